Source: an optimization exercise on an open RTL-to-GDS flow (aim: small area). Production flows keep margins and buffers that such runs may drop.
RTL that was checked went through simulation tests only; none was proved equivalent to the original.
Runs are listed by start time; runs that overlapped did not see each other's results, and the first one shown may already differ from the original design.
Some runs may be left out. An edit can pass the tests and still lose a function that they never use.
Function not checked in run 1: the RTL went through the layout flow alone.
Power is estimated from default activity; no workload was simulated.

--- flow/lut_q31_origin.mem ---
0000
0c8c
18f9
2528
30fb
3c56
471c
5133
5a82
62f1
6a6d
70e2
7641
7a7c
7d89
7f61
7fff
7f61
7d89
7a7c
7641
70e2
6a6d
62f1
5a82
5133
471c
3c56
30fb
2528
18f9
0c8c
0000
f374
e707
dad8
cf05
c3aa
b8e4
aecd
a57e
9d0f
9593
8f1e
89bf
8584
8277
809f
8001
809f
8277
8584
89bf
8f1e
9593
9d0f
a57e
aecd
b8e4
c3aa
cf05
dad8
e707
f374
--- flow/phase_incr_origin.mem ---
0000
03b7
076f
0b26
0edd
1295
164c
1a03
1dbb
2172
2529
28e1
2c98
304f
3407
37be
3b75
3f2d
42e4
469b
4a53
4e0a
51c1
5579
5930
5ce7
609f
6456
680d
6bc5
6f7c
7333
--- flow/run.sh ---
#!/bin/bash
# synth_recipe.tcl (not shown) runs the flow's synth.tcl, then flattens the netlist and writes it again
# the make line also repeats each setting of config.mk as NAME=value (left out here)
make -C /OpenROAD-flow-scripts/flow DESIGN_CONFIG=/design/flow/config.mk WORK_HOME=/design/flow/orfs CLKGATE_MAP_FILE= SYNTH_SCRIPT=/design/flow/synth_recipe.tcl finish
--- flow/config.mk ---
export PLATFORM = sky130hd
export DESIGN_NAME = waveform_generator_v5
export DESIGN_NICKNAME = waveform_generator_v5
export VERILOG_FILES = /design/flow/design.v
export SDC_FILE = /design/flow/constraint.sdc
export NUM_CORES = 4
export LEC_CHECK = 0
export CAP_MARGIN = 20
export CORE_MARGIN = 2
export CORE_UTILIZATION = 35
export SLEW_MARGIN = 20
--- flow/constraint.sdc ---
create_clock -name core_clock -period 11.0 [get_ports {clk}]
set_input_delay 2.2000 -clock core_clock [delete_from_list [all_inputs] [get_ports {clk}]]
set_output_delay 2.2000 -clock core_clock [all_outputs]
set_load 0.01 [all_outputs]
--- flow/design.v ---
`timescale 1ns/1ps
module rom2r_sync #(
    parameter integer DATA_WIDTH = 32,
    parameter integer ADDR_WIDTH = 10,    
    parameter integer ROM_DEPTH  = 1024,
    parameter        INIT_FILE   = "lut_q31_origin.mem"
)(
    input  wire                     clk,
    input  wire [ADDR_WIDTH-1:0]    addr_a,
    output reg  [DATA_WIDTH-1:0]    dout_a,
    input  wire [ADDR_WIDTH-1:0]    addr_b,
    output reg  [DATA_WIDTH-1:0]    dout_b
);
    reg [DATA_WIDTH-1:0] rom [0:ROM_DEPTH-1];
    initial begin
        if (INIT_FILE != "") begin
            $readmemh("lut_q31_origin.mem", rom);
        end
    end
    always @(posedge clk) begin
        dout_a <= rom[addr_a];
        dout_b <= rom[addr_b];
    end
endmodule
`timescale 1ns/1ps
module lut_rom2r #(
    parameter integer LUT_DEPTH  = 4096,
    parameter        INIT_FILE   = "lut_q31_origin.mem",
    parameter integer DATA_WIDTH = 32
)(
    input  wire                          clk,
    input  wire [ADDR_W-1:0]             addr_a,
    output wire [DATA_WIDTH-1:0]         dout_a,
    input  wire [ADDR_W-1:0]             addr_b,
    output wire [DATA_WIDTH-1:0]         dout_b
);
    function integer CLOG2;
        input integer value;
        integer v, i;
    begin
        v = (value > 0) ? value - 1 : 0;
        i = 0;
        while (v > 0) begin
            v = v >> 1;
            i = i + 1;
        end
        CLOG2 = i;
    end
    endfunction
    localparam integer ADDR_W = CLOG2(LUT_DEPTH);
    rom2r_sync #(
        .DATA_WIDTH (DATA_WIDTH),
        .ADDR_WIDTH (ADDR_W),
        .ROM_DEPTH  (LUT_DEPTH),
        .INIT_FILE  (INIT_FILE)
    ) u_rom (
        .clk    (clk),
        .addr_a (addr_a),
        .dout_a (dout_a),
        .addr_b (addr_b),
        .dout_b (dout_b)
    );
endmodule
`timescale 1ns / 1ps
module q_mul_param_hold #(
    parameter integer DATA_WIDTH = 32,                 
    parameter integer GAIN_WIDTH = 18,                 
    parameter integer FRAC_BITS  = 17,                 
    parameter integer PROD_WIDTH = DATA_WIDTH + GAIN_WIDTH
)(
    input  wire                         clk,
    input  wire                         rst_n,
    input  wire                         s_axis_tvalid,
    output wire                         s_axis_tready,
    input  wire signed [DATA_WIDTH-1:0] x_in,        
    input  wire signed [GAIN_WIDTH-1:0] gain_in,     
    output reg                          m_axis_tvalid,
    input  wire                         m_axis_tready,
    output reg  signed [DATA_WIDTH-1:0] y_out        
);
    wire can_load      = (~m_axis_tvalid) || (m_axis_tvalid && m_axis_tready);
    assign s_axis_tready = can_load;
    localparam integer PWIDTH = 2*PROD_WIDTH;
    wire signed [PROD_WIDTH-1:0] x_ext =
        {{(PROD_WIDTH-DATA_WIDTH){x_in[DATA_WIDTH-1]}}, x_in};
    wire signed [PROD_WIDTH-1:0] g_ext =
        {{(PROD_WIDTH-GAIN_WIDTH){gain_in[GAIN_WIDTH-1]}}, gain_in};
    (* use_dsp = "yes" *)
    wire signed [PWIDTH-1:0] prod_full = x_ext * g_ext;
    wire signed [PWIDTH-1:0] one      = {{(PWIDTH-1){1'b0}}, 1'b1};
    wire signed [PWIDTH-1:0] POS_BIAS = one <<< (FRAC_BITS-1);
    wire signed [PWIDTH-1:0] NEG_BIAS = POS_BIAS - one;
    wire signed [PWIDTH-1:0] biased   = prod_full + (prod_full[PWIDTH-1] ? NEG_BIAS : POS_BIAS);
    wire signed [PWIDTH-1:0] shifted  = biased >>> FRAC_BITS;
    wire need_sat =
        (shifted[PWIDTH-1:DATA_WIDTH] != { (PWIDTH-DATA_WIDTH){ shifted[DATA_WIDTH-1] } });
    wire signed [DATA_WIDTH-1:0] sat_val =
        shifted[PWIDTH-1] ? {1'b1, {(DATA_WIDTH-1){1'b0}}}    
                          : {1'b0, {(DATA_WIDTH-1){1'b1}}};   
    wire signed [DATA_WIDTH-1:0] y_next = need_sat ? sat_val : shifted[DATA_WIDTH-1:0];
    always @(posedge clk or negedge rst_n) begin
        if (!rst_n) begin
            m_axis_tvalid <= 1'b0;
            y_out         <= {DATA_WIDTH{1'b0}};
        end else begin
            if (m_axis_tvalid && m_axis_tready) begin
                m_axis_tvalid <= 1'b0;
            end
            if (s_axis_tvalid && s_axis_tready) begin
                y_out         <= y_next;
                m_axis_tvalid <= 1'b1;
            end
        end
    end
    initial begin
        if (FRAC_BITS < 1)
            $display("WARNING(q_mul_param_hold): FRAC_BITS < 1 may disable rounding.");
    end
endmodule
`timescale 1ns / 1ps
module adder_tree8_axis #(
    parameter integer DATA_WIDTH = 32,             
    parameter integer ACC_WIDTH  = DATA_WIDTH + 3  
)(
    input  wire                         clk,
    input  wire                         rst_n,
    input  wire                         s_axis_tvalid,
    output wire                         s_axis_tready,
    input  wire [8*DATA_WIDTH-1:0]      s_axis_tdata,
    output reg                          m_axis_tvalid,
    input  wire                         m_axis_tready,
    output reg  signed [DATA_WIDTH-1:0] m_axis_tdata
);
    wire can_load = (~m_axis_tvalid) || (m_axis_tvalid && m_axis_tready);
    assign s_axis_tready = can_load;
    wire signed [DATA_WIDTH-1:0] x [0:7];
    genvar ui;
    generate
        for (ui=0; ui<8; ui=ui+1) begin : UNPACK
            assign x[ui] = s_axis_tdata[(ui+1)*DATA_WIDTH-1 -: DATA_WIDTH];
        end
    endgenerate
    function signed [DATA_WIDTH-1:0] sat_to_nbits;
        input signed [ACC_WIDTH-1:0] a;
    begin
        if (a[ACC_WIDTH-1:DATA_WIDTH] == { (ACC_WIDTH-DATA_WIDTH){a[DATA_WIDTH-1]} })
            sat_to_nbits = a[DATA_WIDTH-1:0];
        else
            sat_to_nbits = a[ACC_WIDTH-1] ? {1'b1, {(DATA_WIDTH-1){1'b0}}}
                                          : {1'b0, {(DATA_WIDTH-1){1'b1}}};
    end
    endfunction
    reg signed [ACC_WIDTH-1:0] s1 [0:3];   
    reg signed [ACC_WIDTH-1:0] s2 [0:1];   
    reg                        v1, v2;     
    integer i1;
    always @(posedge clk or negedge rst_n) begin
        if (!rst_n) begin
            v1 <= 1'b0;
            for (i1=0; i1<4; i1=i1+1)
                s1[i1] <= {ACC_WIDTH{1'b0}};
        end else if (can_load && s_axis_tvalid) begin
            v1    <= 1'b1;
            s1[0] <= {{(ACC_WIDTH-DATA_WIDTH){x[0][DATA_WIDTH-1]}}, x[0]} +
                     {{(ACC_WIDTH-DATA_WIDTH){x[1][DATA_WIDTH-1]}}, x[1]};
            s1[1] <= {{(ACC_WIDTH-DATA_WIDTH){x[2][DATA_WIDTH-1]}}, x[2]} +
                     {{(ACC_WIDTH-DATA_WIDTH){x[3][DATA_WIDTH-1]}}, x[3]};
            s1[2] <= {{(ACC_WIDTH-DATA_WIDTH){x[4][DATA_WIDTH-1]}}, x[4]} +
                     {{(ACC_WIDTH-DATA_WIDTH){x[5][DATA_WIDTH-1]}}, x[5]};
            s1[3] <= {{(ACC_WIDTH-DATA_WIDTH){x[6][DATA_WIDTH-1]}}, x[6]} +
                     {{(ACC_WIDTH-DATA_WIDTH){x[7][DATA_WIDTH-1]}}, x[7]};
        end else if (can_load && !s_axis_tvalid) begin
            v1 <= 1'b0;  
        end
    end
    always @(posedge clk or negedge rst_n) begin
        if (!rst_n) begin
            v2   <= 1'b0;
            s2[0] <= {ACC_WIDTH{1'b0}};
            s2[1] <= {ACC_WIDTH{1'b0}};
        end else if (can_load) begin
            v2   <= v1;
            s2[0] <= s1[0] + s1[1];
            s2[1] <= s1[2] + s1[3];
        end
    end
    wire signed [DATA_WIDTH-1:0] sum_now = sat_to_nbits(s2[0] + s2[1]);
    always @(posedge clk or negedge rst_n) begin
        if (!rst_n) begin
            m_axis_tvalid <= 1'b0;
            m_axis_tdata  <= {DATA_WIDTH{1'b0}};
        end else begin
            if (m_axis_tvalid && m_axis_tready)
                m_axis_tvalid <= 1'b0;
            if (can_load && v2) begin
                m_axis_tdata  <= sum_now;
                m_axis_tvalid <= 1'b1;
            end
        end
    end
endmodule
`timescale 1ns/1ps
module compute_core_child #(
    parameter integer DATA_WIDTH   = 32,    
    parameter integer IDX_W        = 10,    
    parameter integer GAIN_W       = 18,    
    parameter integer PHASE_W      = 32,    
    parameter integer LUT_ADDR_W   = 12,    
    parameter integer LUT_DEPTH    = (1<<LUT_ADDR_W),
    parameter integer FRAC_BITS    = 17,    
    parameter         PHASE_INCR_INIT = "phase_incr_origin.mem",  
    parameter         SINE_LUT_INIT   = "lut_q31_origin.mem"      
)(
    input  wire                        clk,
    input  wire                        rst_n,
    input  wire [8*IDX_W -1:0]         index_a_bus,
    input  wire [8*GAIN_W-1:0]         gain_a_bus,
    output wire [DATA_WIDTH-1:0]       m_axis_tdata,
    output wire                        m_axis_tvalid,
    input  wire                        m_axis_tready
);
    wire [IDX_W -1:0] idx_a_now  [0:7];
    wire [GAIN_W-1:0] gain_a_now [0:7];
    genvar u;
    generate
        for (u=0; u<8; u=u+1) begin : UNPACK_A
            assign idx_a_now [u] = index_a_bus[(u+1)*IDX_W -1 -: IDX_W];
            assign gain_a_now[u] = gain_a_bus [(u+1)*GAIN_W-1 -: GAIN_W];
        end
    endgenerate
    localparam integer PHASE_TBL_DEPTH = (1<<IDX_W);
    reg [PHASE_W-1:0] phase_incr_tbl [0:PHASE_TBL_DEPTH-1];
    integer ii;
    initial begin
        if (PHASE_INCR_INIT != "") begin
            $readmemh("phase_incr_origin.mem", phase_incr_tbl);
        end else begin
            for (ii=0; ii<PHASE_TBL_DEPTH; ii=ii+1) phase_incr_tbl[ii] = {PHASE_W{1'b0}};
        end
    end
    reg [IDX_W-1:0]   last_idx_a [0:7];
    reg [PHASE_W-1:0] dphi_a_reg [0:7];
    integer ca;
    always @(posedge clk or negedge rst_n) begin
        if (!rst_n) begin
            for (ca=0; ca<8; ca=ca+1) begin
                last_idx_a[ca] <= {IDX_W{1'b0}};
                dphi_a_reg[ca] <= {PHASE_W{1'b0}};
            end
        end else begin
            for (ca=0; ca<8; ca=ca+1) begin
                if (idx_a_now[ca] != last_idx_a[ca]) begin
                    dphi_a_reg[ca] <= phase_incr_tbl[idx_a_now[ca]];  
                    last_idx_a[ca] <= idx_a_now[ca];
                end
            end
        end
    end
    reg [GAIN_W-1:0] gain_a_reg [0:7];
    integer cg;
    always @(posedge clk or negedge rst_n) begin
        if (!rst_n) begin
            for (cg=0; cg<8; cg=cg+1) gain_a_reg[cg] <= {GAIN_W{1'b0}};
        end else begin
            for (cg=0; cg<8; cg=cg+1)
                if (gain_a_now[cg] != gain_a_reg[cg]) gain_a_reg[cg] <= gain_a_now[cg];
        end
    end
    reg                    out_valid_r;
    reg  [DATA_WIDTH-1:0]  out_data_r;
    assign m_axis_tdata  = out_data_r;
    assign m_axis_tvalid = out_valid_r;
    wire can_load = (~out_valid_r) || (out_valid_r && m_axis_tready);
    wire advance  = can_load;
    reg [PHASE_W-1:0] pha_a [0:7];
    integer k;
    always @(posedge clk or negedge rst_n) begin
        if (!rst_n) begin
            for (k=0; k<8; k=k+1) pha_a[k] <= {PHASE_W{1'b0}};
        end else if (advance) begin
            for (k=0; k<8; k=k+1) pha_a[k] <= pha_a[k] + dphi_a_reg[k];
        end
    end
    wire [LUT_ADDR_W-1:0] lut_addr_a [0:7];
    wire signed [DATA_WIDTH-1:0] wav_a      [0:7];
    generate
        for (u=0; u<8; u=u+1) begin : ADDR_A
            assign lut_addr_a[u] = pha_a[u][PHASE_W-1 -: LUT_ADDR_W];
        end
    endgenerate
    genvar l;
    generate
        for (l=0; l<4; l=l+1) begin : G_LUT_A
            lut_rom2r #(
                .LUT_DEPTH (LUT_DEPTH),
                .INIT_FILE (SINE_LUT_INIT),
                .DATA_WIDTH(DATA_WIDTH)
            ) u_lut_a (
                .clk   (clk),
                .addr_a(lut_addr_a[2*l]),
                .dout_a(wav_a     [2*l]),
                .addr_b(lut_addr_a[2*l+1]),
                .dout_b(wav_a     [2*l+1])
            );
        end
    endgenerate
    wire                  mul_v [0:7];
    wire signed [DATA_WIDTH-1:0] mul_y [0:7];
    generate
        for (u=0; u<8; u=u+1) begin : MULS_A
            q_mul_param_hold #(
                .DATA_WIDTH (DATA_WIDTH),
                .GAIN_WIDTH (GAIN_W),
                .FRAC_BITS  (FRAC_BITS)
            ) u_mul (
                .clk           (clk),
                .rst_n         (rst_n),
                .s_axis_tvalid (advance),
                .s_axis_tready ( ),
                .x_in          (wav_a[u]),
                .gain_in       (gain_a_reg[u]),
                .m_axis_tvalid (mul_v[u]),
                .m_axis_tready (can_load),
                .y_out         (mul_y[u])
            );
        end
    endgenerate
    wire mul_all_valid = &{mul_v[0],mul_v[1],mul_v[2],mul_v[3],mul_v[4],mul_v[5],mul_v[6],mul_v[7]};
    wire [8*DATA_WIDTH-1:0] adder_in_bus =
        { mul_y[7], mul_y[6], mul_y[5], mul_y[4],
          mul_y[3], mul_y[2], mul_y[1], mul_y[0] };
    wire                    sumA_valid;
    wire signed [DATA_WIDTH-1:0] sumA_q31;
    adder_tree8_axis #(
        .DATA_WIDTH (DATA_WIDTH),
        .ACC_WIDTH  (DATA_WIDTH+3)
    ) u_adder_chA (
        .clk           (clk),
        .rst_n         (rst_n),
        .s_axis_tvalid (mul_all_valid && can_load),
        .s_axis_tready ( ),
        .s_axis_tdata  (adder_in_bus),
        .m_axis_tvalid (sumA_valid),
        .m_axis_tready (can_load),
        .m_axis_tdata  (sumA_q31)
    );
    always @(posedge clk or negedge rst_n) begin
        if (!rst_n) begin
            out_valid_r <= 1'b0;
            out_data_r  <= {DATA_WIDTH{1'b0}};
        end else begin
            if (out_valid_r && m_axis_tready)
                out_valid_r <= 1'b0;
            if (sumA_valid && can_load) begin
                out_data_r  <= sumA_q31;  
                out_valid_r <= 1'b1;
            end
        end
    end
endmodule
`timescale 1ns/1ps
module gpio_cfg_decoder_axis32 #(
    parameter integer IDX_W  = 10,
    parameter integer GAIN_W = 18
)(
    input  wire         clk,
    input  wire         rst_n,
    input  wire [31:0]  s_axis_tdata,
    input  wire         s_axis_tvalid,
    output wire         s_axis_tready,
    output reg          idx_we,
    output reg          gain_we,
    output reg          wr_ch,
    output reg  [2:0]   wr_tone,
    output reg  [IDX_W-1:0]  wr_index,
    output reg  [GAIN_W-1:0] wr_gain,
    output reg          commit_req,
    output reg          safe_we,
    output reg          safe_val
);
    wire [3:0]  cmd   = s_axis_tdata[31:28];
    wire        ch    = s_axis_tdata[27];
    wire [2:0]  tone  = s_axis_tdata[26:24];
    wire [19:0] data  = s_axis_tdata[19:0];
    localparam [3:0] CMD_IDX            = 4'h1;
    localparam [3:0] CMD_GAIN           = 4'h2;
    localparam [3:0] CMD_SAFE           = 4'hC;
    localparam [3:0] CMD_COMMIT         = 4'hF;
    assign s_axis_tready = 1;
    wire accept = s_axis_tvalid & s_axis_tready;
    always @(posedge clk or negedge rst_n) begin
        if (!rst_n) begin
            wr_ch           <= 1'b0;
            wr_tone         <= 3'd0;
            idx_we          <= 1'b0;
            gain_we         <= 1'b0;
            wr_index        <= {IDX_W{1'b0}};
            wr_gain         <= {GAIN_W{1'b0}};
            commit_req      <= 1'b0;
            safe_we         <= 1'b0;
            safe_val        <= 1'b0;
        end else begin
            commit_req      <= 1'b0;
            safe_we         <= 1'b0;
            idx_we          <= 1'b0;
            gain_we         <= 1'b0;
            if (accept) begin
                case (cmd)
                    CMD_IDX: begin
                        idx_we    <= 1'b1;
                        wr_ch    <= ch;
                        wr_tone  <= tone;
                        wr_index <= data[IDX_W-1:0];
                    end
                    CMD_GAIN: begin
                        gain_we     <= 1'b1;
                        wr_ch       <= ch;
                        wr_tone     <= tone;
                        wr_gain     <= data[GAIN_W-1:0];  
                    end
                    CMD_COMMIT: begin
                        commit_req <= 1'b1;
                    end
                    CMD_SAFE: begin
                        safe_we  <= 1'b1;
                        safe_val <= data[0];  
                    end
                    default: ;  
                endcase
            end
        end
    end
endmodule
`timescale 1ns/1ps
module cfg_pingpong_idx_gain_2x8 #(
    parameter integer IDX_W  = 10,
    parameter integer GAIN_W = 18
)(
    input  wire                clk,
    input  wire                rst_n,
    input  wire                idx_we,        
    input  wire                gain_we,       
    input  wire                wr_ch,         
    input  wire [2:0]          wr_tone,       
    input  wire [IDX_W-1:0]    wr_index,
    input  wire [GAIN_W-1:0]   wr_gain,
    input  wire                commit_req,
    input  wire                commit_safe,
    output reg                 active_bank,
    output wire [8*IDX_W -1:0] index_a_bus,
    output wire [8*GAIN_W-1:0] gain_a_bus,
    output wire [8*IDX_W -1:0] index_b_bus,
    output wire [8*GAIN_W-1:0] gain_b_bus
);
    reg [IDX_W -1:0] idx_a_0 [0:7], idx_a_1 [0:7];
    reg [GAIN_W-1:0] gn_a_0  [0:7], gn_a_1  [0:7];
    reg [IDX_W -1:0] idx_b_0 [0:7], idx_b_1 [0:7];
    reg [GAIN_W-1:0] gn_b_0  [0:7], gn_b_1  [0:7];
    wire shadow_bank = ~active_bank;
    localparam [GAIN_W-1:0] GAIN_ONE = (GAIN_W >= 18) ? 18'h1_0000
                                : {{(GAIN_W-1){1'b0}},1'b1};
    integer i;
    always @(posedge clk or negedge rst_n) begin
        if (!rst_n) begin
            active_bank <= 1'b0;
            for (i=0; i<8; i=i+1) begin
                idx_a_0[i] <= {IDX_W{1'b0}}; gn_a_0[i] <= {GAIN_W{1'b0}};
                idx_b_0[i] <= {IDX_W{1'b0}}; gn_b_0[i] <= {GAIN_W{1'b0}};
                idx_a_1[i] <= {IDX_W{1'b0}}; gn_a_1[i] <= {GAIN_W{1'b0}};
                idx_b_1[i] <= {IDX_W{1'b0}}; gn_b_1[i] <= {GAIN_W{1'b0}};
            end
        end else begin
            if (idx_we && wr_ch == 1'b0) begin
                if (shadow_bank == 1'b0) begin
                    idx_a_0[wr_tone] <= wr_index;
                end else begin
                    idx_a_1[wr_tone] <= wr_index;
                end
            end
            if (idx_we && wr_ch == 1'b1) begin
                if (shadow_bank == 1'b0) begin
                    idx_b_0[wr_tone] <= wr_index;
                end else begin
                    idx_b_1[wr_tone] <= wr_index;
                end
            end
            if (gain_we && wr_ch == 1'b0) begin
                if (shadow_bank == 1'b0) begin
                    gn_a_0[wr_tone] <= wr_gain;
                end else begin
                    gn_a_1[wr_tone] <= wr_gain;
                end
            end
            if (gain_we && wr_ch == 1'b1) begin
                if (shadow_bank == 1'b0) begin
                    gn_b_0[wr_tone] <= wr_gain;
                end else begin
                    gn_b_1[wr_tone] <= wr_gain;
                end
            end
            if (commit_req && commit_safe) begin
                active_bank <= ~active_bank;
            end
        end
    end
    genvar t;
    generate
        for (t=0; t<8; t=t+1) begin : PACK
            assign index_a_bus[(t+1)*IDX_W -1 -: IDX_W] = (active_bank==1'b0) ? idx_a_0[t] : idx_a_1[t];
            assign gain_a_bus [(t+1)*GAIN_W-1 -: GAIN_W]= (active_bank==1'b0) ? gn_a_0 [t] : gn_a_1 [t];
            assign index_b_bus[(t+1)*IDX_W -1 -: IDX_W] = (active_bank==1'b0) ? idx_b_0[t] : idx_b_1[t];
            assign gain_b_bus [(t+1)*GAIN_W-1 -: GAIN_W]= (active_bank==1'b0) ? gn_b_0 [t] : gn_b_1 [t];
        end
    endgenerate
endmodule
`timescale 1ns/1ps
module stream_register_slice #(
    parameter integer DATA_WIDTH    = 32,
    parameter integer STARTUP_DELAY = 0
)(
    input  wire                   clk,
    input  wire                   rst_n,
    input  wire [DATA_WIDTH-1:0]  s_axis_tdata,
    input  wire                   s_axis_tvalid,
    output wire                   s_axis_tready,
    output reg  [DATA_WIDTH-1:0]  m_axis_tdata,
    output reg                    m_axis_tvalid,
    input  wire                   m_axis_tready
);
    localparam integer SCNT_W = (STARTUP_DELAY <= 1) ? 1 :
                                (STARTUP_DELAY <= 2) ? 2 :
                                (STARTUP_DELAY <= 4) ? 3 :
                                (STARTUP_DELAY <= 8) ? 4 : 8;
    reg [SCNT_W-1:0] start_cnt;
    wire startup_done = (STARTUP_DELAY == 0) ? 1'b1
                        : (start_cnt == STARTUP_DELAY[SCNT_W-1:0]);
    always @(posedge clk or negedge rst_n) begin
        if (!rst_n) start_cnt <= {SCNT_W{1'b0}};
        else if (!startup_done) start_cnt <= start_cnt + {{(SCNT_W-1){1'b0}},1'b1};
    end
    reg                  vld0, vld1;
    reg [DATA_WIDTH-1:0] dat0, dat1;
    assign s_axis_tready = !vld1;
    wire   push = s_axis_tvalid && s_axis_tready;
    wire   pop  = m_axis_tvalid && m_axis_tready;
    always @(posedge clk or negedge rst_n) begin
        if (!rst_n) begin
            vld0 <= 1'b0; vld1 <= 1'b0;
            dat0 <= {DATA_WIDTH{1'b0}};
            dat1 <= {DATA_WIDTH{1'b0}};
        end else begin
            if (pop) begin
                if (vld1) begin
                    dat0 <= dat1; vld0 <= 1'b1; vld1 <= 1'b0;
                end else begin
                    vld0 <= 1'b0;
                end
            end
            if (push) begin
                if (!vld0 || (pop && !vld1)) begin
                    dat0 <= s_axis_tdata; vld0 <= 1'b1;
                end else begin
                    dat1 <= s_axis_tdata; vld1 <= 1'b1;
                end
            end
        end
    end
    always @(*) begin
        m_axis_tdata  = dat0;
        m_axis_tvalid = vld0 && startup_done;
    end
endmodule
`timescale 1ns/1ps
module waveform_generator_v5 #(
    parameter integer DATA_WIDTH    = 16,   
    parameter integer IDX_W         = 5,    
    parameter integer GAIN_W        = 8,    
    parameter integer LUT_ADDR_W    = 6,    
    parameter integer PHASE_W       = 16,   
    parameter integer STARTUP_DELAY = 0
)(
    input  wire                   clk,
    input  wire                   rst_n,
    input  wire [31:0]            s_axis_tdata,
    input  wire                   s_axis_tvalid,
    output wire                   s_axis_tready,
    output wire                   active_bank_o,
    output wire [31:0]            m_axis_tdata,
    output wire                   m_axis_tvalid,
    input  wire                   m_axis_tready
);
    wire               idx_we;
    wire               gain_we;
    wire               wr_ch;
    wire [2:0]         wr_tone;
    wire [IDX_W-1:0]   wr_index;
    wire [GAIN_W-1:0]  wr_gain;
    wire               commit_req;
    wire               safe_we;
    wire               safe_val;
    gpio_cfg_decoder_axis32 #(
        .IDX_W (IDX_W),
        .GAIN_W(GAIN_W)
    ) u_dec (
        .clk          (clk),
        .rst_n        (rst_n),
        .s_axis_tdata (s_axis_tdata),
        .s_axis_tvalid(s_axis_tvalid),
        .s_axis_tready(s_axis_tready),    
        .idx_we       (idx_we),
        .gain_we      (gain_we),
        .wr_ch        (wr_ch),
        .wr_tone      (wr_tone),
        .wr_index     (wr_index),
        .wr_gain      (wr_gain),
        .commit_req   (commit_req),
        .safe_we      (safe_we),
        .safe_val     (safe_val)
    );
    reg commit_safe_reg;
    always @(posedge clk or negedge rst_n) begin
        if (!rst_n)
            commit_safe_reg <= 1'b1;    
        else if (safe_we)
            commit_safe_reg <= safe_val;
    end
    wire [8*IDX_W -1:0] index_a_bus_int;
    wire [8*GAIN_W-1:0] gain_a_bus_int;
    wire [8*IDX_W -1:0] index_b_bus_int;
    wire [8*GAIN_W-1:0] gain_b_bus_int;
    wire                 active_bank_int;
    cfg_pingpong_idx_gain_2x8 #(
        .IDX_W (IDX_W),
        .GAIN_W(GAIN_W)
    ) u_cfg (
        .clk         (clk),
        .rst_n       (rst_n),
        .idx_we      (idx_we),
        .gain_we     (gain_we),
        .wr_ch       (wr_ch),
        .wr_tone     (wr_tone),
        .wr_index    (wr_index),
        .wr_gain     (wr_gain),
        .commit_req  (commit_req),
        .commit_safe (commit_safe_reg),
        .active_bank (active_bank_int),
        .index_a_bus (index_a_bus_int),
        .gain_a_bus  (gain_a_bus_int),
        .index_b_bus (index_b_bus_int),
        .gain_b_bus  (gain_b_bus_int)
    );
    assign active_bank_o = active_bank_int;
    wire [DATA_WIDTH-1:0] coreA_tdata;
    wire                  coreA_tvalid;
    wire                  coreA_tready;
    compute_core_child #(
        .DATA_WIDTH(DATA_WIDTH),
        .IDX_W     (IDX_W),
        .GAIN_W    (GAIN_W),
        .LUT_ADDR_W(LUT_ADDR_W),
        .FRAC_BITS (GAIN_W-1),
        .PHASE_W   (PHASE_W)
    ) u_core_A (
        .clk          (clk),
        .rst_n        (rst_n),
        .index_a_bus  (index_a_bus_int),
        .gain_a_bus   (gain_a_bus_int),
        .m_axis_tdata (coreA_tdata),
        .m_axis_tvalid(coreA_tvalid),
        .m_axis_tready(coreA_tready)
    );
    wire [DATA_WIDTH-1:0] coreB_tdata;
    wire                  coreB_tvalid;
    wire                  coreB_tready;
    compute_core_child #(
        .DATA_WIDTH(DATA_WIDTH),
        .IDX_W     (IDX_W),
        .GAIN_W    (GAIN_W),
        .LUT_ADDR_W(LUT_ADDR_W),
        .FRAC_BITS (GAIN_W-1),
        .PHASE_W   (PHASE_W)
    ) u_core_B (
        .clk          (clk),
        .rst_n        (rst_n),
        .index_a_bus  (index_b_bus_int),    
        .gain_a_bus   (gain_b_bus_int),
        .m_axis_tdata (coreB_tdata),
        .m_axis_tvalid(coreB_tvalid),
        .m_axis_tready(coreB_tready)
    );
    wire                 join_s_tready;
    wire                 join_s_tvalid = coreA_tvalid & coreB_tvalid;
    assign coreA_tready = join_s_tready & coreB_tvalid;
    assign coreB_tready = join_s_tready & coreA_tvalid;
    wire [31:0] join_s_tdata = { coreA_tdata[DATA_WIDTH-1 -: 16], coreB_tdata[DATA_WIDTH-1 -: 16] };
    stream_register_slice #(
        .DATA_WIDTH   (32),
        .STARTUP_DELAY(STARTUP_DELAY)
    ) u_slice (
        .clk          (clk),
        .rst_n        (rst_n),
        .s_axis_tdata (join_s_tdata),
        .s_axis_tvalid(join_s_tvalid),
        .s_axis_tready(join_s_tready),
        .m_axis_tdata (m_axis_tdata),
        .m_axis_tvalid(m_axis_tvalid),
        .m_axis_tready(m_axis_tready)
    );
endmodule
==> reports/results.txt, run 1 <==
Status: no timing/DRC/antenna violations
Hold-fix buffers at CTS: 0
CP required: 11.82 ns
Post-layout util: 37.9%
Number of global-route vias before repair: 160985
Core area: 586000 µm²
Final worst path period share: 78.2%
EDFF count, synth: 0
Cell Pwr Density: 192 nW/µm²
Detail-routed via count per cell: 5.30
Mapped Cells: 23836
Die height: 771 µm
DRT antenna net count: 0
Initial antenna violation count: 31
Worst-Skew Late Latency: 0.98 ns
Worst slack at placement: 2.46 ns
DP HPWL: 401000 µm
Ys Warns: 26
#FFs+latches synth: 2022
Reg-to-reg slack, setup: 2.40 ns
Max Slew Vio Count: 0
Initial core utilization: 35.1%
Post-CTS setup buffers: 0
Crit. Startpoint: u_core_B.gain_a_reg[1][2]
Reg2reg end: u_core_B.MULS_A[1].u_mul.y_out[7]
Hold Path Stages: 1
DRC viols: 0
Clock Sinks: 2022
Placed Area: 214000 µm²
Syn Area/Cell: 8.64 µm²
CP endpoint: u_core_B.MULS_A[1].u_mul.y_out[7]
Syn nets: 27070
Mapped Area: 206000 µm²
Worst Setup End Kind: flop
Unrepaired setup endpoints after global routing: false
Vias: 165055
Port buffer count: 53
H-tree levels: 4
Die width: 771 µm
Synth async-reset ratio: 87.3%
Clk buf depth: 4
Tmin final: 8.60 ns
CP max stage cell: dfrtp_1
Area contributors post-synth: dfrtp_1 21%, fa_1 16%, ha_1 9.2%, inv_1 5.1%, and2_1 4.5%
Delay-heaviest family, CP: adder cells
R2R Path Start: u_core_B.gain_a_reg[1][2]
Most used DFF post-synth: dfrtp_1
First-pass GRT wire length: 881000 µm
GRT Total Usage: 17.9%
Area leader, netlist: dfrtp_1
P_leak: 104 nW
Stages on worst setup path: 29
Clock transition at path regs: 0.06 ns
Post-layout net count: 26401
Routed len/inst: 17.4 µm
Fin worst setup slack: 2.40 ns
Worst-case reg-to-reg path depth: 29
Congestion Overflow GR: 0
Row count: 281
Post-synth top area share: 21.5%
Critical Path AT: 9.43 ns
Worst-margin pin slew: 1.23 ns
Max-cap violations: 0
CP Class: flop to flop
Hold Vio Cnt, Final: 0
Routability Congestion: 0.884
P&R area growth vs syn: 7.86%
Design Area, Final: 222000 µm²
Max IR drop VDD: 0.206 mV
CTS tree: yes
FILL cells: 59231
Setup TNS: 0 ns
Fmax: 116 MHz
Max-slew headroom: 17.8%
Final wirelength: 542000 µm
Hold Crit Class: flop to flop
Critical Path Start Type: flop
Crit path buf inv count: 4
Max stage delay on crit path: 0.71 ns
Die ar.: 594000 µm²
Post_cts resized: 0
CTS Buf Count: 241
Initial DRC Count: 13788
Final setup vio count: 0
Sequential-to-total area share from yosys stat: 24.0%
IO Count: 71
Layout cells sized above 1: 7.19%
Largest net degree at the start of global routing: 161
Crit path max fanout: 16
Initial DRT Pass Iterations: 8
Netlist cell types: 130
Skew final: 0.0667 ns
Clock Root Buffer: clkbuf_16
[routing by layer]
metal | up-vias | global-route usage [%] | share of wire, % | wire (µm)
li1 | 79144 | - | - | -
met1 | 80981 | 25.7 | 47 | 255000
met2 | 4257 | 28.7 | 45 | 244000
met3 | 655 | 2.14 | 5.6 | 30500
met4 | 18 | 3.96 | 2.2 | 11700
met5 | - | 0 | 0.021 | 113
[how the worst min path moves through the flow]
stage,startpoint,endpoint,slack (ns)
2_1_floorplan,u_core_A.MULS_A[6].u_mul.m_axis_tvalid,u_core_A.MULS_A[6].u_mul.m_axis_tvalid,0.43
4_1_cts,u_core_B.MULS_A[0].u_mul.m_axis_tvalid,u_core_B.MULS_A[0].u_mul.m_axis_tvalid,0.47
3_3_place_gp,u_core_A.MULS_A[3].u_mul.m_axis_tvalid,u_core_A.MULS_A[3].u_mul.m_axis_tvalid,0.45
6_report,u_core_A.MULS_A[6].u_mul.m_axis_tvalid,u_core_A.MULS_A[6].u_mul.m_axis_tvalid,0.46
5_1_grt,u_core_A.MULS_A[0].u_mul.m_axis_tvalid,u_core_A.MULS_A[0].u_mul.m_axis_tvalid,0.49
3_5_place_dp,u_core_A.MULS_A[6].u_mul.m_axis_tvalid,u_core_A.MULS_A[6].u_mul.m_axis_tvalid,0.45
[synthesized netlist by cell type, types with 51 or more instances]
cell / instances
a31oi_1: 201
dfxtp_1: 256
o21ai_1: 51
xor2_1: 313
nor3_1: 329
clkbuf_1: 995
dfrtp_1: 1765
o211ai_1: 298
inv_1: 2770
a221o_1: 58
and3_1: 82
a21oi_1: 1564
a311oi_1: 91
maj3_1: 57
o31ai_1: 156
a221oi_1: 74
a211oi_1: 234
o21a_1: 145
o22ai_1: 118
nand3_1: 351
mux2_2: 767
mux2i_1: 168
nand4_1: 52
nand2_1: 2130
a21o_1: 217
xnor2_1: 620
nor2_1: 1915
o21ai_0: 1574
nor2b_1: 124
o21bai_1: 74
or3_1: 82
buf_1: 121
a31o_2: 53
fa_1: 1678
a21boi_0: 157
and2_1: 1497
o31a_1: 51
nand2b_1: 196
ha_1: 1520
[power breakdown]
| group | internal, mW | switching, mW | total (mW) |
|---|---|---|---|
| Sequential | 9.72 | 2.95 | 12.7 |
| Combinational | 8.00 | 13.3 | 21.3 |
| Clock | 5.09 | 3.52 | 8.61 |
[kinds of logic (layout without fill, tap and decap cells)]
logic type | count (synthesis) | in the layout | share of synthesized area [%]
other | 1 | 10 | 0.00182
xor gates and xnor gates | 934 | 934 | 3.98
buffers and inverters | 3958 | 3494 | 7.25
DFF | 2022 | 2022 | 24.0
muxes | 976 | 976 | 5.46
adders and majority gates | 3261 | 3261 | 25.9
AOI/OAI and AO/OA | 5665 | 5665 | 17.3
and+or+nand+nor | 7019 | 7019 | 16.2
[layout by cell type (no fill, tap or decap), drive strengths merged, types with 118 or more instances in the layout]
| master | synthesis | layout |
|---|---|---|
| o31ai | 158 | 158 |
| clkbuf | 995 | 325 |
| nand2b | 196 | 196 |
| inv | 2780 | 2807 |
| dfxtp | 256 | 256 |
| nor2b | 124 | 124 |
| a211oi | 240 | 240 |
| nor3 | 334 | 334 |
| mux2i | 168 | 168 |
| xor2 | 313 | 313 |
| fa | 1678 | 1678 |
| a31oi | 201 | 201 |
| o21a | 145 | 145 |
| o21ai | 1627 | 1627 |
| ha | 1520 | 1520 |
| nand3 | 352 | 352 |
| a21o | 218 | 218 |
| buf | 145 | 176 |
| o22ai | 118 | 118 |
| dfrtp | 1765 | 1765 |
| mux2 | 767 | 767 |
| o211ai | 299 | 299 |
| nand2 | 2132 | 2132 |
| a21boi | 162 | 162 |
| xnor2 | 621 | 621 |
| nor2 | 1921 | 1921 |
| a21oi | 1569 | 1569 |
| and2 | 1499 | 1499 |
[through the flow]
step | power (mW) | std cells | hold slack [ns]
2_1_floorplan | 27.4 | 23836 | 0.434
3_3_place_gp | 33.5 | 30705 | 0.448
3_5_place_dp | 33.8 | 30706 | 0.452
4_1_cts | 42.7 | 31154 | 0.469
5_1_grt | 46.0 | 31156 | 0.488
6_report | 42.6 | 31163 | 0.461
[cell type report]
cell class | count | area, µm² | share of cell area, %
antenna | 9 | 22.5 | 0.0101
clock buffer | 325 | 6920 | 3.12
clock inverter | 123 | 1580 | 0.711
inverter | 2818 | 10600 | 4.76
multi-input combinational | 17856 | 142000 | 63.9
sequential | 2022 | 49400 | 22.2
tap | 7782 | 9740 | 4.38
timing repair buffer | 228 | 1990 | 0.896
==> run 2: changes to the inputs <==
==> flow/design.v (replaced) <==
`timescale 1ns/1ps
module waveform_generator_v5 #(
    parameter integer DATA_WIDTH    = 16,
    parameter integer IDX_W         = 5,
    parameter integer GAIN_W        = 8,
    parameter integer LUT_ADDR_W    = 6,
    parameter integer PHASE_W       = 16,
    parameter integer STARTUP_DELAY = 0
)(
    input  wire                   clk,
    input  wire                   rst_n,
    input  wire [31:0]            s_axis_tdata,
    input  wire                   s_axis_tvalid,
    output wire                   s_axis_tready,
    output wire                   active_bank_o,
    output wire [31:0]            m_axis_tdata,
    output wire                   m_axis_tvalid,
    input  wire                   m_axis_tready
);
    function [15:0] sine;
        input [5:0] a;
        reg [15:0] r;
    begin
        case (a)
            6'd0: r = 16'h0000;
            6'd1: r = 16'h0c8c;
            6'd2: r = 16'h18f9;
            6'd3: r = 16'h2528;
            6'd4: r = 16'h30fb;
            6'd5: r = 16'h3c56;
            6'd6: r = 16'h471c;
            6'd7: r = 16'h5133;
            6'd8: r = 16'h5a82;
            6'd9: r = 16'h62f1;
            6'd10: r = 16'h6a6d;
            6'd11: r = 16'h70e2;
            6'd12: r = 16'h7641;
            6'd13: r = 16'h7a7c;
            6'd14: r = 16'h7d89;
            6'd15: r = 16'h7f61;
            6'd16: r = 16'h7fff;
            6'd17: r = 16'h7f61;
            6'd18: r = 16'h7d89;
            6'd19: r = 16'h7a7c;
            6'd20: r = 16'h7641;
            6'd21: r = 16'h70e2;
            6'd22: r = 16'h6a6d;
            6'd23: r = 16'h62f1;
            6'd24: r = 16'h5a82;
            6'd25: r = 16'h5133;
            6'd26: r = 16'h471c;
            6'd27: r = 16'h3c56;
            6'd28: r = 16'h30fb;
            6'd29: r = 16'h2528;
            6'd30: r = 16'h18f9;
            6'd31: r = 16'h0c8c;
            6'd32: r = 16'h0000;
            6'd33: r = 16'hf374;
            6'd34: r = 16'he707;
            6'd35: r = 16'hdad8;
            6'd36: r = 16'hcf05;
            6'd37: r = 16'hc3aa;
            6'd38: r = 16'hb8e4;
            6'd39: r = 16'haecd;
            6'd40: r = 16'ha57e;
            6'd41: r = 16'h9d0f;
            6'd42: r = 16'h9593;
            6'd43: r = 16'h8f1e;
            6'd44: r = 16'h89bf;
            6'd45: r = 16'h8584;
            6'd46: r = 16'h8277;
            6'd47: r = 16'h809f;
            6'd48: r = 16'h8001;
            6'd49: r = 16'h809f;
            6'd50: r = 16'h8277;
            6'd51: r = 16'h8584;
            6'd52: r = 16'h89bf;
            6'd53: r = 16'h8f1e;
            6'd54: r = 16'h9593;
            6'd55: r = 16'h9d0f;
            6'd56: r = 16'ha57e;
            6'd57: r = 16'haecd;
            6'd58: r = 16'hb8e4;
            6'd59: r = 16'hc3aa;
            6'd60: r = 16'hcf05;
            6'd61: r = 16'hdad8;
            6'd62: r = 16'he707;
            6'd63: r = 16'hf374;
        endcase
        sine = r;
    end
    endfunction
    function [15:0] pinc;
        input [4:0] a;
        reg [15:0] r;
    begin
        case (a)
            5'd0: r = 16'h0000;
            5'd1: r = 16'h03b7;
            5'd2: r = 16'h076f;
            5'd3: r = 16'h0b26;
            5'd4: r = 16'h0edd;
            5'd5: r = 16'h1295;
            5'd6: r = 16'h164c;
            5'd7: r = 16'h1a03;
            5'd8: r = 16'h1dbb;
            5'd9: r = 16'h2172;
            5'd10: r = 16'h2529;
            5'd11: r = 16'h28e1;
            5'd12: r = 16'h2c98;
            5'd13: r = 16'h304f;
            5'd14: r = 16'h3407;
            5'd15: r = 16'h37be;
            5'd16: r = 16'h3b75;
            5'd17: r = 16'h3f2d;
            5'd18: r = 16'h42e4;
            5'd19: r = 16'h469b;
            5'd20: r = 16'h4a53;
            5'd21: r = 16'h4e0a;
            5'd22: r = 16'h51c1;
            5'd23: r = 16'h5579;
            5'd24: r = 16'h5930;
            5'd25: r = 16'h5ce7;
            5'd26: r = 16'h609f;
            5'd27: r = 16'h6456;
            5'd28: r = 16'h680d;
            5'd29: r = 16'h6bc5;
            5'd30: r = 16'h6f7c;
            5'd31: r = 16'h7333;
        endcase
        pinc = r;
    end
    endfunction
    assign s_axis_tready = 1'b1;
    wire [3:0] cmd = s_axis_tdata[31:28];
    reg we_idx, we_gain, cpend, safe;
    reg        wch;
    reg [2:0]  wtone;
    reg [7:0]  wdata;
    always @(posedge clk or negedge rst_n) begin
        if (!rst_n) begin
            we_idx <= 1'b0; we_gain <= 1'b0; cpend <= 1'b0; safe <= 1'b1;
        end else begin
            we_idx  <= s_axis_tvalid && (cmd == 4'h1);
            we_gain <= s_axis_tvalid && (cmd == 4'h2);
            cpend   <= s_axis_tvalid && (cmd == 4'hF) && safe;
            if (s_axis_tvalid && (cmd == 4'hC)) safe <= s_axis_tdata[0];
        end
    end
    always @(posedge clk) begin
        wch   <= s_axis_tdata[27];
        wtone <= s_axis_tdata[26:24];
        wdata <= s_axis_tdata[7:0];
    end
    reg act, pa;
    always @(posedge clk or negedge rst_n) begin
        if (!rst_n) begin act <= 1'b0; pa <= 1'b0; end
        else begin act <= act ^ cpend; pa <= act; end
    end
    assign active_bank_o = act;
    reg  [2:0] wcnt;
    wire ov = (wcnt == 3'd5);
    reg  vld0, vld1;
    wire cl = ~ov | ~vld1;
    always @(posedge clk or negedge rst_n) begin
        if (!rst_n) wcnt <= 3'd0;
        else if (!ov) wcnt <= wcnt + 3'd1;
    end
    wire [15:0] chsum [0:1];
    genvar c, t;
    generate
        for (c = 0; c < 2; c = c + 1) begin : CH
            wire signed [18:0] y [0:7];
            for (t = 0; t < 8; t = t + 1) begin : TN
                reg [4:0] ix0, ix1;
                reg [7:0] g0, g1;
                wire wsel = (wch == c) && (wtone == t);
                always @(posedge clk or negedge rst_n) begin
                    if (!rst_n) begin
                        ix0 <= 5'd0; ix1 <= 5'd0; g0 <= 8'd0; g1 <= 8'd0;
                    end else begin
                        if (we_idx  && wsel &&  act) ix0 <= wdata[4:0];
                        if (we_idx  && wsel && !act) ix1 <= wdata[4:0];
                        if (we_gain && wsel &&  act) g0  <= wdata;
                        if (we_gain && wsel && !act) g1  <= wdata;
                    end
                end
                wire [4:0] ix = pa ? ix1 : ix0;
                wire signed [7:0] g = pa ? g1 : g0;
                reg [15:0] ph;
                always @(posedge clk or negedge rst_n) begin
                    if (!rst_n) ph <= 16'd0;
                    else if (cl) ph <= ph + pinc(ix);
                end
                reg [5:0] a;
                always @(posedge clk) a <= ph[15:10];
                wire signed [15:0] s = sine(a);
                wire signed [23:0] p = s * g;
                wire signed [23:0] b = p + (p[23] ? 24'sd63 : 24'sd64);
                assign y[t] = {{2{b[23]}}, b[23:7]};
            end
            wire signed [18:0] sum = ((y[0] + y[1]) + (y[2] + y[3])) + ((y[4] + y[5]) + (y[6] + y[7]));
            assign chsum[c] = (sum[18:15] == {4{sum[15]}}) ? sum[15:0] :
                              (sum[18] ? 16'h8000 : 16'h7fff);
        end
    endgenerate
    reg [31:0] d1, d2, d3, d4, d5;
    always @(posedge clk) begin
        if (cl) begin
            d1 <= {chsum[0], chsum[1]};
            d2 <= d1; d3 <= d2; d4 <= d3; d5 <= d4;
        end
    end
    reg [31:0] dat0, dat1;
    wire push = ov & ~vld1;
    wire pop  = vld0 & m_axis_tready;
    always @(posedge clk or negedge rst_n) begin
        if (!rst_n) begin
            vld0 <= 1'b0; vld1 <= 1'b0;
        end else begin
            if (pop) begin
                if (vld1) begin vld0 <= 1'b1; vld1 <= 1'b0; end
                else vld0 <= 1'b0;
            end
            if (push) begin
                if (!vld0 || pop) vld0 <= 1'b1;
                else vld1 <= 1'b1;
            end
        end
    end
    always @(posedge clk) begin
        if (pop && vld1) dat0 <= dat1;
        if (push && (!vld0 || pop)) dat0 <= d5;
        if (push && vld0 && !pop) dat1 <= d5;
    end
    assign m_axis_tdata  = dat0;
    assign m_axis_tvalid = vld0;
endmodule
removed: flow/lut_q31_origin.mem
removed: flow/phase_incr_origin.mem
==> reports/results.txt, run 2 <==
DRT antenna net count: 0 (unchanged)
Die ar.: 502000 µm² (was 594000 µm²)
CTS tree: yes (unchanged)
Top sig layer: met5 (unchanged)
Clock transition at path regs: 0.06 ns (about the same)
Worst Setup End Kind: flop (unchanged)
Final worst path period share: 113% (was 78.2%)
Fmax: 80.4 MHz (was 116 MHz)
Max-slew headroom: 21.0% (was 17.8%)
Routability Congestion: 0.893 (was 0.884)
WL met3: 26300 µm (was 30500 µm)
H-tree levels: 4 (unchanged)
P&R area growth vs syn: 17.2% (was 7.86%)
Clock Root Buffer: clkbuf_16 (unchanged)
Initial antenna violation count: 16 (was 31)
EDFF count, synth: 224 (was 0)
Count leader, synth: inv_1 (unchanged)
Congestion Overflow GR: 0 (unchanged)
Most used DFF post-synth: dfrtp_1 (unchanged)
Clk buf depth: 4 (unchanged)
Hold Crit Endpoint: d5[1] (was u_core_A.MULS_A[6].u_mul.m_axis_tvalid)
First-pass GRT wire length: 779000 µm (was 881000 µm)
Worst slack at placement: -1.62 ns (was 2.46 ns)
DP HPWL: 367000 µm (was 401000 µm)
Met2 wire length: 221000 µm (was 244000 µm)
M1 WL: 218000 µm (was 255000 µm)
P_leak: 94.6 nW (was 104 nW)
Hold-fix buffers at CTS: 0 (unchanged)
Syn Area/Cell: 8.47 µm² (was 8.64 µm²)
Fin worst setup slack: -1.44 ns (was 2.40 ns)
Netlist cell types: 130 (unchanged)
Hold Path Stages: 0 (was 1)
Commonest non-fill, non-tap cells in the layout: 2773 x inv_1, 2179 x buf_4, 1858 x fa_1 (was 2770 x inv_1, 2128 x nand2_1, 1912 x nor2_1)
Max-cap violations: 0 (unchanged)
Die width: 709 µm (was 771 µm)
Hold Crit Class: flop to flop (unchanged)
Ys Warns: 1 (was 26)
Design Area, Final: 204000 µm² (was 222000 µm²)
CP max stage cell: fa_1 (was dfrtp_1)
Hold Vio Cnt, Final: 0 (unchanged)
Failing Checks: negative setup slack
DRC viols: 0 (unchanged)
Vias: 148238 (was 165055)
Most common cell after layout, fill and taps aside: inv_1 (unchanged)
CTS Buf Count: 158 (was 241)
Port buffer count: 53 (unchanged)
Routed len/inst: 16.6 µm (was 17.4 µm)
Tmin final: 12.44 ns (was 8.60 ns)
Largest net degree at the start of global routing: 124 (was 161)
Initial DRT Pass Iterations: 8 (unchanged)
Unrepaired setup endpoints after global routing: true (was false)
GRT Total Usage: 18.7% (was 17.9%)
Crit path max fanout: 8 (was 16)
Core area: 494000 µm² (was 586000 µm²)
Skew final: 0.0602 ns (was 0.0667 ns)
Syn nets: 23793 (was 27070)
Critical Path AT: 13.08 ns (was 9.43 ns)
Worst-case reg-to-reg path depth: 54 (was 29)
Row count: 258 (was 281)
Post-layout net count: 25297 (was 26401)
Reg-to-reg slack, setup: -1.44 ns (was 2.40 ns)
Reg2reg end: d1[20] (was u_core_B.MULS_A[1].u_mul.y_out[7])
Synth cell count leaders: 2789 x inv_1, 1870 x fa_1, 1825 x nand2_1 (was 2770 x inv_1, 2130 x nand2_1, 1915 x nor2_1)
Layout cells sized above 1: 16.7% (was 7.19%)
Mapped Area: 174000 µm² (was 206000 µm²)
Status: finished with violations (was no timing/DRC/antenna violations)
Area leader, netlist: fa_1 (was dfrtp_1)
Max Slew Vio Count: 0 (unchanged)
Final wirelength: 477000 µm (was 542000 µm)
Clock Sinks: 1175 (was 2022)
Placed Area: 196000 µm² (was 214000 µm²)
R2R Path Start: pa (was u_core_B.gain_a_reg[1][2])
Synth async-reset ratio: 58.1% (was 87.3%)
Number of global-route vias before repair: 146681 (was 160985)
Detail-routed via count per cell: 5.15 (was 5.30)
IO Count: 71 (unchanged)
Max stage delay on crit path: 0.62 ns (was 0.71 ns)
Mapped Cells: 20507 (was 23836)
Sequential-to-total area share from yosys stat: 16.8% (was 24.0%)
Worst-margin pin slew: 1.18 ns (was 1.23 ns)
CP Class: flop to flop (unchanged)
Initial core utilization: 35.2% (was 35.1%)
Tot Pwr: 42.9 mW (was 42.6 mW)
Max IR drop VDD: 0.917 mV (was 0.206 mV)
Critical Path Start Type: flop (unchanged)
Worst-Skew Late Latency: 0.91 ns (was 0.98 ns)
Cell Pwr Density: 211 nW/µm² (was 192 nW/µm²)
Die height: 709 µm (was 771 µm)
Area contributors post-synth: fa_1 22%, ha_1 9.9%, dfrtp_1 9.8%, inv_1 6.0%, nand2_1 3.9% (was dfrtp_1 21%, fa_1 16%, ha_1 9.2%, inv_1 5.1%, and2_1 4.5%)
Hold Path Origin: d4[1] (was u_core_A.MULS_A[6].u_mul.m_axis_tvalid)
Final setup vio count: 32 (was 0)
Most frequent CP cell: buf_4
CP required: 11.64 ns (was 11.82 ns)
#FFs+latches synth: 1175 (was 2022)
Initial DRC Count: 12005 (was 13788)
Post-synth top area share: 21.5% (about the same)
## run 2: cell count changes after synthesis, moves of 309 or more
cell     previous run  this run
a21oi_1          1564      1255
nor2_1           1915      1420
and2_1           1497       489
dfrtp_1          1765       682
o21ai_0          1574      1165
nor2b_1           124       965
## run 2: worst max path at each step
| stage | from | end | slack, ns | cells past startpoint |
|---|---|---|---|---|
| 2_1_floorplan | pa | d1[21] | -0.99 | 54 |
| 3_3_place_gp | pa | d1[10] | -1.50 | 46 |
| 3_5_place_dp | pa | d1[8] | -1.62 | 46 |
| 4_1_cts | pa | d1[17] | -1.20 | 54 |
| 5_1_grt | pa | d1[20] | -1.82 | 53 |
| 6_report | pa | d1[20] | -1.44 | 54 |
## run 2: power breakdown
part / internal [mW] / switching [mW]
combinational: 13.0 / 16.4
clock: 3.27 / 2.27
sequential: 6.31 / 1.60
## run 2: repair_timing
item	CTS	global route
pin swaps	38	63
gates cloned	3	3
buffers inserted	74	38
resized for setup	108	136
setup endpoints to repair	32	32
## run 2: cells by family (layout without fill, tap and decap cells)
family / Yosys count / after routing / synth area share, %
buffers and inverters: 3764 / 5396 / 8.17
AO/OA/AOI/OAI: 4350 / 4351 / 15.9
AND/OR/NAND/NOR: 6275 / 6275 / 17.8
XOR/XNOR: 857 / 857 / 4.33
flip-flops: 1175 / 1175 / 16.8
multiplexers: 833 / 833 / 5.58
other: 1 / 9 / 0.00216
adder cells (fa/ha/maj): 3252 / 3252 / 31.5
## run 2: critical path, delay by kind of cell (launching register included)
family | cells | cell delay [ns]
fa+ha+maj | 10 | 4.65
buf+inv | 28 | 3.28
simple gates | 9 | 2.40
compound gates | 4 | 0.80
flops | 1 | 0.51
xor+xnor | 2 | 0.35
mux | 1 | 0.18
## run 2: routing by layer
layer  global-route usage (%)  vias up
li1                         -    71673
met1                     26.0    72309
met2                     30.7     3638
met3                     2.25      610
met4                     4.71        8
met5                        0        -
## run 2: layout make-up
cell class              count  area [µm²]
inverters                2806       10500
diodes                      8        20.0
fillers                 49065      291000
clock buffers             211        4510
clock inverters            78         988
flip-flops and latches   1175       29300
multi-input cells       15569      132000
repair buffers           2301       18100
well taps                6630        8300
## run 2: per-stage QoR
| stage | util (%) | TNS (ns) | cells | hold WS (ns) |
|---|---|---|---|---|
| 6_report | 41.2 | -41.91 | 28778 | 0.392 |
| 5_1_grt | 41.2 | -55.49 | 28771 | 0.400 |
| 4_1_cts | 41.0 | -35.44 | 28729 | 0.377 |
| 3_5_place_dp | 39.7 | -48.95 | 28365 | 0.405 |
| 3_3_place_gp | 39.7 | -46.81 | 28365 | 0.402 |
| 2_1_floorplan | - | -30.00 | 20507 | 0.400 |
==> run 3: too many edits to list; what changed since run 2 <==
flow/design.v: 238 -> 2231 lines; modules unchanged: 0
  waveform_generator_v5: edited, 237 -> 122 lines
  awg_chsum: new, 1975 lines, shown in part
  awg_phase: new, 129 lines
  awg_fa: new, 4 lines
==> module waveform_generator_v5 as of run 3 <==
module waveform_generator_v5 #(
    parameter integer DATA_WIDTH    = 16,
    parameter integer IDX_W         = 5,
    parameter integer GAIN_W        = 8,
    parameter integer LUT_ADDR_W    = 6,
    parameter integer PHASE_W       = 16,
    parameter integer STARTUP_DELAY = 0
)(
    input  wire                   clk,
    input  wire                   rst_n,
    input  wire [31:0]            s_axis_tdata,
    input  wire                   s_axis_tvalid,
    output wire                   s_axis_tready,
    output wire                   active_bank_o,
    output wire [31:0]            m_axis_tdata,
    output wire                   m_axis_tvalid,
    input  wire                   m_axis_tready
);
    assign s_axis_tready = 1'b1;
    wire [3:0] cmd = s_axis_tdata[31:28];
    reg we_idx, we_gain, cpend, safe;
    reg        wch;
    reg [2:0]  wtone;
    reg [7:0]  wdata;
    always @(posedge clk or negedge rst_n) begin
        if (!rst_n) begin
            we_idx <= 1'b0; we_gain <= 1'b0; cpend <= 1'b0; safe <= 1'b1;
        end else begin
            we_idx  <= s_axis_tvalid && (cmd == 4'h1);
            we_gain <= s_axis_tvalid && (cmd == 4'h2);
            cpend   <= s_axis_tvalid && (cmd == 4'hF) && safe;
            if (s_axis_tvalid && (cmd == 4'hC)) safe <= s_axis_tdata[0];
        end
    end
    always @(posedge clk) begin
        wch   <= s_axis_tdata[27];
        wtone <= s_axis_tdata[26:24];
        wdata <= s_axis_tdata[7:0];
    end
    reg act, pa;
    always @(posedge clk or negedge rst_n) begin
        if (!rst_n) begin act <= 1'b0; pa <= 1'b0; end
        else begin act <= act ^ cpend; pa <= act; end
    end
    assign active_bank_o = act;
    wire swap = act ^ pa;
    reg  [2:0] wcnt;
    wire ov = (wcnt == 3'd5);
    reg  vld0, vld1;
    wire cl = ~ov | ~vld1;
    always @(posedge clk or negedge rst_n) begin
        if (!rst_n) wcnt <= 3'd0;
        else if (!ov) wcnt <= wcnt + 3'd1;
    end
    wire [15:0] chsum [0:1];
    genvar c, t;
    generate
        for (c = 0; c < 2; c = c + 1) begin : CH
            wire [47:0] av;
            wire [63:0] gv;
            for (t = 0; t < 8; t = t + 1) begin : TN
                reg [4:0] ci, oi;
                reg [7:0] cg, og;
                wire wsel = (wch == c) && (wtone == t);
                always @(posedge clk or negedge rst_n) begin
                    if (!rst_n) begin
                        ci <= 5'd0; oi <= 5'd0; cg <= 8'd0; og <= 8'd0;
                    end else begin
                        ci <= swap ? oi : ci;
                        cg <= swap ? og : cg;
                        oi <= (we_idx  && wsel) ? wdata[4:0] : (swap ? ci : oi);
                        og <= (we_gain && wsel) ? wdata      : (swap ? cg : og);
                    end
                end
                reg  [15:0] ph;
                wire [15:0] phn;
                awg_phase u_ph (.ph(ph), .ix(ci & {5{cl}}), .phn(phn));
                always @(posedge clk or negedge rst_n) begin
                    if (!rst_n) ph <= 16'd0;
                    else ph <= phn;
                end
                wire [4:0] x = ph[14:10];
                reg  [5:0] a;
                always @(posedge clk) a <= {ph[15], x[4] ? (5'd16 - {1'b0, x[3:0]}) : x};
                assign av[6*t +: 6] = a;
                assign gv[8*t +: 8] = cg;
            end
            awg_chsum u_sum (.a(av), .g(gv), .y(chsum[c]));
        end
    endgenerate
    reg [31:0] d1, d2, d3, d4, d5;
    always @(posedge clk) begin
        if (cl) begin
            d1 <= {chsum[0], chsum[1]};
            d2 <= d1; d3 <= d2; d4 <= d3; d5 <= d4;
        end
    end
    reg [31:0] dat0, dat1;
    wire push = ov & ~vld1;
    wire pop  = vld0 & m_axis_tready;
    always @(posedge clk or negedge rst_n) begin
        if (!rst_n) begin
            vld0 <= 1'b0; vld1 <= 1'b0;
        end else begin
            if (pop) begin
                if (vld1) begin vld0 <= 1'b1; vld1 <= 1'b0; end
                else vld0 <= 1'b0;
            end
            if (push) begin
                if (!vld0 || pop) vld0 <= 1'b1;
                else vld1 <= 1'b1;
            end
        end
    end
    always @(posedge clk) begin
        if (pop && vld1) dat0 <= dat1;
        if (push && (!vld0 || pop)) dat0 <= d5;
        if (push && vld0 && !pop) dat1 <= d5;
    end
    assign m_axis_tdata  = dat0;
    assign m_axis_tvalid = vld0;
endmodule
==> module awg_chsum as of run 3, first 61 of 1975 lines <==
module awg_chsum (
    input  wire [47:0] a,    
    input  wire [63:0] g,    
    output wire [15:0] y     
);
    function [14:0] qrom;
        input [4:0] k;
        reg [14:0] r;
    begin
        case (k)
            5'd0: r = 15'd0;
            5'd1: r = 15'd3212;
            5'd2: r = 15'd6393;
            5'd3: r = 15'd9512;
            5'd4: r = 15'd12539;
            5'd5: r = 15'd15446;
            5'd6: r = 15'd18204;
            5'd7: r = 15'd20787;
            5'd8: r = 15'd23170;
            5'd9: r = 15'd25329;
            5'd10: r = 15'd27245;
            5'd11: r = 15'd28898;
            5'd12: r = 15'd30273;
            5'd13: r = 15'd31356;
            5'd14: r = 15'd32137;
            5'd15: r = 15'd32609;
            5'd16: r = 15'd32767;
            default: r = 15'bx;
        endcase
        qrom = r;
    end
    endfunction
    wire [14:0] q0 = qrom(a[4:0]);
    wire sg0 = a[5];
    wire [7:0] gg0 = g[7:0];
    wire [14:0] q1 = qrom(a[10:6]);
    wire sg1 = a[11];
    wire [7:0] gg1 = g[15:8];
    wire [14:0] q2 = qrom(a[16:12]);
    wire sg2 = a[17];
    wire [7:0] gg2 = g[23:16];
    wire [14:0] q3 = qrom(a[22:18]);
    wire sg3 = a[23];
    wire [7:0] gg3 = g[31:24];
    wire [14:0] q4 = qrom(a[28:24]);
    wire sg4 = a[29];
    wire [7:0] gg4 = g[39:32];
    wire [14:0] q5 = qrom(a[34:30]);
    wire sg5 = a[35];
    wire [7:0] gg5 = g[47:40];
    wire [14:0] q6 = qrom(a[40:36]);
    wire sg6 = a[41];
    wire [7:0] gg6 = g[55:48];
    wire [14:0] q7 = qrom(a[46:42]);
    wire sg7 = a[47];
    wire [7:0] gg7 = g[63:56];
    wire n0 = gg0[0] ^ 1'b0;
    wire n1 = (gg0[1] & ~gg0[0] & ~1'b0) | (~gg0[1] & gg0[0] & 1'b0);
    wire n2 = gg0[1] ^ sg0;
    wire n3 = ((n0 & q0[0])) ^ n2;
    wire n4 = ((n0 & q0[1]) | (n1 & q0[0])) ^ n2;
==> module awg_phase as of run 3 <==
module awg_phase (
    input  wire [15:0] ph,
    input  wire [4:0]  ix,
    output wire [15:0] phn
);
    function [3:0] hf;
        input [4:0] i;
        reg [3:0] r;
    begin
        case (i)
            5'd0: r = 4'd0;
            5'd1: r = 4'd0;
            5'd2: r = 4'd1;
            5'd3: r = 4'd1;
            5'd4: r = 4'd1;
            5'd5: r = 4'd2;
            5'd6: r = 4'd2;
            5'd7: r = 4'd2;
            5'd8: r = 4'd3;
            5'd9: r = 4'd3;
            5'd10: r = 4'd3;
            5'd11: r = 4'd4;
            5'd12: r = 4'd4;
            5'd13: r = 4'd4;
            5'd14: r = 4'd5;
            5'd15: r = 4'd5;
            5'd16: r = 4'd5;
            5'd17: r = 4'd6;
            5'd18: r = 4'd6;
            5'd19: r = 4'd6;
            5'd20: r = 4'd7;
            5'd21: r = 4'd7;
            5'd22: r = 4'd7;
            5'd23: r = 4'd8;
            5'd24: r = 4'd8;
            5'd25: r = 4'd8;
            5'd26: r = 4'd9;
            5'd27: r = 4'd9;
            5'd28: r = 4'd9;
            5'd29: r = 4'd10;
            5'd30: r = 4'd10;
            5'd31: r = 4'd10;
        endcase
        hf = r;
    end
    endfunction
    wire [3:0] h = hf(ix);
    wire m0 = (ph[0] & 1'b1) | (ph[0] & ~ix[0]) | (1'b1 & ~ix[0]);
    wire m1 = ph[0] ^ 1'b1 ^ ~ix[0];
    wire m2 = m1 & h[0];
    wire m3 = m1 ^ h[0];
    wire m4, m5;
    awg_fa u_m4 (.a(ph[1]), .b(~ix[1]), .c(m0), .s(m4), .co(m5));
    wire m6, m7;
    awg_fa u_m6 (.a(h[1]), .b(m2), .c(m4), .s(m6), .co(m7));
    wire m8, m9;
    awg_fa u_m8 (.a(ph[2]), .b(~ix[2]), .c(h[2]), .s(m8), .co(m9));
    wire m10, m11;
    awg_fa u_m10 (.a(m5), .b(m8), .c(m7), .s(m10), .co(m11));
    wire m12 = (ph[3] & 1'b1) | (ph[3] & ~ix[0]) | (1'b1 & ~ix[0]);
    wire m13 = ph[3] ^ 1'b1 ^ ~ix[0];
    wire m14, m15;
    awg_fa u_m14 (.a(~ix[3]), .b(m13), .c(h[3]), .s(m14), .co(m15));
    wire m16, m17;
    awg_fa u_m16 (.a(m9), .b(m14), .c(m11), .s(m16), .co(m17));
    wire m18, m19;
    awg_fa u_m18 (.a(ph[4]), .b(~ix[1]), .c(~ix[4]), .s(m18), .co(m19));
    wire m20, m21;
    awg_fa u_m20 (.a(m12), .b(m18), .c(m15), .s(m20), .co(m21));
    wire m22 = m20 & m17;
    wire m23 = m20 ^ m17;
    wire m24 = (ph[5] & 1'b1) | (ph[5] & ~ix[2]) | (1'b1 & ~ix[2]);
    wire m25 = ph[5] ^ 1'b1 ^ ~ix[2];
    wire m26, m27;
    awg_fa u_m26 (.a(m19), .b(m25), .c(m21), .s(m26), .co(m27));
    wire m28 = m26 & m22;
    wire m29 = m26 ^ m22;
    wire m30, m31;
    awg_fa u_m30 (.a(ph[6]), .b(~ix[0]), .c(~ix[3]), .s(m30), .co(m31));
    wire m32, m33;
    awg_fa u_m32 (.a(m24), .b(m30), .c(m27), .s(m32), .co(m33));
    wire m34 = m32 & m28;
    wire m35 = m32 ^ m28;
    wire m36, m37;
    awg_fa u_m36 (.a(ph[7]), .b(~ix[1]), .c(~ix[4]), .s(m36), .co(m37));
    wire m38, m39;
    awg_fa u_m38 (.a(m31), .b(m36), .c(m33), .s(m38), .co(m39));
    wire m40 = m38 & m34;
    wire m41 = m38 ^ m34;
    wire m42 = (ph[8] & 1'b1) | (ph[8] & ~ix[2]) | (1'b1 & ~ix[2]);
    wire m43 = ph[8] ^ 1'b1 ^ ~ix[2];
    wire m44, m45;
    awg_fa u_m44 (.a(m37), .b(m43), .c(m39), .s(m44), .co(m45));
    wire m46 = m44 & m40;
    wire m47 = m44 ^ m40;
    wire m48 = (ph[9] & 1'b1) | (ph[9] & ~ix[3]) | (1'b1 & ~ix[3]);
    wire m49 = ph[9] ^ 1'b1 ^ ~ix[3];
    wire m50, m51;
    awg_fa u_m50 (.a(m42), .b(m49), .c(m45), .s(m50), .co(m51));
    wire m52 = m50 & m46;
    wire m53 = m50 ^ m46;
    wire m54 = (ph[10] & 1'b1) | (ph[10] & ix[0]) | (1'b1 & ix[0]);
    wire m55 = ph[10] ^ 1'b1 ^ ix[0];
    wire m56, m57;
    awg_fa u_m56 (.a(~ix[4]), .b(m55), .c(m48), .s(m56), .co(m57));
    wire m58, m59;
    awg_fa u_m58 (.a(m56), .b(m51), .c(m52), .s(m58), .co(m59));
    wire m60, m61;
    awg_fa u_m60 (.a(ph[11]), .b(ix[1]), .c(m54), .s(m60), .co(m61));
    wire m62, m63;
    awg_fa u_m62 (.a(m60), .b(m57), .c(m59), .s(m62), .co(m63));
    wire m64 = (ph[12] & 1'b1) | (ph[12] & ix[2]) | (1'b1 & ix[2]);
    wire m65 = ph[12] ^ 1'b1 ^ ix[2];
    wire m66, m67;
    awg_fa u_m66 (.a(m65), .b(m61), .c(m63), .s(m66), .co(m67));
    wire m68 = (ph[13] & 1'b1) | (ph[13] & ix[3]) | (1'b1 & ix[3]);
    wire m69 = ph[13] ^ 1'b1 ^ ix[3];
    wire m70, m71;
    awg_fa u_m70 (.a(m64), .b(m69), .c(m67), .s(m70), .co(m71));
    wire m72 = (ph[14] & 1'b1) | (ph[14] & ix[4]) | (1'b1 & ix[4]);
    wire m73 = ph[14] ^ 1'b1 ^ ix[4];
    wire m74, m75;
    awg_fa u_m74 (.a(m68), .b(m73), .c(m71), .s(m74), .co(m75));
    wire m76 = (ph[15] & 1'b1) | (ph[15] & m72) | (1'b1 & m72);
    wire m77 = ph[15] ^ 1'b1 ^ m72;
    wire m78 = m77 & m75;
    wire m79 = m77 ^ m75;
    assign phn = {m79, m74, m70, m66, m62, m58, m53, m47, m41, m35, m29, m23, m16, m10, m6, m3};
endmodule
==> module awg_fa as of run 3 <==
module awg_fa (input wire a, input wire b, input wire c, output wire s, output wire co);
    assign s  = a ^ b ^ c;
    assign co = (a & b) | (a & c) | (b & c);
endmodule
--- a/flow/config.mk
+++ b/flow/config.mk
@@ -7,2 +7,4 @@
 export LEC_CHECK = 0
+export ABC_AREA = 1
+export ABC_CLOCK_PERIOD_IN_PS = 11000
 export CAP_MARGIN = 20
==> reports/results.txt, run 3 <==
P&R area growth vs syn: 7.99% (was 17.2%)
Die width: 549 µm (was 709 µm)
Final worst path period share: 84.9% (was 113%)
Status: no timing/DRC/antenna violations (was finished with violations)
Number of global-route vias before repair: 73062 (was 146681)
Most common cell after layout, fill and taps aside: inv_1 (unchanged)
CP max stage cell: a211oi_2 (was fa_1)
CP Class: flop to flop (unchanged)
Fmax: 107 MHz (was 80.4 MHz)
Max-slew headroom: 23.6% (was 21.0%)
DP HPWL: 221000 µm (was 367000 µm)
Hold Vio Cnt, Final: 0 (unchanged)
Worst-margin pin slew: 1.14 ns (was 1.18 ns)
Layout cells sized above 1: 6.07% (was 16.7%)
Congestion Overflow GR: 0 (unchanged)
EDFF count, synth: 224 (unchanged)
Max reg flops: 256
Synth cell count leaders: 2416 x inv_1, 1334 x fa_1, 1162 x nand2_1 (was 2789 x inv_1, 1870 x fa_1, 1825 x nand2_1)
Routed len/inst: 18.9 µm (was 16.6 µm)
#FFs+latches synth: 1015 (was 1175)
Netlist cell types: 76 (was 130)
Port buffer count: 53 (unchanged)
Clock transition at path regs: 0.06 ns (about the same)
CP required: 11.55 ns (was 11.64 ns)
Largest register by flop count: CH.TN.ph
Die height: 549 µm (was 709 µm)
Most frequent CP cell: inv_1 (was buf_4)
Critical Path Start Type: flop (unchanged)
Die ar.: 301000 µm² (was 502000 µm²)
DRC viols: 0 (unchanged)
Row count: 200 (was 258)
Area leader, netlist: fa_1 (unchanged)
Area contributors post-synth: fa_1 26%, dfrtp_1 16%, xor2_1 8.9%, inv_1 8.7%, ha_1 6.6% (was fa_1 22%, ha_1 9.9%, dfrtp_1 9.8%, inv_1 6.0%, nand2_1 3.9%)
DRT antenna net count: 0 (unchanged)
Clk buf depth: 4 (unchanged)
Syn nets: 13064 (was 23793)
Max-cap violations: 0 (unchanged)
Clock Sinks: 1015 (was 1175)
IO Count: 71 (unchanged)
Final wirelength: 283000 µm (was 477000 µm)
Crit path max fanout: 15 (was 8)
Most used DFF post-synth: dfrtp_1 (unchanged)
Area of the multi-input gates: 66500 µm² (was 132000 µm²)
Skew final: 0.0883 ns (was 0.0602 ns)
Post_cts resized: 0 (was 108)
Worst-Skew Late Latency: 0.89 ns (was 0.91 ns)
Initial antenna violation count: 6 (was 16)
Post-layout util: 37.9% (was 41.2%)
Synth async-reset ratio: 67.3% (was 58.1%)
DP Cell Count: 14750 (was 28365)
CTS tree: yes (unchanged)
Mapped Cells: 11142 (was 20507)
Core area: 296000 µm² (was 494000 µm²)
Initial DRC Count: 7286 (was 12005)
Post-layout net count: 12857 (was 25297)
Initial core utilization: 35.1% (was 35.2%)
H-tree levels: 3 (was 4)
Tmin final: 9.34 ns (was 12.44 ns)
Ys Warns: 3 (was 1)
Critical Path AT: 9.89 ns (was 13.08 ns)
Max stage delay on crit path: 0.62 ns (about the same)
Final setup vio count: 0 (was 32)
Sequential-to-total area share from yosys stat: 25.0% (was 16.8%)
Hold-fix buffers at CTS: 0 (unchanged)
Post-CTS setup buffers: 0 (was 74)
Max Slew Vio Count: 0 (unchanged)
Mapped Area: 104000 µm² (was 174000 µm²)
First-pass GRT wire length: 443000 µm (was 779000 µm)
Largest net degree at the start of global routing: 171 (was 124)
Clock Root Buffer: clkbuf_16 (unchanged)
Count leader, synth: inv_1 (unchanged)
Syn Area/Cell: 9.33 µm² (was 8.47 µm²)
Initial DRT Pass Iterations: 8 (unchanged)
CTS Buf Count: 121 (was 158)
Commonest non-fill, non-tap cells in the layout: 2409 x inv_1, 1334 x fa_1, 1160 x nand2_1 (was 2773 x inv_1, 2179 x buf_4, 1858 x fa_1)
Routability Congestion: 1.02 (was 0.893)
FILL cells: 29752 (was 49065)
FF/Latch Area: 26000 µm² (was 29300 µm²)
Vias: 74819 (was 148238)
Cell Count, Final, Fillers Out: 14976 (was 28778)
Unrepaired setup endpoints after global routing: false (was true)
Detail-routed via count per cell: 5.00 (was 5.15)
Hold Crit Class: flop to flop (unchanged)
Worst Setup End Kind: flop (unchanged)
Post-synth top area share: 25.7% (was 21.5%)
GRT Total Usage: 18.8% (was 18.7%)
Setup TNS: 0 ns (was -41.91 ns)
## run 3: cell count changes in the layout (fill, tap and decap cells not counted), sizes merged, moves of 681 or more
cell	delta
a21oi	-1075
nor2	-1047
xor2	+797
ha	-828
o21ai	-681
buf	-2166
nor2b	-965
o22ai	+753
## run 3: kinds of logic after synthesis
family / synth area share, %
buf+inv: 11.2
compound gates: 12.0
other cells: 0.00361
simple gates: 8.93
mux: 0.357
fa+ha+maj: 32.3
xor+xnor: 10.2
flops: 25.0
## run 3: layout make-up
cell class / instances / area share, %
Multi-Input combinational cell: 7156 / 59.3
Timing Repair Buffer: 133 / 1.08
Tap cell: 3939 / 4.39
Inverter: 2508 / 8.42
Clock inverter: 61 / 0.757
Sequential cell: 1015 / 23.1
Antenna cell: 1 / 0.00223
Clock buffer: 163 / 2.94
## run 3: worst max-delay path, delay by kind of cell (launching register included)
kind | cells | cell delay, ns
AOI/OAI and AO/OA | 5 | 1.28
xor gates and xnor gates | 2 | 0.40
adders and majority gates | 12 | 4.85
buffers and inverters | 10 | 0.91
DFF | 1 | 0.44
and+or+nand+nor | 9 | 1.12
## run 3: final timing paths
path	cells after the start	from	to	slack (ns)
worst max-delay path	38	CH[1].TN[5].a[0]	d1[9]	1.66
worst min-delay path	0	CH[0].TN[1].ph[10]	CH[0].TN[1].a[0]	0.35
worst max register to register	38	CH[1].TN[5].a[0]	d1[9]	1.66
worst min register to register	0	CH[0].TN[1].ph[10]	CH[0].TN[1].a[0]	0.35
max in group asynchronous	3	rst_n	CH[0].TN[2].oi[0]	7.45
min in group asynchronous	1	rst_n	CH[0].TN[0].ph[6]	1.37
## run 3: layer usage
metal / track usage, % / wire length [µm]
met5: 0 / 47
met4: 4.85 / 7620
met3: 3.16 / 21900
met2: 28.1 / 122000
met1: 28.0 / 131000
## run 3: stage by stage
step | setup slack (ns) | instance area [µm²] | hold WS, ns
after floorplan | 2.98 | 104000 | 0.347
after global placement | 1.81 | 108000 | 0.352
after detailed placement | 1.78 | 108000 | 0.351
after CTS | 1.72 | 112000 | 0.348
after global routing | 1.03 | 112000 | 0.365
final | 1.66 | 112000 | 0.350
Power of run 3 is left out: the tool's default activity adds up to more than one toggle a clock period on the data nets, which glitch-free logic cannot reach.
--- run 4: outline of the changes from run 3 ---
flow/design.v: 2231 -> 3170 lines; modules unchanged: 2
  awg_chsum: edited, 1975 -> 2915 lines, shown in part
  awg_phase: edited, 129 -> 124 lines
  awg_ha: new, 4 lines
==> module awg_chsum as of run 4, first 62 of 2915 lines <==
module awg_chsum (
    input  wire [47:0] a,    
    input  wire [63:0] g,    
    output wire [15:0] y     
);
    function [14:0] qrom;
        input [4:0] k;
        reg [14:0] r;
    begin
        case (k)
            5'd0: r = 15'd0;
            5'd1: r = 15'd3212;
            5'd2: r = 15'd6393;
            5'd3: r = 15'd9512;
            5'd4: r = 15'd12539;
            5'd5: r = 15'd15446;
            5'd6: r = 15'd18204;
            5'd7: r = 15'd20787;
            5'd8: r = 15'd23170;
            5'd9: r = 15'd25329;
            5'd10: r = 15'd27245;
            5'd11: r = 15'd28898;
            5'd12: r = 15'd30273;
            5'd13: r = 15'd31356;
            5'd14: r = 15'd32137;
            5'd15: r = 15'd32609;
            5'd16: r = 15'd32767;
            default: r = 15'bx;
        endcase
        qrom = r;
    end
    endfunction
    wire [14:0] q0 = qrom(a[4:0]);
    wire sg0 = a[5];
    wire [7:0] gg0 = g[7:0];
    wire [14:0] q1 = qrom(a[10:6]);
    wire sg1 = a[11];
    wire [7:0] gg1 = g[15:8];
    wire [14:0] q2 = qrom(a[16:12]);
    wire sg2 = a[17];
    wire [7:0] gg2 = g[23:16];
    wire [14:0] q3 = qrom(a[22:18]);
    wire sg3 = a[23];
    wire [7:0] gg3 = g[31:24];
    wire [14:0] q4 = qrom(a[28:24]);
    wire sg4 = a[29];
    wire [7:0] gg4 = g[39:32];
    wire [14:0] q5 = qrom(a[34:30]);
    wire sg5 = a[35];
    wire [7:0] gg5 = g[47:40];
    wire [14:0] q6 = qrom(a[40:36]);
    wire sg6 = a[41];
    wire [7:0] gg6 = g[55:48];
    wire [14:0] q7 = qrom(a[46:42]);
    wire sg7 = a[47];
    wire [7:0] gg7 = g[63:56];
    wire n0 = gg0[0] ^ 1'b0;
    wire n1 = (gg0[1] & ~gg0[0] & ~1'b0) | (~gg0[1] & gg0[0] & 1'b0);
    wire n2 = gg0[1] ^ sg0;
    wire n3 = ~(gg0[1] ^ sg0);
    wire n4 = (n0 & q0[0]);
    wire n5 = n4 ^ n2;
==> module awg_phase as of run 4 <==
module awg_phase (
    input  wire [15:0] ph,
    input  wire [4:0]  ix,
    output wire [15:0] phn
);
    function [3:0] hf;
        input [4:0] i;
        reg [3:0] r;
    begin
        case (i)
            5'd0: r = 4'd0;
            5'd1: r = 4'd0;
            5'd2: r = 4'd1;
            5'd3: r = 4'd1;
            5'd4: r = 4'd1;
            5'd5: r = 4'd2;
            5'd6: r = 4'd2;
            5'd7: r = 4'd2;
            5'd8: r = 4'd3;
            5'd9: r = 4'd3;
            5'd10: r = 4'd3;
            5'd11: r = 4'd4;
            5'd12: r = 4'd4;
            5'd13: r = 4'd4;
            5'd14: r = 4'd5;
            5'd15: r = 4'd5;
            5'd16: r = 4'd5;
            5'd17: r = 4'd6;
            5'd18: r = 4'd6;
            5'd19: r = 4'd6;
            5'd20: r = 4'd7;
            5'd21: r = 4'd7;
            5'd22: r = 4'd7;
            5'd23: r = 4'd8;
            5'd24: r = 4'd8;
            5'd25: r = 4'd8;
            5'd26: r = 4'd9;
            5'd27: r = 4'd9;
            5'd28: r = 4'd9;
            5'd29: r = 4'd10;
            5'd30: r = 4'd10;
            5'd31: r = 4'd10;
        endcase
        hf = r;
    end
    endfunction
    wire [3:0] h = hf(ix);
    wire [3:0] hn = ~hf(ix);
    wire m0, m1;
    awg_fa u_m0 (.a(ph[0]), .b(~ix[0]), .c(hn[0]), .s(m0), .co(m1));
    wire m2, m3;
    awg_fa u_m2 (.a(ph[1]), .b(~ix[1]), .c(h[1]), .s(m2), .co(m3));
    wire m4, m5;
    awg_fa u_m4 (.a(h[0]), .b(m1), .c(m2), .s(m4), .co(m5));
    wire m6, m7;
    awg_fa u_m6 (.a(ph[2]), .b(~ix[2]), .c(h[2]), .s(m6), .co(m7));
    wire m8, m9;
    awg_fa u_m8 (.a(m3), .b(m6), .c(m5), .s(m8), .co(m9));
    wire m10, m11;
    awg_fa u_m10 (.a(ph[3]), .b(~ix[0]), .c(~ix[3]), .s(m10), .co(m11));
    wire m12, m13;
    awg_fa u_m12 (.a(m10), .b(hn[3]), .c(m7), .s(m12), .co(m13));
    wire m14, m15;
    awg_ha u_m14 (.a(m12), .b(m9), .s(m14), .co(m15));
    wire m16, m17;
    awg_fa u_m16 (.a(ph[4]), .b(~ix[1]), .c(~ix[4]), .s(m16), .co(m17));
    wire m18, m19;
    awg_fa u_m18 (.a(m11), .b(m16), .c(h[3]), .s(m18), .co(m19));
    wire m20, m21;
    awg_fa u_m20 (.a(m18), .b(m13), .c(m15), .s(m20), .co(m21));
    wire m22, m23;
    awg_fa u_m22 (.a(ph[5]), .b(ix[2]), .c(m17), .s(m22), .co(m23));
    wire m24, m25;
    awg_fa u_m24 (.a(m22), .b(m19), .c(m21), .s(m24), .co(m25));
    wire m26, m27;
    awg_fa u_m26 (.a(ph[6]), .b(~ix[0]), .c(~ix[3]), .s(m26), .co(m27));
    wire m28, m29;
    awg_fa u_m28 (.a(~ix[2]), .b(m26), .c(m23), .s(m28), .co(m29));
    wire m30, m31;
    awg_ha u_m30 (.a(m28), .b(m25), .s(m30), .co(m31));
    wire m32, m33;
    awg_fa u_m32 (.a(ph[7]), .b(~ix[1]), .c(~ix[4]), .s(m32), .co(m33));
    wire m34, m35;
    awg_fa u_m34 (.a(m27), .b(m32), .c(m29), .s(m34), .co(m35));
    wire m36, m37;
    awg_ha u_m36 (.a(m34), .b(m31), .s(m36), .co(m37));
    wire m38, m39;
    awg_fa u_m38 (.a(ph[8]), .b(ix[2]), .c(m33), .s(m38), .co(m39));
    wire m40, m41;
    awg_fa u_m40 (.a(m38), .b(m35), .c(m37), .s(m40), .co(m41));
    wire m42, m43;
    awg_fa u_m42 (.a(ph[9]), .b(ix[3]), .c(~ix[2]), .s(m42), .co(m43));
    wire m44, m45;
    awg_fa u_m44 (.a(m42), .b(m39), .c(m41), .s(m44), .co(m45));
    wire m46, m47;
    awg_fa u_m46 (.a(ph[10]), .b(~ix[0]), .c(~ix[4]), .s(m46), .co(m47));
    wire m48, m49;
    awg_fa u_m48 (.a(~ix[3]), .b(m43), .c(m46), .s(m48), .co(m49));
    wire m50, m51;
    awg_ha u_m50 (.a(m48), .b(m45), .s(m50), .co(m51));
    wire m52, m53;
    awg_fa u_m52 (.a(ph[11]), .b(ix[1]), .c(ix[0]), .s(m52), .co(m53));
    wire m54, m55;
    awg_fa u_m54 (.a(m52), .b(m47), .c(m49), .s(m54), .co(m55));
    wire m56, m57;
    awg_ha u_m56 (.a(m54), .b(m51), .s(m56), .co(m57));
    wire m58, m59;
    awg_fa u_m58 (.a(ph[12]), .b(~ix[2]), .c(m53), .s(m58), .co(m59));
    wire m60, m61;
    awg_fa u_m60 (.a(m58), .b(m55), .c(m57), .s(m60), .co(m61));
    wire m62, m63;
    awg_fa u_m62 (.a(ph[13]), .b(~ix[3]), .c(ix[2]), .s(m62), .co(m63));
    wire m64, m65;
    awg_fa u_m64 (.a(m62), .b(m59), .c(m61), .s(m64), .co(m65));
    wire m66, m67;
    awg_fa u_m66 (.a(ph[14]), .b(~ix[4]), .c(ix[3]), .s(m66), .co(m67));
    wire m68, m69;
    awg_fa u_m68 (.a(m63), .b(m66), .c(m65), .s(m68), .co(m69));
    wire m70, m71;
    awg_fa u_m70 (.a(ph[15]), .b(~ix[4]), .c(m67), .s(m70), .co(m71));
    wire m72, m73;
    awg_ha u_m72 (.a(m70), .b(m69), .s(m72), .co(m73));
    assign phn = {m72, m68, m64, m60, m56, m50, m44, m40, m36, m30, m24, m20, m14, m8, m4, m0};
endmodule
==> module awg_ha as of run 4 <==
module awg_ha (input wire a, input wire b, output wire s, output wire co);
    assign s  = a ^ b;
    assign co = a & b;
endmodule
--- a/flow/config.mk
+++ b/flow/config.mk
@@ -11,3 +11,4 @@
 export CORE_MARGIN = 2
-export CORE_UTILIZATION = 35
+export CORE_UTILIZATION = 50
+export CTS_BUF_LIST = sky130_fd_sc_hd__clkbuf_8
 export SLEW_MARGIN = 20
==> reports/results.txt, run 4 <==
Status: no timing/DRC/antenna violations (unchanged)
P&R area growth vs syn: 6.42% (was 7.99%)
Critical Path AT: 10.49 ns (was 9.89 ns)
Area leader, netlist: fa_1 (unchanged)
Mapped Area: 103000 µm² (was 104000 µm²)
Max reg flops: 256 (unchanged)
FF/Latch Area: 26000 µm² (unchanged)
Netlist cell types: 75 (was 76)
Synth cell count leaders: 2275 x inv_1, 1446 x fa_1, 1295 x nand2_1 (was 2416 x inv_1, 1334 x fa_1, 1162 x nand2_1)
Most frequent CP cell: fa_1 (was inv_1)
Max Slew Vio Count: 0 (unchanged)
DRT antenna net count: 0 (unchanged)
Routed len/inst: 22.3 µm (was 18.9 µm)
Syn nets: 12883 (was 13064)
Post-synth top area share: 28.0% (was 25.7%)
Max stage delay on crit path: 0.65 ns (was 0.62 ns)
Crit path max fanout: 15 (unchanged)
EDFF count, synth: 224 (unchanged)
Clock Root Buffer: clkbuf_8 (was clkbuf_16)
Hold Vio Cnt, Final: 0 (unchanged)
Layout cells sized above 1: 7.58% (was 6.07%)
Hold Path Origin: CH[1].TN[7].ph[15] (was CH[0].TN[1].ph[10])
Final worst path period share: 89.3% (was 84.9%)
DP HPWL: 244000 µm (was 221000 µm)
Synth async-reset ratio: 67.3% (unchanged)
IO Count: 71 (unchanged)
Delay-heaviest family, CP: adder cells (unchanged)
First-pass GRT wire length: 476000 µm (was 443000 µm)
Worst-Skew Late Latency: 0.96 ns (was 0.89 ns)
Detail-routed via count per cell: 5.61 (was 5.00)
Congestion Overflow GR: 0 (unchanged)
Syn Area/Cell: 9.32 µm² (was 9.33 µm²)
Largest register by flop count: CH.TN.ph (unchanged)
Die height: 459 µm (was 549 µm)
Die width: 459 µm (was 549 µm)
CTS Buf Count: 178 (was 121)
GRT Total Usage: 29.6% (was 18.8%)
Tmin final: 9.82 ns (was 9.34 ns)
Clk buf depth: 3 (was 4)
H-tree levels: 4 (was 3)
Hold-fix buffers at CTS: 0 (unchanged)
Initial DRC Count: 7867 (was 7286)
CTS tree: yes (unchanged)
Worst Setup End Kind: flop (unchanged)
Count leader, synth: inv_1 (unchanged)
Clock transition at path regs: 0.06 ns (about the same)
Crit path buf inv count: 4 (was 10)
Reg-to-reg slack, setup: 1.18 ns (was 1.66 ns)
Initial DRT Pass Iterations: 8 (unchanged)
Final wirelength: 308000 µm (was 283000 µm)
Max-slew headroom: 23.9% (was 23.6%)
Core area: 205000 µm² (was 296000 µm²)
Max-cap violations: 0 (unchanged)
CP Class: flop to flop (unchanged)
Port buffer count: 53 (unchanged)
Area of the multi-input gates: 66500 µm² (about the same)
Skew final: 0.0435 ns (was 0.0883 ns)
Most used DFF post-synth: dfrtp_1 (unchanged)
Crit. Startpoint: CH[1].TN[5].a[1] (was CH[1].TN[5].a[0])
Initial antenna violation count: 9 (was 6)
Setup TNS: 0 ns (unchanged)
Mapped Cells: 11101 (was 11142)
Die ar.: 210000 µm² (was 301000 µm²)
Largest net degree at the start of global routing: 164 (was 171)
Fmax: 102 MHz (was 107 MHz)
Hold Crit Class: flop to flop (unchanged)
Ys Warns: 3 (unchanged)
Post-CTS setup buffers: 0 (unchanged)
Most common cell after layout, fill and taps aside: inv_1 (unchanged)
CP max stage cell: a211oi_2 (unchanged)
Routability Congestion: 1.03 (was 1.02)
CP required: 11.67 ns (was 11.55 ns)
Post_cts resized: 0 (unchanged)
Post-layout net count: 12797 (was 12857)
Final setup vio count: 0 (unchanged)
Number of global-route vias before repair: 77635 (was 73062)
Worst slack at placement: 1.33 ns (was 1.78 ns)
#FFs+latches synth: 1015 (unchanged)
Vias: 77743 (was 74819)
Min Hold Slack: 0.379 ns (was 0.350 ns)
Area contributors post-synth: fa_1 28%, dfrtp_1 17%, xor2_1 8.7%, inv_1 8.3%, edfxtp_1 6.5% (was fa_1 26%, dfrtp_1 16%, xor2_1 8.9%, inv_1 8.7%, ha_1 6.6%)
Sequential-to-total area share from yosys stat: 25.1% (was 25.0%)
Worst-margin pin slew: 1.13 ns (was 1.14 ns)
Clock Sinks: 1015 (unchanged)
Fin worst setup slack: 1.18 ns (was 1.66 ns)
Commonest non-fill, non-tap cells in the layout: 2326 x inv_1, 1446 x fa_1, 1294 x nand2_1 (was 2409 x inv_1, 1334 x fa_1, 1160 x nand2_1)
Critical Path Start Type: flop (unchanged)
DRC viols: 0 (unchanged)
Unrepaired setup endpoints after global routing: false (unchanged)
FILL cells: 18746 (was 29752)
Row count: 166 (was 200)
R2R Path Start: CH[1].TN[5].a[1] (was CH[1].TN[5].a[0])
Initial core utilization: 50.4% (was 35.1%)
run 4: cell count changes in the layout (fill, tap and decap cells not counted), sizes merged, moves of 53 or more:
cell   before   now
nand2    1233  1342
nor2      374   477
ha        552   300
inv      2499  2446
fa       1334  1446
nand3     379   433
run 4: kinds of logic (layout without fill, tap and decap cells):
logic type	Yosys count	in the layout	synth area share [%]
compound gates	1967	1967	12.3
xor+xnor	1125	1125	10.0
fa+ha+maj	1746	1746	31.6
buf+inv	2840	2899	10.8
flops	1015	1015	25.1
mux	33	33	0.359
other cells	1	3	0.00363
simple gates	2374	2374	9.88
run 4: path summary, 6_finish.rpt:
check	end	cells past startpoint
max	d1[13]	33
min	CH[1].TN[7].a[5]	0
max reg2reg	d1[13]	33
min reg2reg	CH[1].TN[7].a[5]	0
max in group asynchronous	CH[0].TN[3].cg[0]	3
min in group asynchronous	CH[0].TN[7].ph[2]	1
run 4: area by class of cell:
| class | count | share of cell area [%] |
|---|---|---|
| antenna | 2 | 0.00455 |
| clock buffer | 212 | 2.65 |
| clock inverter | 113 | 0.708 |
| inverter | 2392 | 8.18 |
| multi-input combinational | 7246 | 60.4 |
| sequential | 1015 | 23.6 |
| tap | 2688 | 3.06 |
| timing repair buffer | 182 | 1.39 |
run 4: metrics by stage:
step	cells	cell area (µm²)	util (%)
floorplan	11101	103000	-
global placement	13521	106000	51.8
detailed placement	13523	106000	51.8
CTS	13848	110000	53.6
global route	13849	110000	53.6
finish	13850	110000	53.6
run 4: routing by layer:
layer	track usage, %	routed length [µm]	vias up
met4	7.04	7210	2
met5	0	13	-
met2	43.6	134000	2938
li1	-	-	35180
met3	5.84	27000	378
met1	44.7	140000	39245
Power of run 4 is left out for the same reason.
==> run 5: changes to the inputs <==
--- a/flow/config.mk
+++ b/flow/config.mk
@@ -12,3 +12,3 @@
 export CORE_UTILIZATION = 50
-export CTS_BUF_LIST = sky130_fd_sc_hd__clkbuf_8
+export CTS_BUF_LIST = sky130_fd_sc_hd__clkbuf_4
 export SLEW_MARGIN = 20
==> reports/results.txt, run 5 <==
DRC viols: 0 (unchanged)
GRT Total Usage: 29.6% (about the same)
CP max stage cell: a211oi_2 (unchanged)
Hold-fix buffers at CTS: 0 (unchanged)
Most used DFF post-synth: dfrtp_1 (unchanged)
H-tree levels: 5 (was 4)
Initial core utilization: 50.4% (unchanged)
P&R area growth vs syn: 6.44% (was 6.42%)
Netlist cell types: 75 (unchanged)
Mapped Cells: 11101 (unchanged)
Initial DRT Pass Iterations: 8 (unchanged)
Hold Path Stages: 0 (unchanged)
Hold Crit Endpoint: CH[1].TN[7].a[5] (unchanged)
Tmin final: 9.91 ns (was 9.82 ns)
Final worst path period share: 90.0% (was 89.3%)
Syn Area/Cell: 9.32 µm² (unchanged)
Largest net degree at the start of global routing: 164 (unchanged)
Syn nets: 12883 (unchanged)
Layout cells sized above 1: 9.35% (was 7.58%)
Final wirelength: 309000 µm (was 308000 µm)
Core area: 205000 µm² (unchanged)
Detail-routed via count per cell: 5.58 (was 5.61)
Initial DRC Count: 7834 (was 7867)
Delay-heaviest family, CP: adder cells (unchanged)
Max Slew Vio Count: 0 (unchanged)
Critical Path Start Type: flop (unchanged)
CTS tree: yes (unchanged)
Max-cap violations: 0 (unchanged)
FF/Latch Area: 26000 µm² (unchanged)
Status: no timing/DRC/antenna violations (unchanged)
Fmax: 101 MHz (was 102 MHz)
Clock transition at path regs: 0.07 ns (was 0.06 ns)
Hold Path Origin: CH[1].TN[7].ph[15] (unchanged)
Hold Vio Cnt, Final: 0 (unchanged)
Die width: 459 µm (unchanged)
#FFs+latches synth: 1015 (unchanged)
Row count: 166 (unchanged)
EDFF count, synth: 224 (unchanged)
CTS Buf Count: 303 (was 178)
Post-synth top area share: 28.0% (unchanged)
Max-slew headroom: 18.5% (was 23.9%)
Clk buf depth: 4 (was 3)
Port buffer count: 53 (unchanged)
Min Hold Slack: 0.369 ns (was 0.379 ns)
Largest register by flop count: CH.TN.ph (unchanged)
Congestion Overflow GR: 0 (unchanged)
Area leader, netlist: fa_1 (unchanged)
Max reg flops: 256 (unchanged)
R2R Path Start: CH[1].TN[5].a[0] (was CH[1].TN[5].a[1])
First-pass GRT wire length: 477000 µm (was 476000 µm)
Routed len/inst: 22.0 µm (was 22.3 µm)
Worst-case reg-to-reg path depth: 33 (unchanged)
DP HPWL: 244000 µm (unchanged)
Crit path buf inv count: 4 (unchanged)
Setup TNS: 0 ns (unchanged)
Area of the multi-input gates: 66500 µm² (unchanged)
CP Class: flop to flop (unchanged)
Vias: 78466 (was 77743)
Number of global-route vias before repair: 78598 (was 77635)
Max stage delay on crit path: 0.66 ns (was 0.65 ns)
Most frequent CP cell: fa_1 (unchanged)
DRT antenna net count: 0 (unchanged)
Final setup vio count: 0 (unchanged)
Clock Sinks: 1015 (unchanged)
Reg-to-reg slack, setup: 1.09 ns (was 1.18 ns)
Mapped Area: 103000 µm² (unchanged)
Area contributors post-synth: fa_1 28%, dfrtp_1 17%, xor2_1 8.7%, inv_1 8.3%, edfxtp_1 6.5% (unchanged)
Ys Warns: 3 (unchanged)
Initial antenna violation count: 8 (was 9)
Most common cell after layout, fill and taps aside: inv_1 (unchanged)
Crit path max fanout: 15 (unchanged)
Sequential-to-total area share from yosys stat: 25.1% (unchanged)
Reg2reg end: d1[13] (unchanged)
Synth async-reset ratio: 67.3% (unchanged)
Worst-margin pin slew: 1.21 ns (was 1.13 ns)
Critical Path AT: 10.90 ns (was 10.49 ns)
CP required: 12.00 ns (was 11.67 ns)
Synth cell count leaders: 2275 x inv_1, 1446 x fa_1, 1295 x nand2_1 (unchanged)
Count leader, synth: inv_1 (unchanged)
IO Count: 71 (unchanged)
Die ar.: 210000 µm² (unchanged)
Routability Congestion: 1.03 (unchanged)
Post_cts resized: 0 (unchanged)
Post-CTS setup buffers: 0 (unchanged)
Hold Crit Class: flop to flop (unchanged)
Post-layout net count: 12922 (was 12797)
Unrepaired setup endpoints after global routing: false (unchanged)
FILL cells: 18945 (was 18746)
Worst-Skew Late Latency: 1.32 ns (was 0.96 ns)
Commonest non-fill, non-tap cells in the layout: 2267 x inv_1, 1446 x fa_1, 1294 x nand2_1 (was 2326 x inv_1, 1446 x fa_1, 1294 x nand2_1)
Skew final: 0.132 ns (was 0.0435 ns)
Worst Setup End Kind: flop (unchanged)
Die height: 459 µm (unchanged)
Clock Root Buffer: clkbuf_4 (was clkbuf_8)
==> run 5: cell counts after synthesis <==
Identical to the previous run, type by type.
==> run 5: cell type report <==
cell class                      count  area share (%)
Clock buffer                      455            3.10
Inverter                         2392            8.17
Tap cell                         2688            3.06
Multi-Input combinational cell   7246            60.4
Timing Repair Buffer              182            1.39
Clock inverter                     65           0.265
Sequential cell                  1015            23.6
Antenna cell                        7          0.0159
==> run 5: metrics by stage <==
step | instances | setup WS [ns] | area (µm²) | util, %
6_report | 14050 | 1.09 | 110000 | 53.6
4_1_cts | 14043 | 1.22 | 110000 | 53.6
5_1_grt | 14047 | 0.611 | 110000 | 53.6
3_5_place_dp | 13523 | 1.33 | 106000 | 51.8
2_1_floorplan | 11101 | 2.60 | 103000 | -
3_3_place_gp | 13521 | 1.39 | 106000 | 51.8
==> run 5: cell families (layout without fill, tap and decap cells) <==
family	after synthesis	after routing	share of synthesized area, %
adder cells (fa/ha/maj)	1746	1746	31.6
buffers and inverters	2840	3094	10.8
other	1	8	0.00363
XOR/XNOR	1125	1125	10.0
flip-flops	1015	1015	25.1
multiplexers	33	33	0.359
AO/OA/AOI/OAI	1967	1967	12.3
AND/OR/NAND/NOR	2374	2374	9.88
==> run 5: worst max-delay path by stage <==
stage / cells past startpoint / from / slack (ns) / end
detailed placement: 33 / CH[1].TN[5].a[0] / 1.33 / d1[13]
global route: 38 / CH[1].TN[7].a[0] / 0.61 / d1[1]
finish: 33 / CH[1].TN[5].a[0] / 1.09 / d1[13]
global placement: 31 / CH[1].TN[5].a[3] / 1.39 / d1[0]
CTS: 33 / CH[1].TN[5].a[0] / 1.22 / d1[13]
floorplan: 34 / CH[0].TN[1].a[0] / 2.60 / d1[21]
==> run 5: per-layer routing <==
layer	routed length [µm]	global-route usage (%)
met1	140000	44.4
met2	134000	43.6
met5	0	0
met3	27600	6.33
met4	7690	7.62
Power of run 5 is left out for the same reason.
==> run 6: changes to the inputs <==
--- a/flow/config.mk
+++ b/flow/config.mk
@@ -12,3 +12,5 @@
 export CORE_UTILIZATION = 50
-export CTS_BUF_LIST = sky130_fd_sc_hd__clkbuf_4
+export CTS_BUF_LIST = sky130_fd_sc_hd__clkbuf_16
+export CTS_CLUSTER_DIAMETER = 150
+export CTS_CLUSTER_SIZE = 30
 export SLEW_MARGIN = 20
==> reports/results.txt, run 6 <==
Max stage delay on crit path: 0.64 ns (was 0.66 ns)
Most frequent CP cell: fa_1 (unchanged)
Hold-fix buffers at CTS: 0 (unchanged)
Sequential-to-total area share from yosys stat: 25.1% (unchanged)
Final wirelength: 306000 µm (was 309000 µm)
Post-CTS setup buffers: 0 (unchanged)
Area contributors post-synth: fa_1 28%, dfrtp_1 17%, xor2_1 8.7%, inv_1 8.3%, edfxtp_1 6.5% (unchanged)
Status: no timing/DRC/antenna violations (unchanged)
Count leader, synth: inv_1 (unchanged)
Largest net degree at the start of global routing: 164 (unchanged)
CTS tree: yes (unchanged)
Die height: 459 µm (unchanged)
Synth cell count leaders: 2275 x inv_1, 1446 x fa_1, 1295 x nand2_1 (unchanged)
Simple-gate area share of the yosys netlist: 9.88% (unchanged)
Worst Setup End Kind: flop (unchanged)
DP HPWL: 244000 µm (unchanged)
Max Slew Vio Count: 0 (unchanged)
Mapped Area: 103000 µm² (unchanged)
Initial core utilization: 50.4% (unchanged)
Crit. Startpoint: CH[1].TN[5].a[0] (unchanged)
First-pass GRT wire length: 471000 µm (was 477000 µm)
Syn Area/Cell: 9.32 µm² (unchanged)
Layout cells sized above 1: 5.86% (was 9.35%)
Reg2reg end: d1[13] (unchanged)
GRT Total Usage: 29.2% (was 29.6%)
Netlist cell types: 75 (unchanged)
CP required: 11.46 ns (was 12.00 ns)
Hold Vio Cnt, Final: 0 (unchanged)
Most used DFF post-synth: dfrtp_1 (unchanged)
Congestion Overflow GR: 0 (unchanged)
Worst-case reg-to-reg path depth: 33 (unchanged)
Tmin final: 9.90 ns (was 9.91 ns)
Synth async-reset ratio: 67.3% (unchanged)
Top sig layer: met5 (was met4)
Min Hold Slack: 0.395 ns (was 0.369 ns)
Syn nets: 12883 (unchanged)
Post-synthesis mux area share: 0.359% (unchanged)
Reg-to-reg slack, setup: 1.10 ns (was 1.09 ns)
DRT antenna net count: 0 (unchanged)
CP Class: flop to flop (unchanged)
Xor/xnor share of the synthesized area: 10.0% (unchanged)
Critical Path AT: 10.36 ns (was 10.90 ns)
Max reg flops: 256 (unchanged)
Area leader, netlist: fa_1 (unchanged)
Detail-routed via count per cell: 5.63 (was 5.58)
Clock Root Buffer: clkbuf_16 (was clkbuf_4)
Most common cell after layout, fill and taps aside: inv_1 (unchanged)
Mapped Cells: 11101 (unchanged)
Die ar.: 210000 µm² (unchanged)
P&R area growth vs syn: 4.20% (was 6.44%)
Hold Crit Endpoint: CH[0].TN[0].a[5] (was CH[1].TN[7].a[5])
FILL cells: 18872 (was 18945)
Ys Warns: 3 (unchanged)
Skew final: 0.0485 ns (was 0.132 ns)
#FFs+latches synth: 1015 (unchanged)
Worst-Skew Late Latency: 0.75 ns (was 1.32 ns)
Hold Path Origin: CH[0].TN[0].ph[15] (was CH[1].TN[7].ph[15])
Post-synth top area share: 28.0% (unchanged)
Hold Crit Class: flop to flop (unchanged)
Post_cts resized: 0 (unchanged)
Final worst path period share: 90.0% (about the same)
CP max stage cell: a211oi_2 (unchanged)
Initial antenna violation count: 8 (unchanged)
Routed len/inst: 22.5 µm (was 22.0 µm)
Max-cap violations: 0 (unchanged)
Critical Path Start Type: flop (unchanged)
WL met3: 25400 µm (was 27600 µm)
H-tree levels: 2 (was 5)
Fmax: 101 MHz (about the same)
Core area: 205000 µm² (unchanged)
Row count: 166 (unchanged)
Hold Path Stages: 0 (unchanged)
Vias: 76669 (was 78466)
Crit path buf inv count: 4 (unchanged)
Main combinational cell family by area after synthesis: adder cells (unchanged)
Routability Congestion: 1.03 (unchanged)
Number of global-route vias before repair: 76215 (was 78598)
Unrepaired setup endpoints after global routing: false (unchanged)
CTS Buf Count: 43 (was 303)
M1 WL: 141000 µm (was 140000 µm)
Commonest non-fill, non-tap cells in the layout: 2291 x inv_1, 1446 x fa_1, 1294 x nand2_1 (was 2267 x inv_1, 1446 x fa_1, 1294 x nand2_1)
EDFF count, synth: 224 (unchanged)
Die width: 459 µm (unchanged)
Adder-cell share of the synthesized area: 31.6% (unchanged)
Largest register by flop count: CH.TN.ph (unchanged)
Worst-margin pin slew: 1.17 ns (was 1.21 ns)
Final setup vio count: 0 (unchanged)
Port buffer count: 53 (unchanged)
Crit path max fanout: 15 (unchanged)
Initial DRT Pass Iterations: 6 (was 8)
Met2 wire length: 133000 µm (was 134000 µm)
IO Count: 71 (unchanged)
Setup TNS: 0 ns (unchanged)
R2R Path Start: CH[1].TN[5].a[0] (unchanged)
Initial DRC Count: 8243 (was 7834)
Post-layout net count: 12662 (was 12922)
Clk buf depth: 3 (was 4)
DRC viols: 0 (unchanged)
Synth Area in Compound Gates: 12.3% (unchanged)
Clock Sinks: 1015 (unchanged)
Clock transition at path regs: 0.11 ns (was 0.07 ns)
Max-slew headroom: 21.5% (was 18.5%)
Post-layout util: 52.5% (was 53.6%)
Delay-heaviest family, CP: adder cells (unchanged)
==> run 6: changes by cell type in the layout (fill, tap and decap cells not counted), moves of 3 or more <==
cell       before   now
inv_16          0     3
inv_2         116   109
inv_1        2267  2291
clkbuf_4      455     0
clkbuf_16       0    44
clkinv_1       52    10
clkinv_2       18     6
==> run 6: worst max-delay path by stage <==
stage                     depth (start not counted)      to
after floorplan                                  34  d1[21]
after global placement                           31   d1[0]
after detailed placement                         33  d1[13]
after CTS                                        33  d1[13]
after global routing                             38  d1[13]
final                                            33  d1[13]
==> run 6: routing by layer <==
layer / global-route usage, % / vias up
met5: 0 / -
met4: 5.92 / 2
met3: 4.96 / 268
met2: 43.4 / 2766
met1: 44.8 / 38828
li1: - / 34805
==> run 6: worst reg2reg max path, delay by kind of cell (launching register included) <==
kind / cells / cell delay (ns)
buffers and inverters: 4 / 0.31
XOR/XNOR: 2 / 0.51
flip-flops: 1 / 0.46
AO/OA/AOI/OAI: 7 / 1.80
adder cells (fa/ha/maj): 12 / 5.32
AND/OR/NAND/NOR: 8 / 1.25
==> run 6: metrics by stage <==
| step | instance area (µm²) | cells | worst slack (ns) |
|---|---|---|---|
| 6_report | 108000 | 13609 | 1.10 |
| 5_1_grt | 108000 | 13604 | 0.701 |
| 4_1_cts | 108000 | 13603 | 1.28 |
| 3_5_place_dp | 106000 | 13523 | 1.33 |
| 3_3_place_gp | 106000 | 13521 | 1.39 |
| 2_1_floorplan | 103000 | 11101 | 2.60 |
==> run 6: logic make-up after synthesis <==
group | after synthesis
adder cells (fa/ha/maj) | 1746
buffers and inverters | 2840
AO/OA/AOI/OAI | 1967
XOR/XNOR | 1125
multiplexers | 33
other | 1
flip-flops | 1015
AND/OR/NAND/NOR | 2374
==> run 6: cell type report <==
cell class	count	area [µm²]	area share, %
Clock inverter	36	292	0.271
Sequential cell	1015	26000	24.1
Antenna cell	6	15.0	0.0139
Inverter	2392	9000	8.35
Multi-Input combinational cell	7246	66500	61.7
Tap cell	2688	3360	3.12
Timing Repair Buffer	182	1530	1.42
Clock buffer	44	1100	1.02
Power of run 6 is left out for the same reason.
==> run 7: changes to the inputs <==
==> flow/flow/run.sh (new file) <==
#!/bin/bash
# Own flow: the standard synthesis, then a netlist clean-up that removes
# redundant inverters around full-adder cells (sky130 fa is self-dual, so an
# adder may take complemented inputs and give complemented outputs), then
# the standard layout from the synthesized netlist to finish.
set -euo pipefail
R=orfs/results/${FLOW_PLATFORM}/waveform_generator_v5/base
bash standard.sh synth > flow_synth.log 2>&1
cp "$R/1_2_yosys.v" fainv_in.v
python3 flow/fainv.py fainv_in.v "$R/1_2_yosys.v" > fainv.log 2>&1
rm -f "$R/1_synth.odb" "$R/1_synth.sdc"
bash standard.sh > flow_finish.log 2>&1
==> flow/flow/fainv.py (new file) <==
#!/usr/bin/env python3
"""Remove redundant inverters around full-adder cells in a mapped netlist.

sky130 fa (SUM = A^B^CIN, COUT = MAJ(A,B,CIN)) is self-dual: feeding it the
complements of its inputs yields the complements of both outputs.  Each FA
may therefore be "flipped" (inputs and outputs complemented) without changing
the function.  Inverters are removed and re-inserted (one per signal that
some pin needs complemented), choosing flips by greedy local search so that
as few inverters as possible are needed.  Flip-flops and ports are untouched.
usage: fainv.py in.v out.v
"""
import re, sys, collections

src = open(sys.argv[1]).read()
m = re.search(r'\bmodule\s+(\S+)\s*\(', src)
head_end = src.index(';', m.end()) + 1
body_end = src.rindex('endmodule')
body = src[head_end:body_end]

cell_re = re.compile(r'^\s*(sky130_fd_sc_hd__\w+)\s+(\S+)\s*\((.*?)\);', re.S | re.M)
pin_re = re.compile(r'\.(\w+)\(\s*(.*?)\s*\)\s*(?:,|$)', re.S)
decls, cells = [], []
pos = 0
for cm in cell_re.finditer(body):
    decls.append(body[pos:cm.start()])
    pos = cm.end()
    typ, name, pins = cm.group(1), cm.group(2), cm.group(3)
    pl = [(p, n.strip()) for p, n in pin_re.findall(pins.strip())]
    cells.append([typ, name, pl])
rest = body[pos:]
assert 'assign' not in ''.join(decls) + rest, 'assign statements not supported'

OUTP = {'X', 'Y', 'Q', 'Q_N', 'SUM', 'COUT', 'HI', 'LO'}
ports = set()
for pm in re.finditer(r'^\s*(input|output|inout)\s+(\[[^\]]*\]\s*)?([^;]+);', src[:body_end], re.M):
    for n in pm.group(3).split(','):
        ports.add(n.strip())
def base(net):
    return re.sub(r'\s*\[\d+\]$', '', net)
def isport(net):
    return net in ports or base(net) in ports

invs = {}     # out net -> in net (inverters we may remove)
for c in cells:
    typ, name, pl = c
    if re.match(r'sky130_fd_sc_hd__(clk)?inv_\d+$', typ):
        d = dict(pl)
        if not isport(d['Y']):
            invs[d['Y']] = d['A']
def root(net):
    par = 0
    while net in invs:
        net = invs[net]; par ^= 1
    return net, par

fas = [c for c in cells if c[0] == 'sky130_fd_sc_hd__fa_1']
fa_of_out = {}
for i, c in enumerate(fas):
    d = dict(c[2])
    fa_of_out[d['SUM']] = i
    fa_of_out[d['COUT']] = i
# consumers: (cell index in cells, pin) for every non-inverter input pin
uses = collections.defaultdict(list)   # root signal -> list of (fa index or -1, parity literal)
fa_idx = {id(c): i for i, c in enumerate(fas)}
for c in cells:
    typ, name, pl = c
    d = dict(pl)
    if re.match(r'sky130_fd_sc_hd__(clk)?inv_\d+$', typ) and d['Y'] in invs:
        continue
    for p, n in pl:
        if p in OUTP or n.startswith("1'") or n == '':
            continue
        r, par = root(n)
        uses[r].append((fa_idx.get(id(c), -1), par))
# nets feeding ports through removable inverters: ports are never inverter outputs
# (excluded above), but a port may be a root signal; fine.

f = [0] * len(fas)
def sig_cost(r):
    pol = f[fa_of_out[r]] if r in fa_of_out else 0
    need = False
    for j, par in uses[r]:
        req = par ^ (f[j] if j >= 0 else 0)
        if req != pol:
            return 1
    return 0
fa_sigs = []
for i, c in enumerate(fas):
    d = dict(c[2])
    s = set([d['SUM'], d['COUT']])
    for p in ('A', 'B', 'CIN'):
        s.add(root(d[p])[0])
    fa_sigs.append(s)
total = sum(sig_cost(r) for r in uses)
orig_inv = sum(1 for c in cells if re.match(r'sky130_fd_sc_hd__(clk)?inv_\d+$', c[0]))
improved = True
it = 0
while improved and it < 50:
    improved = False
    it += 1
    for i in range(len(fas)):
        before = sum(sig_cost(r) for r in fa_sigs[i])
        f[i] ^= 1
        after = sum(sig_cost(r) for r in fa_sigs[i])
        if after < before:
            improved = True
            total += after - before
        else:
            f[i] ^= 1
sys.stderr.write(f"fainv: {len(fas)} FAs, {sum(f)} flipped, inverters {orig_inv} -> {total + (orig_inv - len(invs))}\n")

# rewrite: every removable inverter disappears; pins get root signal or its complement
comp_net = {}
new_cells = []
newwires = []
k = 0
def comp(r):
    global k
    if r not in comp_net:
        n = f"_fainv{k}_"; k += 1
        comp_net[r] = n
        newwires.append(n)
        new_cells.append(['sky130_fd_sc_hd__inv_1', f"_fainv_i{k}_", [('A', physical[r]), ('Y', n)]])
    return comp_net[r]
# physical net carrying each FA output: keep net names; a flipped FA's output net
# now carries the complement, so its name keeps meaning "physical value".
physical = collections.defaultdict(lambda: None)
for r in uses:
    physical[r] = r
out_cells = []
for c in cells:
    typ, name, pl = c
    d = dict(pl)
    if re.match(r'sky130_fd_sc_hd__(clk)?inv_\d+$', typ) and d['Y'] in invs:
        continue
    j = fa_idx.get(id(c), -1)
    npl = []
    for p, n in pl:
        if p in OUTP or n.startswith("1'") or n == '':
            npl.append((p, n)); continue
        r, par = root(n)
        pol = f[fa_of_out[r]] if r in fa_of_out else 0
        req = par ^ (f[j] if j >= 0 else 0)
        npl.append((p, r if req == pol else comp(r)))
    out_cells.append([typ, name, npl])
out_cells += new_cells
def fmt(c):
    def q(n):
        return n + ' ' if n.startswith('\\') else n
    return f"  {c[0]} {q(c[1])} (\n" + ",\n".join(f"    .{p}({q(n)})" for p, n in c[2]) + "\n  );\n"
txt = src[:head_end] + ''.join(decls) + ''.join(f"  wire {w};\n" for w in newwires) + ''.join(fmt(c) for c in out_cells) + rest + src[body_end:]
open(sys.argv[2], 'w').write(txt)
==> flow/standard.sh (new file) <==
#!/bin/bash
# synth_recipe.tcl (not shown) runs the flow's synth.tcl, then flattens the netlist and writes it again
# the make line also repeats each setting of config.mk as NAME=value (left out here)
make -C /OpenROAD-flow-scripts/flow DESIGN_CONFIG=/design/flow/config.mk WORK_HOME=/design/flow/orfs CLKGATE_MAP_FILE= SYNTH_SCRIPT=/design/flow/synth_recipe.tcl "${@:-finish}"
removed: flow/run.sh
==> reports/results.txt, run 7 <==
Final setup vio count: 0 (unchanged)
Design Area, Final: 104000 µm² (was 108000 µm²)
Most frequent CP cell: fa_1 (unchanged)
Max-cap violations: 0 (unchanged)
Initial DRC Count: 7757 (was 8243)
Initial core utilization: 50.1% (was 50.4%)
Clock Sinks: 1015 (unchanged)
Post-CTS setup buffers: 0 (unchanged)
Reg2reg end: d1[23] (was d1[13])
DRC viols: 0 (unchanged)
Critical Path AT: 10.47 ns (was 10.36 ns)
Critical Path Start Type: flop (unchanged)
Max stage delay on crit path: 0.62 ns (was 0.64 ns)
Port buffer count: 53 (unchanged)
Largest register by flop count: CH.TN.ph (unchanged)
CTS tree: yes (unchanged)
Die ar.: 203000 µm² (was 210000 µm²)
Syn Area/Cell: 9.83 µm² (was 9.32 µm²)
Max-slew headroom: 24.9% (was 21.5%)
Final worst path period share: 91.3% (was 90.0%)
R2R Path Start: CH[0].TN[0].a[0] (was CH[1].TN[5].a[0])
H-tree levels: 2 (unchanged)
Final wirelength: 285000 µm (was 306000 µm)
FILL cells: 17957 (was 18872)
Syn nets: 11944 (was 12883)
Reg-to-reg slack, setup: 0.96 ns (was 1.10 ns)
Post-layout net count: 11704 (was 12662)
Number of global-route vias before repair: 73437 (was 76215)
Hold Crit Endpoint: d2[20] (was CH[0].TN[0].a[5])
Ys Warns: 3 (unchanged)
Tmin final: 10.04 ns (was 9.90 ns)
CP required: 11.42 ns (was 11.46 ns)
CTS Buf Count: 44 (was 43)
Fmax: 99.6 MHz (was 101 MHz)
DP HPWL: 224000 µm (was 244000 µm)
Worst-margin pin slew: 1.13 ns (was 1.17 ns)
Congestion Overflow GR: 0 (unchanged)
Max reg flops: 256 (unchanged)
DRT antenna net count: 0 (unchanged)
Worst Setup End Kind: flop (unchanged)
CP Class: flop to flop (unchanged)
Max Slew Vio Count: 0 (unchanged)
Clock Root Buffer: clkbuf_16 (unchanged)
Post_cts resized: 0 (unchanged)
Routability Congestion: 1.00 (was 1.03)
Mapped Cells: 10162 (was 11101)
Hold Path Stages: 0 (unchanged)
Hold-fix buffers at CTS: 0 (unchanged)
Crit path max fanout: 15 (unchanged)
Mapped Area: 99900 µm² (was 103000 µm²)
Hold Crit Class: flop to flop (unchanged)
Clock transition at path regs: 0.12 ns (was 0.11 ns)
Hold Vio Cnt, Final: 0 (unchanged)
Status: no timing/DRC/antenna violations (unchanged)
Vias: 73011 (was 76669)
CP max stage cell: nor2_1 (was a211oi_2)
Unrepaired setup endpoints after global routing: false (unchanged)
IO Count: 71 (unchanged)
Routed len/inst: 22.6 µm (was 22.5 µm)
First-pass GRT wire length: 447000 µm (was 471000 µm)
Initial DRT Pass Iterations: 6 (unchanged)
Hold Path Origin: d1[20] (was CH[0].TN[0].ph[15])
Area of the multi-input gates: 66500 µm² (about the same)
Die width: 451 µm (was 459 µm)
Detail-routed via count per cell: 5.79 (was 5.63)
GRT Total Usage: 28.4% (was 29.2%)
Worst-Skew Late Latency: 0.75 ns (about the same)
Most common cell after layout, fill and taps aside: inv_1 (unchanged)
Layout cells sized above 1: 5.21% (was 5.86%)
Worst-case reg-to-reg path depth: 36 (was 33)
Initial antenna violation count: 5 (was 8)
Placed Area: 103000 µm² (was 106000 µm²)
Clk buf depth: 3 (unchanged)
Row count: 164 (was 166)
Commonest non-fill, non-tap cells in the layout: 1468 x inv_1, 1446 x fa_1, 1294 x nand2_1 (was 2291 x inv_1, 1446 x fa_1, 1294 x nand2_1)
Skew final: 0.0747 ns (was 0.0485 ns)
P&R area growth vs syn: 4.32% (was 4.20%)
FF/Latch Area: 26000 µm² (unchanged)
Core area: 199000 µm² (was 205000 µm²)
Largest net degree at the start of global routing: 159 (was 164)
Setup TNS: 0 ns (unchanged)
Die height: 451 µm (was 459 µm)
==> run 7: cell type report <==
cell class                 count  area share (%)
antenna                        6          0.0144
clock buffer                  46            1.10
clock inverter                35           0.292
inverter                    1453            5.26
multi-input combinational   7246            63.8
sequential                  1015            24.9
tap                         2656            3.19
timing repair buffer         162            1.39
==> run 7: worst max-delay path, delay by kind of cell (launching register included) <==
family	cells	cell delay (ns)
AO/OA/AOI/OAI	6	1.12
XOR/XNOR	2	0.41
adder cells (fa/ha/maj)	12	5.23
buffers and inverters	7	0.52
flip-flops	1	0.50
AND/OR/NAND/NOR	9	1.93
==> run 7: metal layers <==
metal  vias up  wire length [µm]  track usage, %
met5         -                 0               0
met3       322             25200            5.82
li1      32912                 -               -
met1     37080            129000            43.2
met2      2697            122000            41.3
met4         0              8440            7.25
==> run 7: metrics by stage <==
stage               cells  worst slack (ns)  util [%]  hold WS (ns)
detailed placement  12530              1.12      51.5         0.380
CTS                 12611              1.05      52.3         0.387
global placement    12529              1.28      51.5         0.380
floorplan           10162              2.46         -         0.366
finish              12619             0.958      52.3         0.389
global route        12614             0.395      52.3         0.388
==> run 7: worst max-delay path by stage <==
stage	from	endpoint	slack (ns)	cells past startpoint
finish	CH[0].TN[0].a[0]	d1[23]	0.96	36
detailed placement	CH[0].TN[0].a[0]	d1[28]	1.12	36
floorplan	wcnt[0]	CH[1].TN[2].ph[15]	2.46	29
CTS	CH[0].TN[0].a[0]	d1[20]	1.05	36
global route	CH[0].TN[0].a[0]	d1[23]	0.39	36
global placement	CH[1].TN[0].a[1]	d1[11]	1.28	34
Power of run 7 is left out for the same reason.
==> run 8: changes to the inputs <==
==> flow/flow/run.sh (replaced) <==
#!/bin/bash
# Own flow: the standard synthesis, then netlist clean-up, then the standard flow's
# standard layout from the cleaned netlist to finish.
# Clean-up (flow/fainv.py, flow/reabc.sh), repeated three times:
#  * fainv.py removes redundant inverters around full-adder cells (sky130 fa
#    is self-dual, so an adder may take complemented inputs and give
#    complemented outputs; xor2/xnor2 absorb inverted inputs);
#  * reabc.sh re-maps the remaining combinational cells with ABC for area,
#    keeping flip-flops, adder cells and tie cells as they are.
# Registers (names, count, cell types) are those of the standard synthesis.
set -euo pipefail
R=orfs/results/${FLOW_PLATFORM}/waveform_generator_v5/base
bash standard.sh synth > flow_synth.log 2>&1
cp "$R/1_2_yosys.v" net_0.v
python3 flow/fainv.py net_0.v net_1.v > fainv_1.log 2>&1
bash flow/reabc.sh net_1.v net_2.v reabc_2.log > /dev/null
python3 flow/fainv.py net_2.v net_3.v > fainv_3.log 2>&1
bash flow/reabc.sh net_3.v net_4.v reabc_4.log > /dev/null
python3 flow/fainv.py net_4.v net_5.v > fainv_5.log 2>&1
cp net_5.v "$R/1_2_yosys.v"
rm -f "$R/1_synth.odb" "$R/1_synth.sdc"
bash standard.sh > flow_finish.log 2>&1
--- a/flow/flow/fainv.py
+++ b/flow/flow/fainv.py
@@ -9,2 +9,4 @@
 as few inverters as possible are needed.  Flip-flops and ports are untouched.
+Flips are chosen by simulated annealing (fixed seed) then a greedy polish;
+XOR/XNOR cells absorb input inversions by swapping xor2 <-> xnor2.
 usage: fainv.py in.v out.v
@@ -55,8 +57,11 @@
 
-fas = [c for c in cells if c[0] == 'sky130_fd_sc_hd__fa_1']
+XRE = re.compile(r'sky130_fd_sc_hd__(xor2|xnor2|xor3|xnor3)_(\d+)$')
+fas = [c for c in cells if c[0] == 'sky130_fd_sc_hd__fa_1' or XRE.match(c[0])]
+def isx(c):
+    return XRE.match(c[0]) is not None
 fa_of_out = {}
 for i, c in enumerate(fas):
-    d = dict(c[2])
-    fa_of_out[d['SUM']] = i
-    fa_of_out[d['COUT']] = i
+    for p, n in c[2]:
+        if p in OUTP:
+            fa_of_out[n] = i
 # consumers: (cell index in cells, pin) for every non-inverter input pin
@@ -73,2 +78,5 @@
         r, par = root(n)
+        if isx(c):
+            uses.setdefault(r, [])
+            continue
         uses[r].append((fa_idx.get(id(c), -1), par))
@@ -88,6 +96,8 @@
 for i, c in enumerate(fas):
-    d = dict(c[2])
-    s = set([d['SUM'], d['COUT']])
-    for p in ('A', 'B', 'CIN'):
-        s.add(root(d[p])[0])
+    s = set()
+    for p, n in c[2]:
+        if p in OUTP:
+            s.add(n)
+        elif not isx(c):
+            s.add(root(n)[0])
     fa_sigs.append(s)
@@ -95,19 +105,43 @@
 orig_inv = sum(1 for c in cells if re.match(r'sky130_fd_sc_hd__(clk)?inv_\d+$', c[0]))
+import random, math, os
+random.seed(1)
+def local(i):
+    return sum(sig_cost(r) for r in fa_sigs[i])
+cur = total
+best = cur
+bestf = list(f)
+N = len(fas)
+steps = int(os.environ.get("FAINV_STEPS", "400")) * N
+for step in range(steps):
+    T = 1.5 * (1 - step / steps) + 0.01
+    i = random.randrange(N)
+    before = local(i)
+    f[i] ^= 1
+    after = local(i)
+    dlt = after - before
+    if dlt <= 0 or random.random() < math.exp(-dlt / T):
+        cur += dlt
+        if cur < best:
+            best = cur; bestf = list(f)
+    else:
+        f[i] ^= 1
+f = bestf
+# final greedy polish
 improved = True
-it = 0
-while improved and it < 50:
+while improved:
     improved = False
-    it += 1
-    for i in range(len(fas)):
-        before = sum(sig_cost(r) for r in fa_sigs[i])
+    for i in range(N):
+        before = local(i)
         f[i] ^= 1
-        after = sum(sig_cost(r) for r in fa_sigs[i])
-        if after < before:
+        if local(i) < before:
             improved = True
-            total += after - before
         else:
             f[i] ^= 1
-sys.stderr.write(f"fainv: {len(fas)} FAs, {sum(f)} flipped, inverters {orig_inv} -> {total + (orig_inv - len(invs))}\n")
+total = sum(sig_cost(r) for r in uses)
+sys.stderr.write(f"fainv: {len(fas)} FA/XOR cells, {sum(f)} flipped, inverters {orig_inv} -> {total + (orig_inv - len(invs))}\n")
 
 # rewrite: every removable inverter disappears; pins get root signal or its complement
+tag = 0
+while f"_fainv{tag}x" in src:
+    tag += 1
 comp_net = {}
@@ -119,6 +153,6 @@
     if r not in comp_net:
-        n = f"_fainv{k}_"; k += 1
+        n = f"_fainv{tag}x{k}_"; k += 1
         comp_net[r] = n
         newwires.append(n)
-        new_cells.append(['sky130_fd_sc_hd__inv_1', f"_fainv_i{k}_", [('A', physical[r]), ('Y', n)]])
+        new_cells.append(['sky130_fd_sc_hd__inv_1', f"_fainv{tag}xi{k}_", [('A', physical[r]), ('Y', n)]])
     return comp_net[r]
@@ -137,2 +171,22 @@
     npl = []
+    if isx(c):
+        mm = XRE.match(typ)
+        parity = (1 if mm.group(1).startswith('xnor') else 0) ^ f[j]
+        for p, n in pl:
+            if p in OUTP:
+                continue
+            r, par = root(n)
+            pol = f[fa_of_out[r]] if r in fa_of_out else 0
+            parity ^= par ^ pol
+            npl.append((p, r))
+        outn = [n for p, n in pl if p in OUTP][0]
+        kind = mm.group(1)[-1]
+        if kind == '2':
+            typ = f"sky130_fd_sc_hd__{'xnor2' if parity else 'xor2'}_{mm.group(2)}"
+            npl.append(('Y' if parity else 'X', outn))
+        else:
+            typ = f"sky130_fd_sc_hd__{'xnor3' if parity else 'xor3'}_{mm.group(2)}"
+            npl.append(('X', outn))
+        out_cells.append([typ, name, npl])
+        continue
     for p, n in pl:
==> flow/flow/reabc.sh (new file) <==
#!/bin/bash
# Re-map the combinational standard cells of a mapped netlist with ABC for
# area; flip-flops, adder cells (fa/ha) and tie cells are kept as they are
# (same instances, same names).  usage: reabc.sh in.v out.v log
set -euo pipefail
LIB=${FLOW_HOME}/platforms/${FLOW_PLATFORM}/lib/sky130_fd_sc_hd__tt_025C_1v80.lib
CFG=${FLOW_HOME}/platforms/${FLOW_PLATFORM}/config.mk
DU=""
for c in $(grep -o "sky130_fd_sc_hd__[a-z0-9_]*" $CFG | sort -u | grep -v "conb\|buf_4\|buf_1\|fill"); do DU="$DU -dont_use $c"; done
DU="$DU -dont_use sky130_fd_sc_hd__clkinv_* -dont_use sky130_fd_sc_hd__clkbuf_* -dont_use sky130_fd_sc_hd__clkdly* -dont_use sky130_fd_sc_hd__dly* -dont_use sky130_fd_sc_hd__probe*"
KEEP=$(grep -o "sky130_fd_sc_hd__\(fa\|ha\|df\|edf\|sdf\|conb\)[a-z0-9_]*" $1 | sort -u | tr '\n' ' ')
yosys -l $3 -p "read_liberty -ignore_miss_func $LIB; read_verilog $1; hierarchy -top ${FLOW_TOP}; setattr -mod -set keep_hierarchy 1 $KEEP; flatten; opt_clean; abc -liberty $LIB $DU -script +strash;dc2;dch,-f;map,-a;amap;topo; opt_clean -purge; select ${FLOW_TOP}; write_verilog -noattr -selected $2; tee -o /dev/null stat -liberty $LIB"
--- a/flow/config.mk
+++ b/flow/config.mk
@@ -13,4 +13,4 @@
 export CTS_BUF_LIST = sky130_fd_sc_hd__clkbuf_16
-export CTS_CLUSTER_DIAMETER = 150
-export CTS_CLUSTER_SIZE = 30
+export CTS_CLUSTER_DIAMETER = 100
+export CTS_CLUSTER_SIZE = 20
 export SLEW_MARGIN = 20
==> reports/results.txt, run 8 <==
Status: no timing/DRC/antenna violations (unchanged)
CP max stage cell: o21ai_0 (was nor2_1)
Initial core utilization: 50.4% (was 50.1%)
Fin worst setup slack: 0.798 ns (was 0.958 ns)
First-pass GRT wire length: 463000 µm (was 447000 µm)
M1 WL: 136000 µm (was 129000 µm)
Max-cap violations: 0 (unchanged)
Worst-margin pin slew: 1.20 ns (was 1.13 ns)
Final worst path period share: 92.7% (was 91.3%)
Post_cts resized: 0 (unchanged)
Vias: 76554 (was 73011)
CTS tree: yes (unchanged)
Post-CTS setup buffers: 0 (unchanged)
P&R area growth vs syn: 8.90% (was 4.32%)
Most common cell after layout, fill and taps aside: nand2_1 (was inv_1)
Layout cells sized above 1: 4.54% (was 5.21%)
Max-slew headroom: 19.0% (was 24.9%)
Final setup vio count: 0 (unchanged)
Syn Area/Cell: 9.71 µm² (was 9.83 µm²)
Die width: 434 µm (was 451 µm)
Hold Vio Cnt, Final: 0 (unchanged)
Initial antenna violation count: 8 (was 5)
CTS Buf Count: 60 (was 44)
Detail-routed via count per cell: 6.16 (was 5.79)
Unrepaired setup endpoints after global routing: false (unchanged)
Worst Setup End Kind: flop (unchanged)
Mapped Cells: 9513 (was 10162)
CP Class: flop to flop (unchanged)
Max reg flops: 256 (unchanged)
Routed len/inst: 24.3 µm (was 22.6 µm)
Most frequent CP cell: fa_1 (unchanged)
Tmin final: 10.20 ns (was 10.04 ns)
Clk buf depth: 3 (unchanged)
Worst-Skew Late Latency: 0.78 ns (was 0.75 ns)
GRT Total Usage: 32.5% (was 28.4%)
DP HPWL: 239000 µm (was 224000 µm)
Largest net degree at the start of global routing: 170 (was 159)
Delay-heaviest family, CP: adder cells (unchanged)
Crit path max fanout: 15 (unchanged)
Critical Path Start Type: flop (unchanged)
Clock transition at path regs: 0.09 ns (was 0.12 ns)
Final wirelength: 302000 µm (was 285000 µm)
Hold-fix buffers at CTS: 0 (unchanged)
Worst slack at placement: 0.357 ns (was 1.12 ns)
Fmax: 98.0 MHz (was 99.6 MHz)
Hold Crit Class: flop to flop (unchanged)
DRT antenna net count: 0 (unchanged)
DRC viols: 0 (unchanged)
Syn nets: 11295 (was 11944)
Crit path buf inv count: 2 (was 7)
WL met3: 31100 µm (was 25200 µm)
Post-layout net count: 11697 (was 11704)
Largest register by flop count: CH.TN.ph (unchanged)
Routability Congestion: 1.04 (was 1.00)
Initial DRT Pass Iterations: 8 (was 6)
Number of global-route vias before repair: 74012 (was 73437)
Skew final: 0.0403 ns (was 0.0747 ns)
Initial DRC Count: 9642 (was 7757)
Core area: 183000 µm² (was 199000 µm²)
Top sig layer: met5 (was met4)
Congestion Overflow GR: 0 (unchanged)
Max stage delay on crit path: 0.87 ns (was 0.62 ns)
Commonest non-fill, non-tap cells in the layout: 1483 x nand2_1, 1446 x o21ai_0, 1445 x fa_1 (was 1468 x inv_1, 1446 x fa_1, 1294 x nand2_1)
Die height: 434 µm (was 451 µm)
Met2 wire length: 126000 µm (was 122000 µm)
IO Count: 71 (unchanged)
Max Slew Vio Count: 0 (unchanged)
Mapped Area: 92300 µm² (was 99900 µm²)
Clock Sinks: 1015 (unchanged)
Row count: 157 (was 164)
CP required: 11.49 ns (was 11.42 ns)
Port buffer count: 53 (unchanged)
Critical Path AT: 10.69 ns (was 10.47 ns)
Ys Warns: 3 (unchanged)
Die ar.: 188000 µm² (was 203000 µm²)
Clock Root Buffer: clkbuf_16 (unchanged)
H-tree levels: 2 (unchanged)
Setup TNS: 0 ns (unchanged)
==> run 8: cell type report <==
| type | instances | area, µm² |
|---|---|---|
| inverters | 853 | 3210 |
| multi-input cells | 7645 | 63700 |
| fillers | 16227 | 82700 |
| clock buffers | 61 | 1530 |
| flip-flops and latches | 1015 | 26000 |
| repair buffers | 340 | 2730 |
| well taps | 2464 | 3080 |
| clock inverters | 53 | 333 |
| diodes | 4 | 10.0 |
==> run 8: metal layers <==
layer | global-route usage, % | up-vias
met3 | 7.33 | 351
li1 | - | 34879
met1 | 50.5 | 37950
met4 | 8.79 | 2
met5 | 0 | -
met2 | 45.6 | 3372
==> run 8: stage by stage <==
step | utilization, % | std cells | hold slack [ns] | cell area [µm²]
global placement | 53.8 | 12317 | 0.378 | 98600
global route | 54.9 | 12432 | 0.419 | 101000
CTS | 54.8 | 12431 | 0.410 | 100000
floorplan | - | 9513 | 0.368 | 92300
finish | 54.9 | 12435 | 0.403 | 101000
detailed placement | 53.8 | 12317 | 0.381 | 98600
==> run 8: final timing paths <==
kind	start	to	slack (ns)	cells after the start
max in group asynchronous	rst_n	CH[1].TN[6].ph[5]	7.29	3
setup / recovery	CH[0].TN[0].a[2]	d1[27]	0.80	31
hold / removal	CH[1].TN[5].ph[15]	CH[1].TN[5].a[5]	0.40	0
min in group asynchronous	rst_n	CH[0].TN[1].ph[12]	1.49	1
hold reg to reg	CH[1].TN[5].ph[15]	CH[1].TN[5].a[5]	0.40	0
setup reg to reg	CH[0].TN[0].a[2]	d1[27]	0.80	31
Power of run 8 is left out for the same reason.
==> run 9: changes to the inputs <==
--- a/flow/design.v
+++ b/flow/design.v
@@ -46,3 +46,4 @@
     assign active_bank_o = act;
-    wire swap = act ^ pa;
+    wire [4:0] wdi = rst_n ? wdata[4:0] : 5'd0;
+    wire [7:0] wdg = rst_n ? wdata : 8'd0;
     reg  [2:0] wcnt;
@@ -62,15 +63,13 @@
             for (t = 0; t < 8; t = t + 1) begin : TN
-                reg [4:0] ci, oi;
-                reg [7:0] cg, og;
+                reg [4:0] bi0, bi1;
+                reg [7:0] bg0, bg1;
                 wire wsel = (wch == c) && (wtone == t);
-                always @(posedge clk or negedge rst_n) begin
-                    if (!rst_n) begin
-                        ci <= 5'd0; oi <= 5'd0; cg <= 8'd0; og <= 8'd0;
-                    end else begin
-                        ci <= swap ? oi : ci;
-                        cg <= swap ? og : cg;
-                        oi <= (we_idx  && wsel) ? wdata[4:0] : (swap ? ci : oi);
-                        og <= (we_gain && wsel) ? wdata      : (swap ? cg : og);
-                    end
+                always @(posedge clk) begin
+                    if ((we_idx  && wsel &&  act) || !rst_n) bi0 <= wdi;
+                    if ((we_idx  && wsel && !act) || !rst_n) bi1 <= wdi;
+                    if ((we_gain && wsel &&  act) || !rst_n) bg0 <= wdg;
+                    if ((we_gain && wsel && !act) || !rst_n) bg1 <= wdg;
                 end
+                wire [4:0] ci = pa ? bi1 : bi0;
+                wire [7:0] cg = pa ? bg1 : bg0;
                 reg  [15:0] ph;
==> reports/results.txt, run 9 <==
Worst-Skew Late Latency: 0.71 ns (was 0.78 ns)
Status: no timing/DRC/antenna violations (unchanged)
Max Slew Vio Count: 0 (unchanged)
Hold-fix buffers at CTS: 0 (unchanged)
P&R area growth vs syn: 9.91% (was 8.90%)
Final wirelength: 287000 µm (was 302000 µm)
Max-cap violations: 0 (unchanged)
Largest register by flop count: CH.TN.ph (unchanged)
Mapped Area: 90900 µm² (was 92300 µm²)
Vias: 71798 (was 76554)
DRC viols: 0 (unchanged)
Tmin final: 10.51 ns (was 10.20 ns)
Die height: 430 µm (was 434 µm)
Hold Path Origin: CH[0].TN[4].ph[15] (was CH[1].TN[5].ph[15])
DRT antenna net count: 0 (unchanged)
Die ar.: 185000 µm² (was 188000 µm²)
DP HPWL: 228000 µm (was 239000 µm)
Critical Path Start Type: flop (unchanged)
Congestion Overflow GR: 0 (unchanged)
Routability Congestion: 1.00 (was 1.04)
R2R Path Start: pa (was CH[0].TN[0].a[2])
Skew final: 0.0426 ns (was 0.0403 ns)
Number of global-route vias before repair: 69699 (was 74012)
GRT Total Usage: 31.3% (was 32.5%)
Layout cells sized above 1: 6.50% (was 4.54%)
CP Class: flop to flop (unchanged)
Die width: 430 µm (was 434 µm)
Crit path buf inv count: 5 (was 2)
Clock Sinks: 1015 (unchanged)
Most common cell after layout, fill and taps aside: fa_1 (was nand2_1)
Reg-to-reg slack, setup: 0.49 ns (was 0.80 ns)
Row count: 156 (was 157)
Initial DRT Pass Iterations: 6 (was 8)
Port buffer count: 53 (unchanged)
Worst-margin pin slew: 1.08 ns (was 1.20 ns)
Commonest non-fill, non-tap cells in the layout: 1378 x fa_1, 1300 x o21ai_0, 1234 x nand2_1 (was 1483 x nand2_1, 1446 x o21ai_0, 1445 x fa_1)
Ys Warns: 3 (unchanged)
Crit path max fanout: 56 (was 15)
Clk buf depth: 3 (unchanged)
Delay-heaviest family, CP: adder cells (unchanged)
CTS tree: yes (unchanged)
Routed len/inst: 24.6 µm (was 24.3 µm)
Initial antenna violation count: 13 (was 8)
Syn nets: 10576 (was 11295)
CP max stage cell: fa_1 (was o21ai_0)
Detail-routed via count per cell: 6.15 (was 6.16)
IO Count: 71 (unchanged)
Max stage delay on crit path: 0.76 ns (was 0.87 ns)
Hold Crit Endpoint: CH[0].TN[4].a[5] (was CH[1].TN[5].a[5])
Final setup vio count: 0 (unchanged)
Unrepaired setup endpoints after global routing: false (unchanged)
Clock transition at path regs: 0.09 ns (about the same)
Hold Vio Cnt, Final: 0 (unchanged)
Worst-case reg-to-reg path depth: 36 (was 31)
Initial core utilization: 50.3% (was 50.4%)
Hold Path Stages: 0 (unchanged)
Worst Setup End Kind: flop (unchanged)
H-tree levels: 3 (was 2)
First-pass GRT wire length: 438000 µm (was 463000 µm)
Reg2reg end: d1[20] (was d1[27])
Largest net degree at the start of global routing: 115 (was 170)
Post-CTS setup buffers: 0 (unchanged)
Core area: 181000 µm² (was 183000 µm²)
Hold Crit Class: flop to flop (unchanged)
Clock Root Buffer: clkbuf_16 (unchanged)
Initial DRC Count: 8794 (was 9642)
CP required: 11.43 ns (was 11.49 ns)
Fmax: 95.2 MHz (was 98.0 MHz)
CTS Buf Count: 66 (was 60)
Mapped Cells: 8794 (was 9513)
Max reg flops: 256 (unchanged)
Post-layout net count: 11021 (was 11697)
DP Cell Count: 11540 (was 12317)
Critical Path AT: 10.94 ns (was 10.69 ns)
Final worst path period share: 95.5% (was 92.7%)
Max-slew headroom: 27.9% (was 19.0%)
Syn Area/Cell: 10.3 µm² (was 9.71 µm²)
FILL cells: 15644 (was 16227)
Cell Count, Final, Fillers Out: 11674 (was 12435)
-- run 9: how the worst max path moves through the flow --
stage | from | to | slack [ns] | depth (start not counted)
floorplan | pa | d1[11] | -1.80 | 31
global route | pa | d1[2] | 0.01 | 38
global placement | pa | d1[1] | 0.60 | 35
finish | pa | d1[20] | 0.49 | 36
detailed placement | pa | d1[2] | 0.52 | 34
CTS | pa | d1[2] | 0.47 | 34
-- run 9: final cells by class --
| type | count | area (µm²) | share of cell area, % |
|---|---|---|---|
| antenna | 13 | 32.5 | 0.0326 |
| tap | 2370 | 2970 | 2.97 |
| multi-input combinational | 7158 | 61300 | 61.4 |
| sequential | 1015 | 28100 | 28.1 |
| clock buffer | 68 | 1700 | 1.70 |
| inverter | 621 | 2340 | 2.34 |
| timing repair buffer | 377 | 3050 | 3.05 |
| clock inverter | 52 | 357 | 0.357 |
-- run 9: metal layers --
layer | global-route usage, % | routed length (µm) | vias up
met2 | 45.6 | 123000 | 3180
met3 | 6.53 | 28600 | 287
met4 | 6.14 | 6020 | 4
li1 | - | - | 32814
met5 | 0 | 26 | -
met1 | 48.5 | 130000 | 35513
-- run 9: repair_timing --
action | CTS | global route
endpoints found under the setup margin | 0 | 27
resized for setup | 0 | 15
endpoints found under the hold margin | 0 | 0
-- run 9: through the flow --
step	setup slack, ns	hold WS (ns)	utilization (%)	setup TNS [ns]	cell area [µm²]
final	0.491	0.401	55.2	0	99900
after global routing	0.0102	0.421	55.2	0	99800
after CTS	0.468	0.404	55.2	0	99800
after detailed placement	0.521	0.385	54.1	0	97700
after global placement	0.598	0.380	54.1	0	97700
after floorplan	-1.80	0.368	-	-55.07	91600
Power of run 9 is left out for the same reason.
==> run 10: changes to the inputs <==
--- a/flow/flow/run.sh
+++ b/flow/flow/run.sh
@@ -8,3 +8,3 @@
 #  * reabc.sh re-maps the remaining combinational cells with ABC for area,
-#    keeping flip-flops, adder cells and tie cells as they are.
+#    keeping flip-flops, full-adder cells and tie cells as they are.
 # Registers (names, count, cell types) are those of the standard synthesis.
--- a/flow/flow/reabc.sh
+++ b/flow/flow/reabc.sh
@@ -3,3 +3,3 @@
 # area; flip-flops, adder cells (fa/ha) and tie cells are kept as they are
-# (same instances, same names).  usage: reabc.sh in.v out.v log
+# (same instances, same names); half adders are re-mapped too.  usage: reabc.sh in.v out.v log
 set -euo pipefail
@@ -10,3 +10,3 @@
 DU="$DU -dont_use sky130_fd_sc_hd__clkinv_* -dont_use sky130_fd_sc_hd__clkbuf_* -dont_use sky130_fd_sc_hd__clkdly* -dont_use sky130_fd_sc_hd__dly* -dont_use sky130_fd_sc_hd__probe*"
-KEEP=$(grep -o "sky130_fd_sc_hd__\(fa\|ha\|df\|edf\|sdf\|conb\)[a-z0-9_]*" $1 | sort -u | tr '\n' ' ')
+KEEP=$(grep -o "sky130_fd_sc_hd__\(fa\|df\|edf\|sdf\|conb\)[a-z0-9_]*" $1 | sort -u | tr '\n' ' ')
 yosys -l $3 -p "read_liberty -ignore_miss_func $LIB; read_verilog $1; hierarchy -top ${FLOW_TOP}; setattr -mod -set keep_hierarchy 1 $KEEP; flatten; opt_clean; abc -liberty $LIB $DU -script +strash;dc2;dch,-f;map,-a;amap;topo; opt_clean -purge; select ${FLOW_TOP}; write_verilog -noattr -selected $2; tee -o /dev/null stat -liberty $LIB"
==> reports/results.txt, run 10 <==
IO Count: 71 (unchanged)
Worst-Skew Late Latency: 0.76 ns (was 0.71 ns)
GRT Total Usage: 31.6% (was 31.3%)
Layout cells sized above 1: 5.76% (was 6.50%)
Ys Warns: 3 (unchanged)
Mapped Cells: 8832 (was 8794)
Final setup vio count: 0 (unchanged)
Worst Setup End Kind: flop (unchanged)
DP HPWL: 225000 µm (was 228000 µm)
Design Area, Final: 97200 µm² (was 99900 µm²)
CP max stage cell: fa_1 (unchanged)
Hold Path Origin: CH[0].TN[0].ph[15] (was CH[0].TN[4].ph[15])
Unrepaired setup endpoints after global routing: false (unchanged)
Status: no timing/DRC/antenna violations (unchanged)
P&R area growth vs syn: 9.57% (was 9.91%)
CTS tree: yes (unchanged)
Min Hold Slack: 0.397 ns (was 0.401 ns)
Clock Root Buffer: clkbuf_16 (unchanged)
Critical Path AT: 10.94 ns (about the same)
Die ar.: 181000 µm² (was 185000 µm²)
Crit path max fanout: 64 (was 56)
Max-slew headroom: 24.0% (was 27.9%)
Commonest non-fill, non-tap cells in the layout: 1425 x fa_1, 1344 x o21ai_0, 1261 x nand2_1 (was 1378 x fa_1, 1300 x o21ai_0, 1234 x nand2_1)
CP Class: flop to flop (unchanged)
Initial DRT Pass Iterations: 7 (was 6)
DRT antenna net count: 0 (unchanged)
Clock transition at path regs: 0.09 ns (about the same)
Final worst path period share: 94.3% (was 95.5%)
Post-layout net count: 10763 (was 11021)
Routed len/inst: 24.2 µm (was 24.6 µm)
Tmin final: 10.37 ns (was 10.51 ns)
Fmax: 96.4 MHz (was 95.2 MHz)
Syn Area/Cell: 10.0 µm² (was 10.3 µm²)
Initial core utilization: 50.3% (about the same)
Die height: 425 µm (was 430 µm)
Congestion Overflow GR: 0 (unchanged)
Largest register by flop count: CH.TN.ph (unchanged)
R2R Path Start: pa (unchanged)
Clock Sinks: 1015 (unchanged)
Hold Path Stages: 0 (unchanged)
Number of global-route vias before repair: 68387 (was 69699)
Skew final: 0.0657 ns (was 0.0426 ns)
Routability Congestion: 1.03 (was 1.00)
Detail-routed via count per cell: 6.12 (was 6.15)
Reg2reg end: d1[16] (was d1[20])
H-tree levels: 2 (was 3)
Post-CTS setup buffers: 0 (unchanged)
Initial antenna violation count: 4 (was 13)
DRC viols: 0 (unchanged)
Clk buf depth: 3 (unchanged)
Most common cell after layout, fill and taps aside: fa_1 (unchanged)
Hold Crit Class: flop to flop (unchanged)
Critical Path Start Type: flop (unchanged)
CTS Buf Count: 59 (was 66)
First-pass GRT wire length: 431000 µm (was 438000 µm)
Vias: 71396 (was 71798)
Worst-case reg-to-reg path depth: 37 (was 36)
Syn nets: 10314 (was 10576)
Initial DRC Count: 8607 (was 8794)
Die width: 425 µm (was 430 µm)
Max stage delay on crit path: 0.67 ns (was 0.76 ns)
Row count: 154 (was 156)
CP required: 11.57 ns (was 11.43 ns)
Max reg flops: 256 (unchanged)
Hold-fix buffers at CTS: 0 (unchanged)
Core area: 176000 µm² (was 181000 µm²)
Largest net degree at the start of global routing: 155 (was 115)
Mapped Area: 88800 µm² (was 90900 µm²)
Setup TNS: 0 ns (unchanged)
Port buffer count: 53 (unchanged)
Worst-margin pin slew: 1.13 ns (was 1.08 ns)
Post_cts resized: 0 (unchanged)
Hold Crit Endpoint: CH[0].TN[0].a[5] (was CH[0].TN[4].a[5])
Hold Vio Cnt, Final: 0 (unchanged)
Max-cap violations: 0 (unchanged)
Placed Area: 95400 µm² (was 97700 µm²)
Max Slew Vio Count: 0 (unchanged)
Reg-to-reg slack, setup: 0.63 ns (was 0.49 ns)
Final wirelength: 283000 µm (was 287000 µm)
==> run 10: routing by layer <==
| layer | GRT usage, % | up-vias | wire length (µm) |
|---|---|---|---|
| met1 | 48.6 | 35240 | 127000 |
| met4 | 5.94 | 0 | 5710 |
| met3 | 6.60 | 259 | 27400 |
| met5 | 0 | - | 0 |
| li1 | - | 32869 | - |
| met2 | 46.5 | 3028 | 123000 |
==> run 10: worst max path at each step <==
stage	startpoint	end	depth (start not counted)
global placement	pa	d1[19]	36
finish	pa	d1[16]	37
global route	pa	d1[28]	38
floorplan	pa	d1[16]	34
detailed placement	pa	d1[16]	36
CTS	pa	d1[16]	36
==> run 10: worst max-delay path, delay by kind of cell (launching register included) <==
kind,cells,cell delay [ns]
adders and majority gates,8,3.66
and+or+nand+nor,7,0.91
buffers and inverters,3,1.01
DFF,1,0.48
AOI/OAI and AO/OA,19,4.05
==> run 10: layout make-up <==
type	instances	area, µm²
multi-input combinational	7201	59000
sequential	1015	28100
timing repair buffer	387	3120
timing repair inverter	1	5.00
tap	2340	2930
clock inverter	51	283
inverter	616	2320
clock buffer	60	1500
fill	15468	79100
antenna	2	5.00
==> run 10: through the flow <==
stage               setup WS [ns]  instances  utilization [%]
floorplan                   -1.63       8832                -
global placement            0.701      11554             54.1
detailed placement          0.625      11557             54.1
CTS                         0.534      11668             55.1
global route               0.0670      11672             55.2
finish                      0.628      11673             55.2
Power of run 10 is left out for the same reason.
==> run 11: changes to the inputs <==
--- a/flow/config.mk
+++ b/flow/config.mk
@@ -11,6 +11,6 @@
 export CORE_MARGIN = 2
-export CORE_UTILIZATION = 50
+export CORE_UTILIZATION = 62
 export CTS_BUF_LIST = sky130_fd_sc_hd__clkbuf_16
-export CTS_CLUSTER_DIAMETER = 100
-export CTS_CLUSTER_SIZE = 20
+export CTS_CLUSTER_DIAMETER = 120
+export CTS_CLUSTER_SIZE = 24
 export SLEW_MARGIN = 20
==> reports/results.txt, run 11 <==
Max-slew headroom: 18.1% (was 24.0%)
Detail-routed via count per cell: 6.58 (was 6.12)
Most common cell after layout, fill and taps aside: fa_1 (unchanged)
Final worst path period share: 96.4% (was 94.3%)
Max Slew Vio Count: 0 (unchanged)
CP Class: flop to flop (unchanged)
GRT Total Usage: 38.4% (was 31.6%)
Cell Count, Final, Fillers Out: 11186 (was 11673)
Fmax: 94.3 MHz (was 96.4 MHz)
CP max stage cell: dfrtp_4 (was fa_1)
Clock transition at path regs: 0.10 ns (was 0.09 ns)
CTS Buf Count: 50 (was 59)
First-pass GRT wire length: 426000 µm (was 431000 µm)
Hold-fix buffers at CTS: 0 (unchanged)
Die width: 382 µm (was 425 µm)
P&R area growth vs syn: 8.51% (was 9.57%)
Reg2reg end: d1[0] (was d1[16])
Mapped Cells: 8832 (unchanged)
Routed len/inst: 24.9 µm (was 24.2 µm)
CP endpoint: d1[0] (was d1[16])
Final wirelength: 279000 µm (was 283000 µm)
Ys Warns: 3 (unchanged)
Hold Path Stages: 0 (unchanged)
Max reg flops: 256 (unchanged)
Number of global-route vias before repair: 70822 (was 68387)
Post-layout net count: 10731 (was 10763)
Hold Vio Cnt, Final: 0 (unchanged)
DP HPWL: 220000 µm (was 225000 µm)
Initial core utilization: 62.6% (was 50.3%)
Crit. Startpoint: pa (unchanged)
Tmin final: 10.61 ns (was 10.37 ns)
Vias: 73597 (was 71396)
Clock Sinks: 1015 (unchanged)
Status: no timing/DRC/antenna violations (unchanged)
Crit path max fanout: 23 (was 64)
Commonest non-fill, non-tap cells in the layout: 1425 x fa_1, 1361 x o21ai_0, 1260 x nand2_1 (was 1425 x fa_1, 1344 x o21ai_0, 1261 x nand2_1)
Initial DRC Count: 10339 (was 8607)
DRT antenna net count: 0 (unchanged)
Grt met2 use: 56.2% (was 46.5%)
R2R Path Start: pa (unchanged)
Worst Setup End Kind: flop (unchanged)
Row count: 138 (was 154)
Critical Path Start Type: flop (unchanged)
Routability Congestion: 1.07 (was 1.03)
Min Hold Slack: 0.399 ns (was 0.397 ns)
Layout cells sized above 1: 5.44% (was 5.76%)
Largest register by flop count: CH.TN.ph (unchanged)
DP Cell Count: 11081 (was 11557)
Congestion Overflow GR: 0 (unchanged)
Worst-Skew Late Latency: 0.76 ns (about the same)
Initial DRT Pass Iterations: 7 (unchanged)
Clock Root Buffer: clkbuf_16 (unchanged)
IO Count: 71 (unchanged)
CTS tree: yes (unchanged)
Max-cap violations: 0 (unchanged)
DRC viols: 0 (unchanged)
Mapped Area: 88800 µm² (unchanged)
Initial antenna violation count: 12 (was 4)
CP required: 11.53 ns (was 11.57 ns)
Met1 Resource Use GR: 56.5% (was 48.6%)
Unrepaired setup endpoints after global routing: false (unchanged)
Reg-to-reg slack, setup: 0.39 ns (was 0.63 ns)
Die ar.: 146000 µm² (was 181000 µm²)
Port buffer count: 53 (unchanged)
Syn nets: 10314 (unchanged)
Hold Path Origin: CH[0].TN[4].ph[15] (was CH[0].TN[0].ph[15])
Clk buf depth: 3 (unchanged)
Most frequent CP cell: fa_1
Worst-margin pin slew: 1.22 ns (was 1.13 ns)
Die height: 382 µm (was 425 µm)
Critical Path AT: 11.14 ns (was 10.94 ns)
Final setup vio count: 0 (unchanged)
Core area: 142000 µm² (was 176000 µm²)
Most Crowded Layer GR: met1 (unchanged)
Largest net degree at the start of global routing: 179 (was 155)
Skew final: 0.0998 ns (was 0.0657 ns)
Max stage delay on crit path: 0.58 ns (was 0.67 ns)
H-tree levels: 2 (unchanged)
Syn Area/Cell: 10.0 µm² (unchanged)
Hold Crit Class: flop to flop (unchanged)
Worst-case reg-to-reg path depth: 33 (was 37)
Met3 Use GR: 11.5% (was 6.60%)
==> run 11: worst min path at each step <==
| stage | to |
|---|---|
| 2_1_floorplan | CH[0].TN[7].a[5] |
| 3_3_place_gp | CH[1].TN[4].a[5] |
| 3_5_place_dp | CH[0].TN[1].a[5] |
| 4_1_cts | CH[0].TN[4].a[5] |
| 5_1_grt | CH[0].TN[4].a[5] |
| 6_report | CH[0].TN[4].a[5] |
==> run 11: cell type report <==
class	count	area (µm²)
Clock buffer	50	1250
Timing Repair inverter	1	5.00
Inverter	616	2320
Tap cell	1890	2360
Fill cell	10703	45500
Sequential cell	1015	28100
Antenna cell	5	12.5
Clock inverter	44	288
Timing Repair Buffer	364	2980
Multi-Input combinational cell	7201	59000
==> run 11: timing repair <==
item | CTS | global route
gates resized for setup | 0 | 11
setup buffers | 0 | 2
endpoints found under the setup margin | 0 | 24
==> run 11: metrics by stage <==
stage               setup WS (ns)  area, µm²  setup TNS, ns  util [%]
floorplan                   -1.63      89200         -49.69         -
global placement            0.664      94600              0      66.7
detailed placement          0.459      94600              0      66.7
CTS                         0.421      96200              0      67.8
global route               0.0368      96300              0      67.9
finish                      0.394      96300              0      67.9
==> run 11: critical path: cells and delay by family, from the launching register on <==
family / cells / cell delay [ns]
adder cells (fa/ha/maj): 8 / 4.09
AND/OR/NAND/NOR: 3 / 0.48
AO/OA/AOI/OAI: 16 / 4.13
flip-flops: 1 / 0.58
buffers and inverters: 6 / 1.13
==> run 11: metal layers <==
metal / part of all wire, % / vias to the layer above
met1: 40 / 35826
met4: 3.3 / 10
met2: 43 / 4392
li1: - / 32817
met3: 13 / 552
met5: 0.026 / -
Power of run 11 is left out for the same reason.
==> run 12: changes to the inputs <==
--- a/flow/config.mk
+++ b/flow/config.mk
@@ -9,3 +9,3 @@
 export ABC_CLOCK_PERIOD_IN_PS = 11000
-export CAP_MARGIN = 20
+export CAP_MARGIN = 10
 export CORE_MARGIN = 2
@@ -15,2 +15,2 @@
 export CTS_CLUSTER_SIZE = 24
-export SLEW_MARGIN = 20
+export SLEW_MARGIN = 10
==> reports/results.txt, run 12 <==
DRC viols: 0 (unchanged)
P&R area growth vs syn: 8.47% (was 8.51%)
Largest net degree at the start of global routing: 179 (unchanged)
CP Class: flop to flop (unchanged)
Clk buf depth: 3 (unchanged)
Die width: 382 µm (unchanged)
Syn nets: 10314 (unchanged)
Max stage delay on crit path: 0.64 ns (was 0.58 ns)
Final worst path period share: 96.1% (was 96.4%)
Reg-to-reg slack, setup: 0.42 ns (was 0.39 ns)
Final wirelength: 278000 µm (was 279000 µm)
Mapped Cells: 8832 (unchanged)
Critical Path Start Type: flop (unchanged)
CP max stage cell: fa_1 (was dfrtp_4)
Delay-heaviest family, CP: compound AO/OA/AOI/OAI gates (unchanged)
Clock transition at path regs: 0.11 ns (was 0.10 ns)
Worst-margin pin slew: 1.25 ns (was 1.22 ns)
Stages on worst setup path: 32 (was 33)
CTS Buf Count: 50 (unchanged)
Ys Warns: 3 (unchanged)
Most common cell after layout, fill and taps aside: fa_1 (unchanged)
Max-cap violations: 0 (unchanged)
Worst-case reg-to-reg path depth: 32 (was 33)
Routed len/inst: 24.9 µm (about the same)
Worst-Skew Late Latency: 0.74 ns (was 0.76 ns)
Syn Area/Cell: 10.0 µm² (unchanged)
Detail-routed via count per cell: 6.59 (was 6.58)
Hold Crit Class: flop to flop (unchanged)
Post-layout net count: 10733 (was 10731)
Mapped Area: 88800 µm² (unchanged)
Worst Setup End Kind: flop (unchanged)
Reg2reg end: d1[0] (unchanged)
Final setup vio count: 0 (unchanged)
Core area: 142000 µm² (unchanged)
Vias: 73655 (was 73597)
Commonest non-fill, non-tap cells in the layout: 1425 x fa_1, 1383 x o21ai_0, 1261 x nand2_1 (was 1425 x fa_1, 1361 x o21ai_0, 1260 x nand2_1)
Routability Congestion: 1.07 (unchanged)
Initial core utilization: 62.6% (unchanged)
Initial antenna violation count: 13 (was 12)
Hold Path Origin: CH[0].TN[1].ph[15] (was CH[0].TN[4].ph[15])
IO Count: 71 (unchanged)
Largest register by flop count: CH.TN.ph (unchanged)
Hold Crit Endpoint: CH[0].TN[1].a[5] (was CH[0].TN[4].a[5])
Initial DRT Pass Iterations: 9 (was 7)
Layout cells sized above 1: 5.40% (was 5.44%)
DRT antenna net count: 0 (unchanged)
Most frequent CP cell: fa_1 (unchanged)
Max reg flops: 256 (unchanged)
Hold Path Stages: 0 (unchanged)
Clock Sinks: 1015 (unchanged)
FILL cells: 10770 (was 10703)
Port buffer count: 53 (unchanged)
Unrepaired setup endpoints after global routing: false (unchanged)
DP HPWL: 220000 µm (about the same)
Critical Path AT: 11.12 ns (was 11.14 ns)
Hold-fix buffers at CTS: 0 (unchanged)
First-pass GRT wire length: 424000 µm (was 426000 µm)
Crit path max fanout: 23 (unchanged)
CP required: 11.54 ns (was 11.53 ns)
Setup TNS: 0 ns (unchanged)
Crit path buf inv count: 5 (was 6)
Max-slew headroom: 16.0% (was 18.1%)
Number of global-route vias before repair: 70864 (was 70822)
Initial DRC Count: 10311 (was 10339)
Fmax: 94.5 MHz (was 94.3 MHz)
GRT Total Usage: 38.3% (was 38.4%)
Max Slew Vio Count: 0 (unchanged)
H-tree levels: 2 (unchanged)
Tmin final: 10.58 ns (was 10.61 ns)
CTS tree: yes (unchanged)
Die height: 382 µm (unchanged)
Die ar.: 146000 µm² (unchanged)
Skew final: 0.0794 ns (was 0.0998 ns)
Status: no timing/DRC/antenna violations (unchanged)
Row count: 138 (unchanged)
Clock Root Buffer: clkbuf_16 (unchanged)
Hold Vio Cnt, Final: 0 (unchanged)
R2R Path Start: pa (unchanged)
Congestion Overflow GR: 0 (unchanged)
-- run 12: final cells by class --
| class | instances | area [µm²] | share of cell area [%] |
|---|---|---|---|
| Inverter | 616 | 2320 | 2.41 |
| Timing Repair inverter | 1 | 5.00 | 0.00520 |
| Timing Repair Buffer | 366 | 2960 | 3.08 |
| Antenna cell | 2 | 5.00 | 0.00520 |
| Clock buffer | 50 | 1250 | 1.30 |
| Tap cell | 1890 | 2360 | 2.46 |
| Multi-Input combinational cell | 7201 | 59000 | 61.3 |
| Clock inverter | 44 | 288 | 0.299 |
| Sequential cell | 1015 | 28100 | 29.2 |
-- run 12: worst max-delay path by stage --
stage,start,endpoint,slack [ns]
global route,pa,d1[0],0.07
detailed placement,pa,d1[0],0.49
finish,pa,d1[0],0.42
CTS,pa,d1[0],0.45
global placement,pa,d1[0],0.66
floorplan,pa,d1[16],-1.63
-- run 12: metal layers --
layer  global-route usage (%)  share of wire, %  routed length (µm)  vias to the layer above
met3                     12.3                14               38000                      533
met5                    0.496             0.059                 163                        -
met4                     10.1               3.0                8450                       12
met1                     55.9                40              111000                    35969
met2                     55.7                43              121000                     4374
li1                         -                 -                   -                    32767
-- run 12: through the flow --
step	std cells	util (%)	worst slack [ns]	hold WS, ns	cell area (µm²)
detailed placement	11081	66.7	0.489	0.379	94600
global route	11184	67.9	0.0736	0.409	96300
finish	11185	67.9	0.424	0.404	96300
floorplan	8832	-	-1.63	0.365	89200
global placement	11081	66.7	0.664	0.378	94600
CTS	11175	67.8	0.451	0.402	96100
-- run 12: timing repair --
item,4_1_cts,5_1_grt
gates resized for setup,0,10
endpoints found under the setup margin,0,21
setup buffers,0,2
Power of run 12 is left out for the same reason.
==> run 13: changes to the inputs <==
--- a/flow/design.v
+++ b/flow/design.v
@@ -56,3 +56,3 @@
     end
-    wire [15:0] chsum [0:1];
+    wire [18:0] chsum [0:1];
     genvar c, t;
@@ -90,7 +90,16 @@
     endgenerate
-    reg [31:0] d1, d2, d3, d4, d5;
+    function [15:0] sat16;
+        input [18:0] v;
+    begin
+        sat16 = (v[18:15] == {4{v[15]}}) ? v[15:0] : (v[18] ? 16'h8000 : 16'h7fff);
+    end
+    endfunction
+    reg [18:0] d1a, d1b;
+    reg [31:0] d2, d3, d4, d5;
     always @(posedge clk) begin
         if (cl) begin
-            d1 <= {chsum[0], chsum[1]};
-            d2 <= d1; d3 <= d2; d4 <= d3; d5 <= d4;
+            d1a <= chsum[0];
+            d1b <= chsum[1];
+            d2 <= {sat16(d1a), sat16(d1b)};
+            d3 <= d2; d4 <= d3; d5 <= d4;
         end
@@ -125,3 +134,3 @@
     input  wire [63:0] g,    
-    output wire [15:0] y     
+    output wire [18:0] y     
 );
@@ -3035,3 +3044,3 @@
     wire [18:0] s = {n2855, n2854, n2853, n2852, n2851, n2850, n2849, n2848, n2847, n2846, n2845, n2844, n2843, n2842, n2841, n2840, n2839, n2838, n2759};
-    assign y = (s[18:15] == {4{s[15]}}) ? s[15:0] : (s[18] ? 16'h8000 : 16'h7fff);
+    assign y = s;
 endmodule
==> reports/results.txt, run 13 <==
Row count: 139 (was 138)
Congestion Overflow GR: 0 (unchanged)
Max-slew headroom: 11.4% (was 16.0%)
Hold Vio Cnt, Final: 0 (unchanged)
Syn nets: 10376 (was 10314)
Largest net degree at the start of global routing: 151 (was 179)
DP HPWL: 213000 µm (was 220000 µm)
Final setup vio count: 0 (unchanged)
Die height: 383 µm (was 382 µm)
Number of global-route vias before repair: 70074 (was 70864)
CTS tree: yes (unchanged)
Routed len/inst: 24.8 µm (was 24.9 µm)
Critical Path Start Type: flop (unchanged)
Layout cells sized above 1: 4.89% (was 5.40%)
IO Count: 71 (unchanged)
Largest register by flop count: CH.TN.ph (unchanged)
Routability Congestion: 1.05 (was 1.07)
Worst-margin pin slew: 1.32 ns (was 1.25 ns)
Hold Crit Class: flop to flop (unchanged)
H-tree levels: 2 (unchanged)
Clk buf depth: 3 (unchanged)
Post-layout util: 67.2% (was 67.9%)
Initial DRC Count: 10741 (was 10311)
CP max stage cell: o21ai_2 (was fa_1)
Max reg flops: 256 (unchanged)
Max Slew Vio Count: 0 (unchanged)
Most frequent CP cell: fa_1 (unchanged)
Cell Count, Final, Fillers Out: 11177 (was 11185)
Worst Setup End Kind: flop (unchanged)
Crit path max fanout: 86 (was 23)
Mapped Cells: 8895 (was 8832)
Syn Area/Cell: 10.0 µm² (about the same)
Worst-Skew Late Latency: 0.72 ns (was 0.74 ns)
Ys Warns: 3 (unchanged)
Die ar.: 147000 µm² (was 146000 µm²)
P&R area growth vs syn: 7.88% (was 8.47%)
DRT antenna net count: 0 (unchanged)
Unrepaired setup endpoints after global routing: false (unchanged)
Initial DRT Pass Iterations: 7 (was 9)
Final worst path period share: 90.8% (was 96.1%)
CTS Buf Count: 53 (was 50)
Initial antenna violation count: 16 (was 13)
Skew final: 0.0493 ns (was 0.0794 ns)
Max stage delay on crit path: 0.99 ns (was 0.64 ns)
Post-layout net count: 10704 (was 10733)
Detail-routed via count per cell: 6.59 (about the same)
Clock Sinks: 1021 (was 1015)
Die width: 383 µm (was 382 µm)
Hold-fix buffers at CTS: 0 (unchanged)
Post-CTS setup buffers: 0 (unchanged)
Fmax: 100 MHz (was 94.5 MHz)
Most common cell after layout, fill and taps aside: fa_1 (unchanged)
DP Cell Count: 11065 (was 11081)
Max-cap violations: 0 (unchanged)
Critical Path AT: 10.41 ns (was 11.12 ns)
First-pass GRT wire length: 424000 µm (about the same)
Core area: 143000 µm² (was 142000 µm²)
Clock Root Buffer: clkbuf_16 (unchanged)
Port buffer count: 53 (unchanged)
Commonest non-fill, non-tap cells in the layout: 1393 x fa_1, 1389 x o21ai_0, 1268 x nand2_1 (was 1425 x fa_1, 1383 x o21ai_0, 1261 x nand2_1)
Tmin final: 9.98 ns (was 10.58 ns)
Mapped Area: 89200 µm² (was 88800 µm²)
CP required: 11.43 ns (was 11.54 ns)
DRC viols: 0 (unchanged)
Clock transition at path regs: 0.10 ns (was 0.11 ns)
Vias: 73711 (was 73655)
CP Class: flop to flop (unchanged)
Status: no timing/DRC/antenna violations (unchanged)
GRT Total Usage: 38.0% (was 38.3%)
Post_cts resized: 0 (unchanged)
Min Hold Slack: 0.394 ns (was 0.404 ns)
Initial core utilization: 62.3% (was 62.6%)
Final wirelength: 277000 µm (was 278000 µm)
run 13: layout make-up:
cell class / count / area [µm²]
Antenna cell: 6 / 15.0
Clock buffer: 53 / 1330
Clock inverter: 47 / 373
Fill cell: 10897 / 46900
Inverter: 675 / 2540
Multi-Input combinational cell: 7199 / 59100
Sequential cell: 1021 / 28200
Tap cell: 1903 / 2380
Timing Repair Buffer: 273 / 2220
run 13: path summary, 6_finish.rpt:
kind / start / slack, ns / end / cells after the start
min reg2reg: CH[1].TN[7].ph[15] / 0.39 / CH[1].TN[7].a[5] / 0
max in group asynchronous: rst_n / 7.61 / CH[1].TN[1].ph[5] / 3
max reg2reg: pa / 1.02 / d1b[17] / 29
min: CH[1].TN[7].ph[15] / 0.39 / CH[1].TN[7].a[5] / 0
min in group asynchronous: rst_n / 1.42 / CH[1].TN[7].ph[9] / 1
max: pa / 1.02 / d1b[17] / 29
run 13: through the flow:
step                      TNS (ns)  area (µm²)  setup slack [ns]
final                            0       96200              1.02
after global routing             0       96200             0.575
after CTS                        0       96100              1.08
after detailed placement         0       94400              1.14
after global placement           0       94400              1.24
after floorplan             -12.66       89700             -1.16
run 13: worst max-delay path: cells and delay by family, from the launching register on:
family                     cells  cell delay, ns
and+or+nand+nor                3            0.41
DFF                            1            0.61
AOI/OAI and AO/OA             12            3.39
adders and majority gates      9            4.02
xor gates and xnor gates       1            0.17
buffers and inverters          4            1.00
run 13: per-layer routing:
layer | routed length [µm] | vias up | GRT usage, %
met5 | 141 | - | 0
met1 | 109000 | 35897 | 55.2
met2 | 127000 | 4412 | 58.9
met4 | 11300 | 22 | 12.8
met3 | 29800 | 608 | 6.44
li1 | - | 32772 | -
Power of run 13 is left out for the same reason.

[separate check: timing with driven ports]
Ports are ideal in the flow. The routed layouts listed here were re-timed in OpenROAD. Step 1 assumes that a clkbuf_16 drives the clock port and a buf_2 every other input. Step 2 adds t to the input delays and takes it off the output delays; t is the mean of the earliest and latest rising clock arrival at the registers after step 1. Input paths then give back, and output paths get back, about the clock's delay inside the block. Three values: ideal ports, drivers, drivers and shift; two values: the first two.
| run | shift t [ns] | setup slack, ns | worst setup path at the end |
|---|---|---|---|
| run 1 | 1.056 | 2.397 / 2.397 / 2.397 | register to register |
| run 2 | 0.995 | -1.440 / -1.440 / -1.440 | register to register |
| run 3 | 0.943 | 1.656 / 1.656 / 1.656 | register to register |
| run 4 | 1.020 | 1.180 / 1.180 / 1.180 | register to register |
| run 5 | 1.347 | 1.095 / 1.095 / 1.095 | register to register |
| run 6 | 0.806 | 1.100 / 1.100 / 1.100 | register to register |
| run 7 | 0.800 | 0.958 / 0.958 / 0.958 | register to register |
| run 8 | 0.845 | 0.798 / 0.798 / 0.798 | register to register |
| run 9 | 0.770 | 0.491 / 0.491 / 0.491 | register to register |
| run 10 | 0.810 | 0.628 / 0.628 / 0.628 | register to register |
| run 11 | 0.792 | 0.394 / 0.394 / 0.394 | register to register |
| run 12 | 0.779 | 0.424 / 0.424 / 0.424 | register to register |
| run 13 | 0.782 | 1.017 / 1.017 / 1.017 | register to register |
